Context: an optimization exercise on an open-source flow, tuned for small area, a short achievable clock period and few clock cycles. The choices shown serve that exercise and are no tape-out recipe.
RTL that was checked went through simulation tests only; none was proved equivalent to the original.
The runs stand in the order in which they began. Some may have run side by side, so a run need not build on the results above it, and the first need not be the original design.
Some runs may be left out. An edit can pass the tests and still lose a function that they never use.
The RTL of runs 2 to 9 was laid out without a check of its function.
Power and IR drop assume default switching activity.

### run.sh
#!/bin/bash
# synth_recipe.tcl (not shown) runs the flow's synth.tcl, then flattens the netlist and writes it again
# the make line also repeats each setting of config.mk as NAME=value (left out here)
make -C /OpenROAD-flow-scripts/flow DESIGN_CONFIG=/design/flow/config.mk WORK_HOME=/design/flow/orfs CLKGATE_MAP_FILE= SYNTH_SCRIPT=/design/flow/synth_recipe.tcl finish
### config.mk
export PLATFORM = sky130hd
export DESIGN_NAME = DoubleMul
export DESIGN_NICKNAME = DoubleMul
export VERILOG_FILES = /design/flow/design.v
export SDC_FILE = /design/flow/constraint.sdc
export NUM_CORES = 8
export LEC_CHECK = 0
export CAP_MARGIN = 40
export CORE_MARGIN = 2
export CORE_UTILIZATION = 22
export PLACE_DENSITY = 0.32
export SLEW_MARGIN = 40
### constraint.sdc
create_clock -name core_clock -period 12.0 [get_ports {i_clk}]
set_input_delay 2.4000 -clock core_clock [delete_from_list [all_inputs] [get_ports {i_clk}]]
set_output_delay 2.4000 -clock core_clock [all_outputs]
set_load 0.01 [all_outputs]
### design.v
package fmul_d_pkg;
typedef struct packed {
    logic busy;
    logic [4:0] ena;
    logic [63:0] a;
    logic [63:0] b;
    logic [63:0] result;
    logic zeroA;
    logic zeroB;
    logic [52:0] mantA;
    logic [52:0] mantB;
    logic [12:0] expAB;
    logic [11:0] expAlign;
    logic [104:0] mantAlign;
    logic [11:0] postShift;
    logic [104:0] mantPostScale;
    logic nanA;
    logic nanB;
    logic overflow;
    logic illegal_op;
} DoubleMul_registers;
endpackage
package imul53_pkg;
typedef struct packed {
    logic [15:0] delay;
    logic [6:0] shift;
    logic accum_ena;
    logic [55:0] b;
    logic [105:0] sum;
    logic overflow;
} imul53_registers;
endpackage
`timescale 1ns/10ps
module zeroenc #(
    parameter int iwidth = 105,                              
    parameter int shiftwidth = 7                             
)
(
    input logic [iwidth-1:0] i_value,                        
    output logic [shiftwidth-1:0] o_shift                    
);
logic [shiftwidth-1:0] wb_muxind[0: (iwidth + 1) - 1];
assign wb_muxind[iwidth] = '0;
for (genvar i = (iwidth - 1); i >= 0; i--) begin: shftgen
    assign wb_muxind[i] = (i_value[i] == 1'b1) ? i : wb_muxind[(i + 1)];
end: shftgen
assign o_shift = wb_muxind[0];
endmodule
`timescale 1ns/10ps
import imul53_pkg::*;
module imul53 #(
    parameter bit async_reset = 1'b0
)
(
    input logic i_clk,                                       
    input logic i_nrst,                                      
    input logic i_ena,                                       
    input logic [52:0] i_a,                                  
    input logic [52:0] i_b,                                  
    output logic [105:0] o_result,                           
    output logic [6:0] o_shift,                              
    output logic o_rdy,                                      
    output logic o_overflow                                  
);
logic [104:0] wb_sumInv;
logic [6:0] wb_lshift;
imul53_pkg::imul53_registers r, rin;
zeroenc #(
    .iwidth(105),
    .shiftwidth(7)
) enc0 (
    .i_value(wb_sumInv),
    .o_shift(wb_lshift)
);
always_comb
begin: comb_proc
    imul53_pkg::imul53_registers v;
    logic v_ena;
    logic [56:0] vb_mux[0: 17-1];
    logic [56:0] vb_sel;
    logic [6:0] vb_shift;
    logic [104:0] vb_sumInv;
    v_ena = 0;
    for (int i = 0; i < 17; i++) begin
        vb_mux[i] = 57'h000000000000000;
    end
    vb_sel = 0;
    vb_shift = 0;
    vb_sumInv = 0;
    v = r;
    vb_mux[0] = '0;
    vb_mux[1] = i_a;
    vb_mux[2] = {i_a, 1'h0};
    vb_mux[3] = (vb_mux[2] + vb_mux[1]);
    vb_mux[4] = {i_a, 2'h0};
    vb_mux[5] = (vb_mux[4] + vb_mux[1]);
    vb_mux[6] = (vb_mux[4] + vb_mux[2]);
    vb_mux[8] = {i_a, 3'h0};
    vb_mux[7] = (vb_mux[8] - vb_mux[1]);
    vb_mux[9] = (vb_mux[8] + vb_mux[1]);
    vb_mux[10] = (vb_mux[8] + vb_mux[2]);
    vb_mux[11] = (vb_mux[10] + vb_mux[1]);
    vb_mux[12] = (vb_mux[8] + vb_mux[4]);
    vb_mux[16] = {i_a, 4'h0};
    vb_mux[13] = (vb_mux[16] - vb_mux[3]);
    vb_mux[14] = (vb_mux[16] - vb_mux[2]);
    vb_mux[15] = (vb_mux[16] - vb_mux[1]);
    v_ena = i_ena;
    v.delay = {r.delay[14: 0], v_ena};
    if (i_ena == 1'b1) begin
        v.b = {3'h0, i_b};
        v.overflow = 1'b0;
        v.accum_ena = 1'b1;
        v.sum = '0;
        v.shift = '0;
    end else if (r.delay[13] == 1'b1) begin
        v.accum_ena = 1'b0;
    end
    case (r.b[55: 52])
    4'h1: begin
        vb_sel = vb_mux[1];
    end
    4'h2: begin
        vb_sel = vb_mux[2];
    end
    4'h3: begin
        vb_sel = vb_mux[3];
    end
    4'h4: begin
        vb_sel = vb_mux[4];
    end
    4'h5: begin
        vb_sel = vb_mux[5];
    end
    4'h6: begin
        vb_sel = vb_mux[6];
    end
    4'h7: begin
        vb_sel = vb_mux[7];
    end
    4'h8: begin
        vb_sel = vb_mux[8];
    end
    4'h9: begin
        vb_sel = vb_mux[9];
    end
    4'ha: begin
        vb_sel = vb_mux[10];
    end
    4'hb: begin
        vb_sel = vb_mux[11];
    end
    4'hc: begin
        vb_sel = vb_mux[12];
    end
    4'hd: begin
        vb_sel = vb_mux[13];
    end
    4'he: begin
        vb_sel = vb_mux[14];
    end
    4'hf: begin
        vb_sel = vb_mux[15];
    end
    default: begin
        vb_sel = '0;
    end
    endcase
    if (r.accum_ena == 1'b1) begin
        v.sum = ({r.sum, 4'h0} + vb_sel);
        v.b = {r.b, 4'h0};
    end
    for (int i = 0; i < 104; i++) begin
        vb_sumInv[(i + 1)] = r.sum[(103 - i)];
    end
    wb_sumInv = vb_sumInv;
    if (r.sum[105] == 1'b1) begin
        vb_shift = '1;
        v.overflow = 1'b1;
    end else if (r.sum[104] == 1'b1) begin
        vb_shift = '0;
    end else begin
        vb_shift = wb_lshift;
    end
    if (r.delay[14] == 1'b1) begin
        v.shift = vb_shift;
        v.overflow = 1'b0;
        if (vb_shift == 7'h7f) begin
            v.overflow = 1'b1;
        end
    end
    if (~async_reset && i_nrst == 1'b0) begin
        v = '0;
    end
    o_result = r.sum;
    o_shift = r.shift;
    o_overflow = r.overflow;
    o_rdy = r.delay[15];
    rin = v;
end: comb_proc
generate
    if (async_reset) begin: async_rst_gen
        always_ff @(posedge i_clk, negedge i_nrst) begin: rg_proc
            if (i_nrst == 1'b0) begin
                r <= '0;
            end else begin
                r <= rin;
            end
        end: rg_proc
    end: async_rst_gen
    else begin: no_rst_gen
        always_ff @(posedge i_clk) begin: rg_proc
            r <= rin;
        end: rg_proc
    end: no_rst_gen
endgenerate
endmodule
`timescale 1ns/10ps
import fmul_d_pkg::*;
module DoubleMul #(
    parameter bit async_reset = 1'b0
)
(
    input logic i_clk,                                       
    input logic i_nrst,                                      
    input logic i_ena,
    input logic [63:0] i_a,                                  
    input logic [63:0] i_b,                                  
    output logic [63:0] o_res,                               
    output logic o_illegal_op,
    output logic o_overflow,
    output logic o_valid,                                    
    output logic o_busy                                      
);
logic w_imul_ena;
logic [105:0] wb_imul_result;
logic [6:0] wb_imul_shift;
logic w_imul_rdy;
logic w_imul_overflow;
fmul_d_pkg::DoubleMul_registers r, rin;
imul53 #(
    .async_reset(async_reset)
) u_imul53 (
    .i_clk(i_clk),
    .i_nrst(i_nrst),
    .i_ena(w_imul_ena),
    .i_a(r.mantA),
    .i_b(r.mantB),
    .o_result(wb_imul_result),
    .o_shift(wb_imul_shift),
    .o_rdy(w_imul_rdy),
    .o_overflow(w_imul_overflow)
);
always_comb
begin: comb_proc
    fmul_d_pkg::DoubleMul_registers v;
    logic [4:0] vb_ena;
    logic signA;
    logic signB;
    logic [52:0] mantA;
    logic [52:0] mantB;
    logic zeroA;
    logic zeroB;
    logic [11:0] expAB_t;
    logic [12:0] expAB;
    logic [104:0] mantAlign;
    logic [12:0] expAlign_t;
    logic [12:0] expAlign;
    logic [11:0] postShift;
    logic [104:0] mantPostScale;
    logic [52:0] mantShort;
    logic [51:0] tmpMant05;
    logic mantOnes;
    logic mantEven;
    logic mant05;
    logic rndBit;
    logic nanA;
    logic nanB;
    logic mantZeroA;
    logic mantZeroB;
    logic v_res_sign;
    logic [10:0] vb_res_exp;
    logic [51:0] vb_res_mant;
    vb_ena = 0;
    signA = 0;
    signB = 0;
    mantA = 0;
    mantB = 0;
    zeroA = 0;
    zeroB = 0;
    expAB_t = 0;
    expAB = 0;
    mantAlign = 0;
    expAlign_t = 0;
    expAlign = 0;
    postShift = 0;
    mantPostScale = 0;
    mantShort = 0;
    tmpMant05 = 0;
    mantOnes = 0;
    mantEven = 0;
    mant05 = 0;
    rndBit = 0;
    nanA = 0;
    nanB = 0;
    mantZeroA = 0;
    mantZeroB = 0;
    v_res_sign = 0;
    vb_res_exp = 0;
    vb_res_mant = 0;
    v = r;
    vb_ena[0] = (i_ena && (~r.busy));
    vb_ena[1] = r.ena[0];
    vb_ena[4: 2] = {r.ena[3: 2], w_imul_rdy};
    v.ena = vb_ena;
    if (i_ena == 1'b1) begin
        v.busy = 1'b1;
        v.overflow = 1'b0;
        v.a = i_a;
        v.b = i_b;
    end
    signA = r.a[63];
    signB = r.b[63];
    if ((|r.a[62: 0]) == 1'b0) begin
        zeroA = 1'b1;
    end
    if ((|r.b[62: 0]) == 1'b0) begin
        zeroB = 1'b1;
    end
    mantA[51: 0] = r.a[51: 0];
    mantA[52] = 1'h0;
    if ((|r.a[62: 52]) == 1'b1) begin
        mantA[52] = 1'h1;
    end
    mantB[51: 0] = r.b[51: 0];
    mantB[52] = 1'h0;
    if ((|r.b[62: 52]) == 1'b1) begin
        mantB[52] = 1'h1;
    end
    expAB_t = ({1'h0, r.a[62: 52]} + {1'h0, r.b[62: 52]});
    expAB = ({1'h0, expAB_t} - 13'h03ff);
    if (r.ena[0] == 1'b1) begin
        v.expAB = expAB;
        v.zeroA = zeroA;
        v.zeroB = zeroB;
        v.mantA = mantA;
        v.mantB = mantB;
    end
    w_imul_ena = r.ena[1];
    if (wb_imul_result[105] == 1'b1) begin
        mantAlign = wb_imul_result[105: 1];
    end else if (wb_imul_result[104] == 1'b1) begin
        mantAlign = wb_imul_result[104: 0];
    end else begin
        for (int i = 1; i < 105; i++) begin
            if (i == int'(wb_imul_shift)) begin
                mantAlign = (wb_imul_result << i);
            end
        end
    end
    expAlign_t = (r.expAB + 1);
    if (wb_imul_result[105] == 1'b1) begin
        expAlign = expAlign_t;
    end else if (((|r.a[62: 52]) == 1'b0) || ((|r.b[62: 52]) == 1'b0)) begin
        expAlign = (expAlign_t - {6'h00, wb_imul_shift});
    end else begin
        expAlign = (r.expAB - {6'h00, wb_imul_shift});
    end
    if ((expAlign[12] == 1'b1) || ((|expAlign) == 1'b0)) begin
        if (((|wb_imul_shift) == 1'b0)
                || (wb_imul_result[105] == 1'b1)
                || ((|r.a[62: 52]) == 1'b0)
                || ((|r.b[62: 52]) == 1'b0)) begin
            postShift = ((~expAlign[11: 0]) + 12'h002);
        end else begin
            postShift = ((~expAlign[11: 0]) + 1);
        end
    end
    if (w_imul_rdy == 1'b1) begin
        v.expAlign = expAlign[11: 0];
        v.mantAlign = mantAlign;
        v.postShift = postShift;
        v.nanA = 1'b0;
        if (r.a[62: 52] == 11'h7ff) begin
            v.nanA = 1'b1;
        end
        v.nanB = 1'b0;
        if (r.b[62: 52] == 11'h7ff) begin
            v.nanB = 1'b1;
        end
        v.overflow = 1'b0;
        if ((expAlign[12] == 1'b0) && (expAlign >= 13'h07ff)) begin
            v.overflow = 1'b1;
        end
    end
    if ((|r.postShift) == 1'b0) begin
        mantPostScale = r.mantAlign;
    end else if (r.postShift < 12'h069) begin
        for (int i = 1; i < 105; i++) begin
            if (i == int'(r.postShift)) begin
                mantPostScale = (r.mantAlign >> i);
            end
        end
    end
    if (r.ena[2] == 1'b1) begin
        v.mantPostScale = mantPostScale;
    end
    mantShort = r.mantPostScale[104: 52];
    tmpMant05 = r.mantPostScale[51: 0];
    if (mantShort == 53'h1fffffffffffff) begin
        mantOnes = 1'b1;
    end
    mantEven = r.mantPostScale[52];
    if (tmpMant05 == 52'h8000000000000) begin
        mant05 = 1'b1;
    end
    rndBit = (r.mantPostScale[51] && (~(mant05 && (~mantEven))));
    if (r.a[62: 52] == 11'h7ff) begin
        nanA = 1'b1;
    end
    if (r.b[62: 52] == 11'h7ff) begin
        nanB = 1'b1;
    end
    if ((|r.a[51: 0]) == 1'b0) begin
        mantZeroA = 1'b1;
    end
    if ((|r.b[51: 0]) == 1'b0) begin
        mantZeroB = 1'b1;
    end
    if ((nanA && mantZeroA && r.zeroB) || (nanB && mantZeroB && r.zeroA)) begin
        v_res_sign = 1'h1;
    end else if ((nanA && (~mantZeroA)) == 1'b1) begin
        v_res_sign = (signA || (nanA && signB));
    end else if ((nanB && (~mantZeroB)) == 1'b1) begin
        v_res_sign = signB;
    end else begin
        v_res_sign = (r.a[63] ^ r.b[63]);
    end
    if (nanA == 1'b1) begin
        vb_res_exp = r.a[62: 52];
    end else if (nanB == 1'b1) begin
        vb_res_exp = r.b[62: 52];
    end else if ((r.expAlign[11] || r.zeroA || r.zeroB) == 1'b1) begin
        vb_res_exp = '0;
    end else if (r.overflow == 1'b1) begin
        vb_res_exp = '1;
    end else begin
        vb_res_exp = (r.expAlign[10: 0]
                + (mantOnes && rndBit && (~r.overflow)));
    end
    if ((nanA && mantZeroA && (~mantZeroB))
            || (nanB && mantZeroB && (~mantZeroA))
            || ((~nanA) && (~nanB) && r.overflow)) begin
        vb_res_mant = '0;
    end else if ((nanA && (~(nanB && signB))) == 1'b1) begin
        vb_res_mant = {1'h1, r.a[50: 0]};
    end else if (nanB == 1'b1) begin
        vb_res_mant = {1'h1, r.b[50: 0]};
    end else begin
        vb_res_mant = (mantShort[51: 0] + rndBit);
    end
    if (r.ena[3] == 1'b1) begin
        v.result = {v_res_sign, vb_res_exp, vb_res_mant};
        v.illegal_op = (nanA || nanB);
        v.busy = 1'b0;
    end
    if (~async_reset && i_nrst == 1'b0) begin
        v = '0;
    end
    o_res = r.result;
    o_illegal_op = r.illegal_op;
    o_overflow = r.overflow;
    o_valid = r.ena[4];
    o_busy = r.busy;
    rin = v;
end: comb_proc
generate
    if (async_reset) begin: async_rst_gen
        always_ff @(posedge i_clk, negedge i_nrst) begin: rg_proc
            if (i_nrst == 1'b0) begin
                r <= '0;
            end else begin
                r <= rin;
            end
        end: rg_proc
    end: async_rst_gen
    else begin: no_rst_gen
        always_ff @(posedge i_clk) begin: rg_proc
            r <= rin;
        end: rg_proc
    end: no_rst_gen
endgenerate
endmodule
==> impl_results.md, run 1 <==
- Status: no timing/DRC/antenna violations
- Final Cycle Share: 0.916
- CTS-repair resized insts: 0
- Most common cell in the synthesized netlist: clkbuf_1
- Vias/cell: 7.50
- Initial Util: 0.221
- Most frequent cells after synthesis: clkbuf_1, nor2_1, a21oi_1
- IO Count: 199
- Setup violations, final: 0
- Seq pwr share: 0.335
- Sw frac: 0.331
- Slowest cell on the critical path: dfxtp_1
- Clock transition at path regs: 0.08 ns
- Hold-fix buffers, CTS: 0
- Pre-CTS WS: between 1 and 1.5 ns
- Post-Place Cells: about 30000
- Crit Path Max Fanout: 17
- Row cnt: 299
- Worst path bufs/invs: 1
- Seq. cell area: 0.0153 mm2
- Yosys top cell by area: dfxtp_1
- FILL cells: between 70000 and 80000
- Post-route ant nets: 0
- CP max stage delay: between 0.8 and 0.9 ns
- CP required: 12.76 ns
- Synthesized area: ~0.15 mm2
- DIE AREA: 0.673 mm2
- TritonCTS clock tree: done
- Sequential area share after synthesis: 0.101
- Nets: 21900
- Share of cells above drive strength 1: 0.109
- Async SR Flop Fraction: 0
- GP Congestion: 1.05
- Wire length per cell: approximately 47 um
- Clock Latency Late Sink: 1.00 ns
- GR Overflow Total: 0
- Synth-to-layout area growth: 12.2%
- Slew @ Worst Pin: 1.12 ns
- Setup TNS: 0 ns
- Int Pwr: 5.13 mW
- Core box area: 0.663 mm2
- Die width: 820 um
- # Max-Cap Violations: 0
- Synth top area cells: dfxtp_1, a21oi_1, o21ai_0, clkbuf_1, nor2_1
- Clock Skew: 0.164 ns
- I/O Buffers: between 150 and 200
- RSZ-0062 raised after global routing: false
- Pin count of the biggest net entering global routing: a little over 100
- Clock power frac: 0.496
- Classification of the worst setup path: flop to flop
- Leak pwr: roughly 58 nW
- Htree depth: 3
- DRC Markers: 0
- Yosys top cell area share: 0.101
- Switching Power: 2.54 mW
- CP Launch Type: flop
- CP top delay family: compound AO/OA/AOI/OAI gates
- Synth Warn #: 5
- First drt pass iteration count: 17
- Detailed-route via count: approximately 230k
- Multi-input logic area: 0.120 mm2
- Cts bufs inserted: about 120
- Placed Area: 0.159 mm2
- Tot Pwr: approximately 7.7 mW
- Vias in the first global route: roughly 200k
- Clk Tree Root Cell: clkbuf_16
- Most common flop cell mapped by yosys: dfxtp_1
- Syn avg cell area: 6.34 um2
- Netlist cell types: 112
- Total GRT Usage: 0.401
- Antenna violations before repair: just under 200
- Fin crit period: about 11 ns
- Global-route wire length before repair: 1920 mm
- Drt total wl: around 1400 mm
- Post-synthesis net count: 23700
- FF-to-FF setup slack: around 1.0 ns
- F_max: ~0.091 GHz
- EDFF count, synth: 0
- Post-route setup slack: 1.00 ns
- Clock sink count: 741
- Worst vdd ir: around 0.14 mV
- Min-Delay Path Class: flop to flop
- FF+latch count, synth: 741
- Initial drt markers: 46700
- Crit path top cell by count: a21oi_1
- Clock buffer depth: 4
- Comb power frac: 0.169
- Final-report hold violation count: 0
- Final Max Tran Viols: 0
- Non-filler cells, final: 30500
- Die height: roughly 820 um
- Instance count of the mapped netlist: 23100
- Placed wire-length estimate: 950 mm
- Pwr/cell area: 46.7 mW/mm2
- Endpoint type of the worst setup path: flop
- CP arrival: around 12 ns
- Worst slew margin: 0.243
- Post-CTS Repair Setup Buffers: 0
- Design Area, Final: 0.164 mm2
## worst paths after layout
check	startpoint	to	cells past startpoint
setup reg to reg	r[306]	u_imul53.r[105]	39
hold reg to reg	u_imul53.r[182]	u_imul53.r[183]	1
hold / removal	u_imul53.r[182]	u_imul53.r[183]	1
setup / recovery	r[306]	u_imul53.r[105]	39
## per-stage QoR
stage           util  hold WS [ns]
5_1_grt        0.247         0.439
4_1_cts        0.246         0.421
6_report       0.248         0.415
2_1_floorplan      -         0.412
3_3_place_gp   0.239         0.415
3_5_place_dp   0.240         0.419
## cell usage in the layout, fill, tap and decap left out, types with 567 or more instances in the layout
| cell | instances |
|---|---|
| o221ai_1 | 645 |
| buf_4 | 1310 |
| nand3_1 | 594 |
| a21oi_1 | 2120 |
| o22ai_1 | 1092 |
| a221oi_1 | 943 |
| o21ai_0 | 1892 |
| nand2_1 | 1888 |
| nor2_1 | 2084 |
| a22oi_1 | 972 |
| dfxtp_1 | 567 |
## registers in the layout (all words and copies together), names as in the netlist
signal,cells
r,555
u_imul53.r,186
## cells by family after synthesis
group	Yosys count	share of synthesized area
AOI/OAI and AO/OA	10800	0.504
and+or+nand+nor	6583	0.205
buffers and inverters	3677	0.0979
DFF	741	0.101
xor gates and xnor gates	467	0.0280
muxes	422	0.0292
adders and majority gates	404	0.0348
## layout make-up
class | count | share of cell area
multi-input combinational | 18700 | 0.729
sequential | 741 | 0.0932
timing repair buffer | 1556 | 0.0764
tap | 8879 | 0.0676
clock buffer | 156 | 0.0201
inverter | 290 | 0.00668
clock inverter | 56 | 0.00422
antenna | 159 | 0.00242
## power by group through the flow
stage	combinational, mW	clock (mW)	sequential, mW
6_report	1.30	3.81	2.58
2_1_floorplan	0.787	0	2.59
3_3_place_gp	1.27	0	2.63
5_1_grt	1.38	3.94	2.57
3_5_place_dp	1.26	0	2.63
4_1_cts	1.27	3.88	2.58
## metal layers
metal  part of all wire  track usage  vias up
met2               0.37        0.532    22700
met1               0.38        0.501   113000
met3               0.15        0.203     6445
met4              0.086        0.255      139
li1                   -            -    87000
met5             0.0022       0.0273        -
Testbench counts, summed over its fixed seeds: cycles 100,800.
--- run 2: outline of the changes from run 1 ---
design.v: 493 -> 9115 lines; modules unchanged: 0
  lzc64: new, 38 lines
  mul53: new, 8947 lines, shown in part
  DoubleMul: edited, 274 -> 128 lines
  removed: zeroenc, imul53
  code outside the modules changed too, not shown
==> module lzc64 as of run 2 <==
module lzc64 (
    input logic [63:0] i_value,
    output logic [6:0] o_lz
);
logic [31:0] v1;
logic [31:0] p1;
logic [15:0] v2;
logic [31:0] p2;
logic [7:0] v3;
logic [23:0] p3;
logic [3:0] v4;
logic [15:0] p4;
logic [1:0] v5;
logic [9:0] p5;
logic [5:0] p6;
for (genvar i = 0; i < 32; i++) begin: l1
    assign v1[i] = i_value[2*i+1] | i_value[2*i];
    assign p1[i] = ~i_value[2*i+1];
end
for (genvar i = 0; i < 16; i++) begin: l2
    assign v2[i] = v1[2*i+1] | v1[2*i];
    assign p2[2*i+1:2*i] = v1[2*i+1] ? {1'b0, p1[2*i+1]} : {1'b1, p1[2*i]};
end
for (genvar i = 0; i < 8; i++) begin: l3
    assign v3[i] = v2[2*i+1] | v2[2*i];
    assign p3[3*i+2:3*i] = v2[2*i+1] ? {1'b0, p2[4*i+3:4*i+2]} : {1'b1, p2[4*i+1:4*i]};
end
for (genvar i = 0; i < 4; i++) begin: l4
    assign v4[i] = v3[2*i+1] | v3[2*i];
    assign p4[4*i+3:4*i] = v3[2*i+1] ? {1'b0, p3[6*i+5:6*i+3]} : {1'b1, p3[6*i+2:6*i]};
end
for (genvar i = 0; i < 2; i++) begin: l5
    assign v5[i] = v4[2*i+1] | v4[2*i];
    assign p5[5*i+4:5*i] = v4[2*i+1] ? {1'b0, p4[8*i+7:8*i+4]} : {1'b1, p4[8*i+3:8*i]};
end
assign p6 = v5[1] ? {1'b0, p5[9:5]} : {1'b1, p5[4:0]};
assign o_lz = (v5[1] | v5[0]) ? {1'b0, p6} : 7'd64;
endmodule
==> module mul53 as of run 2, first 136 of 8947 lines <==
module mul53 (input logic [52:0] a, input logic [52:0] b, output logic [105:0] s, output logic [105:0] c);
logic one0;
logic two0;
logic neg0;
logic pp0;
logic pp2;
logic pp4;
logic pp6;
logic pp8;
logic pp10;
logic pp12;
logic pp14;
logic pp16;
logic pp18;
logic pp20;
logic pp22;
logic pp24;
logic pp26;
logic pp28;
logic pp30;
logic pp32;
logic pp34;
logic pp36;
logic pp38;
logic pp40;
logic pp42;
logic pp44;
logic pp46;
logic pp48;
logic pp50;
logic pp52;
logic pp54;
logic pp56;
logic pp58;
logic pp60;
logic pp62;
logic pp64;
logic pp66;
logic pp68;
logic pp70;
logic pp72;
logic pp74;
logic pp76;
logic pp78;
logic pp80;
logic pp82;
logic pp84;
logic pp86;
logic pp88;
logic pp90;
logic pp92;
logic pp94;
logic pp96;
logic pp98;
logic pp100;
logic pp102;
logic pp104;
logic pp106;
logic ns111;
logic one1;
logic two1;
logic neg1;
logic pp113;
logic pp115;
logic pp117;
logic pp119;
logic pp121;
logic pp123;
logic pp125;
logic pp127;
logic pp129;
logic pp131;
logic pp133;
logic pp135;
logic pp137;
logic pp139;
logic pp141;
logic pp143;
logic pp145;
logic pp147;
logic pp149;
logic pp151;
logic pp153;
logic pp155;
logic pp157;
logic pp159;
logic pp161;
logic pp163;
logic pp165;
logic pp167;
logic pp169;
logic pp171;
logic pp173;
logic pp175;
logic pp177;
logic pp179;
logic pp181;
logic pp183;
logic pp185;
logic pp187;
logic pp189;
logic pp191;
logic pp193;
logic pp195;
logic pp197;
logic pp199;
logic pp201;
logic pp203;
logic pp205;
logic pp207;
logic pp209;
logic pp211;
logic pp213;
logic pp215;
logic pp217;
logic pp219;
logic ns222;
logic one2;
logic two2;
logic neg2;
logic pp225;
logic pp227;
logic pp229;
logic pp231;
logic pp233;
logic pp235;
logic pp237;
logic pp239;
logic pp241;
logic pp243;
logic pp245;
logic pp247;
logic pp249;
logic pp251;
logic pp253;
logic pp255;
==> module DoubleMul as of run 2 <==
module DoubleMul #(
    parameter bit async_reset = 1'b0
)
(
    input logic i_clk,                                       
    input logic i_nrst,                                      
    input logic i_ena,
    input logic [63:0] i_a,                                  
    input logic [63:0] i_b,                                  
    output logic [63:0] o_res,                               
    output logic o_illegal_op,
    output logic o_overflow,
    output logic o_valid,                                    
    output logic o_busy                                      
);
logic [10:0] ea, eb;
logic [51:0] fa, fb;
logic sA, sB;
logic ezA, ezB, nanA, nanB, mzA, mzB, zeroA, zeroB;
logic [105:0] ps, pc;
assign sA = i_a[63];
assign sB = i_b[63];
assign ea = i_a[62:52];
assign eb = i_b[62:52];
assign fa = i_a[51:0];
assign fb = i_b[51:0];
assign ezA = ~|ea;
assign ezB = ~|eb;
assign nanA = &ea;
assign nanB = &eb;
assign mzA = ~|fa;
assign mzB = ~|fb;
assign zeroA = ezA & mzA;
assign zeroB = ezB & mzB;
mul53 u_mul (
    .a({~ezA, fa}),
    .b({~ezB, fb}),
    .s(ps),
    .c(pc)
);
logic [51:0] sub;
logic [6:0] lz;
logic [12:0] e0, xe, nsh;
logic [6:0] z;
logic f, nan, zero, slow, rot;
assign sub = ezA ? fa : fb;
lzc64 u_lzc (
    .i_value({sub, 1'b1, 11'd0}),
    .o_lz(lz)
);
assign z = (ezA | ezB) ? lz + 7'd1 : 7'd0;
assign e0 = {2'b00, ea[10:1], ea[0] | ezA} + {2'b00, eb[10:1], eb[0] | ezB} - 13'd1023;
assign xe = e0 - {6'd0, z};                                  
assign f = xe[12] | ~|xe;                                    
assign nsh = xe[12] ? e0 : {6'd0, z};                       
assign nan = nanA | nanB;
assign zero = ~nan & (zeroA | zeroB | (xe[12] & (xe <= 13'h1fca)));  
assign slow = ~nan & ~zero & (|nsh);
assign rot = ~nsh[12];
logic nanZ, sgn;
logic [51:0] nanm;
assign nanZ = (nanA & mzA & ~mzB) | (nanB & mzB & ~mzA);
assign nanm = nanZ ? 52'd0 : {1'b1, (nanA & ~(nanB & sB)) ? i_a[50:0] : i_b[50:0]};
always_comb begin
    if ((nanA & mzA & zeroB) | (nanB & mzB & zeroA)) sgn = 1'b1;
    else if (nanA & ~mzA) sgn = sA | sB;
    else if (nanB & ~mzB) sgn = sB;
    else sgn = sA ^ sB;
end
logic [105:0] r_s, r_c, p;
logic [51:0] r_nanm;
logic [11:0] r_e;
logic r_f, r_nan, r_zero, r_sgn, r_rot, r_busy, r_valid;
logic [6:0] r_cnt;
logic done;
assign done = r_rot ? (r_cnt == 7'd105) : (&r_cnt);
always_ff @(posedge i_clk) begin
    if (r_busy) begin
        r_s <= {r_rot & p[0], p[105:1]};
        r_c <= '0;
    end else begin
        r_s <= ps;
        r_c <= pc;
    end
    if (~r_busy) begin
        r_nanm <= nanm;
        r_e <= f ? 12'd0 : xe[11:0];
        r_f <= f;
        r_nan <= nan;
        r_zero <= zero;
        r_sgn <= sgn;
        r_rot <= rot;
        r_cnt <= nsh[6:0];
    end else begin
        r_cnt <= r_cnt + 7'd1;
    end
    if (~i_nrst) begin
        r_busy <= 1'b0;
        r_valid <= 1'b0;
    end else if (r_busy) begin
        r_busy <= ~done;
        r_valid <= done;
    end else begin
        r_busy <= i_ena & slow;
        r_valid <= i_ena & ~slow;
    end
end
logic [12:0] ealign;
logic ovf, rnd, ones;
logic [104:0] mps;
logic [10:0] e_n;
logic [51:0] m_n;
assign p = r_s + r_c;
assign ealign = {1'b0, r_e} + {12'd0, p[105]};
assign ovf = ealign >= 13'd2047;
assign mps = (p[105] | r_f) ? p[105:1] : p[104:0];
assign rnd = mps[51] & ~(~|mps[50:0] & ~mps[52]);
assign ones = &mps[104:52];
assign e_n = ealign[11] ? 11'd0 : (ovf ? 11'h7ff : ealign[10:0] + {10'd0, ones & rnd});
assign m_n = ovf ? 52'd0 : mps[103:52] + {51'd0, rnd};
assign o_res = {r_sgn,
                r_nan ? 11'h7ff : (r_zero ? 11'd0 : e_n),
                r_nan ? r_nanm : (r_zero ? 52'd0 : m_n)};
assign o_illegal_op = r_nan;
assign o_overflow = ovf;
assign o_valid = r_valid;
assign o_busy = r_busy;
endmodule
--- a/config.mk
+++ b/config.mk
@@ -5,8 +5,9 @@
 export SDC_FILE = /design/flow/constraint.sdc
 export NUM_CORES = 8
 export LEC_CHECK = 0
+export ABC_AREA = 1
 export CAP_MARGIN = 40
 export CORE_MARGIN = 2
-export CORE_UTILIZATION = 22
-export PLACE_DENSITY = 0.32
+export CORE_UTILIZATION = 45
+export PLACE_DENSITY = 0.6
 export SLEW_MARGIN = 40
==> run 2 against run 1 <==
  * Global-route usage up 12 points
  * Utilization up 24 points
  * Non-clock buffer count down 1110
  * Critical endpoint is now o_res[6]
  * Synthesized area down 43%
  * Critical path depth down 6
  * First-iteration DRC count down 70%
  * Synthesized cell count down 52%
  * Cell area down 46%
==> impl_results.md, run 2 <==
- Setup violations, final: 0 (unchanged)
- Hold-fix buffers, CTS: 0 (unchanged)
- Clk Tree Root Cell: clkbuf_16
- Routed wl met3: 82.6 mm (-63%)
- CP required: 9.60 ns (-3.16 ns)
- Setup TNS: 0 ns (unchanged)
- Vias in the first global route: 89700 (-56%)
- EDFF count, synth: 69 (+69)
- Clock Skew: 0.0749 ns (-0.0895 ns)
- Clock sink count: 289 (-61%)
- FILL cells: 18600 (-75%)
- Most frequent cells in the layout: inv_1, nand2_1, xor2_1, o22ai_1, fa_1
- Post-Place Cells: 13300 (-56%)
- Clock buffer depth: 3 (-1)
- Share of cells above drive strength 1: 0.0549 (-0.0540)
- DRC Markers: 0 (unchanged)
- Htree depth: 2 (-1)
- Yosys top cell area share: 0.312 (+0.210)
- Endpoint type of the worst setup path: primary output
- Worst Setup SP: r_c[40]
- Multi-input logic area: 0.0668 mm2 (-44%)
- Max Used Layer: met5
- CP Launch Type: flop
- R2R Path Start: r_s[71]
- Post-synthesis net count: 12800 (-46%)
- Final Max Tran Viols: 0 (unchanged)
- Synth top area cells: fa_1, xor2_1, o22ai_1, inv_1, nand2_1
- Top Registers: r_s (106), r_c (105), r_nanm (52)
- Die height: 436 um (-47%)
- Final Cycle Share: 0.859 (-0.0570)
- Worst slew margin: 0.318 (+0.0751)
- Total GRT Usage: 0.518 (+0.118)
- Synthesized area: 0.0840 mm2 (-43%)
- Fin crit period: 10.31 ns (-0.684 ns)
- Vias/cell: 6.69 (-11%)
- Pre-CTS WS: 1.99 ns (+0.701 ns)
- Initial drt markers: 14200 (-70%)
- Crit Path Max Fanout: 25 (+8)
- Biggest register: r_s
- Crit path top cell by count: inv_1
- IO Count: 199 (unchanged)
- Critical Path End: o_res[6]
- Min-Delay Path Class: flop to flop
- Global-route wire length before repair: 696 mm (-64%)
- M1 WL: 174 mm (-69%)
- Row cnt: 158 (-47%)
- I/O Buffers: 198 (unchanged)
- GR Overflow Total: 0 (unchanged)
- Pin count of the biggest net entering global routing: 102 (-0.97%)
- Seq. cell area: 0.00648 mm2 (-58%)
- Netlist cell types: 57 (-49%)
- RSZ-0062 raised after global routing: false
- Worst hold stages: 1 (unchanged)
- Synth-to-layout area growth: 6.66%
- Slew @ Worst Pin: 1.01 ns (-0.111 ns)
- FF+latch count, synth: 289 (-61%)
- Yosys top cell by area: fa_1
- FF-to-FF path depth: 11 (-72%)
- Commonest non-fill, non-tap cell in the layout: inv_1
- DIE AREA: 0.190 mm2 (-72%)
- Wire length per cell: 37.7 um (-20%)
- TritonCTS clock tree: done
- F_max: 0.0970 GHz (+6.6%)
- Initial Util: 0.453 (+0.232)
- Antenna violations before repair: 58 (-70%)
- WL met2: 199 mm (-63%)
- Classification of the worst setup path: flop to primary output
- # Max-Cap Violations: 0 (unchanged)
- Nets: 12500 (-43%)
- Largest register FFs: 106 (-81%)
- Placed wire-length estimate: 364 mm (-62%)
- Cts bufs inserted: 40 (-66%)
- Most frequent cells after synthesis: inv_1, nand2_1, xor2_1
- Slowest cell on the critical path: clkdlybuf4s50_1
- Drt total wl: 505 mm (-65%)
- Async SR Flop Fraction: 0 (unchanged)
- CP max stage delay: 0.65 ns (-0.20 ns)
- Clock Latency Late Sink: 0.68 ns (-0.32 ns)
- FF-to-FF setup slack: 8.26 ns (+7.26 ns)
- Instance count of the mapped netlist: 11200 (-52%)
- Status: no timing/DRC/antenna violations
- Final-report hold violation count: 0 (unchanged)
- Post-CTS Repair Setup Buffers: 0 (unchanged)
- Sequential area share after synthesis: 0.0771 (-0.0242)
- Hold slack: 0.503 ns (+0.0879 ns)
- CTS-repair resized insts: 0 (unchanged)
- Non-filler cells, final: 13400 (-56%)
- Post-route ant nets: 0 (unchanged)
- GP Congestion: 1.08 (+3.6%)
- R2R Path End: r_s[71]
- Most common cell in the synthesized netlist: inv_1
- Most common flop cell mapped by yosys: dfxtp_1
- CP arrival: 7.91 ns (-3.85 ns)
- Core box area: 0.185 mm2 (-72%)
- Die width: 436 um (-47%)
- Clock transition at path regs: 0.07 ns (about the same)
- Synth Warn #: 1 (-4)
- Detailed-route via count: 89800 (-61%)
- Post-route setup slack: 1.69 ns (+0.684 ns)
- Syn avg cell area: 7.52 um2 (+19%)
- First drt pass iteration count: 11 (-6)
==> run 2: metal layers <==
layer  up-vias  global-route usage
met3      2877               0.262
met4        61               0.355
met5         -              0.0370
met2      8737               0.731
met1     43400               0.608
li1      34800                   -
==> run 2: worst min-delay path by stage <==
stage / startpoint / slack (ns) / end
2_1_floorplan: r_cnt[0] / 0.46 / r_cnt[0]
3_3_place_gp: r_cnt[0] / 0.48 / r_cnt[0]
3_5_place_dp: r_cnt[0] / 0.49 / r_cnt[0]
4_1_cts: r_cnt[0] / 0.51 / r_cnt[0]
5_1_grt: r_cnt[0] / 0.56 / r_cnt[0]
6_report: r_cnt[0] / 0.50 / r_cnt[0]
==> run 2: metrics by stage <==
step | instance area, um2 | util
final | 89600 | 0.483
after global routing | 89500 | 0.483
after CTS | 89400 | 0.482
after detailed placement | 88000 | 0.475
after global placement | 87800 | 0.474
after floorplan | 84000 | -
==> run 2: kinds of logic (layout without fill, tap and decap cells) <==
group,count (synthesis),after routing,synth area share
AOI/OAI and AO/OA,2041,2041,0.145
xor gates and xnor gates,1487,1487,0.155
adders and majority gates,1538,1538,0.346
buffers and inverters,2852,2572,0.129
DFF,289,289,0.0771
muxes,1,1,0.000119
other,1,43,0.0000446
and+or+nand+nor,2967,2967,0.148
==> run 2: area by class of cell <==
type / count / area share
multi-input cells: 8035 / 0.746
inverters: 2052 / 0.0868
clock buffers: 52 / 0.0124
diodes: 42 / 0.00117
clock inverters: 22 / 0.00377
flip-flops and latches: 289 / 0.0723
well taps: 2480 / 0.0346
repair buffers: 446 / 0.0433
==> run 2: worst max-delay path, delay by kind of cell (launching register included) <==
kind            cells  cell delay [ns]
compound gates      5             1.26
xor+xnor            1             0.27
fa+ha+maj           3             0.71
buf+inv             8             1.94
flops               1             0.58
simple gates       16             2.49
Power of run 2 is not shown: default switching activity piles up to over one toggle a cycle in this logic, so the estimate is an artifact.
==> inputs of run 3 (changes only) <==
--- a/design.v
+++ b/design.v
@@ -8984,6 +8984,1287 @@
 assign s = x;
 assign c = y;
 endmodule
+module add106 (input logic [105:0] a, input logic [105:0] b, output logic [105:0] s, output logic co);
+logic [105:0] g0, p0;
+logic gg1;
+logic gg2;
+logic pp2;
+logic gg3;
+logic pp3;
+logic gg4;
+logic pp4;
+logic gg5;
+logic pp5;
+logic gg6;
+logic pp6;
+logic gg7;
+logic pp7;
+logic gg8;
+logic pp8;
+logic gg9;
+logic pp9;
+logic gg10;
+logic pp10;
+logic gg11;
+logic pp11;
+logic gg12;
+logic pp12;
+logic gg13;
+logic pp13;
+logic gg14;
+logic pp14;
+logic gg15;
+logic pp15;
+logic gg16;
+logic pp16;
+logic gg17;
+logic pp17;
+logic gg18;
+logic pp18;
+logic gg19;
+logic pp19;
+logic gg20;
+logic pp20;
+logic gg21;
+logic pp21;
+logic gg22;
+logic pp22;
+logic gg23;
+logic pp23;
+logic gg24;
+logic pp24;
+logic gg25;
+logic pp25;
+logic gg26;
+logic pp26;
+logic gg27;
+logic pp27;
+logic gg28;
+logic pp28;
+logic gg29;
+logic pp29;
+logic gg30;
+logic pp30;
+logic gg31;
+logic pp31;
+logic gg32;
+logic pp32;
+logic gg33;
+logic pp33;
+logic gg34;
+logic pp34;
+logic gg35;
+logic pp35;
+logic gg36;
+logic pp36;
+logic gg37;
+logic pp37;
+logic gg38;
+logic pp38;
+logic gg39;
+logic pp39;
+logic gg40;
+logic pp40;
+logic gg41;
+logic pp41;
+logic gg42;
+logic pp42;
+logic gg43;
+logic pp43;
+logic gg44;
+logic pp44;
+logic gg45;
+logic pp45;
+logic gg46;
+logic pp46;
+logic gg47;
+logic pp47;
+logic gg48;
+logic pp48;
+logic gg49;
+logic pp49;
+logic gg50;
+logic pp50;
+logic gg51;
+logic pp51;
+logic gg52;
+logic pp52;
+logic gg53;
+logic pp53;
+logic gg54;
+logic gg55;
+logic gg56;
+logic pp56;
+logic gg57;
+logic pp57;
+logic gg58;
+logic pp58;
+logic gg59;
+logic pp59;
+logic gg60;
+logic pp60;
+logic gg61;
+logic pp61;
+logic gg62;
+logic pp62;
+logic gg63;
+logic pp63;
+logic gg64;
+logic pp64;
+logic gg65;
+logic pp65;
+logic gg66;
+logic pp66;
+logic gg67;
+logic pp67;
+logic gg68;
+logic pp68;
+logic gg69;
+logic pp69;
+logic gg70;
+logic pp70;
+logic gg71;
+logic pp71;
+logic gg72;
+logic pp72;
+logic gg73;
+logic pp73;
+logic gg74;
+logic pp74;
+logic gg75;
+logic pp75;
+logic gg76;
+logic pp76;
+logic gg77;
+logic pp77;
+logic gg78;
+logic pp78;
+logic gg79;
+logic pp79;
+logic gg80;
+logic pp80;
+logic gg81;
+logic pp81;
+logic gg82;
+logic pp82;
+logic gg83;
+logic pp83;
+logic gg84;
+logic pp84;
+logic gg85;
+logic pp85;
+logic gg86;
+logic pp86;
+logic gg87;
+logic pp87;
+logic gg88;
+logic pp88;
+logic gg89;
+logic pp89;
+logic gg90;
+logic pp90;
+logic gg91;
+logic pp91;
+logic gg92;
+logic pp92;
+logic gg93;
+logic pp93;
+logic gg94;
+logic pp94;
+logic gg95;
+logic pp95;
+logic gg96;
+logic pp96;
+logic gg97;
+logic pp97;
+logic gg98;
+logic pp98;
+logic gg99;
+logic pp99;
+logic gg100;
+logic pp100;
+logic gg101;
+logic pp101;
+logic gg102;
+logic pp102;
+logic gg103;
+logic pp103;
+logic gg104;
+logic pp104;
+logic gg105;
+logic pp105;
+logic gg106;
+logic gg107;
+logic gg108;
+logic gg109;
+logic gg110;
+logic pp110;
+logic gg111;
+logic pp111;
+logic gg112;
+logic pp112;
+logic gg113;
+logic pp113;
+logic gg114;
+logic pp114;
+logic gg115;
+logic pp115;
+logic gg116;
+logic pp116;
+logic gg117;
+logic pp117;
+logic gg118;
+logic pp118;
+logic gg119;
+logic pp119;
+logic gg120;
+logic pp120;
+logic gg121;
+logic pp121;
+logic gg122;
+logic pp122;
+logic gg123;
+logic pp123;
+logic gg124;
+logic pp124;
+logic gg125;
+logic pp125;
+logic gg126;
+logic pp126;
+logic gg127;
+logic pp127;
+logic gg128;
+logic pp128;
+logic gg129;
+logic pp129;
+logic gg130;
+logic pp130;
+logic gg131;
+logic pp131;
+logic gg132;
+logic pp132;
+logic gg133;
+logic pp133;
+logic gg134;
+logic pp134;
+logic gg135;
+logic pp135;
+logic gg136;
+logic pp136;
+logic gg137;
+logic pp137;
+logic gg138;
+logic pp138;
+logic gg139;
+logic pp139;
+logic gg140;
+logic pp140;
+logic gg141;
+logic pp141;
+logic gg142;
+logic pp142;
+logic gg143;
+logic pp143;
+logic gg144;
+logic pp144;
+logic gg145;
+logic pp145;
+logic gg146;
+logic pp146;
+logic gg147;
+logic pp147;
+logic gg148;
+logic pp148;
+logic gg149;
+logic pp149;
+logic gg150;
+logic pp150;
+logic gg151;
+logic pp151;
+logic gg152;
+logic pp152;
+logic gg153;
+logic pp153;
+logic gg154;
+logic pp154;
+logic gg155;
+logic pp155;
+logic gg156;
+logic pp156;
+logic gg157;
+logic pp157;
+logic gg158;
+logic gg159;
+logic gg160;
+logic gg161;
+logic gg162;
+logic gg163;
+logic gg164;
+logic gg165;
+logic gg166;
+logic pp166;
+logic gg167;
+logic pp167;
+logic gg168;
+logic pp168;
+logic gg169;
+logic pp169;
+logic gg170;
+logic pp170;
+logic gg171;
+logic pp171;
+logic gg172;
+logic pp172;
+logic gg173;
+logic pp173;
+logic gg174;
+logic pp174;
+logic gg175;
+logic pp175;
+logic gg176;
+logic pp176;
+logic gg177;
+logic pp177;
+logic gg178;
+logic pp178;
+logic gg179;
+logic pp179;
+logic gg180;
+logic pp180;
+logic gg181;
+logic pp181;
+logic gg182;
+logic pp182;
+logic gg183;
+logic pp183;
+logic gg184;
+logic pp184;
+logic gg185;
+logic pp185;
+logic gg186;
+logic pp186;
+logic gg187;
+logic pp187;
+logic gg188;
+logic pp188;
+logic gg189;
+logic pp189;
+logic gg190;
+logic pp190;
+logic gg191;
+logic pp191;
+logic gg192;
+logic pp192;
+logic gg193;
+logic pp193;
+logic gg194;
+logic pp194;
+logic gg195;
+logic pp195;
+logic gg196;
+logic pp196;
+logic gg197;
+logic pp197;
+logic gg198;
+logic pp198;
+logic gg199;
+logic pp199;
+logic gg200;
+logic pp200;
+logic gg201;
+logic pp201;
+logic gg202;
+logic pp202;
+logic gg203;
+logic pp203;
+logic gg204;
+logic pp204;
+logic gg205;
+logic pp205;
+logic gg206;
+logic pp206;
+logic gg207;
+logic pp207;
+logic gg208;
+logic gg209;
+logic gg210;
+logic gg211;
+logic gg212;
+logic gg213;
+logic gg214;
+logic gg215;
+logic gg216;
+logic gg217;
+logic gg218;
+logic gg219;
+logic gg220;
+logic gg221;
+logic gg222;
+logic gg223;
+logic gg224;
+logic pp224;
+logic gg225;
+logic pp225;
+logic gg226;
+logic pp226;
+logic gg227;
+logic pp227;
+logic gg228;
+logic pp228;
+logic gg229;
+logic pp229;
+logic gg230;
+logic pp230;
+logic gg231;
+logic pp231;
+logic gg232;
+logic pp232;
+logic gg233;
+logic pp233;
+logic gg234;
+logic pp234;
+logic gg235;
+logic pp235;
+logic gg236;
+logic pp236;
+logic gg237;
+logic pp237;
+logic gg238;
+logic pp238;
+logic gg239;
+logic pp239;
+logic gg240;
+logic pp240;
+logic gg241;
+logic pp241;
+logic gg242;
+logic pp242;
+logic gg243;
+logic pp243;
+logic gg244;
+logic pp244;
+logic gg245;
+logic pp245;
+logic gg246;
+logic pp246;
+logic gg247;
+logic pp247;
+logic gg248;
+logic pp248;
+logic gg249;
+logic pp249;
+logic gg250;
+logic pp250;
+logic gg251;
+logic pp251;
+logic gg252;
+logic pp252;
+logic gg253;
+logic pp253;
+logic gg254;
+logic pp254;
+logic gg255;
+logic pp255;
+logic gg256;
+logic gg257;
+logic gg258;
+logic gg259;
+logic gg260;
+logic gg261;
+logic gg262;
+logic gg263;
+logic gg264;
+logic gg265;
+logic gg266;
+logic gg267;
+logic gg268;
+logic gg269;
+logic gg270;
+logic gg271;
+logic gg272;
+logic gg273;
+logic gg274;
+logic gg275;
+logic gg276;
+logic gg277;
+logic gg278;
+logic gg279;
+logic gg280;
+logic gg281;
+logic gg282;
+logic gg283;
+logic gg284;
+logic gg285;
+logic gg286;
+logic gg287;
+logic gg288;
+logic pp288;
+logic gg289;
+logic pp289;
+logic gg290;
+logic pp290;
+logic gg291;
+logic pp291;
+logic gg292;
+logic pp292;
+logic gg293;
+logic pp293;
+logic gg294;
+logic pp294;
+logic gg295;
+logic pp295;
+logic gg296;
+logic pp296;
+logic gg297;
+logic pp297;
+logic gg298;
+logic gg299;
+logic gg300;
+logic gg301;
+logic gg302;
+logic gg303;
+logic gg304;
+logic gg305;
+logic gg306;
+logic gg307;
+logic gg308;
+logic gg309;
+logic gg310;
+logic gg311;
+logic gg312;
+logic gg313;
+logic gg314;
+logic gg315;
+logic gg316;
+logic gg317;
+logic gg318;
+logic gg319;
+logic gg320;
+logic gg321;
+logic gg322;
+logic gg323;
+logic gg324;
+logic gg325;
+logic gg326;
+logic gg327;
+logic gg328;
+logic gg329;
+logic gg330;
+logic gg331;
+logic gg332;
+logic gg333;
+logic gg334;
+logic gg335;
+logic gg336;
+logic gg337;
+logic gg338;
+logic gg339;
+assign g0 = a & b;
+assign p0 = a ^ b;
+assign gg1 = g0[1] | (p0[1] & g0[0]);
+assign gg2 = g0[3] | (p0[3] & g0[2]);
+assign pp2 = p0[3] & p0[2];
+assign gg3 = g0[5] | (p0[5] & g0[4]);
+assign pp3 = p0[5] & p0[4];
+assign gg4 = g0[7] | (p0[7] & g0[6]);
+assign pp4 = p0[7] & p0[6];
+assign gg5 = g0[9] | (p0[9] & g0[8]);
+assign pp5 = p0[9] & p0[8];
+assign gg6 = g0[11] | (p0[11] & g0[10]);
+assign pp6 = p0[11] & p0[10];
+assign gg7 = g0[13] | (p0[13] & g0[12]);
+assign pp7 = p0[13] & p0[12];
+assign gg8 = g0[15] | (p0[15] & g0[14]);
+assign pp8 = p0[15] & p0[14];
+assign gg9 = g0[17] | (p0[17] & g0[16]);
+assign pp9 = p0[17] & p0[16];
+assign gg10 = g0[19] | (p0[19] & g0[18]);
+assign pp10 = p0[19] & p0[18];
+assign gg11 = g0[21] | (p0[21] & g0[20]);
+assign pp11 = p0[21] & p0[20];
+assign gg12 = g0[23] | (p0[23] & g0[22]);
+assign pp12 = p0[23] & p0[22];
+assign gg13 = g0[25] | (p0[25] & g0[24]);
+assign pp13 = p0[25] & p0[24];
+assign gg14 = g0[27] | (p0[27] & g0[26]);
+assign pp14 = p0[27] & p0[26];
+assign gg15 = g0[29] | (p0[29] & g0[28]);
+assign pp15 = p0[29] & p0[28];
+assign gg16 = g0[31] | (p0[31] & g0[30]);
+assign pp16 = p0[31] & p0[30];
+assign gg17 = g0[33] | (p0[33] & g0[32]);
+assign pp17 = p0[33] & p0[32];
+assign gg18 = g0[35] | (p0[35] & g0[34]);
+assign pp18 = p0[35] & p0[34];
+assign gg19 = g0[37] | (p0[37] & g0[36]);
+assign pp19 = p0[37] & p0[36];
+assign gg20 = g0[39] | (p0[39] & g0[38]);
+assign pp20 = p0[39] & p0[38];
+assign gg21 = g0[41] | (p0[41] & g0[40]);
+assign pp21 = p0[41] & p0[40];
+assign gg22 = g0[43] | (p0[43] & g0[42]);
+assign pp22 = p0[43] & p0[42];
+assign gg23 = g0[45] | (p0[45] & g0[44]);
+assign pp23 = p0[45] & p0[44];
+assign gg24 = g0[47] | (p0[47] & g0[46]);
+assign pp24 = p0[47] & p0[46];
+assign gg25 = g0[49] | (p0[49] & g0[48]);
+assign pp25 = p0[49] & p0[48];
+assign gg26 = g0[51] | (p0[51] & g0[50]);
+assign pp26 = p0[51] & p0[50];
+assign gg27 = g0[53] | (p0[53] & g0[52]);
+assign pp27 = p0[53] & p0[52];
+assign gg28 = g0[55] | (p0[55] & g0[54]);
+assign pp28 = p0[55] & p0[54];
+assign gg29 = g0[57] | (p0[57] & g0[56]);
+assign pp29 = p0[57] & p0[56];
+assign gg30 = g0[59] | (p0[59] & g0[58]);
+assign pp30 = p0[59] & p0[58];
+assign gg31 = g0[61] | (p0[61] & g0[60]);
+assign pp31 = p0[61] & p0[60];
+assign gg32 = g0[63] | (p0[63] & g0[62]);
+assign pp32 = p0[63] & p0[62];
+assign gg33 = g0[65] | (p0[65] & g0[64]);
+assign pp33 = p0[65] & p0[64];
+assign gg34 = g0[67] | (p0[67] & g0[66]);
+assign pp34 = p0[67] & p0[66];
+assign gg35 = g0[69] | (p0[69] & g0[68]);
+assign pp35 = p0[69] & p0[68];
+assign gg36 = g0[71] | (p0[71] & g0[70]);
+assign pp36 = p0[71] & p0[70];
+assign gg37 = g0[73] | (p0[73] & g0[72]);
+assign pp37 = p0[73] & p0[72];
+assign gg38 = g0[75] | (p0[75] & g0[74]);
+assign pp38 = p0[75] & p0[74];
+assign gg39 = g0[77] | (p0[77] & g0[76]);
+assign pp39 = p0[77] & p0[76];
+assign gg40 = g0[79] | (p0[79] & g0[78]);
+assign pp40 = p0[79] & p0[78];
+assign gg41 = g0[81] | (p0[81] & g0[80]);
+assign pp41 = p0[81] & p0[80];
+assign gg42 = g0[83] | (p0[83] & g0[82]);
+assign pp42 = p0[83] & p0[82];
+assign gg43 = g0[85] | (p0[85] & g0[84]);
+assign pp43 = p0[85] & p0[84];
+assign gg44 = g0[87] | (p0[87] & g0[86]);
+assign pp44 = p0[87] & p0[86];
+assign gg45 = g0[89] | (p0[89] & g0[88]);
+assign pp45 = p0[89] & p0[88];
+assign gg46 = g0[91] | (p0[91] & g0[90]);
+assign pp46 = p0[91] & p0[90];
+assign gg47 = g0[93] | (p0[93] & g0[92]);
+assign pp47 = p0[93] & p0[92];
+assign gg48 = g0[95] | (p0[95] & g0[94]);
+assign pp48 = p0[95] & p0[94];
+assign gg49 = g0[97] | (p0[97] & g0[96]);
+assign pp49 = p0[97] & p0[96];
+assign gg50 = g0[99] | (p0[99] & g0[98]);
+assign pp50 = p0[99] & p0[98];
+assign gg51 = g0[101] | (p0[101] & g0[100]);
+assign pp51 = p0[101] & p0[100];
+assign gg52 = g0[103] | (p0[103] & g0[102]);
+assign pp52 = p0[103] & p0[102];
+assign gg53 = g0[105] | (p0[105] & g0[104]);
+assign pp53 = p0[105] & p0[104];
+assign gg54 = g0[2] | (p0[2] & gg1);
+assign gg55 = gg2 | (pp2 & gg1);
+assign gg56 = g0[6] | (p0[6] & gg3);
+assign pp56 = p0[6] & pp3;
+assign gg57 = gg4 | (pp4 & gg3);
+assign pp57 = pp4 & pp3;
+assign gg58 = g0[10] | (p0[10] & gg5);
+assign pp58 = p0[10] & pp5;
+assign gg59 = gg6 | (pp6 & gg5);
+assign pp59 = pp6 & pp5;
+assign gg60 = g0[14] | (p0[14] & gg7);
+assign pp60 = p0[14] & pp7;
+assign gg61 = gg8 | (pp8 & gg7);
+assign pp61 = pp8 & pp7;
+assign gg62 = g0[18] | (p0[18] & gg9);
+assign pp62 = p0[18] & pp9;
+assign gg63 = gg10 | (pp10 & gg9);
+assign pp63 = pp10 & pp9;
+assign gg64 = g0[22] | (p0[22] & gg11);
+assign pp64 = p0[22] & pp11;
+assign gg65 = gg12 | (pp12 & gg11);
+assign pp65 = pp12 & pp11;
+assign gg66 = g0[26] | (p0[26] & gg13);
+assign pp66 = p0[26] & pp13;
+assign gg67 = gg14 | (pp14 & gg13);
+assign pp67 = pp14 & pp13;
+assign gg68 = g0[30] | (p0[30] & gg15);
+assign pp68 = p0[30] & pp15;
+assign gg69 = gg16 | (pp16 & gg15);
+assign pp69 = pp16 & pp15;
+assign gg70 = g0[34] | (p0[34] & gg17);
+assign pp70 = p0[34] & pp17;
+assign gg71 = gg18 | (pp18 & gg17);
+assign pp71 = pp18 & pp17;
+assign gg72 = g0[38] | (p0[38] & gg19);
+assign pp72 = p0[38] & pp19;
+assign gg73 = gg20 | (pp20 & gg19);
+assign pp73 = pp20 & pp19;
+assign gg74 = g0[42] | (p0[42] & gg21);
+assign pp74 = p0[42] & pp21;
+assign gg75 = gg22 | (pp22 & gg21);
+assign pp75 = pp22 & pp21;
+assign gg76 = g0[46] | (p0[46] & gg23);
+assign pp76 = p0[46] & pp23;
+assign gg77 = gg24 | (pp24 & gg23);
+assign pp77 = pp24 & pp23;
+assign gg78 = g0[50] | (p0[50] & gg25);
+assign pp78 = p0[50] & pp25;
+assign gg79 = gg26 | (pp26 & gg25);
+assign pp79 = pp26 & pp25;
+assign gg80 = g0[54] | (p0[54] & gg27);
+assign pp80 = p0[54] & pp27;
+assign gg81 = gg28 | (pp28 & gg27);
+assign pp81 = pp28 & pp27;
+assign gg82 = g0[58] | (p0[58] & gg29);
+assign pp82 = p0[58] & pp29;
+assign gg83 = gg30 | (pp30 & gg29);
+assign pp83 = pp30 & pp29;
+assign gg84 = g0[62] | (p0[62] & gg31);
+assign pp84 = p0[62] & pp31;
+assign gg85 = gg32 | (pp32 & gg31);
+assign pp85 = pp32 & pp31;
+assign gg86 = g0[66] | (p0[66] & gg33);
+assign pp86 = p0[66] & pp33;
+assign gg87 = gg34 | (pp34 & gg33);
+assign pp87 = pp34 & pp33;
+assign gg88 = g0[70] | (p0[70] & gg35);
+assign pp88 = p0[70] & pp35;
+assign gg89 = gg36 | (pp36 & gg35);
+assign pp89 = pp36 & pp35;
+assign gg90 = g0[74] | (p0[74] & gg37);
+assign pp90 = p0[74] & pp37;
+assign gg91 = gg38 | (pp38 & gg37);
+assign pp91 = pp38 & pp37;
+assign gg92 = g0[78] | (p0[78] & gg39);
+assign pp92 = p0[78] & pp39;
+assign gg93 = gg40 | (pp40 & gg39);
+assign pp93 = pp40 & pp39;
+assign gg94 = g0[82] | (p0[82] & gg41);
+assign pp94 = p0[82] & pp41;
+assign gg95 = gg42 | (pp42 & gg41);
+assign pp95 = pp42 & pp41;
+assign gg96 = g0[86] | (p0[86] & gg43);
+assign pp96 = p0[86] & pp43;
+assign gg97 = gg44 | (pp44 & gg43);
+assign pp97 = pp44 & pp43;
+assign gg98 = g0[90] | (p0[90] & gg45);
+assign pp98 = p0[90] & pp45;
+assign gg99 = gg46 | (pp46 & gg45);
+assign pp99 = pp46 & pp45;
+assign gg100 = g0[94] | (p0[94] & gg47);
+assign pp100 = p0[94] & pp47;
+assign gg101 = gg48 | (pp48 & gg47);
+assign pp101 = pp48 & pp47;
+assign gg102 = g0[98] | (p0[98] & gg49);
+assign pp102 = p0[98] & pp49;
+assign gg103 = gg50 | (pp50 & gg49);
+assign pp103 = pp50 & pp49;
+assign gg104 = g0[102] | (p0[102] & gg51);
+assign pp104 = p0[102] & pp51;
+assign gg105 = gg52 | (pp52 & gg51);
+assign pp105 = pp52 & pp51;
+assign gg106 = g0[4] | (p0[4] & gg55);
+assign gg107 = gg3 | (pp3 & gg55);
+assign gg108 = gg56 | (pp56 & gg55);
+assign gg109 = gg57 | (pp57 & gg55);
+assign gg110 = g0[12] | (p0[12] & gg59);
+assign pp110 = p0[12] & pp59;
+assign gg111 = gg7 | (pp7 & gg59);
+assign pp111 = pp7 & pp59;
+assign gg112 = gg60 | (pp60 & gg59);
+assign pp112 = pp60 & pp59;
+assign gg113 = gg61 | (pp61 & gg59);
+assign pp113 = pp61 & pp59;
+assign gg114 = g0[20] | (p0[20] & gg63);
+assign pp114 = p0[20] & pp63;
+assign gg115 = gg11 | (pp11 & gg63);
+assign pp115 = pp11 & pp63;
+assign gg116 = gg64 | (pp64 & gg63);
+assign pp116 = pp64 & pp63;
+assign gg117 = gg65 | (pp65 & gg63);
+assign pp117 = pp65 & pp63;
+assign gg118 = g0[28] | (p0[28] & gg67);
+assign pp118 = p0[28] & pp67;
+assign gg119 = gg15 | (pp15 & gg67);
+assign pp119 = pp15 & pp67;
+assign gg120 = gg68 | (pp68 & gg67);
+assign pp120 = pp68 & pp67;
+assign gg121 = gg69 | (pp69 & gg67);
+assign pp121 = pp69 & pp67;
+assign gg122 = g0[36] | (p0[36] & gg71);
+assign pp122 = p0[36] & pp71;
+assign gg123 = gg19 | (pp19 & gg71);
+assign pp123 = pp19 & pp71;
+assign gg124 = gg72 | (pp72 & gg71);
+assign pp124 = pp72 & pp71;
+assign gg125 = gg73 | (pp73 & gg71);
+assign pp125 = pp73 & pp71;
+assign gg126 = g0[44] | (p0[44] & gg75);
+assign pp126 = p0[44] & pp75;
+assign gg127 = gg23 | (pp23 & gg75);
+assign pp127 = pp23 & pp75;
+assign gg128 = gg76 | (pp76 & gg75);
+assign pp128 = pp76 & pp75;
+assign gg129 = gg77 | (pp77 & gg75);
+assign pp129 = pp77 & pp75;
+assign gg130 = g0[52] | (p0[52] & gg79);
+assign pp130 = p0[52] & pp79;
+assign gg131 = gg27 | (pp27 & gg79);
+assign pp131 = pp27 & pp79;
+assign gg132 = gg80 | (pp80 & gg79);
+assign pp132 = pp80 & pp79;
+assign gg133 = gg81 | (pp81 & gg79);
+assign pp133 = pp81 & pp79;
+assign gg134 = g0[60] | (p0[60] & gg83);
+assign pp134 = p0[60] & pp83;
+assign gg135 = gg31 | (pp31 & gg83);
+assign pp135 = pp31 & pp83;
+assign gg136 = gg84 | (pp84 & gg83);
+assign pp136 = pp84 & pp83;
+assign gg137 = gg85 | (pp85 & gg83);
+assign pp137 = pp85 & pp83;
+assign gg138 = g0[68] | (p0[68] & gg87);
+assign pp138 = p0[68] & pp87;
+assign gg139 = gg35 | (pp35 & gg87);
+assign pp139 = pp35 & pp87;
+assign gg140 = gg88 | (pp88 & gg87);
+assign pp140 = pp88 & pp87;
+assign gg141 = gg89 | (pp89 & gg87);
+assign pp141 = pp89 & pp87;
+assign gg142 = g0[76] | (p0[76] & gg91);
+assign pp142 = p0[76] & pp91;
+assign gg143 = gg39 | (pp39 & gg91);
+assign pp143 = pp39 & pp91;
+assign gg144 = gg92 | (pp92 & gg91);
+assign pp144 = pp92 & pp91;
+assign gg145 = gg93 | (pp93 & gg91);
+assign pp145 = pp93 & pp91;
+assign gg146 = g0[84] | (p0[84] & gg95);
+assign pp146 = p0[84] & pp95;
+assign gg147 = gg43 | (pp43 & gg95);
+assign pp147 = pp43 & pp95;
+assign gg148 = gg96 | (pp96 & gg95);
+assign pp148 = pp96 & pp95;
+assign gg149 = gg97 | (pp97 & gg95);
+assign pp149 = pp97 & pp95;
+assign gg150 = g0[92] | (p0[92] & gg99);
+assign pp150 = p0[92] & pp99;
+assign gg151 = gg47 | (pp47 & gg99);
+assign pp151 = pp47 & pp99;
+assign gg152 = gg100 | (pp100 & gg99);
+assign pp152 = pp100 & pp99;
+assign gg153 = gg101 | (pp101 & gg99);
+assign pp153 = pp101 & pp99;
+assign gg154 = g0[100] | (p0[100] & gg103);
+assign pp154 = p0[100] & pp103;
+assign gg155 = gg51 | (pp51 & gg103);
+assign pp155 = pp51 & pp103;
+assign gg156 = gg104 | (pp104 & gg103);
+assign pp156 = pp104 & pp103;
+assign gg157 = gg105 | (pp105 & gg103);
+assign pp157 = pp105 & pp103;
+assign gg158 = g0[8] | (p0[8] & gg109);
+assign gg159 = gg5 | (pp5 & gg109);
+assign gg160 = gg58 | (pp58 & gg109);
+assign gg161 = gg59 | (pp59 & gg109);
+assign gg162 = gg110 | (pp110 & gg109);
+assign gg163 = gg111 | (pp111 & gg109);
+assign gg164 = gg112 | (pp112 & gg109);
+assign gg165 = gg113 | (pp113 & gg109);
+assign gg166 = g0[24] | (p0[24] & gg117);
+assign pp166 = p0[24] & pp117;
+assign gg167 = gg13 | (pp13 & gg117);
+assign pp167 = pp13 & pp117;
+assign gg168 = gg66 | (pp66 & gg117);
+assign pp168 = pp66 & pp117;
+assign gg169 = gg67 | (pp67 & gg117);
+assign pp169 = pp67 & pp117;
+assign gg170 = gg118 | (pp118 & gg117);
+assign pp170 = pp118 & pp117;
+assign gg171 = gg119 | (pp119 & gg117);
+assign pp171 = pp119 & pp117;
+assign gg172 = gg120 | (pp120 & gg117);
+assign pp172 = pp120 & pp117;
+assign gg173 = gg121 | (pp121 & gg117);
+assign pp173 = pp121 & pp117;
+assign gg174 = g0[40] | (p0[40] & gg125);
+assign pp174 = p0[40] & pp125;
+assign gg175 = gg21 | (pp21 & gg125);
+assign pp175 = pp21 & pp125;
+assign gg176 = gg74 | (pp74 & gg125);
+assign pp176 = pp74 & pp125;
+assign gg177 = gg75 | (pp75 & gg125);
+assign pp177 = pp75 & pp125;
+assign gg178 = gg126 | (pp126 & gg125);
+assign pp178 = pp126 & pp125;
+assign gg179 = gg127 | (pp127 & gg125);
+assign pp179 = pp127 & pp125;
+assign gg180 = gg128 | (pp128 & gg125);
+assign pp180 = pp128 & pp125;
+assign gg181 = gg129 | (pp129 & gg125);
+assign pp181 = pp129 & pp125;
+assign gg182 = g0[56] | (p0[56] & gg133);
+assign pp182 = p0[56] & pp133;
+assign gg183 = gg29 | (pp29 & gg133);
+assign pp183 = pp29 & pp133;
+assign gg184 = gg82 | (pp82 & gg133);
+assign pp184 = pp82 & pp133;
+assign gg185 = gg83 | (pp83 & gg133);
+assign pp185 = pp83 & pp133;
+assign gg186 = gg134 | (pp134 & gg133);
+assign pp186 = pp134 & pp133;
+assign gg187 = gg135 | (pp135 & gg133);
+assign pp187 = pp135 & pp133;
+assign gg188 = gg136 | (pp136 & gg133);
+assign pp188 = pp136 & pp133;
+assign gg189 = gg137 | (pp137 & gg133);
+assign pp189 = pp137 & pp133;
+assign gg190 = g0[72] | (p0[72] & gg141);
+assign pp190 = p0[72] & pp141;
+assign gg191 = gg37 | (pp37 & gg141);
+assign pp191 = pp37 & pp141;
+assign gg192 = gg90 | (pp90 & gg141);
+assign pp192 = pp90 & pp141;
+assign gg193 = gg91 | (pp91 & gg141);
+assign pp193 = pp91 & pp141;
+assign gg194 = gg142 | (pp142 & gg141);
+assign pp194 = pp142 & pp141;
+assign gg195 = gg143 | (pp143 & gg141);
+assign pp195 = pp143 & pp141;
+assign gg196 = gg144 | (pp144 & gg141);
+assign pp196 = pp144 & pp141;
+assign gg197 = gg145 | (pp145 & gg141);
+assign pp197 = pp145 & pp141;
+assign gg198 = g0[88] | (p0[88] & gg149);
+assign pp198 = p0[88] & pp149;
+assign gg199 = gg45 | (pp45 & gg149);
+assign pp199 = pp45 & pp149;
+assign gg200 = gg98 | (pp98 & gg149);
+assign pp200 = pp98 & pp149;
+assign gg201 = gg99 | (pp99 & gg149);
+assign pp201 = pp99 & pp149;
+assign gg202 = gg150 | (pp150 & gg149);
+assign pp202 = pp150 & pp149;
+assign gg203 = gg151 | (pp151 & gg149);
+assign pp203 = pp151 & pp149;
+assign gg204 = gg152 | (pp152 & gg149);
+assign pp204 = pp152 & pp149;
+assign gg205 = gg153 | (pp153 & gg149);
+assign pp205 = pp153 & pp149;
+assign gg206 = g0[104] | (p0[104] & gg157);
+assign pp206 = p0[104] & pp157;
+assign gg207 = gg53 | (pp53 & gg157);
+assign pp207 = pp53 & pp157;
+assign gg208 = g0[16] | (p0[16] & gg165);
+assign gg209 = gg9 | (pp9 & gg165);
+assign gg210 = gg62 | (pp62 & gg165);
+assign gg211 = gg63 | (pp63 & gg165);
+assign gg212 = gg114 | (pp114 & gg165);
+assign gg213 = gg115 | (pp115 & gg165);
+assign gg214 = gg116 | (pp116 & gg165);
+assign gg215 = gg117 | (pp117 & gg165);
+assign gg216 = gg166 | (pp166 & gg165);
+assign gg217 = gg167 | (pp167 & gg165);
+assign gg218 = gg168 | (pp168 & gg165);
+assign gg219 = gg169 | (pp169 & gg165);
+assign gg220 = gg170 | (pp170 & gg165);
+assign gg221 = gg171 | (pp171 & gg165);
+assign gg222 = gg172 | (pp172 & gg165);
+assign gg223 = gg173 | (pp173 & gg165);
+assign gg224 = g0[48] | (p0[48] & gg181);
+assign pp224 = p0[48] & pp181;
+assign gg225 = gg25 | (pp25 & gg181);
+assign pp225 = pp25 & pp181;
+assign gg226 = gg78 | (pp78 & gg181);
+assign pp226 = pp78 & pp181;
+assign gg227 = gg79 | (pp79 & gg181);
+assign pp227 = pp79 & pp181;
+assign gg228 = gg130 | (pp130 & gg181);
+assign pp228 = pp130 & pp181;
+assign gg229 = gg131 | (pp131 & gg181);
+assign pp229 = pp131 & pp181;
+assign gg230 = gg132 | (pp132 & gg181);
+assign pp230 = pp132 & pp181;
+assign gg231 = gg133 | (pp133 & gg181);
+assign pp231 = pp133 & pp181;
+assign gg232 = gg182 | (pp182 & gg181);
+assign pp232 = pp182 & pp181;
+assign gg233 = gg183 | (pp183 & gg181);
+assign pp233 = pp183 & pp181;
+assign gg234 = gg184 | (pp184 & gg181);
+assign pp234 = pp184 & pp181;
+assign gg235 = gg185 | (pp185 & gg181);
+assign pp235 = pp185 & pp181;
+assign gg236 = gg186 | (pp186 & gg181);
+assign pp236 = pp186 & pp181;
+assign gg237 = gg187 | (pp187 & gg181);
+assign pp237 = pp187 & pp181;
+assign gg238 = gg188 | (pp188 & gg181);
+assign pp238 = pp188 & pp181;
+assign gg239 = gg189 | (pp189 & gg181);
+assign pp239 = pp189 & pp181;
+assign gg240 = g0[80] | (p0[80] & gg197);
+assign pp240 = p0[80] & pp197;
+assign gg241 = gg41 | (pp41 & gg197);
+assign pp241 = pp41 & pp197;
+assign gg242 = gg94 | (pp94 & gg197);
+assign pp242 = pp94 & pp197;
+assign gg243 = gg95 | (pp95 & gg197);
+assign pp243 = pp95 & pp197;
+assign gg244 = gg146 | (pp146 & gg197);
+assign pp244 = pp146 & pp197;
+assign gg245 = gg147 | (pp147 & gg197);
+assign pp245 = pp147 & pp197;
+assign gg246 = gg148 | (pp148 & gg197);
+assign pp246 = pp148 & pp197;
+assign gg247 = gg149 | (pp149 & gg197);
+assign pp247 = pp149 & pp197;
+assign gg248 = gg198 | (pp198 & gg197);
+assign pp248 = pp198 & pp197;
+assign gg249 = gg199 | (pp199 & gg197);
+assign pp249 = pp199 & pp197;
+assign gg250 = gg200 | (pp200 & gg197);
+assign pp250 = pp200 & pp197;
+assign gg251 = gg201 | (pp201 & gg197);
+assign pp251 = pp201 & pp197;
+assign gg252 = gg202 | (pp202 & gg197);
+assign pp252 = pp202 & pp197;
+assign gg253 = gg203 | (pp203 & gg197);
+assign pp253 = pp203 & pp197;
+assign gg254 = gg204 | (pp204 & gg197);
+assign pp254 = pp204 & pp197;
+assign gg255 = gg205 | (pp205 & gg197);
+assign pp255 = pp205 & pp197;
+assign gg256 = g0[32] | (p0[32] & gg223);
+assign gg257 = gg17 | (pp17 & gg223);
+assign gg258 = gg70 | (pp70 & gg223);
+assign gg259 = gg71 | (pp71 & gg223);
+assign gg260 = gg122 | (pp122 & gg223);
+assign gg261 = gg123 | (pp123 & gg223);
+assign gg262 = gg124 | (pp124 & gg223);
+assign gg263 = gg125 | (pp125 & gg223);
+assign gg264 = gg174 | (pp174 & gg223);
+assign gg265 = gg175 | (pp175 & gg223);
+assign gg266 = gg176 | (pp176 & gg223);
+assign gg267 = gg177 | (pp177 & gg223);
+assign gg268 = gg178 | (pp178 & gg223);
+assign gg269 = gg179 | (pp179 & gg223);
+assign gg270 = gg180 | (pp180 & gg223);
+assign gg271 = gg181 | (pp181 & gg223);
+assign gg272 = gg224 | (pp224 & gg223);
+assign gg273 = gg225 | (pp225 & gg223);
+assign gg274 = gg226 | (pp226 & gg223);
+assign gg275 = gg227 | (pp227 & gg223);
+assign gg276 = gg228 | (pp228 & gg223);
+assign gg277 = gg229 | (pp229 & gg223);
+assign gg278 = gg230 | (pp230 & gg223);
+assign gg279 = gg231 | (pp231 & gg223);
+assign gg280 = gg232 | (pp232 & gg223);
+assign gg281 = gg233 | (pp233 & gg223);
+assign gg282 = gg234 | (pp234 & gg223);
+assign gg283 = gg235 | (pp235 & gg223);
+assign gg284 = gg236 | (pp236 & gg223);
+assign gg285 = gg237 | (pp237 & gg223);
+assign gg286 = gg238 | (pp238 & gg223);
+assign gg287 = gg239 | (pp239 & gg223);
+assign gg288 = g0[96] | (p0[96] & gg255);
+assign pp288 = p0[96] & pp255;
+assign gg289 = gg49 | (pp49 & gg255);
+assign pp289 = pp49 & pp255;
+assign gg290 = gg102 | (pp102 & gg255);
+assign pp290 = pp102 & pp255;
+assign gg291 = gg103 | (pp103 & gg255);
+assign pp291 = pp103 & pp255;
+assign gg292 = gg154 | (pp154 & gg255);
+assign pp292 = pp154 & pp255;
+assign gg293 = gg155 | (pp155 & gg255);
+assign pp293 = pp155 & pp255;
+assign gg294 = gg156 | (pp156 & gg255);
+assign pp294 = pp156 & pp255;
+assign gg295 = gg157 | (pp157 & gg255);
+assign pp295 = pp157 & pp255;
+assign gg296 = gg206 | (pp206 & gg255);
+assign pp296 = pp206 & pp255;
+assign gg297 = gg207 | (pp207 & gg255);
+assign pp297 = pp207 & pp255;
+assign gg298 = g0[64] | (p0[64] & gg287);
+assign gg299 = gg33 | (pp33 & gg287);
+assign gg300 = gg86 | (pp86 & gg287);
+assign gg301 = gg87 | (pp87 & gg287);
+assign gg302 = gg138 | (pp138 & gg287);
+assign gg303 = gg139 | (pp139 & gg287);
+assign gg304 = gg140 | (pp140 & gg287);
+assign gg305 = gg141 | (pp141 & gg287);
+assign gg306 = gg190 | (pp190 & gg287);
+assign gg307 = gg191 | (pp191 & gg287);
+assign gg308 = gg192 | (pp192 & gg287);
+assign gg309 = gg193 | (pp193 & gg287);
+assign gg310 = gg194 | (pp194 & gg287);
+assign gg311 = gg195 | (pp195 & gg287);
+assign gg312 = gg196 | (pp196 & gg287);
+assign gg313 = gg197 | (pp197 & gg287);
+assign gg314 = gg240 | (pp240 & gg287);
+assign gg315 = gg241 | (pp241 & gg287);
+assign gg316 = gg242 | (pp242 & gg287);
+assign gg317 = gg243 | (pp243 & gg287);
+assign gg318 = gg244 | (pp244 & gg287);
+assign gg319 = gg245 | (pp245 & gg287);
+assign gg320 = gg246 | (pp246 & gg287);
+assign gg321 = gg247 | (pp247 & gg287);
+assign gg322 = gg248 | (pp248 & gg287);
+assign gg323 = gg249 | (pp249 & gg287);
+assign gg324 = gg250 | (pp250 & gg287);
+assign gg325 = gg251 | (pp251 & gg287);
+assign gg326 = gg252 | (pp252 & gg287);
+assign gg327 = gg253 | (pp253 & gg287);
+assign gg328 = gg254 | (pp254 & gg287);
+assign gg329 = gg255 | (pp255 & gg287);
+assign gg330 = gg288 | (pp288 & gg287);
+assign gg331 = gg289 | (pp289 & gg287);
+assign gg332 = gg290 | (pp290 & gg287);
+assign gg333 = gg291 | (pp291 & gg287);
+assign gg334 = gg292 | (pp292 & gg287);
+assign gg335 = gg293 | (pp293 & gg287);
+assign gg336 = gg294 | (pp294 & gg287);
+assign gg337 = gg295 | (pp295 & gg287);
+assign gg338 = gg296 | (pp296 & gg287);
+assign gg339 = gg297 | (pp297 & gg287);
+assign s[0] = p0[0];
+assign s[1] = p0[1] ^ g0[0];
+assign s[2] = p0[2] ^ gg1;
+assign s[3] = p0[3] ^ gg54;
+assign s[4] = p0[4] ^ gg55;
+assign s[5] = p0[5] ^ gg106;
+assign s[6] = p0[6] ^ gg107;
+assign s[7] = p0[7] ^ gg108;
+assign s[8] = p0[8] ^ gg109;
+assign s[9] = p0[9] ^ gg158;
+assign s[10] = p0[10] ^ gg159;
+assign s[11] = p0[11] ^ gg160;
+assign s[12] = p0[12] ^ gg161;
+assign s[13] = p0[13] ^ gg162;
+assign s[14] = p0[14] ^ gg163;
+assign s[15] = p0[15] ^ gg164;
+assign s[16] = p0[16] ^ gg165;
+assign s[17] = p0[17] ^ gg208;
+assign s[18] = p0[18] ^ gg209;
+assign s[19] = p0[19] ^ gg210;
+assign s[20] = p0[20] ^ gg211;
+assign s[21] = p0[21] ^ gg212;
+assign s[22] = p0[22] ^ gg213;
+assign s[23] = p0[23] ^ gg214;
+assign s[24] = p0[24] ^ gg215;
+assign s[25] = p0[25] ^ gg216;
+assign s[26] = p0[26] ^ gg217;
+assign s[27] = p0[27] ^ gg218;
+assign s[28] = p0[28] ^ gg219;
+assign s[29] = p0[29] ^ gg220;
+assign s[30] = p0[30] ^ gg221;
+assign s[31] = p0[31] ^ gg222;
+assign s[32] = p0[32] ^ gg223;
+assign s[33] = p0[33] ^ gg256;
+assign s[34] = p0[34] ^ gg257;
+assign s[35] = p0[35] ^ gg258;
+assign s[36] = p0[36] ^ gg259;
+assign s[37] = p0[37] ^ gg260;
+assign s[38] = p0[38] ^ gg261;
+assign s[39] = p0[39] ^ gg262;
+assign s[40] = p0[40] ^ gg263;
+assign s[41] = p0[41] ^ gg264;
+assign s[42] = p0[42] ^ gg265;
+assign s[43] = p0[43] ^ gg266;
+assign s[44] = p0[44] ^ gg267;
+assign s[45] = p0[45] ^ gg268;
+assign s[46] = p0[46] ^ gg269;
+assign s[47] = p0[47] ^ gg270;
+assign s[48] = p0[48] ^ gg271;
+assign s[49] = p0[49] ^ gg272;
+assign s[50] = p0[50] ^ gg273;
+assign s[51] = p0[51] ^ gg274;
+assign s[52] = p0[52] ^ gg275;
+assign s[53] = p0[53] ^ gg276;
+assign s[54] = p0[54] ^ gg277;
+assign s[55] = p0[55] ^ gg278;
+assign s[56] = p0[56] ^ gg279;
+assign s[57] = p0[57] ^ gg280;
+assign s[58] = p0[58] ^ gg281;
+assign s[59] = p0[59] ^ gg282;
+assign s[60] = p0[60] ^ gg283;
+assign s[61] = p0[61] ^ gg284;
+assign s[62] = p0[62] ^ gg285;
+assign s[63] = p0[63] ^ gg286;
+assign s[64] = p0[64] ^ gg287;
+assign s[65] = p0[65] ^ gg298;
+assign s[66] = p0[66] ^ gg299;
+assign s[67] = p0[67] ^ gg300;
+assign s[68] = p0[68] ^ gg301;
+assign s[69] = p0[69] ^ gg302;
+assign s[70] = p0[70] ^ gg303;
+assign s[71] = p0[71] ^ gg304;
+assign s[72] = p0[72] ^ gg305;
+assign s[73] = p0[73] ^ gg306;
+assign s[74] = p0[74] ^ gg307;
+assign s[75] = p0[75] ^ gg308;
+assign s[76] = p0[76] ^ gg309;
+assign s[77] = p0[77] ^ gg310;
+assign s[78] = p0[78] ^ gg311;
+assign s[79] = p0[79] ^ gg312;
+assign s[80] = p0[80] ^ gg313;
+assign s[81] = p0[81] ^ gg314;
+assign s[82] = p0[82] ^ gg315;
+assign s[83] = p0[83] ^ gg316;
+assign s[84] = p0[84] ^ gg317;
+assign s[85] = p0[85] ^ gg318;
+assign s[86] = p0[86] ^ gg319;
+assign s[87] = p0[87] ^ gg320;
+assign s[88] = p0[88] ^ gg321;
+assign s[89] = p0[89] ^ gg322;
+assign s[90] = p0[90] ^ gg323;
+assign s[91] = p0[91] ^ gg324;
+assign s[92] = p0[92] ^ gg325;
+assign s[93] = p0[93] ^ gg326;
+assign s[94] = p0[94] ^ gg327;
+assign s[95] = p0[95] ^ gg328;
+assign s[96] = p0[96] ^ gg329;
+assign s[97] = p0[97] ^ gg330;
+assign s[98] = p0[98] ^ gg331;
+assign s[99] = p0[99] ^ gg332;
+assign s[100] = p0[100] ^ gg333;
+assign s[101] = p0[101] ^ gg334;
+assign s[102] = p0[102] ^ gg335;
+assign s[103] = p0[103] ^ gg336;
+assign s[104] = p0[104] ^ gg337;
+assign s[105] = p0[105] ^ gg338;
+assign co = gg339;
+endmodule
+module inc52x2 (input logic [52:0] i_p, output logic [51:0] o_a, output logic [51:0] o_b);
+logic [52:0] t [0:6];
+always_comb begin
+    t[0] = i_p;
+    for (int k = 0; k < 6; k++) begin
+        t[k+1] = t[k];
+        for (int i = 1; i < 53; i++) begin
+            if (((i - 1) >> k) & 1) begin
+                t[k+1][i] = t[k][i] & t[k][(((i - 1) >> k) << k)];
+            end
+        end
+    end
+end
+assign o_a[0] = ~i_p[1];
+assign o_b[0] = ~i_p[0];
+assign o_b[1] = i_p[1] ^ i_p[0];
+for (genvar i = 1; i < 52; i++) begin: g_a
+    assign o_a[i] = i_p[i+1] ^ t[6][i];
+end
+for (genvar i = 2; i < 52; i++) begin: g_b
+    assign o_b[i] = i_p[i] ^ (t[6][i-1] & i_p[0]);
+end
+endmodule
 `timescale 1ns/10ps
 module DoubleMul #(
     parameter bit async_reset = 1'b0
@@ -9062,6 +10343,9 @@
 logic done;
 assign done = r_rot ? (r_cnt == 7'd105) : (&r_cnt);
 always_ff @(posedge i_clk) begin
+    r_nanm <= nanm;
+end
+always_ff @(posedge i_clk) begin
     if (r_busy) begin
         r_s <= {r_rot & p[0], p[105:1]};
         r_c <= '0;
@@ -9070,7 +10354,6 @@
         r_c <= pc;
     end
     if (~r_busy) begin
-        r_nanm <= nanm;
         r_e <= f ? 12'd0 : xe[11:0];
         r_f <= f;
         r_nan <= nan;
@@ -9092,19 +10375,42 @@
         r_valid <= i_ena & ~slow;
     end
 end
-logic [12:0] ealign;
-logic ovf, rnd, ones;
-logic [104:0] mps;
+logic sel, z501, rnd_a, rnd_b, ones_a, ones_b, c_a, c_b, carry, ovf, ovf0, ovf1, b11;
+logic [51:0] inc_a, inc_b, m_a, m_b, m_n;
+logic [11:0] re1, re2, ealign, eplus;
 logic [10:0] e_n;
-logic [51:0] m_n;
-assign p = r_s + r_c;
-assign ealign = {1'b0, r_e} + {12'd0, p[105]};
-assign ovf = ealign >= 13'd2047;
-assign mps = (p[105] | r_f) ? p[105:1] : p[104:0];
-assign rnd = mps[51] & ~(~|mps[50:0] & ~mps[52]);
-assign ones = &mps[104:52];
-assign e_n = ealign[11] ? 11'd0 : (ovf ? 11'h7ff : ealign[10:0] + {10'd0, ones & rnd});
-assign m_n = ovf ? 52'd0 : mps[103:52] + {51'd0, rnd};
+add106 u_add (
+    .a(r_s),
+    .b(r_c),
+    .s(p),
+    .co()
+);
+inc52x2 u_inc (
+    .i_p(p[104:52]),
+    .o_a(inc_a),
+    .o_b(inc_b)
+);
+assign sel = p[105] | r_f;
+assign z501 = ~|p[50:1];
+assign rnd_a = p[52] & ~(z501 & ~p[51] & ~p[53]);
+assign rnd_b = p[51] & ~(z501 & ~p[0] & ~p[52]);
+assign ones_a = &p[105:53];
+assign ones_b = &p[104:52];
+assign m_a = rnd_a ? inc_a : p[104:53];
+assign m_b = rnd_b ? inc_b : p[103:52];
+assign c_a = ones_a & rnd_a;
+assign c_b = ones_b & rnd_b;
+assign carry = sel ? c_a : c_b;
+assign re1 = r_e + 12'd1;
+assign re2 = r_e + 12'd2;
+assign ovf0 = (r_e >= 12'd2047);
+assign ovf1 = (r_e >= 12'd2046);
+assign ealign = p[105] ? re1 : r_e;
+assign eplus = p[105] ? re2 : re1;
+assign ovf = p[105] ? ovf1 : ovf0;
+assign b11 = ealign[11];
+assign e_n = b11 ? 11'd0 : (ovf ? 11'h7ff : (carry ? eplus[10:0] : ealign[10:0]));
+assign m_n = ovf ? 52'd0 : (sel ? m_a : m_b);
 assign o_res = {r_sgn,
                 r_nan ? 11'h7ff : (r_zero ? 11'd0 : e_n),
                 r_nan ? r_nanm : (r_zero ? 52'd0 : m_n)};
--- a/config.mk
+++ b/config.mk
@@ -10,4 +10,5 @@
 export CORE_MARGIN = 2
 export CORE_UTILIZATION = 45
 export PLACE_DENSITY = 0.6
+export SETUP_SLACK_MARGIN = 0
 export SLEW_MARGIN = 40
==> run 3 against run 2 <==
  * Still clean
  * Setup slack improved by 0.27 ns
  * Utilization fell by 0.15 points
  * Count of clock-buffer cells in the layout grew 4
  * Synthesized area decreased by 4.4%
  * Via count down 9.0%
==> impl_results.md, run 3 <==
- Nets: 11800 (-6.1%)
- Total GRT Usage: 0.433 (-0.0857)
- IO Count: 199 (unchanged)
- Syn avg cell area: 7.69 um2 (+2.3%)
- Final-report hold violation count: 0 (unchanged)
- Yosys top cell by area: fa_1
- Max Used Layer: met5
- CP Launch Type: flop
- WP depth: 26 (-21%)
- Min-Delay Path Class: flop to flop
- Endpoint type of the worst setup path: primary output
- Setup TNS: 0 ns (unchanged)
- Routed wl met3: 68.5 mm (-17%)
- FF-to-FF path depth: 15 (+4)
- Clock Latency Late Sink: 0.71 ns (+0.03 ns)
- Netlist cell types: 55 (-3.5%)
- Status: no timing/DRC/antenna violations
- Clock transition at path regs: 0.06 ns (about the same)
- Worst Setup SP: r_s[33]
- # Max-Cap Violations: 0 (unchanged)
- Worst slew margin: 0.296 (-0.0226)
- Commonest non-fill, non-tap cell in the layout: inv_1
- Die height: 426 um (-2.2%)
- CP max stage delay: 0.58 ns (-0.07 ns)
- Core box area: 0.178 mm2 (-4.1%)
- EDFF count, synth: 17 (-75%)
- Synth top area cells: fa_1, xor2_1, o22ai_1, inv_1, dfxtp_1
- Initial drt markers: 12900 (-9.0%)
- CP top delay family: simple AND/OR/NAND/NOR gates
- RSZ-0062 raised after global routing: false
- Drt total wl: 402 mm (-20%)
- Pin count of the biggest net entering global routing: 87 (-15%)
- Instance count of the mapped netlist: 10400 (-6.5%)
- Clock buffer depth: 3 (unchanged)
- FF+latch count, synth: 289 (unchanged)
- Global-route wire length before repair: 569 mm (-18%)
- Post-CTS Repair Setup Buffers: 0 (unchanged)
- Clock sink count: 289 (unchanged)
- Synth-to-layout area growth: 6.64% (about the same)
- Antenna violations before repair: 20 (-66%)
- Classification of the worst setup path: flop to primary output
- R2R Path Start: r_s[33]
- Fin crit period: 10.04 ns (-0.273 ns)
- Placed wire-length estimate: 270 mm (-26%)
- Cts bufs inserted: 42 (+5.0%)
- Most common cell in the synthesized netlist: inv_1
- Largest register FFs: 106 (unchanged)
- Htree depth: 2 (unchanged)
- Post-synthesis net count: 12100 (-5.6%)
- Share of cells above drive strength 1: 0.0530 (-0.00190)
- Die width: 426 um (-2.2%)
- CTS-repair resized insts: 0 (unchanged)
- Detailed-route via count: 81700 (-9.0%)
- R2R Path End: r_s[77]
- Sequential area share after synthesis: 0.0741 (-0.00295)
- Crit path top cell by count: nand2_1
- Post-route ant nets: 0 (unchanged)
- Most frequent cells in the layout: inv_1, xor2_1, o22ai_1, nand2_1, fa_1
- GR Overflow Total: 0 (unchanged)
- Async SR Flop Fraction: 0 (unchanged)
- Wire length per cell: 32.2 um (-14%)
- WL met2: 156 mm (-22%)
- CP required: 9.60 ns (about the same)
- Final Cycle Share: 0.836 (-0.0228)
- DIE AREA: 0.182 mm2 (-4.3%)
- Biggest register: r_s
- Worst path bufs/invs: 1 (-7)
- Hold-fix buffers, CTS: 0 (unchanged)
- DRC Markers: 0 (unchanged)
- TritonCTS clock tree: done
- Vias in the first global route: 80100 (-11%)
- Most common flop cell mapped by yosys: dfxtp_1
- Setup violations, final: 0 (unchanged)
- Slew @ Worst Pin: 1.05 ns (+0.0408 ns)
- FF-to-FF setup slack: 7.44 ns (-0.82 ns)
- First drt pass iteration count: 11 (unchanged)
- Top Registers: r_s (106), r_c (105), r_nanm (52)
- GP Congestion: 1.06 (-2.4%)
- F_max: 0.0996 GHz (+2.7%)
- Crit Path Max Fanout: 45 (+80%)
- I/O Buffers: 198 (unchanged)
- Vias/cell: 6.55 (-2.2%)
- Clk Tree Root Cell: clkbuf_16
- M1 WL: 142 mm (-18%)
- Yosys top cell area share: 0.327 (+0.0158)
- CP arrival: 7.64 ns (-0.27 ns)
- Row cnt: 155 (-1.9%)
- Slowest cell on the critical path: nand2_2
- Critical Path End: o_res[43]
- Clock Skew: 0.0363 ns (-0.0386 ns)
- Synth Warn #: 3 (+2)
- Final Max Tran Viols: 0 (unchanged)
- Most frequent cells after synthesis: inv_1, xor2_1, o22ai_1
- Synthesized area: 0.0803 mm2 (-4.4%)
- Initial Util: 0.452 (-0.00134)
==> run 3: area by class of cell <==
type                            instances  area [um2]
Antenna cell                           12        30.0
Clock buffer                           56        1170
Clock inverter                         19         218
Fill cell                           17500       92200
Inverter                             1910        7230
Multi-Input combinational cell       7392       64100
Sequential cell                       289        5960
Tap cell                             2355        2950
Timing Repair Buffer                  450        3980
==> run 3: stage by stage <==
stage	setup WS [ns]	util	cells	cell area, um2	hold WS, ns
2_1_floorplan	4.53	-	10400	80300	0.460
3_3_place_gp	2.34	0.472	12400	83900	0.510
3_5_place_dp	2.35	0.473	12400	84100	0.516
4_1_cts	2.38	0.481	12500	85500	0.529
5_1_grt	1.76	0.482	12500	85600	0.573
6_report	1.96	0.482	12500	85700	0.526
==> run 3: cells by family after synthesis <==
group / share of synthesized area
buf+inv: 0.130
simple gates: 0.126
other cells: 0.0000467
fa+ha+maj: 0.364
compound gates: 0.150
flops: 0.0741
xor+xnor: 0.155
==> run 3: metal layers <==
metal  global-route usage  vias to the layer above
met1                0.536                    39300
met2                0.594                     7662
met3                0.206                     2249
met5               0.0402                        -
met4                0.275                       26
li1                     -                    32400
==> run 3: worst min path at each step <==
stage	depth (start not counted)	start	endpoint
finish	1	r_cnt[0]	r_cnt[0]
CTS	1	r_cnt[0]	r_cnt[0]
global placement	1	r_cnt[0]	r_cnt[0]
global route	1	r_cnt[0]	r_cnt[0]
floorplan	1	r_cnt[0]	r_cnt[0]
detailed placement	1	r_cnt[0]	r_cnt[0]
Power of run 3 is not shown: the default activity estimate is doubtful for this run.
==> inputs of run 4 (changes only) <==
--- a/config.mk
+++ b/config.mk
@@ -10,5 +10,5 @@
 export CORE_MARGIN = 2
 export CORE_UTILIZATION = 45
 export PLACE_DENSITY = 0.6
-export SETUP_SLACK_MARGIN = 0
+export SETUP_SLACK_MARGIN = 2
 export SLEW_MARGIN = 40
==> run 4 against run 3 <==
  * Worst hold slack lost 0.0029 ns
  * Global-route usage is the same
  * Clock skew shrank 0.0066 ns
  * Non-clock buffer count is the same
  * Synthesized cell count is the same
  * Cell area is essentially flat
  * Sequential share of layout area is essentially flat
  * Maximum frequency grew 3.4%
  * Still clean on timing, DRC and antenna
  * Register-to-register slack gained 0.34 ns
  * First-iteration DRC count grew 0.29%
==> impl_results.md, run 4 <==
- Nets: 11800 (unchanged)
- IO Count: 199 (unchanged)
- FF-to-FF path depth: 13 (-2)
- GR Overflow Total: 0 (unchanged)
- CP top delay family: simple AND/OR/NAND/NOR gates
- Biggest register: r_s
- Hold slack: 0.523 ns (-0.00285 ns)
- Setup TNS: 0 ns (unchanged)
- Synth-to-layout area growth: 6.67% (about the same)
- Hold Crit Start: r_cnt[0]
- Sequential area share after synthesis: 0.0741 (unchanged)
- Initial drt markers: 12900 (+0.29%)
- Core box area: 0.178 mm2 (unchanged)
- Most common cell in the synthesized netlist: inv_1
- WP depth: 24 (-7.7%)
- Detailed-route via count: 81700 (-0.028%)
- Vias in the first global route: 80100 (unchanged)
- Drt total wl: 402 mm (about the same)
- CTS-repair resized insts: 0 (unchanged)
- Vias/cell: 6.54 (about the same)
- Fin crit period: 9.71 ns (-0.329 ns)
- Most common flop cell mapped by yosys: dfxtp_1
- Global-route wire length before repair: 569 mm (unchanged)
- CP required: 9.60 ns (about the same)
- Cts bufs inserted: 42 (unchanged)
- Worst hold stages: 1 (unchanged)
- Most frequent cells after synthesis: inv_1, xor2_1, o22ai_1
- I/O Buffers: 198 (unchanged)
- Total GRT Usage: 0.433 (unchanged)
- FILL cells: 17500 (unchanged)
- CP max stage delay: 0.54 ns (-0.04 ns)
- Worst slew margin: 0.302 (+0.00663)
- Wire length per cell: 32.2 um (about the same)
- Share of cells above drive strength 1: 0.0530 (unchanged)
- EDFF count, synth: 17 (unchanged)
- DRC Markers: 0 (unchanged)
- Yosys top cell by area: fa_1
- Commonest non-fill, non-tap cell in the layout: inv_1
- Instance count of the mapped netlist: 10400 (unchanged)
- Synth top area cells: fa_1, xor2_1, o22ai_1, inv_1, dfxtp_1
- GP Congestion: 1.06 (unchanged)
- First drt pass iteration count: 15 (+4)
- Clk Tree Root Cell: clkbuf_16
- Worst path bufs/invs: 1 (unchanged)
- Row cnt: 155 (unchanged)
- Clock transition at path regs: 0.06 ns (about the same)
- Post-synthesis net count: 12100 (unchanged)
- Die width: 426 um (unchanged)
- CP Launch Type: flop
- Slowest cell on the critical path: clkdlybuf4s50_1
- Crit path top cell by count: nand2_1
- Netlist cell types: 55 (unchanged)
- DIE AREA: 0.182 mm2 (unchanged)
- Clock sink count: 289 (unchanged)
- Slew @ Worst Pin: 1.04 ns (-0.00991 ns)
- Initial Util: 0.452 (unchanged)
- Clock Latency Late Sink: 0.71 ns (about the same)
- Hold-critical path endpoint: r_cnt[0]
- Antenna violations before repair: 20 (unchanged)
- # Max-Cap Violations: 0 (unchanged)
- Post-route ant nets: 0 (unchanged)
- Pin count of the biggest net entering global routing: 87 (unchanged)
- Syn avg cell area: 7.69 um2 (unchanged)
- Largest register FFs: 106 (unchanged)
- Most frequent cells in the layout: inv_1, xor2_1, o22ai_1, nand2_1, fa_1
- Yosys top cell area share: 0.327 (unchanged)
- Top Registers: r_s (106), r_c (105), r_nanm (52)
- F_max: 0.103 GHz (+3.4%)
- R2R Path End: r_s[77]
- Final-report hold violation count: 0 (unchanged)
- Htree depth: 2 (unchanged)
- RSZ-0062 raised after global routing: false
- Clock buffer depth: 3 (unchanged)
- Min-Delay Path Class: flop to flop
- FF+latch count, synth: 289 (unchanged)
- TritonCTS clock tree: done
- Status: no timing/DRC/antenna violations
- Synth Warn #: 3 (unchanged)
- Hold-fix buffers, CTS: 0 (unchanged)
- Die height: 426 um (unchanged)
- Post-CTS Repair Setup Buffers: 0 (unchanged)
- Clock Skew: 0.0297 ns (-0.00661 ns)
- Endpoint type of the worst setup path: primary output
- CP arrival: 7.31 ns (-0.33 ns)
- FF-to-FF setup slack: 7.78 ns (+0.34 ns)
- Final Cycle Share: 0.809 (-0.0275)
- Setup violations, final: 0 (unchanged)
- Final Max Tran Viols: 0 (unchanged)
- Worst path cell trace: ha_1 > nand2_1 > nor2_1 > nand2_1 > nor2_1 > nand3_1 > nor3_2 > nand2_2 > nand2_8 > nand2_1 > nand3_1 > nand2_1 > nor2_2 > nand2_2 > nor2_4 > nand3_4 > nor2_2 > nand2_1 > nand2_1 > nand2_1 > a21oi_1 > nand2_1 > nand2_1 > clkdlybuf4s50_1
- R2R Path Start: r_s[48]
- Classification of the worst setup path: flop to primary output
- Synthesized area: 0.0803 mm2 (unchanged)
- Placed wire-length estimate: 270 mm (unchanged)
- Async SR Flop Fraction: 0 (unchanged)
- Crit Path Max Fanout: 45 (unchanged)
==> run 4: worst max path at each step <==
stage           endpoint  slack (ns)     from
4_1_cts        o_res[43]        2.38  r_s[33]
3_5_place_dp     r_c[50]        2.35  i_b[27]
6_report       o_res[43]        2.29  r_s[48]
5_1_grt        o_res[62]        2.12  r_s[17]
2_1_floorplan    r_c[50]        4.53   i_b[3]
3_3_place_gp     r_s[59]        2.34  i_b[24]
==> run 4: metal layers <==
metal	global-route usage	share of wire	vias up
li1	-	-	32400
met1	0.536	0.36	39400
met2	0.594	0.39	7606
met3	0.206	0.17	2207
met4	0.275	0.085	37
met5	0.0402	0.0031	-
==> run 4: logic make-up after synthesis <==
group / count (synthesis) / share of synthesized area
AND/OR/NAND/NOR: 2403 / 0.126
adder cells (fa/ha/maj): 1549 / 0.364
XOR/XNOR: 1425 / 0.155
flip-flops: 289 / 0.0741
AO/OA/AOI/OAI: 2014 / 0.150
buffers and inverters: 2764 / 0.130
other: 1 / 0.0000467
==> run 4: cell type report <==
type | count | area (um2) | share of cell area
antenna | 14 | 35.0 | 0.000409
inverter | 1910 | 7230 | 0.0843
tap | 2355 | 2950 | 0.0344
sequential | 289 | 5960 | 0.0696
timing repair buffer | 450 | 3980 | 0.0464
clock buffer | 56 | 1170 | 0.0136
clock inverter | 19 | 218 | 0.00254
multi-input combinational | 7392 | 64200 | 0.749
==> run 4: stage by stage <==
stage / std cells / worst slack [ns] / utilization / area (um2)
floorplan: 10400 / 4.53 / - / 80300
global placement: 12400 / 2.34 / 0.472 / 83900
detailed placement: 12400 / 2.35 / 0.473 / 84100
CTS: 12500 / 2.38 / 0.481 / 85500
global route: 12500 / 2.12 / 0.482 / 85700
finish: 12500 / 2.29 / 0.482 / 85700
==> run 4: worst register-to-register path, stage by stage (launching register included) <==
cell and delay, ns:
dfxtp_1 0.44, ha_1 0.47, nand2_1 0.13, nor2_1 0.21, nand2_1 0.37, nor2_1 0.32
nand3_1 0.16, nor3_2 0.16, nand2_2 0.12, nand2_8 0.34, nand2_1 0.18, nand3_1 0.42
nand2_1 0.51, o21ai_0 0.28
Power of run 4 is not shown: the default activity estimate is doubtful for this run.
==> inputs of run 5 (changes only) <==
--- a/design.v
+++ b/design.v
@@ -8984,8 +8984,7 @@
 assign s = x;
 assign c = y;
 endmodule
-module add106 (input logic [105:0] a, input logic [105:0] b, output logic [105:0] s, output logic co);
-logic [105:0] g0, p0;
+module add106pg (input logic [105:0] p0, input logic [105:0] g0, output logic [105:0] s, output logic co);
 logic gg1;
 logic gg2;
 logic pp2;
@@ -9559,8 +9558,6 @@
 logic gg337;
 logic gg338;
 logic gg339;
-assign g0 = a & b;
-assign p0 = a ^ b;
 assign gg1 = g0[1] | (p0[1] & g0[0]);
 assign gg2 = g0[3] | (p0[3] & g0[2]);
 assign pp2 = p0[3] & p0[2];
@@ -10328,7 +10325,7 @@
 logic nanZ, sgn;
 logic [51:0] nanm;
 assign nanZ = (nanA & mzA & ~mzB) | (nanB & mzB & ~mzA);
-assign nanm = nanZ ? 52'd0 : {1'b1, (nanA & ~(nanB & sB)) ? i_a[50:0] : i_b[50:0]};
+assign nanm = {1'b1, (nanA & ~(nanB & sB)) ? i_a[50:0] : i_b[50:0]};
 always_comb begin
     if ((nanA & mzA & zeroB) | (nanB & mzB & zeroA)) sgn = 1'b1;
     else if (nanA & ~mzA) sgn = sA | sB;
@@ -10336,22 +10333,24 @@
     else sgn = sA ^ sB;
 end
 logic [105:0] r_s, r_c, p;
-logic [51:0] r_nanm;
+logic [50:0] r_nanm;
+logic r_nanz;
 logic [11:0] r_e;
 logic r_f, r_nan, r_zero, r_sgn, r_rot, r_busy, r_valid;
 logic [6:0] r_cnt;
 logic done;
 assign done = r_rot ? (r_cnt == 7'd105) : (&r_cnt);
 always_ff @(posedge i_clk) begin
-    r_nanm <= nanm;
+    r_nanm <= nanm[50:0];
+    r_nanz <= nanZ;
 end
 always_ff @(posedge i_clk) begin
     if (r_busy) begin
         r_s <= {r_rot & p[0], p[105:1]};
         r_c <= '0;
     end else begin
-        r_s <= ps;
-        r_c <= pc;
+        r_s <= ps ^ pc;
+        r_c <= ps & pc;
     end
     if (~r_busy) begin
         r_e <= f ? 12'd0 : xe[11:0];
@@ -10379,9 +10378,9 @@
 logic [51:0] inc_a, inc_b, m_a, m_b, m_n;
 logic [11:0] re1, re2, ealign, eplus;
 logic [10:0] e_n;
-add106 u_add (
-    .a(r_s),
-    .b(r_c),
+add106pg u_add (
+    .p0(r_s),
+    .g0(r_c),
     .s(p),
     .co()
 );
@@ -10413,7 +10412,7 @@
 assign m_n = ovf ? 52'd0 : (sel ? m_a : m_b);
 assign o_res = {r_sgn,
                 r_nan ? 11'h7ff : (r_zero ? 11'd0 : e_n),
-                r_nan ? r_nanm : (r_zero ? 52'd0 : m_n)};
+                r_nan ? {~r_nanz, r_nanm & {51{~r_nanz}}} : (r_zero ? 52'd0 : m_n)};
 assign o_illegal_op = r_nan;
 assign o_overflow = ovf;
 assign o_valid = r_valid;
==> flow/run.sh (new file) <==
#!/bin/bash
set -euo pipefail
export SYNTH_ARGS=-noabc
export BUFFER_PORTS_ARGS="-buffer_cell sky130_fd_sc_hd__buf_4"
bash standard.sh > standard_flow.log 2>&1
==> standard.sh (new file) <==
#!/bin/bash
# synth_recipe.tcl (not shown) runs the flow's synth.tcl, then flattens the netlist and writes it again
# the make line also repeats each setting of config.mk as NAME=value (left out here)
make -C /OpenROAD-flow-scripts/flow DESIGN_CONFIG=/design/flow/config.mk WORK_HOME=/design/flow/orfs CLKGATE_MAP_FILE= SYNTH_SCRIPT=/design/flow/synth_recipe.tcl "${@:-finish}"
--- a/config.mk
+++ b/config.mk
@@ -8,7 +8,7 @@
 export ABC_AREA = 1
 export CAP_MARGIN = 40
 export CORE_MARGIN = 2
-export CORE_UTILIZATION = 45
-export PLACE_DENSITY = 0.6
-export SETUP_SLACK_MARGIN = 2
+export CORE_UTILIZATION = 35
+export PLACE_DENSITY = 0.5
+export SETUP_SLACK_MARGIN = 3
 export SLEW_MARGIN = 40
removed: run.sh
==> run 5 against run 4 <==
  * Setup slack better by 0.93 ns
  * Critical endpoint is now r_s[63]
  * Synthesized cell count is 11% lower
  * Maximum frequency is 11% higher
  * Still clean on timing, DRC and antenna
  * Final cell count is 5.1% lower
  * Non-clock buffer count is 1 lower
  * Sequential cell count is 1 lower
  * Count of clock-buffer cells in the layout is 4 lower
  * Critical path depth is 8 lower
  * Sequential share of layout area is 0.28 points higher
  * Cell area is 4.2% lower
  * First-iteration DRC count is 14% lower
==> impl_results.md, run 5 <==
- Nets: 10600 (-9.7%)
- Clk Tree Root Cell: clkbuf_16
- Global-route wire length before repair: 566 mm (-0.47%)
- Final Max Tran Viols: 0 (unchanged)
- Clock Latency Late Sink: 0.68 ns (-0.03 ns)
- Post-synthesis net count: 11000 (-9.4%)
- Vias/cell: 6.40 (-2.2%)
- FF-to-FF setup slack: 8.06 ns (+0.28 ns)
- Clock transition at path regs: 0.06 ns (about the same)
- Commonest non-fill, non-tap cell in the layout: nand2_1
- Final Cycle Share: 0.731 (-0.0776)
- Drt total wl: 406 mm (+1.1%)
- IO Count: 199 (unchanged)
- GP Congestion: 1.03 (-2.4%)
- FILL cells: 22200 (+27%)
- Setup violations, final: 0 (unchanged)
- Biggest register: r_s
- Async SR Flop Fraction: 0 (unchanged)
- Pin count of the biggest net entering global routing: 84 (-3.4%)
- Yosys top cell by area: fa_1
- First drt pass iteration count: 9 (-6)
- Synth-to-layout area growth: 7.83%
- Top Registers: r_s (106), r_c (104), r_nanm (51)
- Clock buffer depth: 3 (unchanged)
- Largest register FFs: 106 (unchanged)
- Detailed-route via count: 75800 (-7.2%)
- EDFF count, synth: 17 (unchanged)
- Antenna violations before repair: 13 (-35%)
- RSZ-0062 raised after global routing: true
- Initial drt markers: 11100 (-14%)
- Row cnt: 171 (+10%)
- Placed wire-length estimate: 277 mm (+2.6%)
- Vias in the first global route: 75300 (-6.0%)
- # Max-Cap Violations: 0 (unchanged)
- CP Launch Type: input pin
- Most common flop cell mapped by yosys: dfxtp_1
- DRC Markers: 0 (unchanged)
- CP arrival: 9.30 ns (+1.99 ns)
- DIE AREA: 0.221 mm2 (+22%)
- Status: no timing/DRC/antenna violations
- Synth top area cells: fa_1, xor2_1, o22ai_1, nand2_1, dfxtp_1
- CP max stage delay: 0.72 ns (+0.18 ns)
- Die width: 470 um (+10%)
- Synth Warn #: 3 (unchanged)
- Worst path cell trace: buf_4 > nand2_1 > nand2_2 > buf_4 > o22ai_1 > xor2_1 > fa_1 > fa_1 > fa_1 > fa_1 > fa_1 > fa_1 > fa_1 > ha_1 > nand2_1 > o21ai_0
- Clock Skew: 0.0497 ns (+0.0200 ns)
- Syn avg cell area: 8.19 um2 (+6.5%)
- Most frequent cells after synthesis: nand2_1, xor2_1, o22ai_1
- Final-report hold violation count: 0 (unchanged)
- Core box area: 0.217 mm2 (+22%)
- Sequential area share after synthesis: 0.0780 (+0.00384)
- FF+latch count, synth: 288 (-0.35%)
- Htree depth: 2 (unchanged)
- TritonCTS clock tree: done
- Setup TNS: 0 ns (unchanged)
- Yosys top cell area share: 0.344 (+0.0168)
- Most frequent cells in the layout: nand2_1, xor2_1, o22ai_1, fa_1, inv_1
- Share of cells above drive strength 1: 0.0850 (+0.0320)
- Min-Delay Path Class: flop to flop
- Classification of the worst setup path: input pin to flop
- Seq. cell area: 0.00594 mm2 (-0.34%)
- CP required: 12.53 ns (+2.93 ns)
- Multi-input logic area: 0.0647 mm2 (+0.78%)
- Crit Path Max Fanout: 30 (-33%)
- Fin crit period: 8.78 ns (-0.931 ns)
- Hold-fix buffers, CTS: 0 (unchanged)
- Pre-CTS WS: 2.69 ns (+0.339 ns)
- Slowest cell on the critical path: nand2_2
- Most common cell in the synthesized netlist: nand2_1
- Cts bufs inserted: 42 (unchanged)
- Die height: 470 um (+10%)
- I/O Buffers: 198 (unchanged)
- Clock sink count: 288 (-0.35%)
- Slew @ Worst Pin: 1.01 ns (-0.0302 ns)
- Worst slew margin: 0.325 (+0.0227)
- Crit path top cell by count: fa_1
- Instance count of the mapped netlist: 9297 (-11%)
- GR Overflow Total: 0 (unchanged)
- Post-route setup slack: 3.22 ns (+0.931 ns)
- Netlist cell types: 61 (+11%)
- Initial Util: 0.351 (-0.101)
- Total GRT Usage: 0.355 (-0.0774)
- Wire length per cell: 34.3 um (+6.5%)
- Synthesized area: 0.0761 mm2 (-5.2%)
- F_max: 0.114 GHz (+11%)
- Post-route ant nets: 0 (unchanged)
- Endpoint type of the worst setup path: flop
==> run 5: layer usage <==
metal,part of all wire,global-route usage
met5,0.0010,0.00714
met1,0.38,0.456
met4,0.075,0.223
met3,0.13,0.120
met2,0.41,0.509
==> run 5: path summary, 6_finish.rpt <==
check | startpoint | to | cells past startpoint
setup / recovery | i_b[21] | r_s[63] | 16
hold / removal | r_cnt[0] | r_cnt[0] | 1
setup reg to reg | r_s[1] | r_s[104] | 19
hold reg to reg | r_cnt[0] | r_cnt[0] | 1
==> run 5: cell type report <==
class	instances	share of cell area
clock inverters	25	0.00308
multi-input cells	7434	0.788
diodes	13	0.000396
well taps	2854	0.0435
flip-flops and latches	288	0.0724
repair buffers	449	0.0453
inverters	731	0.0337
clock buffers	52	0.0139
==> run 5: logic make-up after synthesis <==
| logic type | share of synthesized area |
|---|---|
| AOI/OAI and AO/OA | 0.152 |
| xor gates and xnor gates | 0.167 |
| adders and majority gates | 0.384 |
| buffers and inverters | 0.0794 |
| DFF | 0.0780 |
| muxes | 0.000263 |
| other | 0.0000493 |
| and+or+nand+nor | 0.139 |
==> run 5: stage by stage <==
stage	area [um2]	std cells	hold slack, ns	utilization
after CTS	81900	11800	0.515	0.378
after global routing	82000	11800	0.567	0.379
after global placement	80200	11700	0.488	0.370
final	82100	11800	0.505	0.379
after floorplan	76100	9297	0.429	-
after detailed placement	80500	11700	0.500	0.371
==> run 5: critical path: cells and delay by family <==
family / cells / cell delay (ns)
adders and majority gates: 8 / 3.94
and+or+nand+nor: 3 / 1.10
AOI/OAI and AO/OA: 2 / 0.28
xor gates and xnor gates: 1 / 0.20
buffers and inverters: 2 / 1.28
==> run 5: repair_timing <==
action                     4_1_cts  5_1_grt
setup endpoints to repair       58       69
pin swaps                        1        2
setup buffers                    1        6
resized for setup                3        7
gates cloned                     0        1
Power of run 5 is left out: the tool's default activity adds up to more than one toggle a clock period on the data nets, which glitch-free logic cannot reach.
==> inputs of run 6 (changes only) <==
--- a/config.mk
+++ b/config.mk
@@ -8,7 +8,7 @@
 export ABC_AREA = 1
 export CAP_MARGIN = 40
 export CORE_MARGIN = 2
-export CORE_UTILIZATION = 35
-export PLACE_DENSITY = 0.5
-export SETUP_SLACK_MARGIN = 3
+export CORE_UTILIZATION = 45
+export PLACE_DENSITY = 0.6
+export SETUP_SLACK_MARGIN = 4
 export SLEW_MARGIN = 40
==> run 6 against run 5 <==
  * Still clean
  * Sequential cell count unchanged
  * Worst hold slack improved by 0.0036 ns
  * Utilization increased by 11 points
  * Via count increased by 2.8%
  * Maximum frequency increased by 8.1%
  * Count of clock-buffer cells in the layout decreased by 3
  * Cell area about the same
  * Final cell count decreased by 5.4%
==> impl_results.md, run 6 <==
- IO Count: 199 (unchanged)
- Worst slew margin: 0.360 (+0.0345)
- Placed wire-length estimate: 273 mm (-1.4%)
- Hold slack: 0.508 ns (+0.00358 ns)
- DIE AREA: 0.172 mm2 (-22%)
- Antenna violations before repair: 19 (+6)
- Setup TNS: 0 ns (unchanged)
- Most frequent cells in the layout: xor2_1, nand2_1, o22ai_1, fa_1, inv_1
- Fin crit period: 8.12 ns (-0.657 ns)
- Die width: 415 um (-12%)
- Post-route ant nets: 0 (unchanged)
- Hold-fix buffers, CTS: 0 (unchanged)
- Row cnt: 150 (-12%)
- Seq. cell area: 0.00594 mm2 (unchanged)
- GR Overflow Total: 0 (unchanged)
- Clock buffer depth: 3 (unchanged)
- DRC Markers: 0 (unchanged)
- Yosys top cell by area: fa_1
- Synthesized area: 0.0761 mm2 (unchanged)
- Commonest non-fill, non-tap cell in the layout: xor2_1
- FF-to-FF setup slack: 8.52 ns (+0.46 ns)
- Clock Latency Late Sink: 0.68 ns (about the same)
- Final-report hold violation count: 0 (unchanged)
- Total GRT Usage: 0.459 (+0.104)
- Worst hold stages: 1 (unchanged)
- FILL cells: 16200 (-27%)
- GRT busiest layer: met2
- Crit Path Max Fanout: 24 (-20%)
- Met2 usage: 0.621 (+0.112)
- Clock sink count: 288 (unchanged)
- EDFF count, synth: 17 (unchanged)
- Initial drt markers: 13200 (+19%)
- CP required: 12.51 ns (-0.02 ns)
- Most frequent cells after synthesis: nand2_1, xor2_1, o22ai_1
- F_max: 0.123 GHz (+8.1%)
- Most common cell in the synthesized netlist: nand2_1
- Detailed-route via count: 77900 (+2.8%)
- # Max-Cap Violations: 0 (unchanged)
- Netlist cell types: 61 (unchanged)
- Endpoint type of the worst setup path: flop
- Vias/cell: 6.95 (+8.6%)
- Global-route wire length before repair: 569 mm (+0.54%)
- Min-Delay Path Class: flop to flop
- Final Cycle Share: 0.677 (-0.0548)
- Pin count of the biggest net entering global routing: 87 (+3.6%)
- Clock transition at path regs: 0.06 ns (about the same)
- FF-to-FF path depth: 11 (-8)
- Htree depth: 2 (unchanged)
- Hold Crit Start: r_cnt[0]
- Synth top area cells: fa_1, xor2_1, o22ai_1, nand2_1, dfxtp_1
- Vias in the first global route: 76400 (+1.5%)
- Instance count of the mapped netlist: 9297 (unchanged)
- Post-route setup slack: 3.88 ns (+0.657 ns)
- Post-synthesis net count: 11000 (unchanged)
- Largest register FFs: 106 (unchanged)
- Classification of the worst setup path: input pin to flop
- Async SR Flop Fraction: 0 (unchanged)
- Design Area, Final: 0.0821 mm2 (about the same)
- Cts bufs inserted: 39 (-7.1%)
- Most common flop cell mapped by yosys: dfxtp_1
- Final Max Tran Viols: 0 (unchanged)
- Slew @ Worst Pin: 0.961 ns (-0.0518 ns)
- Multi-input logic area: 0.0650 mm2 (+0.47%)
- Drt total wl: 409 mm (+0.66%)
- First drt pass iteration count: 12 (+3)
- Synth Warn #: 3 (unchanged)
- Worst Setup SP: i_b[43]
- RSZ-0062 raised after global routing: true
- Top Registers: r_s (106), r_c (104), r_nanm (51)
- CP arrival: 8.63 ns (-0.67 ns)
- Pre-CTS WS: 2.72 ns (+0.0302 ns)
- R2R Path Start: r_s[65]
- Core box area: 0.168 mm2 (-23%)
- Placed Area: 0.0795 mm2 (-1.2%)
- Die height: 415 um (-12%)
- Nets: 10700 (+0.22%)
- Hold-critical path endpoint: r_cnt[0]
- Sequential area share after synthesis: 0.0780 (unchanged)
- I/O Buffers: 198 (unchanged)
- GR Util met3: 0.235 (+0.115)
- Yosys top cell area share: 0.344 (unchanged)
- TritonCTS clock tree: done
- GRT met1 Usage: 0.577 (+0.122)
- Wire length per cell: 36.5 um (+6.4%)
- R2R Path End: r_s[104]
- Share of cells above drive strength 1: 0.0916 (+0.00661)
- Syn avg cell area: 8.19 um2 (unchanged)
- FF+latch count, synth: 288 (unchanged)
- Setup violations, final: 0 (unchanged)
- Clk Tree Root Cell: clkbuf_16
- Initial Util: 0.454 (+0.103)
- Biggest register: r_s
- GP Congestion: 1.08 (+4.5%)
- Status: no timing/DRC/antenna violations
- Synth-to-layout area growth: 7.85% (about the same)
- Clock Skew: 0.0388 ns (-0.0109 ns)
- CP Launch Type: input pin
run 6: cell counts after synthesis:
No cell type changed its count.
run 6: cell families after synthesis:
family,share of synthesized area
buffers and inverters,0.0794
adder cells (fa/ha/maj),0.384
AND/OR/NAND/NOR,0.139
flip-flops,0.0780
other,0.0000493
XOR/XNOR,0.167
AO/OA/AOI/OAI,0.152
multiplexers,0.000263
run 6: how the worst max path moves through the flow:
stage                end  slack, ns  cells after the start
2_1_floorplan    r_s[60]       4.07                     18
3_3_place_gp      r_e[8]       2.41                     32
3_5_place_dp      r_e[6]       2.72                     33
4_1_cts        o_res[44]       3.97                     33
5_1_grt          r_s[55]       3.97                     16
6_report         r_s[55]       3.88                     16
run 6: critical path, stage by stage:
cell and delay, ns:
buf_4 0.35, clkinv_1 0.50, o21ai_4 0.30, buf_4 0.45
o22ai_1 0.15, xor2_1 0.20, fa_1 0.53, fa_1 0.58
fa_1 0.45, fa_1 0.55, fa_1 0.47, fa_1 0.58
fa_1 0.58, ha_1 0.32, nand2_1 0.07, o21ai_0 0.08
run 6: timing repair:
action	in CTS	in global routing
buffers inserted	16	27
endpoints found under the setup margin	171	137
pin swaps	11	15
resized for setup	68	105
cloned	4	3
run 6: area by class of cell:
class | instances | area share
Sequential cell | 288 | 0.0724
Clock buffer | 49 | 0.0125
Tap cell | 2204 | 0.0336
Antenna cell | 10 | 0.000305
Multi-Input combinational cell | 7437 | 0.791
Clock inverter | 20 | 0.00363
Timing Repair Buffer | 472 | 0.0514
Inverter | 731 | 0.0349
run 6: through the flow:
stage                util  cells
detailed placement  0.474  11100
finish              0.490  11200
global placement    0.473  11100
CTS                 0.486  11200
global route        0.490  11200
floorplan               -   9297
run 6: layer usage:
layer  share of wire  vias up
met1            0.36    38100
met5         0.00097        -
li1                -    30200
met3            0.17     2019
met2            0.38     7602
met4           0.080       29
Power of run 6 is left out for the same reason.
==> inputs of run 7 (changes only) <==
--- a/config.mk
+++ b/config.mk
@@ -8,7 +8,7 @@
 export ABC_AREA = 1
 export CAP_MARGIN = 40
 export CORE_MARGIN = 2
-export CORE_UTILIZATION = 45
-export PLACE_DENSITY = 0.6
+export CORE_UTILIZATION = 35
+export PLACE_DENSITY = 0.5
 export SETUP_SLACK_MARGIN = 4
 export SLEW_MARGIN = 40
==> run 7 against run 6 <==
  * Still clean
  * Count of clock-buffer cells in the layout increased by 3
  * Sequential share of layout area decreased by 0.11 points
  * Clock skew increased by 0.0053 ns
  * Synthesized area unchanged
  * Sequential cell count unchanged
  * Cell area increased by 1.5%
  * Synthesized cell count unchanged
  * First-iteration DRC count decreased by 12%
  * Final cell count increased by 6.0%
  * Maximum frequency increased by 0.88%
  * Global-route usage decreased by 10 points
  * Via count decreased by 2.4%
  * Critical path type unchanged
  * Largest cell class unchanged
==> impl_results.md, run 7 <==
- GR Overflow Total: 0 (unchanged)
- DIE AREA: 0.221 mm2 (+28%)
- Yosys top cell area share: 0.344 (unchanged)
- Non-filler cells, final: 11900 (+6.0%)
- Most frequent cells in the layout: xor2_1, nand2_1, o22ai_1, fa_1, inv_1
- Min-Delay Path Class: flop to flop
- Worst slew margin: 0.330 (-0.0292)
- Total GRT Usage: 0.358 (-0.101)
- TritonCTS clock tree: done
- Hold-critical path endpoint: r_cnt[0]
- Setup violations, final: 0 (unchanged)
- Drt total wl: 412 mm (+0.70%)
- Post-route ant nets: 0 (unchanged)
- Status: no timing/DRC/antenna violations
- FF+latch count, synth: 288 (unchanged)
- Netlist cell types: 61 (unchanged)
- I/O Buffers: 198 (unchanged)
- Row cnt: 171 (+14%)
- Top Registers: r_s (106), r_c (104), r_nanm (51)
- Worst hold stages: 1 (unchanged)
- Clock transition at path regs: 0.06 ns (about the same)
- Clock Latency Late Sink: 0.68 ns (about the same)
- Clock sink count: 288 (unchanged)
- Post-synthesis net count: 11000 (unchanged)
- Biggest register: r_s
- Clock Skew: 0.0442 ns (+0.00533 ns)
- Vias in the first global route: 75500 (-1.1%)
- # Max-Cap Violations: 0 (unchanged)
- Share of cells above drive strength 1: 0.0966 (+0.00501)
- Async SR Flop Fraction: 0 (unchanged)
- Yosys top cell by area: fa_1
- Largest register FFs: 106 (unchanged)
- Initial Util: 0.351 (-0.103)
- Classification of the worst setup path: input pin to flop
- Synth-to-layout area growth: 9.49%
- EDFF count, synth: 17 (unchanged)
- Commonest non-fill, non-tap cell in the layout: xor2_1
- CP arrival: 8.59 ns (-0.04 ns)
- Detailed-route via count: 76100 (-2.4%)
- Most common flop cell mapped by yosys: dfxtp_1
- Pin count of the biggest net entering global routing: 84 (-3.4%)
- Instance count of the mapped netlist: 9297 (unchanged)
- Crit Path Max Fanout: 30 (+25%)
- Final-report hold violation count: 0 (unchanged)
- IO Count: 199 (unchanged)
- F_max: 0.124 GHz (+0.88%)
- Nets: 10700 (+0.23%)
- Antenna violations before repair: 13 (-6)
- Slew @ Worst Pin: 1.00 ns (+0.0439 ns)
- Die height: 470 um (+13%)
- Core box area: 0.217 mm2 (+29%)
- Post-Place Cells: 11700 (+6.0%)
- Setup TNS: 0 ns (unchanged)
- Htree depth: 2 (unchanged)
- Vias/cell: 6.40 (-7.9%)
- Die width: 470 um (+13%)
- Sequential area share after synthesis: 0.0780 (unchanged)
- Synth top area cells: fa_1, xor2_1, o22ai_1, nand2_1, dfxtp_1
- First drt pass iteration count: 10 (-2)
- Final Max Tran Viols: 0 (unchanged)
- Most common cell in the synthesized netlist: nand2_1
- Syn avg cell area: 8.19 um2 (unchanged)
- Synthesized area: 0.0761 mm2 (unchanged)
- Initial drt markers: 11600 (-12%)
- FF-to-FF setup slack: 8.47 ns (-0.05 ns)
- Cts bufs inserted: 42 (+7.7%)
- Global-route wire length before repair: 569 mm (about the same)
- R2R Path End: r_s[104]
- GP Congestion: 1.03 (-4.3%)
- CP required: 12.54 ns (+0.03 ns)
- Synth Warn #: 3 (unchanged)
- Endpoint type of the worst setup path: flop
- Hold Crit Start: r_cnt[0]
- Placed wire-length estimate: 277 mm (+1.4%)
- Wire length per cell: 34.6 um (-5.0%)
- Fin crit period: 8.05 ns (-0.0708 ns)
- R2R Path Start: r_s[67]
- Final Cycle Share: 0.671 (-0.00590)
- FF-to-FF path depth: 11 (unchanged)
- Clk Tree Root Cell: clkbuf_16
- Clock buffer depth: 3 (unchanged)
- RSZ-0062 raised after global routing: false
- Most frequent cells after synthesis: nand2_1, xor2_1, o22ai_1
- DRC Markers: 0 (unchanged)
- CP Launch Type: input pin
run 7: cell counts after synthesis:
Identical to the previous run, type by type.
run 7: cell type report:
class                           instances  area [um2]
Fill cell                           22100      133000
Multi-Input combinational cell       7440       65100
Sequential cell                       288        5940
Timing Repair Buffer                  490        4470
Tap cell                             2854        3570
Inverter                              731        2810
Clock buffer                           52        1140
Clock inverter                         25         253
Antenna cell                            7        17.5
Timing Repair inverter                  1        5.00
run 7: kinds of logic after synthesis:
logic type,share of synthesized area
buf+inv,0.0794
compound gates,0.152
xor+xnor,0.167
simple gates,0.139
fa+ha+maj,0.384
other cells,0.0000493
flops,0.0780
mux,0.000263
run 7: worst max-delay path, cell delays in order:
cell and delay [ns]:
buf_4 0.27, xnor2_4 0.47, buf_6 0.43, buf_4 0.50, o22ai_1 0.17, xor2_1 0.19
fa_1 0.49, inv_1 0.05, fa_1 0.46, fa_1 0.52, fa_1 0.54, fa_1 0.47
fa_1 0.51, fa_1 0.65, ha_1 0.26, nand2_1 0.07, o21ai_0 0.08
run 7: repair_timing:
action | 4_1_cts | 5_1_grt
gates resized for setup | 85 | 129
setup buffers | 16 | 26
cloned | 5 | 9
endpoints found under the hold margin | 0 | 0
endpoints found under the setup margin | 170 | 145
pin swaps | 12 | 21
hold buffers | 0 | 0
run 7: worst max path at each step:
stage                 start   endpoint  slack [ns]
floorplan           i_b[15]    r_s[60]        4.07
global placement    i_a[58]     r_e[3]        2.64
detailed placement  i_b[21]    r_s[68]        2.69
CTS                  r_s[1]  o_res[57]        3.99
global route         r_s[1]   o_res[3]        3.99
finish               i_b[5]    r_s[59]        3.95
run 7: metal layers:
metal | track usage | part of all wire | vias to the layer above
met1 | 0.457 | 0.38 | 37700
li1 | - | - | 30200
met2 | 0.512 | 0.41 | 6444
met3 | 0.124 | 0.14 | 1613
met4 | 0.226 | 0.078 | 19
met5 | 0.00973 | 0.0014 | -
run 7: per-stage QoR:
step           hold WS [ns]  utilization  instance area [um2]  setup slack, ns
2_1_floorplan         0.429            -                76100             4.07
3_3_place_gp          0.488        0.370                80200             2.64
3_5_place_dp          0.500        0.371                80500             2.69
4_1_cts               0.515        0.380                82400             3.99
5_1_grt               0.567        0.384                83300             3.99
6_report              0.509        0.384                83300             3.95
Power of run 7 is left out for the same reason.
==> inputs of run 8 (changes only) <==
--- a/design.v
+++ b/design.v
@@ -8984,7 +8984,8 @@
 assign s = x;
 assign c = y;
 endmodule
-module add106pg (input logic [105:0] p0, input logic [105:0] g0, output logic [105:0] s, output logic co);
+module add106 (input logic [105:0] a, input logic [105:0] b, output logic [105:0] s, output logic co);
+logic [105:0] g0, p0;
 logic gg1;
 logic gg2;
 logic pp2;
@@ -9558,6 +9559,8 @@
 logic gg337;
 logic gg338;
 logic gg339;
+assign g0 = a & b;
+assign p0 = a ^ b;
 assign gg1 = g0[1] | (p0[1] & g0[0]);
 assign gg2 = g0[3] | (p0[3] & g0[2]);
 assign pp2 = p0[3] & p0[2];
@@ -10239,29 +10242,6 @@
 assign s[105] = p0[105] ^ gg338;
 assign co = gg339;
 endmodule
-module inc52x2 (input logic [52:0] i_p, output logic [51:0] o_a, output logic [51:0] o_b);
-logic [52:0] t [0:6];
-always_comb begin
-    t[0] = i_p;
-    for (int k = 0; k < 6; k++) begin
-        t[k+1] = t[k];
-        for (int i = 1; i < 53; i++) begin
-            if (((i - 1) >> k) & 1) begin
-                t[k+1][i] = t[k][i] & t[k][(((i - 1) >> k) << k)];
-            end
-        end
-    end
-end
-assign o_a[0] = ~i_p[1];
-assign o_b[0] = ~i_p[0];
-assign o_b[1] = i_p[1] ^ i_p[0];
-for (genvar i = 1; i < 52; i++) begin: g_a
-    assign o_a[i] = i_p[i+1] ^ t[6][i];
-end
-for (genvar i = 2; i < 52; i++) begin: g_b
-    assign o_b[i] = i_p[i] ^ (t[6][i-1] & i_p[0]);
-end
-endmodule
 `timescale 1ns/10ps
 module DoubleMul #(
     parameter bit async_reset = 1'b0
@@ -10349,8 +10329,8 @@
         r_s <= {r_rot & p[0], p[105:1]};
         r_c <= '0;
     end else begin
-        r_s <= ps ^ pc;
-        r_c <= ps & pc;
+        r_s <= ps;
+        r_c <= pc;
     end
     if (~r_busy) begin
         r_e <= f ? 12'd0 : xe[11:0];
@@ -10374,32 +10354,24 @@
         r_valid <= i_ena & ~slow;
     end
 end
-logic sel, z501, rnd_a, rnd_b, ones_a, ones_b, c_a, c_b, carry, ovf, ovf0, ovf1, b11;
-logic [51:0] inc_a, inc_b, m_a, m_b, m_n;
+logic sel, z501, rnd, ones, carry, ovf, ovf0, ovf1, b11;
+logic [53:0] q;
+logic [51:0] inc, m_n;
 logic [11:0] re1, re2, ealign, eplus;
 logic [10:0] e_n;
-add106pg u_add (
-    .p0(r_s),
-    .g0(r_c),
+add106 u_add (
+    .a(r_s),
+    .b(r_c),
     .s(p),
     .co()
 );
-inc52x2 u_inc (
-    .i_p(p[104:52]),
-    .o_a(inc_a),
-    .o_b(inc_b)
-);
 assign sel = p[105] | r_f;
 assign z501 = ~|p[50:1];
-assign rnd_a = p[52] & ~(z501 & ~p[51] & ~p[53]);
-assign rnd_b = p[51] & ~(z501 & ~p[0] & ~p[52]);
-assign ones_a = &p[105:53];
-assign ones_b = &p[104:52];
-assign m_a = rnd_a ? inc_a : p[104:53];
-assign m_b = rnd_b ? inc_b : p[103:52];
-assign c_a = ones_a & rnd_a;
-assign c_b = ones_b & rnd_b;
-assign carry = sel ? c_a : c_b;
+assign q = sel ? p[105:52] : p[104:51];                     
+assign rnd = q[0] & ~(z501 & ~(sel ? p[51] : p[0]) & ~q[1]);
+assign ones = &q[53:1];
+assign inc = q[52:1] + 52'd1;
+assign carry = ones & rnd;
 assign re1 = r_e + 12'd1;
 assign re2 = r_e + 12'd2;
 assign ovf0 = (r_e >= 12'd2047);
@@ -10409,7 +10381,7 @@
 assign ovf = p[105] ? ovf1 : ovf0;
 assign b11 = ealign[11];
 assign e_n = b11 ? 11'd0 : (ovf ? 11'h7ff : (carry ? eplus[10:0] : ealign[10:0]));
-assign m_n = ovf ? 52'd0 : (sel ? m_a : m_b);
+assign m_n = ovf ? 52'd0 : (rnd ? inc : q[52:1]);
 assign o_res = {r_sgn,
                 r_nan ? 11'h7ff : (r_zero ? 11'd0 : e_n),
                 r_nan ? {~r_nanz, r_nanm & {51{~r_nanz}}} : (r_zero ? 52'd0 : m_n)};
--- a/config.mk
+++ b/config.mk
@@ -8,7 +8,7 @@
 export ABC_AREA = 1
 export CAP_MARGIN = 40
 export CORE_MARGIN = 2
-export CORE_UTILIZATION = 35
-export PLACE_DENSITY = 0.5
-export SETUP_SLACK_MARGIN = 4
+export CORE_UTILIZATION = 45
+export PLACE_DENSITY = 0.6
+export SETUP_SLACK_MARGIN = 4.5
 export SLEW_MARGIN = 40
==> run 8 against run 7 <==
  * Still clean on timing, DRC and antenna
  * Non-clock buffer count up 91
  * Critical path depth decreased by 1
  * First-iteration DRC count up 2.2%
  * Count of clock-buffer cells in the layout is the same
  * Sequential cell count increased by 1
  * Final cell count decreased by 6.2%
==> impl_results.md, run 8 <==
- Die width: 414 um (-12%)
- FILL cells: 15600 (-29%)
- Top Registers: r_s (106), r_c (105), r_nanm (51)
- Final Cycle Share: 0.632 (-0.0383)
- Post-route ant nets: 0 (unchanged)
- CP arrival: 8.10 ns (-0.49 ns)
- Htree depth: 2 (unchanged)
- Clk Tree Root Cell: clkbuf_16
- Clock Latency Late Sink: 0.69 ns (about the same)
- DIE AREA: 0.171 mm2 (-23%)
- Hold slack: 0.515 ns (+0.00589 ns)
- Synth-to-layout area growth: 13.3%
- Most common cell in the synthesized netlist: xor2_1
- Yosys top cell area share: 0.349 (+0.00441)
- Setup violations, final: 0 (unchanged)
- Synth Area in Adders: 0.387 (+0.00258)
- Status: no timing/DRC/antenna violations
- Post-synthesis net count: 10800 (-1.9%)
- Xor/xnor cell area share of the yosys netlist: 0.168 (+0.00138)
- Clock buffer depth: 3 (unchanged)
- Pin count of the biggest net entering global routing: 80 (-4.8%)
- Detailed-route via count: 77000 (+1.2%)
- Min-Delay Path Class: flop to flop
- Global-route wire length before repair: 536 mm (-5.8%)
- Wire length per cell: 34.7 um (about the same)
- Total GRT Usage: 0.435 (+0.0775)
- Most frequent cells after synthesis: xor2_1, o22ai_1, fa_1
- IO Count: 199 (unchanged)
- I/O Buffers: 198 (unchanged)
- Slew @ Worst Pin: 0.975 ns (-0.0295 ns)
- Antenna violations before repair: 25 (+12)
- Seq. cell area: 0.00602 mm2 (+1.3%)
- CP required: 12.51 ns (-0.03 ns)
- First drt pass iteration count: 14 (+4)
- Hold-fix buffers, CTS: 0 (unchanged)
- F_max: 0.132 GHz (+6.1%)
- FF+latch count, synth: 289 (+0.35%)
- # Max-Cap Violations: 0 (unchanged)
- Vias/cell: 6.90 (+7.9%)
- GRT busiest layer: met2
- Placed wire-length estimate: 257 mm (-7.2%)
- Nets: 10600 (-0.94%)
- CP Launch Type: input pin
- Netlist cell types: 59 (-3.3%)
- Clock sink count: 289 (+0.35%)
- Syn avg cell area: 8.30 um2 (+1.3%)
- Share of cells above drive strength 1: 0.152 (+0.0553)
- Classification of the worst setup path: input pin to flop
- Largest family of logic cells by synthesized area: adder cells
- Cts bufs inserted: 42 (unchanged)
- Multiplexer share of the synthesized area: 0.000265 (+0.00000215)
- Row cnt: 150 (-12%)
- RSZ-0062 raised after global routing: true
- Synth Warn #: 1 (-2)
- FF-to-FF path depth: 16 (+5)
- Final-report hold violation count: 0 (unchanged)
- Initial drt markers: 11900 (+2.2%)
- Met2 usage: 0.597 (+0.0851)
- Drt total wl: 386 mm (-6.2%)
- Clock Skew: 0.0596 ns (+0.0154 ns)
- Vias in the first global route: 75700 (+0.19%)
- GRT met1 Usage: 0.533 (+0.0753)
- Synth Area in Simple Gates: 0.130 (-0.00934)
- Clock transition at path regs: 0.06 ns (about the same)
- Largest register FFs: 106 (unchanged)
- Most frequent cells in the layout: xor2_1, o22ai_1, fa_1, nand2_1, inv_1
- EDFF count, synth: 17 (unchanged)
- Compound-Gate Fraction of Synth Area: 0.155 (+0.00327)
- Core box area: 0.167 mm2 (-23%)
- Critical Path End: r_s[48]
- Initial Util: 0.452 (+0.101)
- TritonCTS clock tree: done
- R2R Path Start: r_s[22]
- Crit Path Max Fanout: 25 (-17%)
- Yosys top cell by area: fa_1
- Sequential area share after synthesis: 0.0789 (+0.000904)
- Instance count of the mapped netlist: 9100 (-2.1%)
- GP Congestion: 1.08 (+4.2%)
- R2R Path End: r_s[64]
- Worst Setup SP: i_b[11]
- Commonest non-fill, non-tap cell in the layout: xor2_1
- Biggest register: r_s
- FF-to-FF setup slack: 8.76 ns (+0.29 ns)
- Endpoint type of the worst setup path: flop
- GR Util met3: 0.235 (+0.111)
- Async SR Flop Fraction: 0 (unchanged)
- Multi-input logic area: 0.0665 mm2 (+2.2%)
- DRC Markers: 0 (unchanged)
- Synth top area cells: fa_1, xor2_1, o22ai_1, dfxtp_1, nand2_1
- GR Overflow Total: 0 (unchanged)
- Final Max Tran Viols: 0 (unchanged)
- Most common flop cell mapped by yosys: dfxtp_1
- Setup TNS: 0 ns (unchanged)
- Fin crit period: 7.59 ns (-0.459 ns)
- Worst slew margin: 0.350 (+0.0197)
- Die height: 414 um (-12%)
- Synthesized area: 0.0755 mm2 (-0.81%)
run 8: changes by cell type after synthesis, sizes merged, moves of 9 or more:
| cell | delta |
|---|---|
| nor2 | -12 |
| o21ai | +15 |
| buf | +18 |
| nor3 | +10 |
| a31oi | +18 |
| xnor2 | +9 |
| ha | -13 |
| clkbuf | -27 |
| nand3 | -76 |
| a21oi | +9 |
| nand2 | -154 |
run 8: area by class of cell:
class | count | area share
Antenna cell | 13 | 0.000381
Clock buffer | 52 | 0.0134
Clock inverter | 25 | 0.00312
Inverter | 739 | 0.0340
Multi-Input combinational cell | 7248 | 0.778
Sequential cell | 289 | 0.0704
Tap cell | 2204 | 0.0323
Timing Repair Buffer | 581 | 0.0682
run 8: worst max-delay path: stages:
cell,delay [ns]
buf_4,0.29
clkinvlp_4,0.34
o21ai_4,0.24
buf_8,0.25
buf_6,0.34
o22ai_1,0.14
xor2_1,0.19
fa_1,0.51
fa_1,0.53
fa_1,0.54
fa_1,0.54
fa_1,0.46
fa_1,0.50
fa_1,0.55
nor2_1,0.15
a31oi_1,0.05
run 8: timing repair:
item | in CTS | in global routing
buffers inserted | 58 | 85
endpoints found under the setup margin | 186 | 174
pin swaps | 117 | 167
resized for setup | 373 | 513
gates cloned | 12 | 14
run 8: worst min-delay path by stage:
stage               startpoint       end  slack (ns)  depth (start not counted)
floorplan             r_cnt[0]  r_cnt[0]        0.48                          1
global placement      r_cnt[0]  r_cnt[0]        0.50                          1
detailed placement    r_cnt[0]  r_cnt[0]        0.51                          1
CTS                   r_cnt[0]  r_cnt[0]        0.52                          1
global route          r_cnt[0]  r_cnt[0]        0.57                          1
finish                r_cnt[0]  r_cnt[0]        0.52                          1
run 8: per-stage QoR:
stage	setup slack, ns	util	std cells	area (um2)
6_report	4.41	0.512	11200	85500
5_1_grt	4.21	0.512	11100	85500
4_1_cts	4.10	0.493	11000	82300
3_5_place_dp	2.94	0.472	10900	78700
3_3_place_gp	2.60	0.471	10900	78500
2_1_floorplan	4.50	-	9100	75500
run 8: per-layer routing:
metal / wire, um / vias up
li1: - / 29900
met1: 137000 / 37500
met2: 152000 / 7448
met3: 66900 / 2073
met4: 29400 / 43
met5: 1100 / -
run 8: cell families (layout without fill, tap and decap cells):
logic type / count (synthesis) / count (layout)
adders and majority gates: 1545 / 1545
buffers and inverters: 1575 / 1397
and+or+nand+nor: 2291 / 2302
DFF: 289 / 289
xor gates and xnor gates: 1451 / 1451
AOI/OAI and AO/OA: 1946 / 1947
other: 1 / 14
muxes: 2 / 2
Power of run 8 is left out for the same reason.
==> inputs of run 9 (changes only) <==
==> design.v: back to that of run 5 <==
--- a/config.mk
+++ b/config.mk
@@ -8,7 +8,7 @@
 export ABC_AREA = 1
 export CAP_MARGIN = 40
 export CORE_MARGIN = 2
-export CORE_UTILIZATION = 45
-export PLACE_DENSITY = 0.6
+export CORE_UTILIZATION = 35
+export PLACE_DENSITY = 0.5
 export SETUP_SLACK_MARGIN = 4.5
 export SLEW_MARGIN = 40
==> run 9 against run 8 <==
  * Still clean
  * Synthesized area is 0.82% higher
  * Global-route usage decreased by 6.3 points
  * Die area up 29%
  * Critical endpoint is now r_s[44]
==> impl_results.md, run 9 <==
- Compound-Gate Fraction of Synth Area: 0.152 (-0.00327)
- Synth top area cells: fa_1, xor2_1, o22ai_1, nand2_1, dfxtp_1
- I/O Buffers: 198 (unchanged)
- Synth-to-layout area growth: 15.3%
- Classification of the worst setup path: input pin to flop
- Most frequent cells after synthesis: nand2_1, xor2_1, o22ai_1
- GR Overflow Total: 0 (unchanged)
- GP Congestion: 1.00 (-7.1%)
- Vias/cell: 6.58 (-4.6%)
- Final Cycle Share: 0.630 (-0.00228)
- Instance count of the mapped netlist: 9297 (+2.2%)
- Detailed-route via count: 79100 (+2.8%)
- Fin crit period: 7.56 ns (-0.0273 ns)
- Clock Latency Late Sink: 0.71 ns (+0.02 ns)
- Slowest cell on the critical path: fa_1
- RSZ-0062 raised after global routing: true
- Slew @ Worst Pin: 1.01 ns (+0.0312 ns)
- Final-report hold violation count: 0 (unchanged)
- CP top delay family: adder cells
- Most common flop cell mapped by yosys: dfxtp_1
- Pin count of the biggest net entering global routing: 103 (+29%)
- Async SR Flop Fraction: 0 (unchanged)
- Drt total wl: 434 mm (+12%)
- CP required: 12.57 ns (+0.06 ns)
- Nets: 10800 (+2.1%)
- Row cnt: 171 (+14%)
- Clock Skew: 0.0476 ns (-0.0120 ns)
- Die height: 470 um (+14%)
- DIE AREA: 0.221 mm2 (+29%)
- Initial drt markers: 13000 (+9.7%)
- Yosys top cell area share: 0.344 (-0.00441)
- Wire length per cell: 36.1 um (+4.2%)
- Multiplexer share of the synthesized area: 0.000263 (-0.00000215)
- Post-synthesis net count: 11000 (+1.9%)
- Synth Area in Simple Gates: 0.139 (+0.00934)
- Final Max Tran Viols: 0 (unchanged)
- Die width: 470 um (+14%)
- Seq. cell area: 0.00595 mm2 (-1.2%)
- IO Count: 199 (unchanged)
- Placed wire-length estimate: 277 mm (+7.8%)
- Pre-CTS WS: 2.79 ns (-0.146 ns)
- Antenna violations before repair: 24 (-4.0%)
- Global-route wire length before repair: 591 mm (+10%)
- Post-route ant nets: 0 (unchanged)
- Htree depth: 2 (unchanged)
- Status: no timing/DRC/antenna violations
- Cts bufs inserted: 43 (+2.4%)
- Worst path bufs/invs: 4 (unchanged)
- Xor/xnor cell area share of the yosys netlist: 0.167 (-0.00138)
- CP max stage delay: 0.55 ns (about the same)
- Largest register FFs: 106 (unchanged)
- Most common cell in the synthesized netlist: nand2_1
- F_max: 0.132 GHz (+0.36%)
- DRC Markers: 0 (unchanged)
- Share of cells above drive strength 1: 0.140 (-0.0122)
- CP Launch Type: input pin
- Netlist cell types: 61 (+3.4%)
- Hold-fix buffers, CTS: 0 (unchanged)
- Endpoint type of the worst setup path: flop
- Crit path top cell by count: fa_1
- Synth Warn #: 3 (+2)
- Clock transition at path regs: 0.06 ns (about the same)
- Clock buffer depth: 3 (unchanged)
- Yosys top cell by area: fa_1
- Initial Util: 0.351 (-0.101)
- TritonCTS clock tree: done
- EDFF count, synth: 17 (unchanged)
- Commonest non-fill, non-tap cell in the layout: xor2_1
- Clk Tree Root Cell: clkbuf_16
- Placed Area: 0.0803 mm2 (+2.0%)
- Design Area, Final: 0.0878 mm2 (+2.7%)
- Synthesized area: 0.0761 mm2 (+0.82%)
- Sequential area share after synthesis: 0.0780 (-0.000904)
- Largest family of logic cells by synthesized area: adder cells
- Post-route setup slack: 4.44 ns (+0.0273 ns)
- FF+latch count, synth: 288 (-0.35%)
- CP arrival: 8.13 ns (+0.03 ns)
- FILL cells: 21600 (+38%)
- Multi-input logic area: 0.0668 mm2 (+0.33%)
- Worst path cell trace: buf_4 > inv_4 > buf_16 > nand2_8 > buf_12 > o22ai_1 > xor2_1 > fa_1 > fa_1 > fa_1 > fa_1 > fa_1 > fa_1 > fa_1 > ha_1 > nand2_1 > o21ai_0
- Most frequent cells in the layout: xor2_1, o22ai_1, fa_1, nand2_1, inv_1
- Setup violations, final: 0 (unchanged)
- # Max-Cap Violations: 0 (unchanged)
- Top Registers: r_s (106), r_c (104), r_nanm (51)
- Min-Delay Path Class: flop to flop
- Total GRT Usage: 0.373 (-0.0626)
- Vias in the first global route: 77000 (+1.8%)
- Setup TNS: 0 ns (unchanged)
- Synth Area in Adders: 0.384 (-0.00258)
- Crit Path Max Fanout: 30 (+20%)
- Biggest register: r_s
- Syn avg cell area: 8.19 um2 (-1.3%)
- Clock sink count: 288 (-0.35%)
- Worst slew margin: 0.329 (-0.0208)
- First drt pass iteration count: 14 (unchanged)
- Core box area: 0.217 mm2 (+30%)
[run 9: per-stage QoR]
step,utilization,cells,hold WS (ns)
floorplan,-,9297,0.429
global placement,0.369,11700,0.488
detailed placement,0.370,11700,0.497
CTS,0.393,11900,0.515
global route,0.405,12000,0.556
finish,0.405,12000,0.508
[run 9: cells by family (layout without fill, tap and decap cells)]
group / Yosys count / after routing
buffers and inverters: 1576 / 1413
other: 1 / 21
AND/OR/NAND/NOR: 2508 / 2520
XOR/XNOR: 1450 / 1450
AO/OA/AOI/OAI: 1920 / 1923
adder cells (fa/ha/maj): 1552 / 1552
multiplexers: 2 / 2
flip-flops: 288 / 288
[run 9: layer usage]
metal / GRT usage / vias to the layer above / wire length [um]
met5: 0.0123 / - / 725
met4: 0.257 / 25 / 39300
met3: 0.160 / 2083 / 65600
met2: 0.514 / 7348 / 170000
met1: 0.464 / 39100 / 158000
li1: - / 30500 / -
[run 9: repair_timing]
item / 4_1_cts / 5_1_grt
pin swaps: 134 / 142
gates cloned: 31 / 20
gates resized for setup: 507 / 405
endpoints found under the setup margin: 214 / 156
buffers inserted: 72 / 74
[run 9: path summary, 6_finish.rpt]
| check | from | end | slack [ns] | cells after the start |
|---|---|---|---|---|
| setup / recovery | i_b[0] | r_s[44] | 4.44 | 17 |
| hold / removal | r_cnt[0] | r_cnt[0] | 0.51 | 1 |
| setup reg to reg | r_s[69] | r_s[104] | 8.76 | 12 |
| hold reg to reg | r_cnt[0] | r_cnt[0] | 0.51 | 1 |
[run 9: layout make-up]
type,count,area share
diodes,20,0.000570
repair inverters,3,0.000242
clock buffers,53,0.0133
multi-input cells,7448,0.761
repair buffers,599,0.0779
flip-flops and latches,288,0.0677
well taps,2854,0.0407
clock inverters,27,0.00442
inverters,731,0.0346
[run 9: worst reg2reg max path: stages, from the launching register on]
cell and delay [ns]:
dfxtp_1 0.58, nand2_1 0.13, nor2_1 0.26, nand2_2 0.26, nor2_4 0.29, inv_2 0.18
nor3_4 0.26, buf_12 0.16, nand3_1 0.11, nand3_1 0.15, nand2_2 0.28, inv_4 0.33
o21ai_0 0.11
Power of run 9 is left out for the same reason.

port drivers added, routing unchanged:
In the flow no input, the clock included, has a driving cell. The finished layouts below were timed again as built, in two steps. Step 1: set_driving_cell puts a clkbuf_16 on i_clk and a buf_2 on each other input, an assumption about the parent block. Step 2 also shifts input and output timing later by t, the mid clock arrival at the registers, as if the neighbouring blocks saw the same clock. a / b / c = ideal ports / drivers / drivers and shift; a / b = the first two.
run | t, ns | slack for setup (ns) | clock arrival spread, ns | worst slew at a driven data input, ns
run 1 | 1.045 | 1.005 / 1.005 / 1.005 | 0.173 / 0.172 | 0.12
run 2 | 0.731 | 1.689 / 1.603 / 1.260 | 0.076 / 0.076 | 0.31
run 3 | 0.760 | 1.962 / 1.895 / 1.592 | 0.037 / 0.037 | 0.14
run 4 | 0.760 | 2.292 / 2.226 / 1.628 | 0.030 / 0.030 | 0.14
run 5 | 0.746 | 3.223 / 3.240 / 2.538 | 0.049 / 0.050 | 0.24
run 6 | 0.718 | 3.881 / 3.914 / 3.196 | 0.039 / 0.039 | 0.25
run 7 | 0.746 | 3.951 / 4.007 / 3.261 | 0.044 / 0.044 | 0.25
run 8 | 0.728 | 4.411 / 4.368 / 3.728 | 0.061 / 0.061 | 0.25
run 9 | 0.775 | 4.438 / 4.172 / 3.397 | 0.047 / 0.048 | 0.46
After both steps every run listed still meets setup and hold. The setup slack of run 9, which loses most, moves by -0.266 ns with the drivers and by -1.041 ns with both steps.
